What follows belongs to an exercise in optimizing a design on an open flow for small area, a short achievable clock period and few clock cycles; a production flow would make more cautious choices.
Function was checked by simulation only, so behaviour that the tests miss may differ from the original.
The runs stand in the order in which they began. Some may have run side by side, so a run need not build on the results above it, and the first need not be the original design.
Not every run is shown, and edits may drop behaviour that the tests do not exercise.
Power figures rest on the tool's default switching activity, not on a simulated workload.

===== config.mk =====
export PLATFORM = sky130hd
export DESIGN_NAME = shake256_top
export DESIGN_NICKNAME = shake256_top
export VERILOG_FILES = /design/flow/design.v
export SDC_FILE = /design/flow/constraint.sdc
export NUM_CORES = 4
export LEC_CHECK = 0
export CAP_MARGIN = 40
export CORE_MARGIN = 2
export CORE_UTILIZATION = 30
export SLEW_MARGIN = 50

===== constraint.sdc =====
create_clock -name core_clock -period 5.0 [get_ports {clk_i}]
set_input_delay 1.0000 -clock core_clock [delete_from_list [all_inputs] [get_ports {clk_i}]]
set_output_delay 1.0000 -clock core_clock [all_outputs]
set_load 0.01 [all_outputs]

===== design.v =====
module keccak_round_constants_gen(
        input   [4:0]          round_number,
        output  reg [63:0]  round_constant_signal_out);
    always@(round_number)
    begin
        case(round_number)
            5'b00000 : round_constant_signal_out = 64'h0000_0000_0000_0001;
            5'b00001 : round_constant_signal_out = 64'h0000_0000_0000_8082;
            5'b00010 : round_constant_signal_out = 64'h8000_0000_0000_808A;
            5'b00011 : round_constant_signal_out = 64'h8000_0000_8000_8000;
            5'b00100 : round_constant_signal_out = 64'h0000_0000_0000_808B;
            5'b00101 : round_constant_signal_out = 64'h0000_0000_8000_0001;
            5'b00110 : round_constant_signal_out = 64'h8000_0000_8000_8081;
            5'b00111 : round_constant_signal_out = 64'h8000_0000_0000_8009;
            5'b01000 : round_constant_signal_out = 64'h0000_0000_0000_008A;
            5'b01001 : round_constant_signal_out = 64'h0000_0000_0000_0088;
            5'b01010 : round_constant_signal_out = 64'h0000_0000_8000_8009;
            5'b01011 : round_constant_signal_out = 64'h0000_0000_8000_000A;
            5'b01100 : round_constant_signal_out = 64'h0000_0000_8000_808B;
            5'b01101 : round_constant_signal_out = 64'h8000_0000_0000_008B;
            5'b01110 : round_constant_signal_out = 64'h8000_0000_0000_8089;
            5'b01111 : round_constant_signal_out = 64'h8000_0000_0000_8003;
            5'b10000 : round_constant_signal_out = 64'h8000_0000_0000_8002;
            5'b10001 : round_constant_signal_out = 64'h8000_0000_0000_0080;
            5'b10010 : round_constant_signal_out = 64'h0000_0000_0000_800A;
            5'b10011 : round_constant_signal_out = 64'h8000_0000_8000_000A;
            5'b10100 : round_constant_signal_out = 64'h8000_0000_8000_8081;
            5'b10101 : round_constant_signal_out = 64'h8000_0000_0000_8080;
            5'b10110 : round_constant_signal_out = 64'h0000_0000_8000_0001;
            5'b10111 : round_constant_signal_out = 64'h8000_0000_8000_8008;
            default : round_constant_signal_out = 0;
        endcase
    end
endmodule
module keccak_round 
#(
    parameter N = 64
)
(
    input   [1599:0]        Round_in,
    input   [N-1:0]         Round_constant_signal,
    output  [1599:0]        Round_out
    );
wire [N-1:0] theta_in [4:0][4:0];
wire [N-1:0] theta_out[4:0][4:0];
wire [N-1:0] pi_in    [4:0][4:0];
wire [N-1:0] pi_out   [4:0][4:0];
wire [N-1:0] rho_in   [4:0][4:0];
wire [N-1:0] rho_out  [4:0][4:0];
wire [N-1:0] chi_in   [4:0][4:0];
wire [N-1:0] chi_out  [4:0][4:0];
wire [N-1:0] iota_in  [4:0][4:0];
wire [N-1:0] iota_out [4:0][4:0];
wire [N-1:0] sum_sheet[4:0];
wire [N-1:0] round_in_map [4:0][4:0];
wire [N-1:0] round_out_map[4:0][4:0];
genvar i,j,k;
generate        
    for(i=0; i<5; i=i+1) begin
        for (j=0; j<5; j=j+1) begin
            for (k=0; k<64; k=k+1) begin
                assign round_in_map[i][j][k] = Round_in[64*(24-(5*i+j))+k];
            end
        end
    end
endgenerate
generate
    for(i=0; i<5; i=i+1) begin
        for (j=0; j<5; j=j+1) begin
            for (k=0; k<64; k=k+1) begin
                assign Round_out[64*(24-(5*i+j))+k] = round_out_map[i][j][k];
            end
        end
    end
endgenerate
genvar i_i, j_j;
generate
    for (i_i = 0; i_i < 5; i_i = i_i + 1) begin
        for (j_j = 0; j_j < 5; j_j = j_j + 1) begin
            assign  theta_in[i_i][j_j]          = round_in_map[i_i][j_j];
            assign  pi_in[i_i][j_j]             = rho_out[i_i][j_j];
            assign  rho_in[i_i][j_j]            = theta_out[i_i][j_j];
            assign  chi_in[i_i][j_j]            = pi_out[i_i][j_j];
            assign  iota_in[i_i][j_j]           = chi_out[i_i][j_j];
            assign  round_out_map[i_i][j_j]     = iota_out[i_i][j_j];
        end
    end
endgenerate
genvar y, x, z;
generate
    for (y = 0; y <= 4; y = y + 1) begin
        for (x = 0; x <= 2; x = x + 1) begin
            for (z = 0; z <= N-1; z = z + 1) begin
                assign chi_out[y][x][z] = chi_in[y][x][z] ^ (~(chi_in[y][x+1][z]) & chi_in[y][x+2][z]);
            end
        end
    end
endgenerate
genvar yy, ii;
generate
    for (yy = 0; yy <= 4; yy = yy + 1) begin
        for (ii = 0; ii <= N-1; ii = ii + 1) begin
            assign chi_out[yy][3][ii] = chi_in[yy][3][ii] ^ (~(chi_in[yy][4][ii]) & chi_in[yy][0][ii]);
        end
    end
endgenerate
genvar yyy, iii;
generate
   for (yyy = 0; yyy <= 4; yyy = yyy+ 1) begin 
       for (iii = 0; iii <= N-1; iii = iii + 1) begin 
           assign chi_out[yyy][4][iii] = chi_in[yyy][4][iii] ^ (~(chi_in[yyy][0][iii]) & chi_in[yyy][1][iii]);
       end
   end
endgenerate
genvar xx, jj;
generate
    for (xx = 0; xx <= 4; xx = xx + 1) begin 
        for (jj = 0; jj <= N-1; jj = jj + 1) begin 
            assign sum_sheet[xx][jj] = theta_in[0][xx][jj] ^ theta_in[1][xx][jj] ^ theta_in[2][xx][jj] ^ theta_in[3][xx][jj] ^ theta_in[4][xx][jj];
        end
    end
endgenerate
genvar m,n,o;
generate
    for(m = 0; m <= 4; m = m + 1) begin 
        for(n = 1; n <= 3; n = n + 1) begin
            assign theta_out[m][n][0] = theta_in[m][n][0] ^ sum_sheet[n-1][0] ^ sum_sheet[n+1][N-1];
            for(o = 1; o <= N-1; o = o + 1) begin 
                assign theta_out[m][n][o] = theta_in[m][n][o] ^ sum_sheet[n-1][o] ^ sum_sheet[n+1][o-1];
            end
        end
    end
endgenerate
genvar mm, oo;
generate
    for(mm = 0; mm <= 4; mm = mm + 1) begin
        assign theta_out[mm][0][0] = theta_in[mm][0][0] ^ sum_sheet[4][0] ^ sum_sheet[1][N-1];
        for(oo = 1; oo <= N-1; oo = oo + 1) begin 
            assign theta_out[mm][0][oo] = theta_in[mm][0][oo] ^ sum_sheet[4][oo] ^ sum_sheet[1][oo-1];
        end
    end
endgenerate
genvar p, q;
generate
    for(p = 0; p <= 4; p = p + 1) begin 
        assign theta_out[p][4][0] = theta_in[p][4][0] ^ sum_sheet[3][0] ^ sum_sheet[0][N-1];
        for(q = 1; q <= N-1; q = q + 1) begin 
            assign theta_out[p][4][q] = theta_in[p][4][q] ^ sum_sheet[3][q] ^ sum_sheet[0][q-1];
        end
    end
endgenerate
genvar pp,qq,rr;
generate
    for (pp = 0; pp <= 4; pp = pp + 1) begin
        for (qq = 0; qq <= 4; qq = qq + 1) begin
            for (rr = 0; rr <= N-1; rr = rr + 1) begin
                assign pi_out[(2*qq+3*pp) % 5][0*qq+1*pp][rr] = pi_in[pp][qq][rr];
            end
        end
    end
endgenerate
genvar f, g, h;
generate
    for (f = 1; f <= 4; f = f + 1) begin 
        for (g = 0; g <= 4; g = g + 1) begin
            for (h = 0; h <= N-1; h = h + 1) begin
                assign iota_out[f][g][h] = iota_in[f][g][h];
            end
        end
    end
endgenerate
genvar ff, gg;
generate
    for (ff = 1; ff <= 4; ff = ff + 1) begin 
        for (gg = 0; gg <= N-1; gg = gg + 1) begin 
            assign iota_out[0][ff][gg] = iota_in[0][ff][gg];
        end
    end
endgenerate
assign rho_out[0][0][ 0 ] = rho_in[0][0][ 0 ];
assign rho_out[0][1][ 0 ] = rho_in[0][1][ 63 ];
assign rho_out[0][2][ 0 ] = rho_in[0][2][ 2 ];
assign rho_out[0][3][ 0 ] = rho_in[0][3][ 36 ];
assign rho_out[0][4][ 0 ] = rho_in[0][4][ 37 ];
assign rho_out[1][0][ 0 ] = rho_in[1][0][ 28 ];
assign rho_out[1][1][ 0 ] = rho_in[1][1][ 20 ];
assign rho_out[1][2][ 0 ] = rho_in[1][2][ 58 ];
assign rho_out[1][3][ 0 ] = rho_in[1][3][ 9 ];
assign rho_out[1][4][ 0 ] = rho_in[1][4][ 44 ];
assign rho_out[2][0][ 0 ] = rho_in[2][0][ 61 ];
assign rho_out[2][1][ 0 ] = rho_in[2][1][ 54 ];
assign rho_out[2][2][ 0 ] = rho_in[2][2][ 21 ];
assign rho_out[2][3][ 0 ] = rho_in[2][3][ 39 ];
assign rho_out[2][4][ 0 ] = rho_in[2][4][ 25 ];
assign rho_out[3][0][ 0 ] = rho_in[3][0][ 23 ];
assign rho_out[3][1][ 0 ] = rho_in[3][1][ 19 ];
assign rho_out[3][2][ 0 ] = rho_in[3][2][ 49 ];
assign rho_out[3][3][ 0 ] = rho_in[3][3][ 43 ];
assign rho_out[3][4][ 0 ] = rho_in[3][4][ 56 ];
assign rho_out[4][0][ 0 ] = rho_in[4][0][ 46 ];
assign rho_out[4][1][ 0 ] = rho_in[4][1][ 62 ];
assign rho_out[4][2][ 0 ] = rho_in[4][2][ 3 ];
assign rho_out[4][3][ 0 ] = rho_in[4][3][ 8 ];
assign rho_out[4][4][ 0 ] = rho_in[4][4][ 50 ];
assign rho_out[0][0][ 1 ] = rho_in[0][0][ 1 ];
assign rho_out[0][1][ 1 ] = rho_in[0][1][ 0 ];
assign rho_out[0][2][ 1 ] = rho_in[0][2][ 3 ];
assign rho_out[0][3][ 1 ] = rho_in[0][3][ 37 ];
assign rho_out[0][4][ 1 ] = rho_in[0][4][ 38 ];
assign rho_out[1][0][ 1 ] = rho_in[1][0][ 29 ];
assign rho_out[1][1][ 1 ] = rho_in[1][1][ 21 ];
assign rho_out[1][2][ 1 ] = rho_in[1][2][ 59 ];
assign rho_out[1][3][ 1 ] = rho_in[1][3][ 10 ];
assign rho_out[1][4][ 1 ] = rho_in[1][4][ 45 ];
assign rho_out[2][0][ 1 ] = rho_in[2][0][ 62 ];
assign rho_out[2][1][ 1 ] = rho_in[2][1][ 55 ];
assign rho_out[2][2][ 1 ] = rho_in[2][2][ 22 ];
assign rho_out[2][3][ 1 ] = rho_in[2][3][ 40 ];
assign rho_out[2][4][ 1 ] = rho_in[2][4][ 26 ];
assign rho_out[3][0][ 1 ] = rho_in[3][0][ 24 ];
assign rho_out[3][1][ 1 ] = rho_in[3][1][ 20 ];
assign rho_out[3][2][ 1 ] = rho_in[3][2][ 50 ];
assign rho_out[3][3][ 1 ] = rho_in[3][3][ 44 ];
assign rho_out[3][4][ 1 ] = rho_in[3][4][ 57 ];
assign rho_out[4][0][ 1 ] = rho_in[4][0][ 47 ];
assign rho_out[4][1][ 1 ] = rho_in[4][1][ 63 ];
assign rho_out[4][2][ 1 ] = rho_in[4][2][ 4 ];
assign rho_out[4][3][ 1 ] = rho_in[4][3][ 9 ];
assign rho_out[4][4][ 1 ] = rho_in[4][4][ 51 ];
assign rho_out[0][0][ 2 ] = rho_in[0][0][ 2 ];
assign rho_out[0][1][ 2 ] = rho_in[0][1][ 1 ];
assign rho_out[0][2][ 2 ] = rho_in[0][2][ 4 ];
assign rho_out[0][3][ 2 ] = rho_in[0][3][ 38 ];
assign rho_out[0][4][ 2 ] = rho_in[0][4][ 39 ];
assign rho_out[1][0][ 2 ] = rho_in[1][0][ 30 ];
assign rho_out[1][1][ 2 ] = rho_in[1][1][ 22 ];
assign rho_out[1][2][ 2 ] = rho_in[1][2][ 60 ];
assign rho_out[1][3][ 2 ] = rho_in[1][3][ 11 ];
assign rho_out[1][4][ 2 ] = rho_in[1][4][ 46 ];
assign rho_out[2][0][ 2 ] = rho_in[2][0][ 63 ];
assign rho_out[2][1][ 2 ] = rho_in[2][1][ 56 ];
assign rho_out[2][2][ 2 ] = rho_in[2][2][ 23 ];
assign rho_out[2][3][ 2 ] = rho_in[2][3][ 41 ];
assign rho_out[2][4][ 2 ] = rho_in[2][4][ 27 ];
assign rho_out[3][0][ 2 ] = rho_in[3][0][ 25 ];
assign rho_out[3][1][ 2 ] = rho_in[3][1][ 21 ];
assign rho_out[3][2][ 2 ] = rho_in[3][2][ 51 ];
assign rho_out[3][3][ 2 ] = rho_in[3][3][ 45 ];
assign rho_out[3][4][ 2 ] = rho_in[3][4][ 58 ];
assign rho_out[4][0][ 2 ] = rho_in[4][0][ 48 ];
assign rho_out[4][1][ 2 ] = rho_in[4][1][ 0 ];
assign rho_out[4][2][ 2 ] = rho_in[4][2][ 5 ];
assign rho_out[4][3][ 2 ] = rho_in[4][3][ 10 ];
assign rho_out[4][4][ 2 ] = rho_in[4][4][ 52 ];
assign rho_out[0][0][ 3 ] = rho_in[0][0][ 3 ];
assign rho_out[0][1][ 3 ] = rho_in[0][1][ 2 ];
assign rho_out[0][2][ 3 ] = rho_in[0][2][ 5 ];
assign rho_out[0][3][ 3 ] = rho_in[0][3][ 39 ];
assign rho_out[0][4][ 3 ] = rho_in[0][4][ 40 ];
assign rho_out[1][0][ 3 ] = rho_in[1][0][ 31 ];
assign rho_out[1][1][ 3 ] = rho_in[1][1][ 23 ];
assign rho_out[1][2][ 3 ] = rho_in[1][2][ 61 ];
assign rho_out[1][3][ 3 ] = rho_in[1][3][ 12 ];
assign rho_out[1][4][ 3 ] = rho_in[1][4][ 47 ];
assign rho_out[2][0][ 3 ] = rho_in[2][0][ 0 ];
assign rho_out[2][1][ 3 ] = rho_in[2][1][ 57 ];
assign rho_out[2][2][ 3 ] = rho_in[2][2][ 24 ];
assign rho_out[2][3][ 3 ] = rho_in[2][3][ 42 ];
assign rho_out[2][4][ 3 ] = rho_in[2][4][ 28 ];
assign rho_out[3][0][ 3 ] = rho_in[3][0][ 26 ];
assign rho_out[3][1][ 3 ] = rho_in[3][1][ 22 ];
assign rho_out[3][2][ 3 ] = rho_in[3][2][ 52 ];
assign rho_out[3][3][ 3 ] = rho_in[3][3][ 46 ];
assign rho_out[3][4][ 3 ] = rho_in[3][4][ 59 ];
assign rho_out[4][0][ 3 ] = rho_in[4][0][ 49 ];
assign rho_out[4][1][ 3 ] = rho_in[4][1][ 1 ];
assign rho_out[4][2][ 3 ] = rho_in[4][2][ 6 ];
assign rho_out[4][3][ 3 ] = rho_in[4][3][ 11 ];
assign rho_out[4][4][ 3 ] = rho_in[4][4][ 53 ];
assign rho_out[0][0][ 4 ] = rho_in[0][0][ 4 ];
assign rho_out[0][1][ 4 ] = rho_in[0][1][ 3 ];
assign rho_out[0][2][ 4 ] = rho_in[0][2][ 6 ];
assign rho_out[0][3][ 4 ] = rho_in[0][3][ 40 ];
assign rho_out[0][4][ 4 ] = rho_in[0][4][ 41 ];
assign rho_out[1][0][ 4 ] = rho_in[1][0][ 32 ];
assign rho_out[1][1][ 4 ] = rho_in[1][1][ 24 ];
assign rho_out[1][2][ 4 ] = rho_in[1][2][ 62 ];
assign rho_out[1][3][ 4 ] = rho_in[1][3][ 13 ];
assign rho_out[1][4][ 4 ] = rho_in[1][4][ 48 ];
assign rho_out[2][0][ 4 ] = rho_in[2][0][ 1 ];
assign rho_out[2][1][ 4 ] = rho_in[2][1][ 58 ];
assign rho_out[2][2][ 4 ] = rho_in[2][2][ 25 ];
assign rho_out[2][3][ 4 ] = rho_in[2][3][ 43 ];
assign rho_out[2][4][ 4 ] = rho_in[2][4][ 29 ];
assign rho_out[3][0][ 4 ] = rho_in[3][0][ 27 ];
assign rho_out[3][1][ 4 ] = rho_in[3][1][ 23 ];
assign rho_out[3][2][ 4 ] = rho_in[3][2][ 53 ];
assign rho_out[3][3][ 4 ] = rho_in[3][3][ 47 ];
assign rho_out[3][4][ 4 ] = rho_in[3][4][ 60 ];
assign rho_out[4][0][ 4 ] = rho_in[4][0][ 50 ];
assign rho_out[4][1][ 4 ] = rho_in[4][1][ 2 ];
assign rho_out[4][2][ 4 ] = rho_in[4][2][ 7 ];
assign rho_out[4][3][ 4 ] = rho_in[4][3][ 12 ];
assign rho_out[4][4][ 4 ] = rho_in[4][4][ 54 ];
assign rho_out[0][0][ 5 ] = rho_in[0][0][ 5 ];
assign rho_out[0][1][ 5 ] = rho_in[0][1][ 4 ];
assign rho_out[0][2][ 5 ] = rho_in[0][2][ 7 ];
assign rho_out[0][3][ 5 ] = rho_in[0][3][ 41 ];
assign rho_out[0][4][ 5 ] = rho_in[0][4][ 42 ];
assign rho_out[1][0][ 5 ] = rho_in[1][0][ 33 ];
assign rho_out[1][1][ 5 ] = rho_in[1][1][ 25 ];
assign rho_out[1][2][ 5 ] = rho_in[1][2][ 63 ];
assign rho_out[1][3][ 5 ] = rho_in[1][3][ 14 ];
assign rho_out[1][4][ 5 ] = rho_in[1][4][ 49 ];
assign rho_out[2][0][ 5 ] = rho_in[2][0][ 2 ];
assign rho_out[2][1][ 5 ] = rho_in[2][1][ 59 ];
assign rho_out[2][2][ 5 ] = rho_in[2][2][ 26 ];
assign rho_out[2][3][ 5 ] = rho_in[2][3][ 44 ];
assign rho_out[2][4][ 5 ] = rho_in[2][4][ 30 ];
assign rho_out[3][0][ 5 ] = rho_in[3][0][ 28 ];
assign rho_out[3][1][ 5 ] = rho_in[3][1][ 24 ];
assign rho_out[3][2][ 5 ] = rho_in[3][2][ 54 ];
assign rho_out[3][3][ 5 ] = rho_in[3][3][ 48 ];
assign rho_out[3][4][ 5 ] = rho_in[3][4][ 61 ];
assign rho_out[4][0][ 5 ] = rho_in[4][0][ 51 ];
assign rho_out[4][1][ 5 ] = rho_in[4][1][ 3 ];
assign rho_out[4][2][ 5 ] = rho_in[4][2][ 8 ];
assign rho_out[4][3][ 5 ] = rho_in[4][3][ 13 ];
assign rho_out[4][4][ 5 ] = rho_in[4][4][ 55 ];
assign rho_out[0][0][ 6 ] = rho_in[0][0][ 6 ];
assign rho_out[0][1][ 6 ] = rho_in[0][1][ 5 ];
assign rho_out[0][2][ 6 ] = rho_in[0][2][ 8 ];
assign rho_out[0][3][ 6 ] = rho_in[0][3][ 42 ];
assign rho_out[0][4][ 6 ] = rho_in[0][4][ 43 ];
assign rho_out[1][0][ 6 ] = rho_in[1][0][ 34 ];
assign rho_out[1][1][ 6 ] = rho_in[1][1][ 26 ];
assign rho_out[1][2][ 6 ] = rho_in[1][2][ 0 ];
assign rho_out[1][3][ 6 ] = rho_in[1][3][ 15 ];
assign rho_out[1][4][ 6 ] = rho_in[1][4][ 50 ];
assign rho_out[2][0][ 6 ] = rho_in[2][0][ 3 ];
assign rho_out[2][1][ 6 ] = rho_in[2][1][ 60 ];
assign rho_out[2][2][ 6 ] = rho_in[2][2][ 27 ];
assign rho_out[2][3][ 6 ] = rho_in[2][3][ 45 ];
assign rho_out[2][4][ 6 ] = rho_in[2][4][ 31 ];
assign rho_out[3][0][ 6 ] = rho_in[3][0][ 29 ];
assign rho_out[3][1][ 6 ] = rho_in[3][1][ 25 ];
assign rho_out[3][2][ 6 ] = rho_in[3][2][ 55 ];
assign rho_out[3][3][ 6 ] = rho_in[3][3][ 49 ];
assign rho_out[3][4][ 6 ] = rho_in[3][4][ 62 ];
assign rho_out[4][0][ 6 ] = rho_in[4][0][ 52 ];
assign rho_out[4][1][ 6 ] = rho_in[4][1][ 4 ];
assign rho_out[4][2][ 6 ] = rho_in[4][2][ 9 ];
assign rho_out[4][3][ 6 ] = rho_in[4][3][ 14 ];
assign rho_out[4][4][ 6 ] = rho_in[4][4][ 56 ];
assign rho_out[0][0][ 7 ] = rho_in[0][0][ 7 ];
assign rho_out[0][1][ 7 ] = rho_in[0][1][ 6 ];
assign rho_out[0][2][ 7 ] = rho_in[0][2][ 9 ];
assign rho_out[0][3][ 7 ] = rho_in[0][3][ 43 ];
assign rho_out[0][4][ 7 ] = rho_in[0][4][ 44 ];
assign rho_out[1][0][ 7 ] = rho_in[1][0][ 35 ];
assign rho_out[1][1][ 7 ] = rho_in[1][1][ 27 ];
assign rho_out[1][2][ 7 ] = rho_in[1][2][ 1 ];
assign rho_out[1][3][ 7 ] = rho_in[1][3][ 16 ];
assign rho_out[1][4][ 7 ] = rho_in[1][4][ 51 ];
assign rho_out[2][0][ 7 ] = rho_in[2][0][ 4 ];
assign rho_out[2][1][ 7 ] = rho_in[2][1][ 61 ];
assign rho_out[2][2][ 7 ] = rho_in[2][2][ 28 ];
assign rho_out[2][3][ 7 ] = rho_in[2][3][ 46 ];
assign rho_out[2][4][ 7 ] = rho_in[2][4][ 32 ];
assign rho_out[3][0][ 7 ] = rho_in[3][0][ 30 ];
assign rho_out[3][1][ 7 ] = rho_in[3][1][ 26 ];
assign rho_out[3][2][ 7 ] = rho_in[3][2][ 56 ];
assign rho_out[3][3][ 7 ] = rho_in[3][3][ 50 ];
assign rho_out[3][4][ 7 ] = rho_in[3][4][ 63 ];
assign rho_out[4][0][ 7 ] = rho_in[4][0][ 53 ];
assign rho_out[4][1][ 7 ] = rho_in[4][1][ 5 ];
assign rho_out[4][2][ 7 ] = rho_in[4][2][ 10 ];
assign rho_out[4][3][ 7 ] = rho_in[4][3][ 15 ];
assign rho_out[4][4][ 7 ] = rho_in[4][4][ 57 ];
assign rho_out[0][0][ 8 ] = rho_in[0][0][ 8 ];
assign rho_out[0][1][ 8 ] = rho_in[0][1][ 7 ];
assign rho_out[0][2][ 8 ] = rho_in[0][2][ 10 ];
assign rho_out[0][3][ 8 ] = rho_in[0][3][ 44 ];
assign rho_out[0][4][ 8 ] = rho_in[0][4][ 45 ];
assign rho_out[1][0][ 8 ] = rho_in[1][0][ 36 ];
assign rho_out[1][1][ 8 ] = rho_in[1][1][ 28 ];
assign rho_out[1][2][ 8 ] = rho_in[1][2][ 2 ];
assign rho_out[1][3][ 8 ] = rho_in[1][3][ 17 ];
assign rho_out[1][4][ 8 ] = rho_in[1][4][ 52 ];
assign rho_out[2][0][ 8 ] = rho_in[2][0][ 5 ];
assign rho_out[2][1][ 8 ] = rho_in[2][1][ 62 ];
assign rho_out[2][2][ 8 ] = rho_in[2][2][ 29 ];
assign rho_out[2][3][ 8 ] = rho_in[2][3][ 47 ];
assign rho_out[2][4][ 8 ] = rho_in[2][4][ 33 ];
assign rho_out[3][0][ 8 ] = rho_in[3][0][ 31 ];
assign rho_out[3][1][ 8 ] = rho_in[3][1][ 27 ];
assign rho_out[3][2][ 8 ] = rho_in[3][2][ 57 ];
assign rho_out[3][3][ 8 ] = rho_in[3][3][ 51 ];
assign rho_out[3][4][ 8 ] = rho_in[3][4][ 0 ];
assign rho_out[4][0][ 8 ] = rho_in[4][0][ 54 ];
assign rho_out[4][1][ 8 ] = rho_in[4][1][ 6 ];
assign rho_out[4][2][ 8 ] = rho_in[4][2][ 11 ];
assign rho_out[4][3][ 8 ] = rho_in[4][3][ 16 ];
assign rho_out[4][4][ 8 ] = rho_in[4][4][ 58 ];
assign rho_out[0][0][ 9 ] = rho_in[0][0][ 9 ];
assign rho_out[0][1][ 9 ] = rho_in[0][1][ 8 ];
assign rho_out[0][2][ 9 ] = rho_in[0][2][ 11 ];
assign rho_out[0][3][ 9 ] = rho_in[0][3][ 45 ];
assign rho_out[0][4][ 9 ] = rho_in[0][4][ 46 ];
assign rho_out[1][0][ 9 ] = rho_in[1][0][ 37 ];
assign rho_out[1][1][ 9 ] = rho_in[1][1][ 29 ];
assign rho_out[1][2][ 9 ] = rho_in[1][2][ 3 ];
assign rho_out[1][3][ 9 ] = rho_in[1][3][ 18 ];
assign rho_out[1][4][ 9 ] = rho_in[1][4][ 53 ];
assign rho_out[2][0][ 9 ] = rho_in[2][0][ 6 ];
assign rho_out[2][1][ 9 ] = rho_in[2][1][ 63 ];
assign rho_out[2][2][ 9 ] = rho_in[2][2][ 30 ];
assign rho_out[2][3][ 9 ] = rho_in[2][3][ 48 ];
assign rho_out[2][4][ 9 ] = rho_in[2][4][ 34 ];
assign rho_out[3][0][ 9 ] = rho_in[3][0][ 32 ];
assign rho_out[3][1][ 9 ] = rho_in[3][1][ 28 ];
assign rho_out[3][2][ 9 ] = rho_in[3][2][ 58 ];
assign rho_out[3][3][ 9 ] = rho_in[3][3][ 52 ];
assign rho_out[3][4][ 9 ] = rho_in[3][4][ 1 ];
assign rho_out[4][0][ 9 ] = rho_in[4][0][ 55 ];
assign rho_out[4][1][ 9 ] = rho_in[4][1][ 7 ];
assign rho_out[4][2][ 9 ] = rho_in[4][2][ 12 ];
assign rho_out[4][3][ 9 ] = rho_in[4][3][ 17 ];
assign rho_out[4][4][ 9 ] = rho_in[4][4][ 59 ];
assign rho_out[0][0][ 10 ] = rho_in[0][0][ 10 ];
assign rho_out[0][1][ 10 ] = rho_in[0][1][ 9 ];
assign rho_out[0][2][ 10 ] = rho_in[0][2][ 12 ];
assign rho_out[0][3][ 10 ] = rho_in[0][3][ 46 ];
assign rho_out[0][4][ 10 ] = rho_in[0][4][ 47 ];
assign rho_out[1][0][ 10 ] = rho_in[1][0][ 38 ];
assign rho_out[1][1][ 10 ] = rho_in[1][1][ 30 ];
assign rho_out[1][2][ 10 ] = rho_in[1][2][ 4 ];
assign rho_out[1][3][ 10 ] = rho_in[1][3][ 19 ];
assign rho_out[1][4][ 10 ] = rho_in[1][4][ 54 ];
assign rho_out[2][0][ 10 ] = rho_in[2][0][ 7 ];
assign rho_out[2][1][ 10 ] = rho_in[2][1][ 0 ];
assign rho_out[2][2][ 10 ] = rho_in[2][2][ 31 ];
assign rho_out[2][3][ 10 ] = rho_in[2][3][ 49 ];
assign rho_out[2][4][ 10 ] = rho_in[2][4][ 35 ];
assign rho_out[3][0][ 10 ] = rho_in[3][0][ 33 ];
assign rho_out[3][1][ 10 ] = rho_in[3][1][ 29 ];
assign rho_out[3][2][ 10 ] = rho_in[3][2][ 59 ];
assign rho_out[3][3][ 10 ] = rho_in[3][3][ 53 ];
assign rho_out[3][4][ 10 ] = rho_in[3][4][ 2 ];
assign rho_out[4][0][ 10 ] = rho_in[4][0][ 56 ];
assign rho_out[4][1][ 10 ] = rho_in[4][1][ 8 ];
assign rho_out[4][2][ 10 ] = rho_in[4][2][ 13 ];
assign rho_out[4][3][ 10 ] = rho_in[4][3][ 18 ];
assign rho_out[4][4][ 10 ] = rho_in[4][4][ 60 ];
assign rho_out[0][0][ 11 ] = rho_in[0][0][ 11 ];
assign rho_out[0][1][ 11 ] = rho_in[0][1][ 10 ];
assign rho_out[0][2][ 11 ] = rho_in[0][2][ 13 ];
assign rho_out[0][3][ 11 ] = rho_in[0][3][ 47 ];
assign rho_out[0][4][ 11 ] = rho_in[0][4][ 48 ];
assign rho_out[1][0][ 11 ] = rho_in[1][0][ 39 ];
assign rho_out[1][1][ 11 ] = rho_in[1][1][ 31 ];
assign rho_out[1][2][ 11 ] = rho_in[1][2][ 5 ];
assign rho_out[1][3][ 11 ] = rho_in[1][3][ 20 ];
assign rho_out[1][4][ 11 ] = rho_in[1][4][ 55 ];
assign rho_out[2][0][ 11 ] = rho_in[2][0][ 8 ];
assign rho_out[2][1][ 11 ] = rho_in[2][1][ 1 ];
assign rho_out[2][2][ 11 ] = rho_in[2][2][ 32 ];
assign rho_out[2][3][ 11 ] = rho_in[2][3][ 50 ];
assign rho_out[2][4][ 11 ] = rho_in[2][4][ 36 ];
assign rho_out[3][0][ 11 ] = rho_in[3][0][ 34 ];
assign rho_out[3][1][ 11 ] = rho_in[3][1][ 30 ];
assign rho_out[3][2][ 11 ] = rho_in[3][2][ 60 ];
assign rho_out[3][3][ 11 ] = rho_in[3][3][ 54 ];
assign rho_out[3][4][ 11 ] = rho_in[3][4][ 3 ];
assign rho_out[4][0][ 11 ] = rho_in[4][0][ 57 ];
assign rho_out[4][1][ 11 ] = rho_in[4][1][ 9 ];
assign rho_out[4][2][ 11 ] = rho_in[4][2][ 14 ];
assign rho_out[4][3][ 11 ] = rho_in[4][3][ 19 ];
assign rho_out[4][4][ 11 ] = rho_in[4][4][ 61 ];
assign rho_out[0][0][ 12 ] = rho_in[0][0][ 12 ];
assign rho_out[0][1][ 12 ] = rho_in[0][1][ 11 ];
assign rho_out[0][2][ 12 ] = rho_in[0][2][ 14 ];
assign rho_out[0][3][ 12 ] = rho_in[0][3][ 48 ];
assign rho_out[0][4][ 12 ] = rho_in[0][4][ 49 ];
assign rho_out[1][0][ 12 ] = rho_in[1][0][ 40 ];
assign rho_out[1][1][ 12 ] = rho_in[1][1][ 32 ];
assign rho_out[1][2][ 12 ] = rho_in[1][2][ 6 ];
assign rho_out[1][3][ 12 ] = rho_in[1][3][ 21 ];
assign rho_out[1][4][ 12 ] = rho_in[1][4][ 56 ];
assign rho_out[2][0][ 12 ] = rho_in[2][0][ 9 ];
assign rho_out[2][1][ 12 ] = rho_in[2][1][ 2 ];
assign rho_out[2][2][ 12 ] = rho_in[2][2][ 33 ];
assign rho_out[2][3][ 12 ] = rho_in[2][3][ 51 ];
assign rho_out[2][4][ 12 ] = rho_in[2][4][ 37 ];
assign rho_out[3][0][ 12 ] = rho_in[3][0][ 35 ];
assign rho_out[3][1][ 12 ] = rho_in[3][1][ 31 ];
assign rho_out[3][2][ 12 ] = rho_in[3][2][ 61 ];
assign rho_out[3][3][ 12 ] = rho_in[3][3][ 55 ];
assign rho_out[3][4][ 12 ] = rho_in[3][4][ 4 ];
assign rho_out[4][0][ 12 ] = rho_in[4][0][ 58 ];
assign rho_out[4][1][ 12 ] = rho_in[4][1][ 10 ];
assign rho_out[4][2][ 12 ] = rho_in[4][2][ 15 ];
assign rho_out[4][3][ 12 ] = rho_in[4][3][ 20 ];
assign rho_out[4][4][ 12 ] = rho_in[4][4][ 62 ];
assign rho_out[0][0][ 13 ] = rho_in[0][0][ 13 ];
assign rho_out[0][1][ 13 ] = rho_in[0][1][ 12 ];
assign rho_out[0][2][ 13 ] = rho_in[0][2][ 15 ];
assign rho_out[0][3][ 13 ] = rho_in[0][3][ 49 ];
assign rho_out[0][4][ 13 ] = rho_in[0][4][ 50 ];
assign rho_out[1][0][ 13 ] = rho_in[1][0][ 41 ];
assign rho_out[1][1][ 13 ] = rho_in[1][1][ 33 ];
assign rho_out[1][2][ 13 ] = rho_in[1][2][ 7 ];
assign rho_out[1][3][ 13 ] = rho_in[1][3][ 22 ];
assign rho_out[1][4][ 13 ] = rho_in[1][4][ 57 ];
assign rho_out[2][0][ 13 ] = rho_in[2][0][ 10 ];
assign rho_out[2][1][ 13 ] = rho_in[2][1][ 3 ];
assign rho_out[2][2][ 13 ] = rho_in[2][2][ 34 ];
assign rho_out[2][3][ 13 ] = rho_in[2][3][ 52 ];
assign rho_out[2][4][ 13 ] = rho_in[2][4][ 38 ];
assign rho_out[3][0][ 13 ] = rho_in[3][0][ 36 ];
assign rho_out[3][1][ 13 ] = rho_in[3][1][ 32 ];
assign rho_out[3][2][ 13 ] = rho_in[3][2][ 62 ];
assign rho_out[3][3][ 13 ] = rho_in[3][3][ 56 ];
assign rho_out[3][4][ 13 ] = rho_in[3][4][ 5 ];
assign rho_out[4][0][ 13 ] = rho_in[4][0][ 59 ];
assign rho_out[4][1][ 13 ] = rho_in[4][1][ 11 ];
assign rho_out[4][2][ 13 ] = rho_in[4][2][ 16 ];
assign rho_out[4][3][ 13 ] = rho_in[4][3][ 21 ];
assign rho_out[4][4][ 13 ] = rho_in[4][4][ 63 ];
assign rho_out[0][0][ 14 ] = rho_in[0][0][ 14 ];
assign rho_out[0][1][ 14 ] = rho_in[0][1][ 13 ];
assign rho_out[0][2][ 14 ] = rho_in[0][2][ 16 ];
assign rho_out[0][3][ 14 ] = rho_in[0][3][ 50 ];
assign rho_out[0][4][ 14 ] = rho_in[0][4][ 51 ];
assign rho_out[1][0][ 14 ] = rho_in[1][0][ 42 ];
assign rho_out[1][1][ 14 ] = rho_in[1][1][ 34 ];
assign rho_out[1][2][ 14 ] = rho_in[1][2][ 8 ];
assign rho_out[1][3][ 14 ] = rho_in[1][3][ 23 ];
assign rho_out[1][4][ 14 ] = rho_in[1][4][ 58 ];
assign rho_out[2][0][ 14 ] = rho_in[2][0][ 11 ];
assign rho_out[2][1][ 14 ] = rho_in[2][1][ 4 ];
assign rho_out[2][2][ 14 ] = rho_in[2][2][ 35 ];
assign rho_out[2][3][ 14 ] = rho_in[2][3][ 53 ];
assign rho_out[2][4][ 14 ] = rho_in[2][4][ 39 ];
assign rho_out[3][0][ 14 ] = rho_in[3][0][ 37 ];
assign rho_out[3][1][ 14 ] = rho_in[3][1][ 33 ];
assign rho_out[3][2][ 14 ] = rho_in[3][2][ 63 ];
assign rho_out[3][3][ 14 ] = rho_in[3][3][ 57 ];
assign rho_out[3][4][ 14 ] = rho_in[3][4][ 6 ];
assign rho_out[4][0][ 14 ] = rho_in[4][0][ 60 ];
assign rho_out[4][1][ 14 ] = rho_in[4][1][ 12 ];
assign rho_out[4][2][ 14 ] = rho_in[4][2][ 17 ];
assign rho_out[4][3][ 14 ] = rho_in[4][3][ 22 ];
assign rho_out[4][4][ 14 ] = rho_in[4][4][ 0 ];
assign rho_out[0][0][ 15 ] = rho_in[0][0][ 15 ];
assign rho_out[0][1][ 15 ] = rho_in[0][1][ 14 ];
assign rho_out[0][2][ 15 ] = rho_in[0][2][ 17 ];
assign rho_out[0][3][ 15 ] = rho_in[0][3][ 51 ];
assign rho_out[0][4][ 15 ] = rho_in[0][4][ 52 ];
assign rho_out[1][0][ 15 ] = rho_in[1][0][ 43 ];
assign rho_out[1][1][ 15 ] = rho_in[1][1][ 35 ];
assign rho_out[1][2][ 15 ] = rho_in[1][2][ 9 ];
assign rho_out[1][3][ 15 ] = rho_in[1][3][ 24 ];
assign rho_out[1][4][ 15 ] = rho_in[1][4][ 59 ];
assign rho_out[2][0][ 15 ] = rho_in[2][0][ 12 ];
assign rho_out[2][1][ 15 ] = rho_in[2][1][ 5 ];
assign rho_out[2][2][ 15 ] = rho_in[2][2][ 36 ];
assign rho_out[2][3][ 15 ] = rho_in[2][3][ 54 ];
assign rho_out[2][4][ 15 ] = rho_in[2][4][ 40 ];
assign rho_out[3][0][ 15 ] = rho_in[3][0][ 38 ];
assign rho_out[3][1][ 15 ] = rho_in[3][1][ 34 ];
assign rho_out[3][2][ 15 ] = rho_in[3][2][ 0 ];
assign rho_out[3][3][ 15 ] = rho_in[3][3][ 58 ];
assign rho_out[3][4][ 15 ] = rho_in[3][4][ 7 ];
assign rho_out[4][0][ 15 ] = rho_in[4][0][ 61 ];
assign rho_out[4][1][ 15 ] = rho_in[4][1][ 13 ];
assign rho_out[4][2][ 15 ] = rho_in[4][2][ 18 ];
assign rho_out[4][3][ 15 ] = rho_in[4][3][ 23 ];
assign rho_out[4][4][ 15 ] = rho_in[4][4][ 1 ];
assign rho_out[0][0][ 16 ] = rho_in[0][0][ 16 ];
assign rho_out[0][1][ 16 ] = rho_in[0][1][ 15 ];
assign rho_out[0][2][ 16 ] = rho_in[0][2][ 18 ];
assign rho_out[0][3][ 16 ] = rho_in[0][3][ 52 ];
assign rho_out[0][4][ 16 ] = rho_in[0][4][ 53 ];
assign rho_out[1][0][ 16 ] = rho_in[1][0][ 44 ];
assign rho_out[1][1][ 16 ] = rho_in[1][1][ 36 ];
assign rho_out[1][2][ 16 ] = rho_in[1][2][ 10 ];
assign rho_out[1][3][ 16 ] = rho_in[1][3][ 25 ];
assign rho_out[1][4][ 16 ] = rho_in[1][4][ 60 ];
assign rho_out[2][0][ 16 ] = rho_in[2][0][ 13 ];
assign rho_out[2][1][ 16 ] = rho_in[2][1][ 6 ];
assign rho_out[2][2][ 16 ] = rho_in[2][2][ 37 ];
assign rho_out[2][3][ 16 ] = rho_in[2][3][ 55 ];
assign rho_out[2][4][ 16 ] = rho_in[2][4][ 41 ];
assign rho_out[3][0][ 16 ] = rho_in[3][0][ 39 ];
assign rho_out[3][1][ 16 ] = rho_in[3][1][ 35 ];
assign rho_out[3][2][ 16 ] = rho_in[3][2][ 1 ];
assign rho_out[3][3][ 16 ] = rho_in[3][3][ 59 ];
assign rho_out[3][4][ 16 ] = rho_in[3][4][ 8 ];
assign rho_out[4][0][ 16 ] = rho_in[4][0][ 62 ];
assign rho_out[4][1][ 16 ] = rho_in[4][1][ 14 ];
assign rho_out[4][2][ 16 ] = rho_in[4][2][ 19 ];
assign rho_out[4][3][ 16 ] = rho_in[4][3][ 24 ];
assign rho_out[4][4][ 16 ] = rho_in[4][4][ 2 ];
assign rho_out[0][0][ 17 ] = rho_in[0][0][ 17 ];
assign rho_out[0][1][ 17 ] = rho_in[0][1][ 16 ];
assign rho_out[0][2][ 17 ] = rho_in[0][2][ 19 ];
assign rho_out[0][3][ 17 ] = rho_in[0][3][ 53 ];
assign rho_out[0][4][ 17 ] = rho_in[0][4][ 54 ];
assign rho_out[1][0][ 17 ] = rho_in[1][0][ 45 ];
assign rho_out[1][1][ 17 ] = rho_in[1][1][ 37 ];
assign rho_out[1][2][ 17 ] = rho_in[1][2][ 11 ];
assign rho_out[1][3][ 17 ] = rho_in[1][3][ 26 ];
assign rho_out[1][4][ 17 ] = rho_in[1][4][ 61 ];
assign rho_out[2][0][ 17 ] = rho_in[2][0][ 14 ];
assign rho_out[2][1][ 17 ] = rho_in[2][1][ 7 ];
assign rho_out[2][2][ 17 ] = rho_in[2][2][ 38 ];
assign rho_out[2][3][ 17 ] = rho_in[2][3][ 56 ];
assign rho_out[2][4][ 17 ] = rho_in[2][4][ 42 ];
assign rho_out[3][0][ 17 ] = rho_in[3][0][ 40 ];
assign rho_out[3][1][ 17 ] = rho_in[3][1][ 36 ];
assign rho_out[3][2][ 17 ] = rho_in[3][2][ 2 ];
assign rho_out[3][3][ 17 ] = rho_in[3][3][ 60 ];
assign rho_out[3][4][ 17 ] = rho_in[3][4][ 9 ];
assign rho_out[4][0][ 17 ] = rho_in[4][0][ 63 ];
assign rho_out[4][1][ 17 ] = rho_in[4][1][ 15 ];
assign rho_out[4][2][ 17 ] = rho_in[4][2][ 20 ];
assign rho_out[4][3][ 17 ] = rho_in[4][3][ 25 ];
assign rho_out[4][4][ 17 ] = rho_in[4][4][ 3 ];
assign rho_out[0][0][ 18 ] = rho_in[0][0][ 18 ];
assign rho_out[0][1][ 18 ] = rho_in[0][1][ 17 ];
assign rho_out[0][2][ 18 ] = rho_in[0][2][ 20 ];
assign rho_out[0][3][ 18 ] = rho_in[0][3][ 54 ];
assign rho_out[0][4][ 18 ] = rho_in[0][4][ 55 ];
assign rho_out[1][0][ 18 ] = rho_in[1][0][ 46 ];
assign rho_out[1][1][ 18 ] = rho_in[1][1][ 38 ];
assign rho_out[1][2][ 18 ] = rho_in[1][2][ 12 ];
assign rho_out[1][3][ 18 ] = rho_in[1][3][ 27 ];
assign rho_out[1][4][ 18 ] = rho_in[1][4][ 62 ];
assign rho_out[2][0][ 18 ] = rho_in[2][0][ 15 ];
assign rho_out[2][1][ 18 ] = rho_in[2][1][ 8 ];
assign rho_out[2][2][ 18 ] = rho_in[2][2][ 39 ];
assign rho_out[2][3][ 18 ] = rho_in[2][3][ 57 ];
assign rho_out[2][4][ 18 ] = rho_in[2][4][ 43 ];
assign rho_out[3][0][ 18 ] = rho_in[3][0][ 41 ];
assign rho_out[3][1][ 18 ] = rho_in[3][1][ 37 ];
assign rho_out[3][2][ 18 ] = rho_in[3][2][ 3 ];
assign rho_out[3][3][ 18 ] = rho_in[3][3][ 61 ];
assign rho_out[3][4][ 18 ] = rho_in[3][4][ 10 ];
assign rho_out[4][0][ 18 ] = rho_in[4][0][ 0 ];
assign rho_out[4][1][ 18 ] = rho_in[4][1][ 16 ];
assign rho_out[4][2][ 18 ] = rho_in[4][2][ 21 ];
assign rho_out[4][3][ 18 ] = rho_in[4][3][ 26 ];
assign rho_out[4][4][ 18 ] = rho_in[4][4][ 4 ];
assign rho_out[0][0][ 19 ] = rho_in[0][0][ 19 ];
assign rho_out[0][1][ 19 ] = rho_in[0][1][ 18 ];
assign rho_out[0][2][ 19 ] = rho_in[0][2][ 21 ];
assign rho_out[0][3][ 19 ] = rho_in[0][3][ 55 ];
assign rho_out[0][4][ 19 ] = rho_in[0][4][ 56 ];
assign rho_out[1][0][ 19 ] = rho_in[1][0][ 47 ];
assign rho_out[1][1][ 19 ] = rho_in[1][1][ 39 ];
assign rho_out[1][2][ 19 ] = rho_in[1][2][ 13 ];
assign rho_out[1][3][ 19 ] = rho_in[1][3][ 28 ];
assign rho_out[1][4][ 19 ] = rho_in[1][4][ 63 ];
assign rho_out[2][0][ 19 ] = rho_in[2][0][ 16 ];
assign rho_out[2][1][ 19 ] = rho_in[2][1][ 9 ];
assign rho_out[2][2][ 19 ] = rho_in[2][2][ 40 ];
assign rho_out[2][3][ 19 ] = rho_in[2][3][ 58 ];
assign rho_out[2][4][ 19 ] = rho_in[2][4][ 44 ];
assign rho_out[3][0][ 19 ] = rho_in[3][0][ 42 ];
assign rho_out[3][1][ 19 ] = rho_in[3][1][ 38 ];
assign rho_out[3][2][ 19 ] = rho_in[3][2][ 4 ];
assign rho_out[3][3][ 19 ] = rho_in[3][3][ 62 ];
assign rho_out[3][4][ 19 ] = rho_in[3][4][ 11 ];
assign rho_out[4][0][ 19 ] = rho_in[4][0][ 1 ];
assign rho_out[4][1][ 19 ] = rho_in[4][1][ 17 ];
assign rho_out[4][2][ 19 ] = rho_in[4][2][ 22 ];
assign rho_out[4][3][ 19 ] = rho_in[4][3][ 27 ];
assign rho_out[4][4][ 19 ] = rho_in[4][4][ 5 ];
assign rho_out[0][0][ 20 ] = rho_in[0][0][ 20 ];
assign rho_out[0][1][ 20 ] = rho_in[0][1][ 19 ];
assign rho_out[0][2][ 20 ] = rho_in[0][2][ 22 ];
assign rho_out[0][3][ 20 ] = rho_in[0][3][ 56 ];
assign rho_out[0][4][ 20 ] = rho_in[0][4][ 57 ];
assign rho_out[1][0][ 20 ] = rho_in[1][0][ 48 ];
assign rho_out[1][1][ 20 ] = rho_in[1][1][ 40 ];
assign rho_out[1][2][ 20 ] = rho_in[1][2][ 14 ];
assign rho_out[1][3][ 20 ] = rho_in[1][3][ 29 ];
assign rho_out[1][4][ 20 ] = rho_in[1][4][ 0 ];
assign rho_out[2][0][ 20 ] = rho_in[2][0][ 17 ];
assign rho_out[2][1][ 20 ] = rho_in[2][1][ 10 ];
assign rho_out[2][2][ 20 ] = rho_in[2][2][ 41 ];
assign rho_out[2][3][ 20 ] = rho_in[2][3][ 59 ];
assign rho_out[2][4][ 20 ] = rho_in[2][4][ 45 ];
assign rho_out[3][0][ 20 ] = rho_in[3][0][ 43 ];
assign rho_out[3][1][ 20 ] = rho_in[3][1][ 39 ];
assign rho_out[3][2][ 20 ] = rho_in[3][2][ 5 ];
assign rho_out[3][3][ 20 ] = rho_in[3][3][ 63 ];
assign rho_out[3][4][ 20 ] = rho_in[3][4][ 12 ];
assign rho_out[4][0][ 20 ] = rho_in[4][0][ 2 ];
assign rho_out[4][1][ 20 ] = rho_in[4][1][ 18 ];
assign rho_out[4][2][ 20 ] = rho_in[4][2][ 23 ];
assign rho_out[4][3][ 20 ] = rho_in[4][3][ 28 ];
assign rho_out[4][4][ 20 ] = rho_in[4][4][ 6 ];
assign rho_out[0][0][ 21 ] = rho_in[0][0][ 21 ];
assign rho_out[0][1][ 21 ] = rho_in[0][1][ 20 ];
assign rho_out[0][2][ 21 ] = rho_in[0][2][ 23 ];
assign rho_out[0][3][ 21 ] = rho_in[0][3][ 57 ];
assign rho_out[0][4][ 21 ] = rho_in[0][4][ 58 ];
assign rho_out[1][0][ 21 ] = rho_in[1][0][ 49 ];
assign rho_out[1][1][ 21 ] = rho_in[1][1][ 41 ];
assign rho_out[1][2][ 21 ] = rho_in[1][2][ 15 ];
assign rho_out[1][3][ 21 ] = rho_in[1][3][ 30 ];
assign rho_out[1][4][ 21 ] = rho_in[1][4][ 1 ];
assign rho_out[2][0][ 21 ] = rho_in[2][0][ 18 ];
assign rho_out[2][1][ 21 ] = rho_in[2][1][ 11 ];
assign rho_out[2][2][ 21 ] = rho_in[2][2][ 42 ];
assign rho_out[2][3][ 21 ] = rho_in[2][3][ 60 ];
assign rho_out[2][4][ 21 ] = rho_in[2][4][ 46 ];
assign rho_out[3][0][ 21 ] = rho_in[3][0][ 44 ];
assign rho_out[3][1][ 21 ] = rho_in[3][1][ 40 ];
assign rho_out[3][2][ 21 ] = rho_in[3][2][ 6 ];
assign rho_out[3][3][ 21 ] = rho_in[3][3][ 0 ];
assign rho_out[3][4][ 21 ] = rho_in[3][4][ 13 ];
assign rho_out[4][0][ 21 ] = rho_in[4][0][ 3 ];
assign rho_out[4][1][ 21 ] = rho_in[4][1][ 19 ];
assign rho_out[4][2][ 21 ] = rho_in[4][2][ 24 ];
assign rho_out[4][3][ 21 ] = rho_in[4][3][ 29 ];
assign rho_out[4][4][ 21 ] = rho_in[4][4][ 7 ];
assign rho_out[0][0][ 22 ] = rho_in[0][0][ 22 ];
assign rho_out[0][1][ 22 ] = rho_in[0][1][ 21 ];
assign rho_out[0][2][ 22 ] = rho_in[0][2][ 24 ];
assign rho_out[0][3][ 22 ] = rho_in[0][3][ 58 ];
assign rho_out[0][4][ 22 ] = rho_in[0][4][ 59 ];
assign rho_out[1][0][ 22 ] = rho_in[1][0][ 50 ];
assign rho_out[1][1][ 22 ] = rho_in[1][1][ 42 ];
assign rho_out[1][2][ 22 ] = rho_in[1][2][ 16 ];
assign rho_out[1][3][ 22 ] = rho_in[1][3][ 31 ];
assign rho_out[1][4][ 22 ] = rho_in[1][4][ 2 ];
assign rho_out[2][0][ 22 ] = rho_in[2][0][ 19 ];
assign rho_out[2][1][ 22 ] = rho_in[2][1][ 12 ];
assign rho_out[2][2][ 22 ] = rho_in[2][2][ 43 ];
assign rho_out[2][3][ 22 ] = rho_in[2][3][ 61 ];
assign rho_out[2][4][ 22 ] = rho_in[2][4][ 47 ];
assign rho_out[3][0][ 22 ] = rho_in[3][0][ 45 ];
assign rho_out[3][1][ 22 ] = rho_in[3][1][ 41 ];
assign rho_out[3][2][ 22 ] = rho_in[3][2][ 7 ];
assign rho_out[3][3][ 22 ] = rho_in[3][3][ 1 ];
assign rho_out[3][4][ 22 ] = rho_in[3][4][ 14 ];
assign rho_out[4][0][ 22 ] = rho_in[4][0][ 4 ];
assign rho_out[4][1][ 22 ] = rho_in[4][1][ 20 ];
assign rho_out[4][2][ 22 ] = rho_in[4][2][ 25 ];
assign rho_out[4][3][ 22 ] = rho_in[4][3][ 30 ];
assign rho_out[4][4][ 22 ] = rho_in[4][4][ 8 ];
assign rho_out[0][0][ 23 ] = rho_in[0][0][ 23 ];
assign rho_out[0][1][ 23 ] = rho_in[0][1][ 22 ];
assign rho_out[0][2][ 23 ] = rho_in[0][2][ 25 ];
assign rho_out[0][3][ 23 ] = rho_in[0][3][ 59 ];
assign rho_out[0][4][ 23 ] = rho_in[0][4][ 60 ];
assign rho_out[1][0][ 23 ] = rho_in[1][0][ 51 ];
assign rho_out[1][1][ 23 ] = rho_in[1][1][ 43 ];
assign rho_out[1][2][ 23 ] = rho_in[1][2][ 17 ];
assign rho_out[1][3][ 23 ] = rho_in[1][3][ 32 ];
assign rho_out[1][4][ 23 ] = rho_in[1][4][ 3 ];
assign rho_out[2][0][ 23 ] = rho_in[2][0][ 20 ];
assign rho_out[2][1][ 23 ] = rho_in[2][1][ 13 ];
assign rho_out[2][2][ 23 ] = rho_in[2][2][ 44 ];
assign rho_out[2][3][ 23 ] = rho_in[2][3][ 62 ];
assign rho_out[2][4][ 23 ] = rho_in[2][4][ 48 ];
assign rho_out[3][0][ 23 ] = rho_in[3][0][ 46 ];
assign rho_out[3][1][ 23 ] = rho_in[3][1][ 42 ];
assign rho_out[3][2][ 23 ] = rho_in[3][2][ 8 ];
assign rho_out[3][3][ 23 ] = rho_in[3][3][ 2 ];
assign rho_out[3][4][ 23 ] = rho_in[3][4][ 15 ];
assign rho_out[4][0][ 23 ] = rho_in[4][0][ 5 ];
assign rho_out[4][1][ 23 ] = rho_in[4][1][ 21 ];
assign rho_out[4][2][ 23 ] = rho_in[4][2][ 26 ];
assign rho_out[4][3][ 23 ] = rho_in[4][3][ 31 ];
assign rho_out[4][4][ 23 ] = rho_in[4][4][ 9 ];
assign rho_out[0][0][ 24 ] = rho_in[0][0][ 24 ];
assign rho_out[0][1][ 24 ] = rho_in[0][1][ 23 ];
assign rho_out[0][2][ 24 ] = rho_in[0][2][ 26 ];
assign rho_out[0][3][ 24 ] = rho_in[0][3][ 60 ];
assign rho_out[0][4][ 24 ] = rho_in[0][4][ 61 ];
assign rho_out[1][0][ 24 ] = rho_in[1][0][ 52 ];
assign rho_out[1][1][ 24 ] = rho_in[1][1][ 44 ];
assign rho_out[1][2][ 24 ] = rho_in[1][2][ 18 ];
assign rho_out[1][3][ 24 ] = rho_in[1][3][ 33 ];
assign rho_out[1][4][ 24 ] = rho_in[1][4][ 4 ];
assign rho_out[2][0][ 24 ] = rho_in[2][0][ 21 ];
assign rho_out[2][1][ 24 ] = rho_in[2][1][ 14 ];
assign rho_out[2][2][ 24 ] = rho_in[2][2][ 45 ];
assign rho_out[2][3][ 24 ] = rho_in[2][3][ 63 ];
assign rho_out[2][4][ 24 ] = rho_in[2][4][ 49 ];
assign rho_out[3][0][ 24 ] = rho_in[3][0][ 47 ];
assign rho_out[3][1][ 24 ] = rho_in[3][1][ 43 ];
assign rho_out[3][2][ 24 ] = rho_in[3][2][ 9 ];
assign rho_out[3][3][ 24 ] = rho_in[3][3][ 3 ];
assign rho_out[3][4][ 24 ] = rho_in[3][4][ 16 ];
assign rho_out[4][0][ 24 ] = rho_in[4][0][ 6 ];
assign rho_out[4][1][ 24 ] = rho_in[4][1][ 22 ];
assign rho_out[4][2][ 24 ] = rho_in[4][2][ 27 ];
assign rho_out[4][3][ 24 ] = rho_in[4][3][ 32 ];
assign rho_out[4][4][ 24 ] = rho_in[4][4][ 10 ];
assign rho_out[0][0][ 25 ] = rho_in[0][0][ 25 ];
assign rho_out[0][1][ 25 ] = rho_in[0][1][ 24 ];
assign rho_out[0][2][ 25 ] = rho_in[0][2][ 27 ];
assign rho_out[0][3][ 25 ] = rho_in[0][3][ 61 ];
assign rho_out[0][4][ 25 ] = rho_in[0][4][ 62 ];
assign rho_out[1][0][ 25 ] = rho_in[1][0][ 53 ];
assign rho_out[1][1][ 25 ] = rho_in[1][1][ 45 ];
assign rho_out[1][2][ 25 ] = rho_in[1][2][ 19 ];
assign rho_out[1][3][ 25 ] = rho_in[1][3][ 34 ];
assign rho_out[1][4][ 25 ] = rho_in[1][4][ 5 ];
assign rho_out[2][0][ 25 ] = rho_in[2][0][ 22 ];
assign rho_out[2][1][ 25 ] = rho_in[2][1][ 15 ];
assign rho_out[2][2][ 25 ] = rho_in[2][2][ 46 ];
assign rho_out[2][3][ 25 ] = rho_in[2][3][ 0 ];
assign rho_out[2][4][ 25 ] = rho_in[2][4][ 50 ];
assign rho_out[3][0][ 25 ] = rho_in[3][0][ 48 ];
assign rho_out[3][1][ 25 ] = rho_in[3][1][ 44 ];
assign rho_out[3][2][ 25 ] = rho_in[3][2][ 10 ];
assign rho_out[3][3][ 25 ] = rho_in[3][3][ 4 ];
assign rho_out[3][4][ 25 ] = rho_in[3][4][ 17 ];
assign rho_out[4][0][ 25 ] = rho_in[4][0][ 7 ];
assign rho_out[4][1][ 25 ] = rho_in[4][1][ 23 ];
assign rho_out[4][2][ 25 ] = rho_in[4][2][ 28 ];
assign rho_out[4][3][ 25 ] = rho_in[4][3][ 33 ];
assign rho_out[4][4][ 25 ] = rho_in[4][4][ 11 ];
assign rho_out[0][0][ 26 ] = rho_in[0][0][ 26 ];
assign rho_out[0][1][ 26 ] = rho_in[0][1][ 25 ];
assign rho_out[0][2][ 26 ] = rho_in[0][2][ 28 ];
assign rho_out[0][3][ 26 ] = rho_in[0][3][ 62 ];
assign rho_out[0][4][ 26 ] = rho_in[0][4][ 63 ];
assign rho_out[1][0][ 26 ] = rho_in[1][0][ 54 ];
assign rho_out[1][1][ 26 ] = rho_in[1][1][ 46 ];
assign rho_out[1][2][ 26 ] = rho_in[1][2][ 20 ];
assign rho_out[1][3][ 26 ] = rho_in[1][3][ 35 ];
assign rho_out[1][4][ 26 ] = rho_in[1][4][ 6 ];
assign rho_out[2][0][ 26 ] = rho_in[2][0][ 23 ];
assign rho_out[2][1][ 26 ] = rho_in[2][1][ 16 ];
assign rho_out[2][2][ 26 ] = rho_in[2][2][ 47 ];
assign rho_out[2][3][ 26 ] = rho_in[2][3][ 1 ];
assign rho_out[2][4][ 26 ] = rho_in[2][4][ 51 ];
assign rho_out[3][0][ 26 ] = rho_in[3][0][ 49 ];
assign rho_out[3][1][ 26 ] = rho_in[3][1][ 45 ];
assign rho_out[3][2][ 26 ] = rho_in[3][2][ 11 ];
assign rho_out[3][3][ 26 ] = rho_in[3][3][ 5 ];
assign rho_out[3][4][ 26 ] = rho_in[3][4][ 18 ];
assign rho_out[4][0][ 26 ] = rho_in[4][0][ 8 ];
assign rho_out[4][1][ 26 ] = rho_in[4][1][ 24 ];
assign rho_out[4][2][ 26 ] = rho_in[4][2][ 29 ];
assign rho_out[4][3][ 26 ] = rho_in[4][3][ 34 ];
assign rho_out[4][4][ 26 ] = rho_in[4][4][ 12 ];
assign rho_out[0][0][ 27 ] = rho_in[0][0][ 27 ];
assign rho_out[0][1][ 27 ] = rho_in[0][1][ 26 ];
assign rho_out[0][2][ 27 ] = rho_in[0][2][ 29 ];
assign rho_out[0][3][ 27 ] = rho_in[0][3][ 63 ];
assign rho_out[0][4][ 27 ] = rho_in[0][4][ 0 ];
assign rho_out[1][0][ 27 ] = rho_in[1][0][ 55 ];
assign rho_out[1][1][ 27 ] = rho_in[1][1][ 47 ];
assign rho_out[1][2][ 27 ] = rho_in[1][2][ 21 ];
assign rho_out[1][3][ 27 ] = rho_in[1][3][ 36 ];
assign rho_out[1][4][ 27 ] = rho_in[1][4][ 7 ];
assign rho_out[2][0][ 27 ] = rho_in[2][0][ 24 ];
assign rho_out[2][1][ 27 ] = rho_in[2][1][ 17 ];
assign rho_out[2][2][ 27 ] = rho_in[2][2][ 48 ];
assign rho_out[2][3][ 27 ] = rho_in[2][3][ 2 ];
assign rho_out[2][4][ 27 ] = rho_in[2][4][ 52 ];
assign rho_out[3][0][ 27 ] = rho_in[3][0][ 50 ];
assign rho_out[3][1][ 27 ] = rho_in[3][1][ 46 ];
assign rho_out[3][2][ 27 ] = rho_in[3][2][ 12 ];
assign rho_out[3][3][ 27 ] = rho_in[3][3][ 6 ];
assign rho_out[3][4][ 27 ] = rho_in[3][4][ 19 ];
assign rho_out[4][0][ 27 ] = rho_in[4][0][ 9 ];
assign rho_out[4][1][ 27 ] = rho_in[4][1][ 25 ];
assign rho_out[4][2][ 27 ] = rho_in[4][2][ 30 ];
assign rho_out[4][3][ 27 ] = rho_in[4][3][ 35 ];
assign rho_out[4][4][ 27 ] = rho_in[4][4][ 13 ];
assign rho_out[0][0][ 28 ] = rho_in[0][0][ 28 ];
assign rho_out[0][1][ 28 ] = rho_in[0][1][ 27 ];
assign rho_out[0][2][ 28 ] = rho_in[0][2][ 30 ];
assign rho_out[0][3][ 28 ] = rho_in[0][3][ 0 ];
assign rho_out[0][4][ 28 ] = rho_in[0][4][ 1 ];
assign rho_out[1][0][ 28 ] = rho_in[1][0][ 56 ];
assign rho_out[1][1][ 28 ] = rho_in[1][1][ 48 ];
assign rho_out[1][2][ 28 ] = rho_in[1][2][ 22 ];
assign rho_out[1][3][ 28 ] = rho_in[1][3][ 37 ];
assign rho_out[1][4][ 28 ] = rho_in[1][4][ 8 ];
assign rho_out[2][0][ 28 ] = rho_in[2][0][ 25 ];
assign rho_out[2][1][ 28 ] = rho_in[2][1][ 18 ];
assign rho_out[2][2][ 28 ] = rho_in[2][2][ 49 ];
assign rho_out[2][3][ 28 ] = rho_in[2][3][ 3 ];
assign rho_out[2][4][ 28 ] = rho_in[2][4][ 53 ];
assign rho_out[3][0][ 28 ] = rho_in[3][0][ 51 ];
assign rho_out[3][1][ 28 ] = rho_in[3][1][ 47 ];
assign rho_out[3][2][ 28 ] = rho_in[3][2][ 13 ];
assign rho_out[3][3][ 28 ] = rho_in[3][3][ 7 ];
assign rho_out[3][4][ 28 ] = rho_in[3][4][ 20 ];
assign rho_out[4][0][ 28 ] = rho_in[4][0][ 10 ];
assign rho_out[4][1][ 28 ] = rho_in[4][1][ 26 ];
assign rho_out[4][2][ 28 ] = rho_in[4][2][ 31 ];
assign rho_out[4][3][ 28 ] = rho_in[4][3][ 36 ];
assign rho_out[4][4][ 28 ] = rho_in[4][4][ 14 ];
assign rho_out[0][0][ 29 ] = rho_in[0][0][ 29 ];
assign rho_out[0][1][ 29 ] = rho_in[0][1][ 28 ];
assign rho_out[0][2][ 29 ] = rho_in[0][2][ 31 ];
assign rho_out[0][3][ 29 ] = rho_in[0][3][ 1 ];
assign rho_out[0][4][ 29 ] = rho_in[0][4][ 2 ];
assign rho_out[1][0][ 29 ] = rho_in[1][0][ 57 ];
assign rho_out[1][1][ 29 ] = rho_in[1][1][ 49 ];
assign rho_out[1][2][ 29 ] = rho_in[1][2][ 23 ];
assign rho_out[1][3][ 29 ] = rho_in[1][3][ 38 ];
assign rho_out[1][4][ 29 ] = rho_in[1][4][ 9 ];
assign rho_out[2][0][ 29 ] = rho_in[2][0][ 26 ];
assign rho_out[2][1][ 29 ] = rho_in[2][1][ 19 ];
assign rho_out[2][2][ 29 ] = rho_in[2][2][ 50 ];
assign rho_out[2][3][ 29 ] = rho_in[2][3][ 4 ];
assign rho_out[2][4][ 29 ] = rho_in[2][4][ 54 ];
assign rho_out[3][0][ 29 ] = rho_in[3][0][ 52 ];
assign rho_out[3][1][ 29 ] = rho_in[3][1][ 48 ];
assign rho_out[3][2][ 29 ] = rho_in[3][2][ 14 ];
assign rho_out[3][3][ 29 ] = rho_in[3][3][ 8 ];
assign rho_out[3][4][ 29 ] = rho_in[3][4][ 21 ];
assign rho_out[4][0][ 29 ] = rho_in[4][0][ 11 ];
assign rho_out[4][1][ 29 ] = rho_in[4][1][ 27 ];
assign rho_out[4][2][ 29 ] = rho_in[4][2][ 32 ];
assign rho_out[4][3][ 29 ] = rho_in[4][3][ 37 ];
assign rho_out[4][4][ 29 ] = rho_in[4][4][ 15 ];
assign rho_out[0][0][ 30 ] = rho_in[0][0][ 30 ];
assign rho_out[0][1][ 30 ] = rho_in[0][1][ 29 ];
assign rho_out[0][2][ 30 ] = rho_in[0][2][ 32 ];
assign rho_out[0][3][ 30 ] = rho_in[0][3][ 2 ];
assign rho_out[0][4][ 30 ] = rho_in[0][4][ 3 ];
assign rho_out[1][0][ 30 ] = rho_in[1][0][ 58 ];
assign rho_out[1][1][ 30 ] = rho_in[1][1][ 50 ];
assign rho_out[1][2][ 30 ] = rho_in[1][2][ 24 ];
assign rho_out[1][3][ 30 ] = rho_in[1][3][ 39 ];
assign rho_out[1][4][ 30 ] = rho_in[1][4][ 10 ];
assign rho_out[2][0][ 30 ] = rho_in[2][0][ 27 ];
assign rho_out[2][1][ 30 ] = rho_in[2][1][ 20 ];
assign rho_out[2][2][ 30 ] = rho_in[2][2][ 51 ];
assign rho_out[2][3][ 30 ] = rho_in[2][3][ 5 ];
assign rho_out[2][4][ 30 ] = rho_in[2][4][ 55 ];
assign rho_out[3][0][ 30 ] = rho_in[3][0][ 53 ];
assign rho_out[3][1][ 30 ] = rho_in[3][1][ 49 ];
assign rho_out[3][2][ 30 ] = rho_in[3][2][ 15 ];
assign rho_out[3][3][ 30 ] = rho_in[3][3][ 9 ];
assign rho_out[3][4][ 30 ] = rho_in[3][4][ 22 ];
assign rho_out[4][0][ 30 ] = rho_in[4][0][ 12 ];
assign rho_out[4][1][ 30 ] = rho_in[4][1][ 28 ];
assign rho_out[4][2][ 30 ] = rho_in[4][2][ 33 ];
assign rho_out[4][3][ 30 ] = rho_in[4][3][ 38 ];
assign rho_out[4][4][ 30 ] = rho_in[4][4][ 16 ];
assign rho_out[0][0][ 31 ] = rho_in[0][0][ 31 ];
assign rho_out[0][1][ 31 ] = rho_in[0][1][ 30 ];
assign rho_out[0][2][ 31 ] = rho_in[0][2][ 33 ];
assign rho_out[0][3][ 31 ] = rho_in[0][3][ 3 ];
assign rho_out[0][4][ 31 ] = rho_in[0][4][ 4 ];
assign rho_out[1][0][ 31 ] = rho_in[1][0][ 59 ];
assign rho_out[1][1][ 31 ] = rho_in[1][1][ 51 ];
assign rho_out[1][2][ 31 ] = rho_in[1][2][ 25 ];
assign rho_out[1][3][ 31 ] = rho_in[1][3][ 40 ];
assign rho_out[1][4][ 31 ] = rho_in[1][4][ 11 ];
assign rho_out[2][0][ 31 ] = rho_in[2][0][ 28 ];
assign rho_out[2][1][ 31 ] = rho_in[2][1][ 21 ];
assign rho_out[2][2][ 31 ] = rho_in[2][2][ 52 ];
assign rho_out[2][3][ 31 ] = rho_in[2][3][ 6 ];
assign rho_out[2][4][ 31 ] = rho_in[2][4][ 56 ];
assign rho_out[3][0][ 31 ] = rho_in[3][0][ 54 ];
assign rho_out[3][1][ 31 ] = rho_in[3][1][ 50 ];
assign rho_out[3][2][ 31 ] = rho_in[3][2][ 16 ];
assign rho_out[3][3][ 31 ] = rho_in[3][3][ 10 ];
assign rho_out[3][4][ 31 ] = rho_in[3][4][ 23 ];
assign rho_out[4][0][ 31 ] = rho_in[4][0][ 13 ];
assign rho_out[4][1][ 31 ] = rho_in[4][1][ 29 ];
assign rho_out[4][2][ 31 ] = rho_in[4][2][ 34 ];
assign rho_out[4][3][ 31 ] = rho_in[4][3][ 39 ];
assign rho_out[4][4][ 31 ] = rho_in[4][4][ 17 ];
assign rho_out[0][0][ 32 ] = rho_in[0][0][ 32 ];
assign rho_out[0][1][ 32 ] = rho_in[0][1][ 31 ];
assign rho_out[0][2][ 32 ] = rho_in[0][2][ 34 ];
assign rho_out[0][3][ 32 ] = rho_in[0][3][ 4 ];
assign rho_out[0][4][ 32 ] = rho_in[0][4][ 5 ];
assign rho_out[1][0][ 32 ] = rho_in[1][0][ 60 ];
assign rho_out[1][1][ 32 ] = rho_in[1][1][ 52 ];
assign rho_out[1][2][ 32 ] = rho_in[1][2][ 26 ];
assign rho_out[1][3][ 32 ] = rho_in[1][3][ 41 ];
assign rho_out[1][4][ 32 ] = rho_in[1][4][ 12 ];
assign rho_out[2][0][ 32 ] = rho_in[2][0][ 29 ];
assign rho_out[2][1][ 32 ] = rho_in[2][1][ 22 ];
assign rho_out[2][2][ 32 ] = rho_in[2][2][ 53 ];
assign rho_out[2][3][ 32 ] = rho_in[2][3][ 7 ];
assign rho_out[2][4][ 32 ] = rho_in[2][4][ 57 ];
assign rho_out[3][0][ 32 ] = rho_in[3][0][ 55 ];
assign rho_out[3][1][ 32 ] = rho_in[3][1][ 51 ];
assign rho_out[3][2][ 32 ] = rho_in[3][2][ 17 ];
assign rho_out[3][3][ 32 ] = rho_in[3][3][ 11 ];
assign rho_out[3][4][ 32 ] = rho_in[3][4][ 24 ];
assign rho_out[4][0][ 32 ] = rho_in[4][0][ 14 ];
assign rho_out[4][1][ 32 ] = rho_in[4][1][ 30 ];
assign rho_out[4][2][ 32 ] = rho_in[4][2][ 35 ];
assign rho_out[4][3][ 32 ] = rho_in[4][3][ 40 ];
assign rho_out[4][4][ 32 ] = rho_in[4][4][ 18 ];
assign rho_out[0][0][ 33 ] = rho_in[0][0][ 33 ];
assign rho_out[0][1][ 33 ] = rho_in[0][1][ 32 ];
assign rho_out[0][2][ 33 ] = rho_in[0][2][ 35 ];
assign rho_out[0][3][ 33 ] = rho_in[0][3][ 5 ];
assign rho_out[0][4][ 33 ] = rho_in[0][4][ 6 ];
assign rho_out[1][0][ 33 ] = rho_in[1][0][ 61 ];
assign rho_out[1][1][ 33 ] = rho_in[1][1][ 53 ];
assign rho_out[1][2][ 33 ] = rho_in[1][2][ 27 ];
assign rho_out[1][3][ 33 ] = rho_in[1][3][ 42 ];
assign rho_out[1][4][ 33 ] = rho_in[1][4][ 13 ];
assign rho_out[2][0][ 33 ] = rho_in[2][0][ 30 ];
assign rho_out[2][1][ 33 ] = rho_in[2][1][ 23 ];
assign rho_out[2][2][ 33 ] = rho_in[2][2][ 54 ];
assign rho_out[2][3][ 33 ] = rho_in[2][3][ 8 ];
assign rho_out[2][4][ 33 ] = rho_in[2][4][ 58 ];
assign rho_out[3][0][ 33 ] = rho_in[3][0][ 56 ];
assign rho_out[3][1][ 33 ] = rho_in[3][1][ 52 ];
assign rho_out[3][2][ 33 ] = rho_in[3][2][ 18 ];
assign rho_out[3][3][ 33 ] = rho_in[3][3][ 12 ];
assign rho_out[3][4][ 33 ] = rho_in[3][4][ 25 ];
assign rho_out[4][0][ 33 ] = rho_in[4][0][ 15 ];
assign rho_out[4][1][ 33 ] = rho_in[4][1][ 31 ];
assign rho_out[4][2][ 33 ] = rho_in[4][2][ 36 ];
assign rho_out[4][3][ 33 ] = rho_in[4][3][ 41 ];
assign rho_out[4][4][ 33 ] = rho_in[4][4][ 19 ];
assign rho_out[0][0][ 34 ] = rho_in[0][0][ 34 ];
assign rho_out[0][1][ 34 ] = rho_in[0][1][ 33 ];
assign rho_out[0][2][ 34 ] = rho_in[0][2][ 36 ];
assign rho_out[0][3][ 34 ] = rho_in[0][3][ 6 ];
assign rho_out[0][4][ 34 ] = rho_in[0][4][ 7 ];
assign rho_out[1][0][ 34 ] = rho_in[1][0][ 62 ];
assign rho_out[1][1][ 34 ] = rho_in[1][1][ 54 ];
assign rho_out[1][2][ 34 ] = rho_in[1][2][ 28 ];
assign rho_out[1][3][ 34 ] = rho_in[1][3][ 43 ];
assign rho_out[1][4][ 34 ] = rho_in[1][4][ 14 ];
assign rho_out[2][0][ 34 ] = rho_in[2][0][ 31 ];
assign rho_out[2][1][ 34 ] = rho_in[2][1][ 24 ];
assign rho_out[2][2][ 34 ] = rho_in[2][2][ 55 ];
assign rho_out[2][3][ 34 ] = rho_in[2][3][ 9 ];
assign rho_out[2][4][ 34 ] = rho_in[2][4][ 59 ];
assign rho_out[3][0][ 34 ] = rho_in[3][0][ 57 ];
assign rho_out[3][1][ 34 ] = rho_in[3][1][ 53 ];
assign rho_out[3][2][ 34 ] = rho_in[3][2][ 19 ];
assign rho_out[3][3][ 34 ] = rho_in[3][3][ 13 ];
assign rho_out[3][4][ 34 ] = rho_in[3][4][ 26 ];
assign rho_out[4][0][ 34 ] = rho_in[4][0][ 16 ];
assign rho_out[4][1][ 34 ] = rho_in[4][1][ 32 ];
assign rho_out[4][2][ 34 ] = rho_in[4][2][ 37 ];
assign rho_out[4][3][ 34 ] = rho_in[4][3][ 42 ];
assign rho_out[4][4][ 34 ] = rho_in[4][4][ 20 ];
assign rho_out[0][0][ 35 ] = rho_in[0][0][ 35 ];
assign rho_out[0][1][ 35 ] = rho_in[0][1][ 34 ];
assign rho_out[0][2][ 35 ] = rho_in[0][2][ 37 ];
assign rho_out[0][3][ 35 ] = rho_in[0][3][ 7 ];
assign rho_out[0][4][ 35 ] = rho_in[0][4][ 8 ];
assign rho_out[1][0][ 35 ] = rho_in[1][0][ 63 ];
assign rho_out[1][1][ 35 ] = rho_in[1][1][ 55 ];
assign rho_out[1][2][ 35 ] = rho_in[1][2][ 29 ];
assign rho_out[1][3][ 35 ] = rho_in[1][3][ 44 ];
assign rho_out[1][4][ 35 ] = rho_in[1][4][ 15 ];
assign rho_out[2][0][ 35 ] = rho_in[2][0][ 32 ];
assign rho_out[2][1][ 35 ] = rho_in[2][1][ 25 ];
assign rho_out[2][2][ 35 ] = rho_in[2][2][ 56 ];
assign rho_out[2][3][ 35 ] = rho_in[2][3][ 10 ];
assign rho_out[2][4][ 35 ] = rho_in[2][4][ 60 ];
assign rho_out[3][0][ 35 ] = rho_in[3][0][ 58 ];
assign rho_out[3][1][ 35 ] = rho_in[3][1][ 54 ];
assign rho_out[3][2][ 35 ] = rho_in[3][2][ 20 ];
assign rho_out[3][3][ 35 ] = rho_in[3][3][ 14 ];
assign rho_out[3][4][ 35 ] = rho_in[3][4][ 27 ];
assign rho_out[4][0][ 35 ] = rho_in[4][0][ 17 ];
assign rho_out[4][1][ 35 ] = rho_in[4][1][ 33 ];
assign rho_out[4][2][ 35 ] = rho_in[4][2][ 38 ];
assign rho_out[4][3][ 35 ] = rho_in[4][3][ 43 ];
assign rho_out[4][4][ 35 ] = rho_in[4][4][ 21 ];
assign rho_out[0][0][ 36 ] = rho_in[0][0][ 36 ];
assign rho_out[0][1][ 36 ] = rho_in[0][1][ 35 ];
assign rho_out[0][2][ 36 ] = rho_in[0][2][ 38 ];
assign rho_out[0][3][ 36 ] = rho_in[0][3][ 8 ];
assign rho_out[0][4][ 36 ] = rho_in[0][4][ 9 ];
assign rho_out[1][0][ 36 ] = rho_in[1][0][ 0 ];
assign rho_out[1][1][ 36 ] = rho_in[1][1][ 56 ];
assign rho_out[1][2][ 36 ] = rho_in[1][2][ 30 ];
assign rho_out[1][3][ 36 ] = rho_in[1][3][ 45 ];
assign rho_out[1][4][ 36 ] = rho_in[1][4][ 16 ];
assign rho_out[2][0][ 36 ] = rho_in[2][0][ 33 ];
assign rho_out[2][1][ 36 ] = rho_in[2][1][ 26 ];
assign rho_out[2][2][ 36 ] = rho_in[2][2][ 57 ];
assign rho_out[2][3][ 36 ] = rho_in[2][3][ 11 ];
assign rho_out[2][4][ 36 ] = rho_in[2][4][ 61 ];
assign rho_out[3][0][ 36 ] = rho_in[3][0][ 59 ];
assign rho_out[3][1][ 36 ] = rho_in[3][1][ 55 ];
assign rho_out[3][2][ 36 ] = rho_in[3][2][ 21 ];
assign rho_out[3][3][ 36 ] = rho_in[3][3][ 15 ];
assign rho_out[3][4][ 36 ] = rho_in[3][4][ 28 ];
assign rho_out[4][0][ 36 ] = rho_in[4][0][ 18 ];
assign rho_out[4][1][ 36 ] = rho_in[4][1][ 34 ];
assign rho_out[4][2][ 36 ] = rho_in[4][2][ 39 ];
assign rho_out[4][3][ 36 ] = rho_in[4][3][ 44 ];
assign rho_out[4][4][ 36 ] = rho_in[4][4][ 22 ];
assign rho_out[0][0][ 37 ] = rho_in[0][0][ 37 ];
assign rho_out[0][1][ 37 ] = rho_in[0][1][ 36 ];
assign rho_out[0][2][ 37 ] = rho_in[0][2][ 39 ];
assign rho_out[0][3][ 37 ] = rho_in[0][3][ 9 ];
assign rho_out[0][4][ 37 ] = rho_in[0][4][ 10 ];
assign rho_out[1][0][ 37 ] = rho_in[1][0][ 1 ];
assign rho_out[1][1][ 37 ] = rho_in[1][1][ 57 ];
assign rho_out[1][2][ 37 ] = rho_in[1][2][ 31 ];
assign rho_out[1][3][ 37 ] = rho_in[1][3][ 46 ];
assign rho_out[1][4][ 37 ] = rho_in[1][4][ 17 ];
assign rho_out[2][0][ 37 ] = rho_in[2][0][ 34 ];
assign rho_out[2][1][ 37 ] = rho_in[2][1][ 27 ];
assign rho_out[2][2][ 37 ] = rho_in[2][2][ 58 ];
assign rho_out[2][3][ 37 ] = rho_in[2][3][ 12 ];
assign rho_out[2][4][ 37 ] = rho_in[2][4][ 62 ];
assign rho_out[3][0][ 37 ] = rho_in[3][0][ 60 ];
assign rho_out[3][1][ 37 ] = rho_in[3][1][ 56 ];
assign rho_out[3][2][ 37 ] = rho_in[3][2][ 22 ];
assign rho_out[3][3][ 37 ] = rho_in[3][3][ 16 ];
assign rho_out[3][4][ 37 ] = rho_in[3][4][ 29 ];
assign rho_out[4][0][ 37 ] = rho_in[4][0][ 19 ];
assign rho_out[4][1][ 37 ] = rho_in[4][1][ 35 ];
assign rho_out[4][2][ 37 ] = rho_in[4][2][ 40 ];
assign rho_out[4][3][ 37 ] = rho_in[4][3][ 45 ];
assign rho_out[4][4][ 37 ] = rho_in[4][4][ 23 ];
assign rho_out[0][0][ 38 ] = rho_in[0][0][ 38 ];
assign rho_out[0][1][ 38 ] = rho_in[0][1][ 37 ];
assign rho_out[0][2][ 38 ] = rho_in[0][2][ 40 ];
assign rho_out[0][3][ 38 ] = rho_in[0][3][ 10 ];
assign rho_out[0][4][ 38 ] = rho_in[0][4][ 11 ];
assign rho_out[1][0][ 38 ] = rho_in[1][0][ 2 ];
assign rho_out[1][1][ 38 ] = rho_in[1][1][ 58 ];
assign rho_out[1][2][ 38 ] = rho_in[1][2][ 32 ];
assign rho_out[1][3][ 38 ] = rho_in[1][3][ 47 ];
assign rho_out[1][4][ 38 ] = rho_in[1][4][ 18 ];
assign rho_out[2][0][ 38 ] = rho_in[2][0][ 35 ];
assign rho_out[2][1][ 38 ] = rho_in[2][1][ 28 ];
assign rho_out[2][2][ 38 ] = rho_in[2][2][ 59 ];
assign rho_out[2][3][ 38 ] = rho_in[2][3][ 13 ];
assign rho_out[2][4][ 38 ] = rho_in[2][4][ 63 ];
assign rho_out[3][0][ 38 ] = rho_in[3][0][ 61 ];
assign rho_out[3][1][ 38 ] = rho_in[3][1][ 57 ];
assign rho_out[3][2][ 38 ] = rho_in[3][2][ 23 ];
assign rho_out[3][3][ 38 ] = rho_in[3][3][ 17 ];
assign rho_out[3][4][ 38 ] = rho_in[3][4][ 30 ];
assign rho_out[4][0][ 38 ] = rho_in[4][0][ 20 ];
assign rho_out[4][1][ 38 ] = rho_in[4][1][ 36 ];
assign rho_out[4][2][ 38 ] = rho_in[4][2][ 41 ];
assign rho_out[4][3][ 38 ] = rho_in[4][3][ 46 ];
assign rho_out[4][4][ 38 ] = rho_in[4][4][ 24 ];
assign rho_out[0][0][ 39 ] = rho_in[0][0][ 39 ];
assign rho_out[0][1][ 39 ] = rho_in[0][1][ 38 ];
assign rho_out[0][2][ 39 ] = rho_in[0][2][ 41 ];
assign rho_out[0][3][ 39 ] = rho_in[0][3][ 11 ];
assign rho_out[0][4][ 39 ] = rho_in[0][4][ 12 ];
assign rho_out[1][0][ 39 ] = rho_in[1][0][ 3 ];
assign rho_out[1][1][ 39 ] = rho_in[1][1][ 59 ];
assign rho_out[1][2][ 39 ] = rho_in[1][2][ 33 ];
assign rho_out[1][3][ 39 ] = rho_in[1][3][ 48 ];
assign rho_out[1][4][ 39 ] = rho_in[1][4][ 19 ];
assign rho_out[2][0][ 39 ] = rho_in[2][0][ 36 ];
assign rho_out[2][1][ 39 ] = rho_in[2][1][ 29 ];
assign rho_out[2][2][ 39 ] = rho_in[2][2][ 60 ];
assign rho_out[2][3][ 39 ] = rho_in[2][3][ 14 ];
assign rho_out[2][4][ 39 ] = rho_in[2][4][ 0 ];
assign rho_out[3][0][ 39 ] = rho_in[3][0][ 62 ];
assign rho_out[3][1][ 39 ] = rho_in[3][1][ 58 ];
assign rho_out[3][2][ 39 ] = rho_in[3][2][ 24 ];
assign rho_out[3][3][ 39 ] = rho_in[3][3][ 18 ];
assign rho_out[3][4][ 39 ] = rho_in[3][4][ 31 ];
assign rho_out[4][0][ 39 ] = rho_in[4][0][ 21 ];
assign rho_out[4][1][ 39 ] = rho_in[4][1][ 37 ];
assign rho_out[4][2][ 39 ] = rho_in[4][2][ 42 ];
assign rho_out[4][3][ 39 ] = rho_in[4][3][ 47 ];
assign rho_out[4][4][ 39 ] = rho_in[4][4][ 25 ];
assign rho_out[0][0][ 40 ] = rho_in[0][0][ 40 ];
assign rho_out[0][1][ 40 ] = rho_in[0][1][ 39 ];
assign rho_out[0][2][ 40 ] = rho_in[0][2][ 42 ];
assign rho_out[0][3][ 40 ] = rho_in[0][3][ 12 ];
assign rho_out[0][4][ 40 ] = rho_in[0][4][ 13 ];
assign rho_out[1][0][ 40 ] = rho_in[1][0][ 4 ];
assign rho_out[1][1][ 40 ] = rho_in[1][1][ 60 ];
assign rho_out[1][2][ 40 ] = rho_in[1][2][ 34 ];
assign rho_out[1][3][ 40 ] = rho_in[1][3][ 49 ];
assign rho_out[1][4][ 40 ] = rho_in[1][4][ 20 ];
assign rho_out[2][0][ 40 ] = rho_in[2][0][ 37 ];
assign rho_out[2][1][ 40 ] = rho_in[2][1][ 30 ];
assign rho_out[2][2][ 40 ] = rho_in[2][2][ 61 ];
assign rho_out[2][3][ 40 ] = rho_in[2][3][ 15 ];
assign rho_out[2][4][ 40 ] = rho_in[2][4][ 1 ];
assign rho_out[3][0][ 40 ] = rho_in[3][0][ 63 ];
assign rho_out[3][1][ 40 ] = rho_in[3][1][ 59 ];
assign rho_out[3][2][ 40 ] = rho_in[3][2][ 25 ];
assign rho_out[3][3][ 40 ] = rho_in[3][3][ 19 ];
assign rho_out[3][4][ 40 ] = rho_in[3][4][ 32 ];
assign rho_out[4][0][ 40 ] = rho_in[4][0][ 22 ];
assign rho_out[4][1][ 40 ] = rho_in[4][1][ 38 ];
assign rho_out[4][2][ 40 ] = rho_in[4][2][ 43 ];
assign rho_out[4][3][ 40 ] = rho_in[4][3][ 48 ];
assign rho_out[4][4][ 40 ] = rho_in[4][4][ 26 ];
assign rho_out[0][0][ 41 ] = rho_in[0][0][ 41 ];
assign rho_out[0][1][ 41 ] = rho_in[0][1][ 40 ];
assign rho_out[0][2][ 41 ] = rho_in[0][2][ 43 ];
assign rho_out[0][3][ 41 ] = rho_in[0][3][ 13 ];
assign rho_out[0][4][ 41 ] = rho_in[0][4][ 14 ];
assign rho_out[1][0][ 41 ] = rho_in[1][0][ 5 ];
assign rho_out[1][1][ 41 ] = rho_in[1][1][ 61 ];
assign rho_out[1][2][ 41 ] = rho_in[1][2][ 35 ];
assign rho_out[1][3][ 41 ] = rho_in[1][3][ 50 ];
assign rho_out[1][4][ 41 ] = rho_in[1][4][ 21 ];
assign rho_out[2][0][ 41 ] = rho_in[2][0][ 38 ];
assign rho_out[2][1][ 41 ] = rho_in[2][1][ 31 ];
assign rho_out[2][2][ 41 ] = rho_in[2][2][ 62 ];
assign rho_out[2][3][ 41 ] = rho_in[2][3][ 16 ];
assign rho_out[2][4][ 41 ] = rho_in[2][4][ 2 ];
assign rho_out[3][0][ 41 ] = rho_in[3][0][ 0 ];
assign rho_out[3][1][ 41 ] = rho_in[3][1][ 60 ];
assign rho_out[3][2][ 41 ] = rho_in[3][2][ 26 ];
assign rho_out[3][3][ 41 ] = rho_in[3][3][ 20 ];
assign rho_out[3][4][ 41 ] = rho_in[3][4][ 33 ];
assign rho_out[4][0][ 41 ] = rho_in[4][0][ 23 ];
assign rho_out[4][1][ 41 ] = rho_in[4][1][ 39 ];
assign rho_out[4][2][ 41 ] = rho_in[4][2][ 44 ];
assign rho_out[4][3][ 41 ] = rho_in[4][3][ 49 ];
assign rho_out[4][4][ 41 ] = rho_in[4][4][ 27 ];
assign rho_out[0][0][ 42 ] = rho_in[0][0][ 42 ];
assign rho_out[0][1][ 42 ] = rho_in[0][1][ 41 ];
assign rho_out[0][2][ 42 ] = rho_in[0][2][ 44 ];
assign rho_out[0][3][ 42 ] = rho_in[0][3][ 14 ];
assign rho_out[0][4][ 42 ] = rho_in[0][4][ 15 ];
assign rho_out[1][0][ 42 ] = rho_in[1][0][ 6 ];
assign rho_out[1][1][ 42 ] = rho_in[1][1][ 62 ];
assign rho_out[1][2][ 42 ] = rho_in[1][2][ 36 ];
assign rho_out[1][3][ 42 ] = rho_in[1][3][ 51 ];
assign rho_out[1][4][ 42 ] = rho_in[1][4][ 22 ];
assign rho_out[2][0][ 42 ] = rho_in[2][0][ 39 ];
assign rho_out[2][1][ 42 ] = rho_in[2][1][ 32 ];
assign rho_out[2][2][ 42 ] = rho_in[2][2][ 63 ];
assign rho_out[2][3][ 42 ] = rho_in[2][3][ 17 ];
assign rho_out[2][4][ 42 ] = rho_in[2][4][ 3 ];
assign rho_out[3][0][ 42 ] = rho_in[3][0][ 1 ];
assign rho_out[3][1][ 42 ] = rho_in[3][1][ 61 ];
assign rho_out[3][2][ 42 ] = rho_in[3][2][ 27 ];
assign rho_out[3][3][ 42 ] = rho_in[3][3][ 21 ];
assign rho_out[3][4][ 42 ] = rho_in[3][4][ 34 ];
assign rho_out[4][0][ 42 ] = rho_in[4][0][ 24 ];
assign rho_out[4][1][ 42 ] = rho_in[4][1][ 40 ];
assign rho_out[4][2][ 42 ] = rho_in[4][2][ 45 ];
assign rho_out[4][3][ 42 ] = rho_in[4][3][ 50 ];
assign rho_out[4][4][ 42 ] = rho_in[4][4][ 28 ];
assign rho_out[0][0][ 43 ] = rho_in[0][0][ 43 ];
assign rho_out[0][1][ 43 ] = rho_in[0][1][ 42 ];
assign rho_out[0][2][ 43 ] = rho_in[0][2][ 45 ];
assign rho_out[0][3][ 43 ] = rho_in[0][3][ 15 ];
assign rho_out[0][4][ 43 ] = rho_in[0][4][ 16 ];
assign rho_out[1][0][ 43 ] = rho_in[1][0][ 7 ];
assign rho_out[1][1][ 43 ] = rho_in[1][1][ 63 ];
assign rho_out[1][2][ 43 ] = rho_in[1][2][ 37 ];
assign rho_out[1][3][ 43 ] = rho_in[1][3][ 52 ];
assign rho_out[1][4][ 43 ] = rho_in[1][4][ 23 ];
assign rho_out[2][0][ 43 ] = rho_in[2][0][ 40 ];
assign rho_out[2][1][ 43 ] = rho_in[2][1][ 33 ];
assign rho_out[2][2][ 43 ] = rho_in[2][2][ 0 ];
assign rho_out[2][3][ 43 ] = rho_in[2][3][ 18 ];
assign rho_out[2][4][ 43 ] = rho_in[2][4][ 4 ];
assign rho_out[3][0][ 43 ] = rho_in[3][0][ 2 ];
assign rho_out[3][1][ 43 ] = rho_in[3][1][ 62 ];
assign rho_out[3][2][ 43 ] = rho_in[3][2][ 28 ];
assign rho_out[3][3][ 43 ] = rho_in[3][3][ 22 ];
assign rho_out[3][4][ 43 ] = rho_in[3][4][ 35 ];
assign rho_out[4][0][ 43 ] = rho_in[4][0][ 25 ];
assign rho_out[4][1][ 43 ] = rho_in[4][1][ 41 ];
assign rho_out[4][2][ 43 ] = rho_in[4][2][ 46 ];
assign rho_out[4][3][ 43 ] = rho_in[4][3][ 51 ];
assign rho_out[4][4][ 43 ] = rho_in[4][4][ 29 ];
assign rho_out[0][0][ 44 ] = rho_in[0][0][ 44 ];
assign rho_out[0][1][ 44 ] = rho_in[0][1][ 43 ];
assign rho_out[0][2][ 44 ] = rho_in[0][2][ 46 ];
assign rho_out[0][3][ 44 ] = rho_in[0][3][ 16 ];
assign rho_out[0][4][ 44 ] = rho_in[0][4][ 17 ];
assign rho_out[1][0][ 44 ] = rho_in[1][0][ 8 ];
assign rho_out[1][1][ 44 ] = rho_in[1][1][ 0 ];
assign rho_out[1][2][ 44 ] = rho_in[1][2][ 38 ];
assign rho_out[1][3][ 44 ] = rho_in[1][3][ 53 ];
assign rho_out[1][4][ 44 ] = rho_in[1][4][ 24 ];
assign rho_out[2][0][ 44 ] = rho_in[2][0][ 41 ];
assign rho_out[2][1][ 44 ] = rho_in[2][1][ 34 ];
assign rho_out[2][2][ 44 ] = rho_in[2][2][ 1 ];
assign rho_out[2][3][ 44 ] = rho_in[2][3][ 19 ];
assign rho_out[2][4][ 44 ] = rho_in[2][4][ 5 ];
assign rho_out[3][0][ 44 ] = rho_in[3][0][ 3 ];
assign rho_out[3][1][ 44 ] = rho_in[3][1][ 63 ];
assign rho_out[3][2][ 44 ] = rho_in[3][2][ 29 ];
assign rho_out[3][3][ 44 ] = rho_in[3][3][ 23 ];
assign rho_out[3][4][ 44 ] = rho_in[3][4][ 36 ];
assign rho_out[4][0][ 44 ] = rho_in[4][0][ 26 ];
assign rho_out[4][1][ 44 ] = rho_in[4][1][ 42 ];
assign rho_out[4][2][ 44 ] = rho_in[4][2][ 47 ];
assign rho_out[4][3][ 44 ] = rho_in[4][3][ 52 ];
assign rho_out[4][4][ 44 ] = rho_in[4][4][ 30 ];
assign rho_out[0][0][ 45 ] = rho_in[0][0][ 45 ];
assign rho_out[0][1][ 45 ] = rho_in[0][1][ 44 ];
assign rho_out[0][2][ 45 ] = rho_in[0][2][ 47 ];
assign rho_out[0][3][ 45 ] = rho_in[0][3][ 17 ];
assign rho_out[0][4][ 45 ] = rho_in[0][4][ 18 ];
assign rho_out[1][0][ 45 ] = rho_in[1][0][ 9 ];
assign rho_out[1][1][ 45 ] = rho_in[1][1][ 1 ];
assign rho_out[1][2][ 45 ] = rho_in[1][2][ 39 ];
assign rho_out[1][3][ 45 ] = rho_in[1][3][ 54 ];
assign rho_out[1][4][ 45 ] = rho_in[1][4][ 25 ];
assign rho_out[2][0][ 45 ] = rho_in[2][0][ 42 ];
assign rho_out[2][1][ 45 ] = rho_in[2][1][ 35 ];
assign rho_out[2][2][ 45 ] = rho_in[2][2][ 2 ];
assign rho_out[2][3][ 45 ] = rho_in[2][3][ 20 ];
assign rho_out[2][4][ 45 ] = rho_in[2][4][ 6 ];
assign rho_out[3][0][ 45 ] = rho_in[3][0][ 4 ];
assign rho_out[3][1][ 45 ] = rho_in[3][1][ 0 ];
assign rho_out[3][2][ 45 ] = rho_in[3][2][ 30 ];
assign rho_out[3][3][ 45 ] = rho_in[3][3][ 24 ];
assign rho_out[3][4][ 45 ] = rho_in[3][4][ 37 ];
assign rho_out[4][0][ 45 ] = rho_in[4][0][ 27 ];
assign rho_out[4][1][ 45 ] = rho_in[4][1][ 43 ];
assign rho_out[4][2][ 45 ] = rho_in[4][2][ 48 ];
assign rho_out[4][3][ 45 ] = rho_in[4][3][ 53 ];
assign rho_out[4][4][ 45 ] = rho_in[4][4][ 31 ];
assign rho_out[0][0][ 46 ] = rho_in[0][0][ 46 ];
assign rho_out[0][1][ 46 ] = rho_in[0][1][ 45 ];
assign rho_out[0][2][ 46 ] = rho_in[0][2][ 48 ];
assign rho_out[0][3][ 46 ] = rho_in[0][3][ 18 ];
assign rho_out[0][4][ 46 ] = rho_in[0][4][ 19 ];
assign rho_out[1][0][ 46 ] = rho_in[1][0][ 10 ];
assign rho_out[1][1][ 46 ] = rho_in[1][1][ 2 ];
assign rho_out[1][2][ 46 ] = rho_in[1][2][ 40 ];
assign rho_out[1][3][ 46 ] = rho_in[1][3][ 55 ];
assign rho_out[1][4][ 46 ] = rho_in[1][4][ 26 ];
assign rho_out[2][0][ 46 ] = rho_in[2][0][ 43 ];
assign rho_out[2][1][ 46 ] = rho_in[2][1][ 36 ];
assign rho_out[2][2][ 46 ] = rho_in[2][2][ 3 ];
assign rho_out[2][3][ 46 ] = rho_in[2][3][ 21 ];
assign rho_out[2][4][ 46 ] = rho_in[2][4][ 7 ];
assign rho_out[3][0][ 46 ] = rho_in[3][0][ 5 ];
assign rho_out[3][1][ 46 ] = rho_in[3][1][ 1 ];
assign rho_out[3][2][ 46 ] = rho_in[3][2][ 31 ];
assign rho_out[3][3][ 46 ] = rho_in[3][3][ 25 ];
assign rho_out[3][4][ 46 ] = rho_in[3][4][ 38 ];
assign rho_out[4][0][ 46 ] = rho_in[4][0][ 28 ];
assign rho_out[4][1][ 46 ] = rho_in[4][1][ 44 ];
assign rho_out[4][2][ 46 ] = rho_in[4][2][ 49 ];
assign rho_out[4][3][ 46 ] = rho_in[4][3][ 54 ];
assign rho_out[4][4][ 46 ] = rho_in[4][4][ 32 ];
assign rho_out[0][0][ 47 ] = rho_in[0][0][ 47 ];
assign rho_out[0][1][ 47 ] = rho_in[0][1][ 46 ];
assign rho_out[0][2][ 47 ] = rho_in[0][2][ 49 ];
assign rho_out[0][3][ 47 ] = rho_in[0][3][ 19 ];
assign rho_out[0][4][ 47 ] = rho_in[0][4][ 20 ];
assign rho_out[1][0][ 47 ] = rho_in[1][0][ 11 ];
assign rho_out[1][1][ 47 ] = rho_in[1][1][ 3 ];
assign rho_out[1][2][ 47 ] = rho_in[1][2][ 41 ];
assign rho_out[1][3][ 47 ] = rho_in[1][3][ 56 ];
assign rho_out[1][4][ 47 ] = rho_in[1][4][ 27 ];
assign rho_out[2][0][ 47 ] = rho_in[2][0][ 44 ];
assign rho_out[2][1][ 47 ] = rho_in[2][1][ 37 ];
assign rho_out[2][2][ 47 ] = rho_in[2][2][ 4 ];
assign rho_out[2][3][ 47 ] = rho_in[2][3][ 22 ];
assign rho_out[2][4][ 47 ] = rho_in[2][4][ 8 ];
assign rho_out[3][0][ 47 ] = rho_in[3][0][ 6 ];
assign rho_out[3][1][ 47 ] = rho_in[3][1][ 2 ];
assign rho_out[3][2][ 47 ] = rho_in[3][2][ 32 ];
assign rho_out[3][3][ 47 ] = rho_in[3][3][ 26 ];
assign rho_out[3][4][ 47 ] = rho_in[3][4][ 39 ];
assign rho_out[4][0][ 47 ] = rho_in[4][0][ 29 ];
assign rho_out[4][1][ 47 ] = rho_in[4][1][ 45 ];
assign rho_out[4][2][ 47 ] = rho_in[4][2][ 50 ];
assign rho_out[4][3][ 47 ] = rho_in[4][3][ 55 ];
assign rho_out[4][4][ 47 ] = rho_in[4][4][ 33 ];
assign rho_out[0][0][ 48 ] = rho_in[0][0][ 48 ];
assign rho_out[0][1][ 48 ] = rho_in[0][1][ 47 ];
assign rho_out[0][2][ 48 ] = rho_in[0][2][ 50 ];
assign rho_out[0][3][ 48 ] = rho_in[0][3][ 20 ];
assign rho_out[0][4][ 48 ] = rho_in[0][4][ 21 ];
assign rho_out[1][0][ 48 ] = rho_in[1][0][ 12 ];
assign rho_out[1][1][ 48 ] = rho_in[1][1][ 4 ];
assign rho_out[1][2][ 48 ] = rho_in[1][2][ 42 ];
assign rho_out[1][3][ 48 ] = rho_in[1][3][ 57 ];
assign rho_out[1][4][ 48 ] = rho_in[1][4][ 28 ];
assign rho_out[2][0][ 48 ] = rho_in[2][0][ 45 ];
assign rho_out[2][1][ 48 ] = rho_in[2][1][ 38 ];
assign rho_out[2][2][ 48 ] = rho_in[2][2][ 5 ];
assign rho_out[2][3][ 48 ] = rho_in[2][3][ 23 ];
assign rho_out[2][4][ 48 ] = rho_in[2][4][ 9 ];
assign rho_out[3][0][ 48 ] = rho_in[3][0][ 7 ];
assign rho_out[3][1][ 48 ] = rho_in[3][1][ 3 ];
assign rho_out[3][2][ 48 ] = rho_in[3][2][ 33 ];
assign rho_out[3][3][ 48 ] = rho_in[3][3][ 27 ];
assign rho_out[3][4][ 48 ] = rho_in[3][4][ 40 ];
assign rho_out[4][0][ 48 ] = rho_in[4][0][ 30 ];
assign rho_out[4][1][ 48 ] = rho_in[4][1][ 46 ];
assign rho_out[4][2][ 48 ] = rho_in[4][2][ 51 ];
assign rho_out[4][3][ 48 ] = rho_in[4][3][ 56 ];
assign rho_out[4][4][ 48 ] = rho_in[4][4][ 34 ];
assign rho_out[0][0][ 49 ] = rho_in[0][0][ 49 ];
assign rho_out[0][1][ 49 ] = rho_in[0][1][ 48 ];
assign rho_out[0][2][ 49 ] = rho_in[0][2][ 51 ];
assign rho_out[0][3][ 49 ] = rho_in[0][3][ 21 ];
assign rho_out[0][4][ 49 ] = rho_in[0][4][ 22 ];
assign rho_out[1][0][ 49 ] = rho_in[1][0][ 13 ];
assign rho_out[1][1][ 49 ] = rho_in[1][1][ 5 ];
assign rho_out[1][2][ 49 ] = rho_in[1][2][ 43 ];
assign rho_out[1][3][ 49 ] = rho_in[1][3][ 58 ];
assign rho_out[1][4][ 49 ] = rho_in[1][4][ 29 ];
assign rho_out[2][0][ 49 ] = rho_in[2][0][ 46 ];
assign rho_out[2][1][ 49 ] = rho_in[2][1][ 39 ];
assign rho_out[2][2][ 49 ] = rho_in[2][2][ 6 ];
assign rho_out[2][3][ 49 ] = rho_in[2][3][ 24 ];
assign rho_out[2][4][ 49 ] = rho_in[2][4][ 10 ];
assign rho_out[3][0][ 49 ] = rho_in[3][0][ 8 ];
assign rho_out[3][1][ 49 ] = rho_in[3][1][ 4 ];
assign rho_out[3][2][ 49 ] = rho_in[3][2][ 34 ];
assign rho_out[3][3][ 49 ] = rho_in[3][3][ 28 ];
assign rho_out[3][4][ 49 ] = rho_in[3][4][ 41 ];
assign rho_out[4][0][ 49 ] = rho_in[4][0][ 31 ];
assign rho_out[4][1][ 49 ] = rho_in[4][1][ 47 ];
assign rho_out[4][2][ 49 ] = rho_in[4][2][ 52 ];
assign rho_out[4][3][ 49 ] = rho_in[4][3][ 57 ];
assign rho_out[4][4][ 49 ] = rho_in[4][4][ 35 ];
assign rho_out[0][0][ 50 ] = rho_in[0][0][ 50 ];
assign rho_out[0][1][ 50 ] = rho_in[0][1][ 49 ];
assign rho_out[0][2][ 50 ] = rho_in[0][2][ 52 ];
assign rho_out[0][3][ 50 ] = rho_in[0][3][ 22 ];
assign rho_out[0][4][ 50 ] = rho_in[0][4][ 23 ];
assign rho_out[1][0][ 50 ] = rho_in[1][0][ 14 ];
assign rho_out[1][1][ 50 ] = rho_in[1][1][ 6 ];
assign rho_out[1][2][ 50 ] = rho_in[1][2][ 44 ];
assign rho_out[1][3][ 50 ] = rho_in[1][3][ 59 ];
assign rho_out[1][4][ 50 ] = rho_in[1][4][ 30 ];
assign rho_out[2][0][ 50 ] = rho_in[2][0][ 47 ];
assign rho_out[2][1][ 50 ] = rho_in[2][1][ 40 ];
assign rho_out[2][2][ 50 ] = rho_in[2][2][ 7 ];
assign rho_out[2][3][ 50 ] = rho_in[2][3][ 25 ];
assign rho_out[2][4][ 50 ] = rho_in[2][4][ 11 ];
assign rho_out[3][0][ 50 ] = rho_in[3][0][ 9 ];
assign rho_out[3][1][ 50 ] = rho_in[3][1][ 5 ];
assign rho_out[3][2][ 50 ] = rho_in[3][2][ 35 ];
assign rho_out[3][3][ 50 ] = rho_in[3][3][ 29 ];
assign rho_out[3][4][ 50 ] = rho_in[3][4][ 42 ];
assign rho_out[4][0][ 50 ] = rho_in[4][0][ 32 ];
assign rho_out[4][1][ 50 ] = rho_in[4][1][ 48 ];
assign rho_out[4][2][ 50 ] = rho_in[4][2][ 53 ];
assign rho_out[4][3][ 50 ] = rho_in[4][3][ 58 ];
assign rho_out[4][4][ 50 ] = rho_in[4][4][ 36 ];
assign rho_out[0][0][ 51 ] = rho_in[0][0][ 51 ];
assign rho_out[0][1][ 51 ] = rho_in[0][1][ 50 ];
assign rho_out[0][2][ 51 ] = rho_in[0][2][ 53 ];
assign rho_out[0][3][ 51 ] = rho_in[0][3][ 23 ];
assign rho_out[0][4][ 51 ] = rho_in[0][4][ 24 ];
assign rho_out[1][0][ 51 ] = rho_in[1][0][ 15 ];
assign rho_out[1][1][ 51 ] = rho_in[1][1][ 7 ];
assign rho_out[1][2][ 51 ] = rho_in[1][2][ 45 ];
assign rho_out[1][3][ 51 ] = rho_in[1][3][ 60 ];
assign rho_out[1][4][ 51 ] = rho_in[1][4][ 31 ];
assign rho_out[2][0][ 51 ] = rho_in[2][0][ 48 ];
assign rho_out[2][1][ 51 ] = rho_in[2][1][ 41 ];
assign rho_out[2][2][ 51 ] = rho_in[2][2][ 8 ];
assign rho_out[2][3][ 51 ] = rho_in[2][3][ 26 ];
assign rho_out[2][4][ 51 ] = rho_in[2][4][ 12 ];
assign rho_out[3][0][ 51 ] = rho_in[3][0][ 10 ];
assign rho_out[3][1][ 51 ] = rho_in[3][1][ 6 ];
assign rho_out[3][2][ 51 ] = rho_in[3][2][ 36 ];
assign rho_out[3][3][ 51 ] = rho_in[3][3][ 30 ];
assign rho_out[3][4][ 51 ] = rho_in[3][4][ 43 ];
assign rho_out[4][0][ 51 ] = rho_in[4][0][ 33 ];
assign rho_out[4][1][ 51 ] = rho_in[4][1][ 49 ];
assign rho_out[4][2][ 51 ] = rho_in[4][2][ 54 ];
assign rho_out[4][3][ 51 ] = rho_in[4][3][ 59 ];
assign rho_out[4][4][ 51 ] = rho_in[4][4][ 37 ];
assign rho_out[0][0][ 52 ] = rho_in[0][0][ 52 ];
assign rho_out[0][1][ 52 ] = rho_in[0][1][ 51 ];
assign rho_out[0][2][ 52 ] = rho_in[0][2][ 54 ];
assign rho_out[0][3][ 52 ] = rho_in[0][3][ 24 ];
assign rho_out[0][4][ 52 ] = rho_in[0][4][ 25 ];
assign rho_out[1][0][ 52 ] = rho_in[1][0][ 16 ];
assign rho_out[1][1][ 52 ] = rho_in[1][1][ 8 ];
assign rho_out[1][2][ 52 ] = rho_in[1][2][ 46 ];
assign rho_out[1][3][ 52 ] = rho_in[1][3][ 61 ];
assign rho_out[1][4][ 52 ] = rho_in[1][4][ 32 ];
assign rho_out[2][0][ 52 ] = rho_in[2][0][ 49 ];
assign rho_out[2][1][ 52 ] = rho_in[2][1][ 42 ];
assign rho_out[2][2][ 52 ] = rho_in[2][2][ 9 ];
assign rho_out[2][3][ 52 ] = rho_in[2][3][ 27 ];
assign rho_out[2][4][ 52 ] = rho_in[2][4][ 13 ];
assign rho_out[3][0][ 52 ] = rho_in[3][0][ 11 ];
assign rho_out[3][1][ 52 ] = rho_in[3][1][ 7 ];
assign rho_out[3][2][ 52 ] = rho_in[3][2][ 37 ];
assign rho_out[3][3][ 52 ] = rho_in[3][3][ 31 ];
assign rho_out[3][4][ 52 ] = rho_in[3][4][ 44 ];
assign rho_out[4][0][ 52 ] = rho_in[4][0][ 34 ];
assign rho_out[4][1][ 52 ] = rho_in[4][1][ 50 ];
assign rho_out[4][2][ 52 ] = rho_in[4][2][ 55 ];
assign rho_out[4][3][ 52 ] = rho_in[4][3][ 60 ];
assign rho_out[4][4][ 52 ] = rho_in[4][4][ 38 ];
assign rho_out[0][0][ 53 ] = rho_in[0][0][ 53 ];
assign rho_out[0][1][ 53 ] = rho_in[0][1][ 52 ];
assign rho_out[0][2][ 53 ] = rho_in[0][2][ 55 ];
assign rho_out[0][3][ 53 ] = rho_in[0][3][ 25 ];
assign rho_out[0][4][ 53 ] = rho_in[0][4][ 26 ];
assign rho_out[1][0][ 53 ] = rho_in[1][0][ 17 ];
assign rho_out[1][1][ 53 ] = rho_in[1][1][ 9 ];
assign rho_out[1][2][ 53 ] = rho_in[1][2][ 47 ];
assign rho_out[1][3][ 53 ] = rho_in[1][3][ 62 ];
assign rho_out[1][4][ 53 ] = rho_in[1][4][ 33 ];
assign rho_out[2][0][ 53 ] = rho_in[2][0][ 50 ];
assign rho_out[2][1][ 53 ] = rho_in[2][1][ 43 ];
assign rho_out[2][2][ 53 ] = rho_in[2][2][ 10 ];
assign rho_out[2][3][ 53 ] = rho_in[2][3][ 28 ];
assign rho_out[2][4][ 53 ] = rho_in[2][4][ 14 ];
assign rho_out[3][0][ 53 ] = rho_in[3][0][ 12 ];
assign rho_out[3][1][ 53 ] = rho_in[3][1][ 8 ];
assign rho_out[3][2][ 53 ] = rho_in[3][2][ 38 ];
assign rho_out[3][3][ 53 ] = rho_in[3][3][ 32 ];
assign rho_out[3][4][ 53 ] = rho_in[3][4][ 45 ];
assign rho_out[4][0][ 53 ] = rho_in[4][0][ 35 ];
assign rho_out[4][1][ 53 ] = rho_in[4][1][ 51 ];
assign rho_out[4][2][ 53 ] = rho_in[4][2][ 56 ];
assign rho_out[4][3][ 53 ] = rho_in[4][3][ 61 ];
assign rho_out[4][4][ 53 ] = rho_in[4][4][ 39 ];
assign rho_out[0][0][ 54 ] = rho_in[0][0][ 54 ];
assign rho_out[0][1][ 54 ] = rho_in[0][1][ 53 ];
assign rho_out[0][2][ 54 ] = rho_in[0][2][ 56 ];
assign rho_out[0][3][ 54 ] = rho_in[0][3][ 26 ];
assign rho_out[0][4][ 54 ] = rho_in[0][4][ 27 ];
assign rho_out[1][0][ 54 ] = rho_in[1][0][ 18 ];
assign rho_out[1][1][ 54 ] = rho_in[1][1][ 10 ];
assign rho_out[1][2][ 54 ] = rho_in[1][2][ 48 ];
assign rho_out[1][3][ 54 ] = rho_in[1][3][ 63 ];
assign rho_out[1][4][ 54 ] = rho_in[1][4][ 34 ];
assign rho_out[2][0][ 54 ] = rho_in[2][0][ 51 ];
assign rho_out[2][1][ 54 ] = rho_in[2][1][ 44 ];
assign rho_out[2][2][ 54 ] = rho_in[2][2][ 11 ];
assign rho_out[2][3][ 54 ] = rho_in[2][3][ 29 ];
assign rho_out[2][4][ 54 ] = rho_in[2][4][ 15 ];
assign rho_out[3][0][ 54 ] = rho_in[3][0][ 13 ];
assign rho_out[3][1][ 54 ] = rho_in[3][1][ 9 ];
assign rho_out[3][2][ 54 ] = rho_in[3][2][ 39 ];
assign rho_out[3][3][ 54 ] = rho_in[3][3][ 33 ];
assign rho_out[3][4][ 54 ] = rho_in[3][4][ 46 ];
assign rho_out[4][0][ 54 ] = rho_in[4][0][ 36 ];
assign rho_out[4][1][ 54 ] = rho_in[4][1][ 52 ];
assign rho_out[4][2][ 54 ] = rho_in[4][2][ 57 ];
assign rho_out[4][3][ 54 ] = rho_in[4][3][ 62 ];
assign rho_out[4][4][ 54 ] = rho_in[4][4][ 40 ];
assign rho_out[0][0][ 55 ] = rho_in[0][0][ 55 ];
assign rho_out[0][1][ 55 ] = rho_in[0][1][ 54 ];
assign rho_out[0][2][ 55 ] = rho_in[0][2][ 57 ];
assign rho_out[0][3][ 55 ] = rho_in[0][3][ 27 ];
assign rho_out[0][4][ 55 ] = rho_in[0][4][ 28 ];
assign rho_out[1][0][ 55 ] = rho_in[1][0][ 19 ];
assign rho_out[1][1][ 55 ] = rho_in[1][1][ 11 ];
assign rho_out[1][2][ 55 ] = rho_in[1][2][ 49 ];
assign rho_out[1][3][ 55 ] = rho_in[1][3][ 0 ];
assign rho_out[1][4][ 55 ] = rho_in[1][4][ 35 ];
assign rho_out[2][0][ 55 ] = rho_in[2][0][ 52 ];
assign rho_out[2][1][ 55 ] = rho_in[2][1][ 45 ];
assign rho_out[2][2][ 55 ] = rho_in[2][2][ 12 ];
assign rho_out[2][3][ 55 ] = rho_in[2][3][ 30 ];
assign rho_out[2][4][ 55 ] = rho_in[2][4][ 16 ];
assign rho_out[3][0][ 55 ] = rho_in[3][0][ 14 ];
assign rho_out[3][1][ 55 ] = rho_in[3][1][ 10 ];
assign rho_out[3][2][ 55 ] = rho_in[3][2][ 40 ];
assign rho_out[3][3][ 55 ] = rho_in[3][3][ 34 ];
assign rho_out[3][4][ 55 ] = rho_in[3][4][ 47 ];
assign rho_out[4][0][ 55 ] = rho_in[4][0][ 37 ];
assign rho_out[4][1][ 55 ] = rho_in[4][1][ 53 ];
assign rho_out[4][2][ 55 ] = rho_in[4][2][ 58 ];
assign rho_out[4][3][ 55 ] = rho_in[4][3][ 63 ];
assign rho_out[4][4][ 55 ] = rho_in[4][4][ 41 ];
assign rho_out[0][0][ 56 ] = rho_in[0][0][ 56 ];
assign rho_out[0][1][ 56 ] = rho_in[0][1][ 55 ];
assign rho_out[0][2][ 56 ] = rho_in[0][2][ 58 ];
assign rho_out[0][3][ 56 ] = rho_in[0][3][ 28 ];
assign rho_out[0][4][ 56 ] = rho_in[0][4][ 29 ];
assign rho_out[1][0][ 56 ] = rho_in[1][0][ 20 ];
assign rho_out[1][1][ 56 ] = rho_in[1][1][ 12 ];
assign rho_out[1][2][ 56 ] = rho_in[1][2][ 50 ];
assign rho_out[1][3][ 56 ] = rho_in[1][3][ 1 ];
assign rho_out[1][4][ 56 ] = rho_in[1][4][ 36 ];
assign rho_out[2][0][ 56 ] = rho_in[2][0][ 53 ];
assign rho_out[2][1][ 56 ] = rho_in[2][1][ 46 ];
assign rho_out[2][2][ 56 ] = rho_in[2][2][ 13 ];
assign rho_out[2][3][ 56 ] = rho_in[2][3][ 31 ];
assign rho_out[2][4][ 56 ] = rho_in[2][4][ 17 ];
assign rho_out[3][0][ 56 ] = rho_in[3][0][ 15 ];
assign rho_out[3][1][ 56 ] = rho_in[3][1][ 11 ];
assign rho_out[3][2][ 56 ] = rho_in[3][2][ 41 ];
assign rho_out[3][3][ 56 ] = rho_in[3][3][ 35 ];
assign rho_out[3][4][ 56 ] = rho_in[3][4][ 48 ];
assign rho_out[4][0][ 56 ] = rho_in[4][0][ 38 ];
assign rho_out[4][1][ 56 ] = rho_in[4][1][ 54 ];
assign rho_out[4][2][ 56 ] = rho_in[4][2][ 59 ];
assign rho_out[4][3][ 56 ] = rho_in[4][3][ 0 ];
assign rho_out[4][4][ 56 ] = rho_in[4][4][ 42 ];
assign rho_out[0][0][ 57 ] = rho_in[0][0][ 57 ];
assign rho_out[0][1][ 57 ] = rho_in[0][1][ 56 ];
assign rho_out[0][2][ 57 ] = rho_in[0][2][ 59 ];
assign rho_out[0][3][ 57 ] = rho_in[0][3][ 29 ];
assign rho_out[0][4][ 57 ] = rho_in[0][4][ 30 ];
assign rho_out[1][0][ 57 ] = rho_in[1][0][ 21 ];
assign rho_out[1][1][ 57 ] = rho_in[1][1][ 13 ];
assign rho_out[1][2][ 57 ] = rho_in[1][2][ 51 ];
assign rho_out[1][3][ 57 ] = rho_in[1][3][ 2 ];
assign rho_out[1][4][ 57 ] = rho_in[1][4][ 37 ];
assign rho_out[2][0][ 57 ] = rho_in[2][0][ 54 ];
assign rho_out[2][1][ 57 ] = rho_in[2][1][ 47 ];
assign rho_out[2][2][ 57 ] = rho_in[2][2][ 14 ];
assign rho_out[2][3][ 57 ] = rho_in[2][3][ 32 ];
assign rho_out[2][4][ 57 ] = rho_in[2][4][ 18 ];
assign rho_out[3][0][ 57 ] = rho_in[3][0][ 16 ];
assign rho_out[3][1][ 57 ] = rho_in[3][1][ 12 ];
assign rho_out[3][2][ 57 ] = rho_in[3][2][ 42 ];
assign rho_out[3][3][ 57 ] = rho_in[3][3][ 36 ];
assign rho_out[3][4][ 57 ] = rho_in[3][4][ 49 ];
assign rho_out[4][0][ 57 ] = rho_in[4][0][ 39 ];
assign rho_out[4][1][ 57 ] = rho_in[4][1][ 55 ];
assign rho_out[4][2][ 57 ] = rho_in[4][2][ 60 ];
assign rho_out[4][3][ 57 ] = rho_in[4][3][ 1 ];
assign rho_out[4][4][ 57 ] = rho_in[4][4][ 43 ];
assign rho_out[0][0][ 58 ] = rho_in[0][0][ 58 ];
assign rho_out[0][1][ 58 ] = rho_in[0][1][ 57 ];
assign rho_out[0][2][ 58 ] = rho_in[0][2][ 60 ];
assign rho_out[0][3][ 58 ] = rho_in[0][3][ 30 ];
assign rho_out[0][4][ 58 ] = rho_in[0][4][ 31 ];
assign rho_out[1][0][ 58 ] = rho_in[1][0][ 22 ];
assign rho_out[1][1][ 58 ] = rho_in[1][1][ 14 ];
assign rho_out[1][2][ 58 ] = rho_in[1][2][ 52 ];
assign rho_out[1][3][ 58 ] = rho_in[1][3][ 3 ];
assign rho_out[1][4][ 58 ] = rho_in[1][4][ 38 ];
assign rho_out[2][0][ 58 ] = rho_in[2][0][ 55 ];
assign rho_out[2][1][ 58 ] = rho_in[2][1][ 48 ];
assign rho_out[2][2][ 58 ] = rho_in[2][2][ 15 ];
assign rho_out[2][3][ 58 ] = rho_in[2][3][ 33 ];
assign rho_out[2][4][ 58 ] = rho_in[2][4][ 19 ];
assign rho_out[3][0][ 58 ] = rho_in[3][0][ 17 ];
assign rho_out[3][1][ 58 ] = rho_in[3][1][ 13 ];
assign rho_out[3][2][ 58 ] = rho_in[3][2][ 43 ];
assign rho_out[3][3][ 58 ] = rho_in[3][3][ 37 ];
assign rho_out[3][4][ 58 ] = rho_in[3][4][ 50 ];
assign rho_out[4][0][ 58 ] = rho_in[4][0][ 40 ];
assign rho_out[4][1][ 58 ] = rho_in[4][1][ 56 ];
assign rho_out[4][2][ 58 ] = rho_in[4][2][ 61 ];
assign rho_out[4][3][ 58 ] = rho_in[4][3][ 2 ];
assign rho_out[4][4][ 58 ] = rho_in[4][4][ 44 ];
assign rho_out[0][0][ 59 ] = rho_in[0][0][ 59 ];
assign rho_out[0][1][ 59 ] = rho_in[0][1][ 58 ];
assign rho_out[0][2][ 59 ] = rho_in[0][2][ 61 ];
assign rho_out[0][3][ 59 ] = rho_in[0][3][ 31 ];
assign rho_out[0][4][ 59 ] = rho_in[0][4][ 32 ];
assign rho_out[1][0][ 59 ] = rho_in[1][0][ 23 ];
assign rho_out[1][1][ 59 ] = rho_in[1][1][ 15 ];
assign rho_out[1][2][ 59 ] = rho_in[1][2][ 53 ];
assign rho_out[1][3][ 59 ] = rho_in[1][3][ 4 ];
assign rho_out[1][4][ 59 ] = rho_in[1][4][ 39 ];
assign rho_out[2][0][ 59 ] = rho_in[2][0][ 56 ];
assign rho_out[2][1][ 59 ] = rho_in[2][1][ 49 ];
assign rho_out[2][2][ 59 ] = rho_in[2][2][ 16 ];
assign rho_out[2][3][ 59 ] = rho_in[2][3][ 34 ];
assign rho_out[2][4][ 59 ] = rho_in[2][4][ 20 ];
assign rho_out[3][0][ 59 ] = rho_in[3][0][ 18 ];
assign rho_out[3][1][ 59 ] = rho_in[3][1][ 14 ];
assign rho_out[3][2][ 59 ] = rho_in[3][2][ 44 ];
assign rho_out[3][3][ 59 ] = rho_in[3][3][ 38 ];
assign rho_out[3][4][ 59 ] = rho_in[3][4][ 51 ];
assign rho_out[4][0][ 59 ] = rho_in[4][0][ 41 ];
assign rho_out[4][1][ 59 ] = rho_in[4][1][ 57 ];
assign rho_out[4][2][ 59 ] = rho_in[4][2][ 62 ];
assign rho_out[4][3][ 59 ] = rho_in[4][3][ 3 ];
assign rho_out[4][4][ 59 ] = rho_in[4][4][ 45 ];
assign rho_out[0][0][ 60 ] = rho_in[0][0][ 60 ];
assign rho_out[0][1][ 60 ] = rho_in[0][1][ 59 ];
assign rho_out[0][2][ 60 ] = rho_in[0][2][ 62 ];
assign rho_out[0][3][ 60 ] = rho_in[0][3][ 32 ];
assign rho_out[0][4][ 60 ] = rho_in[0][4][ 33 ];
assign rho_out[1][0][ 60 ] = rho_in[1][0][ 24 ];
assign rho_out[1][1][ 60 ] = rho_in[1][1][ 16 ];
assign rho_out[1][2][ 60 ] = rho_in[1][2][ 54 ];
assign rho_out[1][3][ 60 ] = rho_in[1][3][ 5 ];
assign rho_out[1][4][ 60 ] = rho_in[1][4][ 40 ];
assign rho_out[2][0][ 60 ] = rho_in[2][0][ 57 ];
assign rho_out[2][1][ 60 ] = rho_in[2][1][ 50 ];
assign rho_out[2][2][ 60 ] = rho_in[2][2][ 17 ];
assign rho_out[2][3][ 60 ] = rho_in[2][3][ 35 ];
assign rho_out[2][4][ 60 ] = rho_in[2][4][ 21 ];
assign rho_out[3][0][ 60 ] = rho_in[3][0][ 19 ];
assign rho_out[3][1][ 60 ] = rho_in[3][1][ 15 ];
assign rho_out[3][2][ 60 ] = rho_in[3][2][ 45 ];
assign rho_out[3][3][ 60 ] = rho_in[3][3][ 39 ];
assign rho_out[3][4][ 60 ] = rho_in[3][4][ 52 ];
assign rho_out[4][0][ 60 ] = rho_in[4][0][ 42 ];
assign rho_out[4][1][ 60 ] = rho_in[4][1][ 58 ];
assign rho_out[4][2][ 60 ] = rho_in[4][2][ 63 ];
assign rho_out[4][3][ 60 ] = rho_in[4][3][ 4 ];
assign rho_out[4][4][ 60 ] = rho_in[4][4][ 46 ];
assign rho_out[0][0][ 61 ] = rho_in[0][0][ 61 ];
assign rho_out[0][1][ 61 ] = rho_in[0][1][ 60 ];
assign rho_out[0][2][ 61 ] = rho_in[0][2][ 63 ];
assign rho_out[0][3][ 61 ] = rho_in[0][3][ 33 ];
assign rho_out[0][4][ 61 ] = rho_in[0][4][ 34 ];
assign rho_out[1][0][ 61 ] = rho_in[1][0][ 25 ];
assign rho_out[1][1][ 61 ] = rho_in[1][1][ 17 ];
assign rho_out[1][2][ 61 ] = rho_in[1][2][ 55 ];
assign rho_out[1][3][ 61 ] = rho_in[1][3][ 6 ];
assign rho_out[1][4][ 61 ] = rho_in[1][4][ 41 ];
assign rho_out[2][0][ 61 ] = rho_in[2][0][ 58 ];
assign rho_out[2][1][ 61 ] = rho_in[2][1][ 51 ];
assign rho_out[2][2][ 61 ] = rho_in[2][2][ 18 ];
assign rho_out[2][3][ 61 ] = rho_in[2][3][ 36 ];
assign rho_out[2][4][ 61 ] = rho_in[2][4][ 22 ];
assign rho_out[3][0][ 61 ] = rho_in[3][0][ 20 ];
assign rho_out[3][1][ 61 ] = rho_in[3][1][ 16 ];
assign rho_out[3][2][ 61 ] = rho_in[3][2][ 46 ];
assign rho_out[3][3][ 61 ] = rho_in[3][3][ 40 ];
assign rho_out[3][4][ 61 ] = rho_in[3][4][ 53 ];
assign rho_out[4][0][ 61 ] = rho_in[4][0][ 43 ];
assign rho_out[4][1][ 61 ] = rho_in[4][1][ 59 ];
assign rho_out[4][2][ 61 ] = rho_in[4][2][ 0 ];
assign rho_out[4][3][ 61 ] = rho_in[4][3][ 5 ];
assign rho_out[4][4][ 61 ] = rho_in[4][4][ 47 ];
assign rho_out[0][0][ 62 ] = rho_in[0][0][ 62 ];
assign rho_out[0][1][ 62 ] = rho_in[0][1][ 61 ];
assign rho_out[0][2][ 62 ] = rho_in[0][2][ 0 ];
assign rho_out[0][3][ 62 ] = rho_in[0][3][ 34 ];
assign rho_out[0][4][ 62 ] = rho_in[0][4][ 35 ];
assign rho_out[1][0][ 62 ] = rho_in[1][0][ 26 ];
assign rho_out[1][1][ 62 ] = rho_in[1][1][ 18 ];
assign rho_out[1][2][ 62 ] = rho_in[1][2][ 56 ];
assign rho_out[1][3][ 62 ] = rho_in[1][3][ 7 ];
assign rho_out[1][4][ 62 ] = rho_in[1][4][ 42 ];
assign rho_out[2][0][ 62 ] = rho_in[2][0][ 59 ];
assign rho_out[2][1][ 62 ] = rho_in[2][1][ 52 ];
assign rho_out[2][2][ 62 ] = rho_in[2][2][ 19 ];
assign rho_out[2][3][ 62 ] = rho_in[2][3][ 37 ];
assign rho_out[2][4][ 62 ] = rho_in[2][4][ 23 ];
assign rho_out[3][0][ 62 ] = rho_in[3][0][ 21 ];
assign rho_out[3][1][ 62 ] = rho_in[3][1][ 17 ];
assign rho_out[3][2][ 62 ] = rho_in[3][2][ 47 ];
assign rho_out[3][3][ 62 ] = rho_in[3][3][ 41 ];
assign rho_out[3][4][ 62 ] = rho_in[3][4][ 54 ];
assign rho_out[4][0][ 62 ] = rho_in[4][0][ 44 ];
assign rho_out[4][1][ 62 ] = rho_in[4][1][ 60 ];
assign rho_out[4][2][ 62 ] = rho_in[4][2][ 1 ];
assign rho_out[4][3][ 62 ] = rho_in[4][3][ 6 ];
assign rho_out[4][4][ 62 ] = rho_in[4][4][ 48 ];
assign rho_out[0][0][ 63 ] = rho_in[0][0][ 63 ];
assign rho_out[0][1][ 63 ] = rho_in[0][1][ 62 ];
assign rho_out[0][2][ 63 ] = rho_in[0][2][ 1 ];
assign rho_out[0][3][ 63 ] = rho_in[0][3][ 35 ];
assign rho_out[0][4][ 63 ] = rho_in[0][4][ 36 ];
assign rho_out[1][0][ 63 ] = rho_in[1][0][ 27 ];
assign rho_out[1][1][ 63 ] = rho_in[1][1][ 19 ];
assign rho_out[1][2][ 63 ] = rho_in[1][2][ 57 ];
assign rho_out[1][3][ 63 ] = rho_in[1][3][ 8 ];
assign rho_out[1][4][ 63 ] = rho_in[1][4][ 43 ];
assign rho_out[2][0][ 63 ] = rho_in[2][0][ 60 ];
assign rho_out[2][1][ 63 ] = rho_in[2][1][ 53 ];
assign rho_out[2][2][ 63 ] = rho_in[2][2][ 20 ];
assign rho_out[2][3][ 63 ] = rho_in[2][3][ 38 ];
assign rho_out[2][4][ 63 ] = rho_in[2][4][ 24 ];
assign rho_out[3][0][ 63 ] = rho_in[3][0][ 22 ];
assign rho_out[3][1][ 63 ] = rho_in[3][1][ 18 ];
assign rho_out[3][2][ 63 ] = rho_in[3][2][ 48 ];
assign rho_out[3][3][ 63 ] = rho_in[3][3][ 42 ];
assign rho_out[3][4][ 63 ] = rho_in[3][4][ 55 ];
assign rho_out[4][0][ 63 ] = rho_in[4][0][ 45 ];
assign rho_out[4][1][ 63 ] = rho_in[4][1][ 61 ];
assign rho_out[4][2][ 63 ] = rho_in[4][2][ 2 ];
assign rho_out[4][3][ 63 ] = rho_in[4][3][ 7 ];
assign rho_out[4][4][ 63 ] = rho_in[4][4][ 49 ];
genvar hh;
generate
    for (hh = 0; hh <= N-1; hh = hh + 1) begin 
        assign iota_out[0][0][hh] = iota_in[0][0][hh] ^ Round_constant_signal[hh];
    end
endgenerate
function integer ABS;
    input integer numberIn;
    begin
        ABS = (numberIn < 0) ? -numberIn : numberIn;
    end
endfunction
endmodule
module keccak_top 
#(
    parameter N = 64,
    parameter IN_BUF_SIZE = 200,
    parameter OUT_BUF_SIZE = 200
)
(
    input                             Clock,        
    input                             Reset,        
    input                             Start,        
    input   [200*8-1:0]               Din,          
    input                             Req_more,     
    output  reg                       Ready,        
    output  [200*8-1:0]               Dout
                );        
reg  [4:0]       counter_nr_rounds;
wire [N-1:0]    Round_constant_signal;
wire [1599:0]   state_in;
wire [1599:0]   state_out;
reg  [1599:0]    reg_data;
wire [1599:0]   swap_data_in, swap_data_out;
wire [1599:0]  Round_in, Round_out;
genvar i;
generate
    for (i=0; i < 25; i=i+1)
    begin: swap_input
      assign swap_data_in[64*(i+1) -1:64*i] =   {   
                                                    Din[64*(i)+08-1:64*(i)+00], Din[64*(i)+16-1:64*(i)+08],
                                                    Din[64*(i)+24-1:64*(i)+16], Din[64*(i)+32-1:64*(i)+24],
                                                    Din[64*(i)+40-1:64*(i)+32], Din[64*(i)+48-1:64*(i)+40],
                                                    Din[64*(i)+56-1:64*(i)+48], Din[64*(i)+64-1:64*(i)+56]
                                                };
    end
endgenerate
assign state_in  = reg_data;
assign Round_in  = state_in;
keccak_round 
keccak_round_i
    (
    .Round_in               (Round_in),
    .Round_constant_signal  (Round_constant_signal),
    .Round_out              (Round_out)
    );
keccak_round_constants_gen 
keccak_round_constants_gen_i
    (
    .round_number(counter_nr_rounds),
    .round_constant_signal_out(Round_constant_signal)
    );
assign state_out = Round_out;
genvar j;
generate
    for (j=0; j < 25; j=j+1)
    begin: swap_output
      assign swap_data_out[64*(j+1)-1:64*j] =   {   
                                                    reg_data[64*(j)+08-1:64*(j)+00], reg_data[64*(j)+16-1:64*(j)+08],
                                                    reg_data[64*(j)+24-1:64*(j)+16], reg_data[64*(j)+32-1:64*(j)+24],
                                                    reg_data[64*(j)+40-1:64*(j)+32], reg_data[64*(j)+48-1:64*(j)+40],
                                                    reg_data[64*(j)+56-1:64*(j)+48], reg_data[64*(j)+64-1:64*(j)+56]
                                                };
    end
endgenerate
assign Dout = swap_data_out;
always @ (posedge Clock) begin
    if(Reset) begin
        reg_data        <= 0;
    end else if(Start) begin
        reg_data        <= swap_data_in;
    end else if(~Ready) begin
        reg_data        <= state_out;
    end
end
always @ (posedge Clock) begin
    if(Reset) begin
        counter_nr_rounds       <= 0;
        Ready                   <= 1;
    end else if((Start | Req_more) & Ready) begin
        counter_nr_rounds       <= 0;
        Ready                   <= 0;
    end else if(counter_nr_rounds == 23) begin
        counter_nr_rounds       <= 0;
        Ready                   <= 1;
    end else if(~Ready) begin
        counter_nr_rounds       <= counter_nr_rounds + 1;
    end
end
endmodule
module shake256_top
(
  input                     clk_i,               
  input                     rst_ni,              
  input                     start_i,             
  input   [63:0]            din_i,               
  input                     din_valid_i,         
  input                     last_din_i,          
  input   [3:0]             last_din_byte_i,     
  input                     dout_ready_i,        
  output                    din_ready_o,         
  output  [63:0]            dout_o,              
  output                    dout_valid_o         
);
localparam  DELIMITER = 8'h1F;  
localparam  S_IDLE      = 3'd0;
localparam  S_ABSORB    = 3'd1;
localparam  S_FULL      = 3'd2;
localparam  S_APPEND    = 3'd3;
localparam  S_LAST_FULL = 3'd4;
localparam  S_SQUEEZE   = 3'd5;
reg     [2:0]   state, nstate;   
reg             last_data;
reg             first_append;
reg     [3:0]   last_din_byte;
wire            buf_overflow;      
wire    [63:0]  sampled_din;       
reg     [63:0]  last_sampled_din;  
wire            buf_en;            
reg     [7:0]   byte_cnt;          
wire    [7:0]   byte_cnt_next;     
reg             dout_buf_available;  
wire            last_dout_buf;       
reg     [4:0]   dout_buf_cnt;        
reg     [1087:0]  data_buf;    
wire                keccak_start;
wire                keccak_squeeze;
wire                keccak_ready;
wire    [1599:0]    keccak_state_in;
wire    [1599:0]    keccak_state_out;
always @(posedge clk_i)
if(!rst_ni)
  data_buf <= 'h0;
else if(keccak_squeeze)
  data_buf <= keccak_state_out[1599-:1088];
else if(buf_en)
  data_buf <= {data_buf, sampled_din};
assign buf_en = din_ready_o & din_valid_i & (last_din_i? last_din_byte_i!=0 : 1'b1) | state==S_APPEND | dout_valid_o & dout_ready_i;
assign sampled_din = (din_ready_o & din_valid_i & last_din_i)? last_sampled_din :
                     state==S_APPEND? ((first_append & last_din_byte[2:0]==3'b000)? {DELIMITER, 56'd0} : 64'd0) :
                     state==S_SQUEEZE? 64'd0 :
                     din_i;
always @(*)
begin
  case(last_din_byte_i)
    1: last_sampled_din = {din_i[63-:1*8], DELIMITER, {6*8{1'b0}}};
    2: last_sampled_din = {din_i[63-:2*8], DELIMITER, {5*8{1'b0}}};
    3: last_sampled_din = {din_i[63-:3*8], DELIMITER, {4*8{1'b0}}};
    4: last_sampled_din = {din_i[63-:4*8], DELIMITER, {3*8{1'b0}}};
    5: last_sampled_din = {din_i[63-:5*8], DELIMITER, {2*8{1'b0}}};
    6: last_sampled_din = {din_i[63-:6*8], DELIMITER, {1*8{1'b0}}};
    7: last_sampled_din = {din_i[63-:7*8], DELIMITER             };
    default: last_sampled_din = din_i;
  endcase
end
always @(posedge clk_i)
if(!rst_ni)
  byte_cnt <= 0;
else if(start_i | buf_overflow)
  byte_cnt <= 0;
else if(buf_en)
  byte_cnt <= byte_cnt_next;
assign byte_cnt_next = (state!=S_SQUEEZE & din_valid_i & last_din_i & last_din_byte_i==0)? byte_cnt : byte_cnt + 8;
assign buf_overflow  = buf_en & byte_cnt_next==136;
always @(posedge clk_i)
if(!rst_ni)
  dout_buf_available <= 0;
else if(start_i)
  dout_buf_available <= 0;
else if(keccak_squeeze)
  dout_buf_available <= 1;
else if(last_dout_buf & dout_ready_i)
  dout_buf_available <= 0;
assign last_dout_buf = buf_overflow;
always @(posedge clk_i)
if(!rst_ni)
  state <= S_IDLE;
else if(start_i)
  state <= S_ABSORB;
else
  state <= nstate;
always @(*)
begin
  nstate = state;
  case(state)
    S_IDLE      : if(start_i)
                    nstate = S_ABSORB;
    S_ABSORB    : if(din_valid_i & last_din_i & last_din_byte_i!=8 & last_din_byte_i!=0 & byte_cnt==(136-8))
                    nstate = S_LAST_FULL;
                  else if(buf_overflow)
                    nstate = S_FULL;
                  else if(din_valid_i & last_din_i)
                    nstate = S_APPEND;
    S_FULL      : if(keccak_ready)
                    nstate = (last_data | last_din_i & din_valid_i)? S_APPEND : S_ABSORB;
    S_APPEND    : if(buf_overflow)
                    nstate = S_LAST_FULL;
    S_LAST_FULL : if(keccak_ready)
                    nstate = S_SQUEEZE;
    S_SQUEEZE   : if(start_i)
                    nstate = S_ABSORB;
    default     : nstate = S_IDLE;
  endcase
end
always @(posedge clk_i)
if(!rst_ni) begin
  last_data     <= 0;
  first_append  <= 0;
  last_din_byte <= 0;
end
else if(start_i) begin
  last_data     <= 0;
  first_append  <= 0;
  last_din_byte <= 0;
end
else if(last_din_i & din_ready_o) begin
  last_data     <= 1;
  first_append  <= 1;
  last_din_byte <= last_din_byte_i;
end
else if (first_append & state==S_APPEND)
  first_append <= 0;
assign din_ready_o = state==S_ABSORB | state==S_FULL & keccak_ready & ~last_data;
assign keccak_start     = (state==S_FULL | state==S_LAST_FULL) & keccak_ready;
assign keccak_squeeze   = state==S_SQUEEZE & keccak_ready & (~dout_buf_available | last_dout_buf & dout_ready_i);
assign keccak_state_in  = {keccak_state_out[1599-:1088]^ {data_buf[1087:8], data_buf[7]^(state==S_LAST_FULL), data_buf[6:0]}, keccak_state_out[1599-1088:0]};
assign dout_o       = data_buf[1087 -:64];
assign dout_valid_o = dout_buf_available;
keccak_top keccak_top (
    .Clock    (clk_i            ),       
    .Reset    (~rst_ni | start_i),       
    .Start    (keccak_start     ),       
    .Din      (keccak_state_in  ),       
    .Req_more (keccak_squeeze   ),       
    .Ready    (keccak_ready     ),       
    .Dout     (keccak_state_out ));      
endmodule 

===== run.sh =====
#!/bin/bash
# synth_recipe.tcl (not shown) runs the flow's synth.tcl, then flattens the netlist and writes it again
# the make line also repeats each setting of config.mk as NAME=value (left out here)
make -C /OpenROAD-flow-scripts/flow DESIGN_CONFIG=/design/flow/config.mk WORK_HOME=/design/flow/orfs CLKGATE_MAP_FILE= SYNTH_SCRIPT=/design/flow/synth_recipe.tcl finish

==> impl_metrics.toml, run 1 <==
[yosys]
async_reset_ff_frac = 0
synth_edf_count = 0
synth_area_leaders = "dfxtp_1, xnor2_1, nand2_1, o211a_1, xor2_1"
synth_top_area_frac = 0.3099
synthDistinctLibCells = 64
synthCells = 20130
syn_area_per_cell_um2 = 8.713
ys_seq_area_frac = 0.3099
yosys-top-cells-count = "nand2_1, xnor2_1, dfxtp_1"
yosysTopAreaCell = "dfxtp_1"
synth_nets = 20220
ys_ff_latch = 2715
yosysMostFrequentCell = "nand2_1"
synth_area_um2 = 175400
synth_flop_cell = "dfxtp_1"
ys_warn_count = 4

[route]
wl_mm = 1146
vias_per_cell = 5.626
antenna_left = 0
drc = 0
drt-initial-drc-count = 24820
drt-pass1-iter-count = 7
routedWlPerCell_um = 40.08
num_vias = 160900

[timing]
tightestPinTransition_ns = 0.9037
fin_ws_ns = 1.069
tns_ns = 0
clock.fmax_ghz = 0.2544
hold_viol_final = 0
fin_crit_sh = 0.7862
rsz0062_at_grt = "false"
setup-violations-final = 0
clock_skew_ns = 0.09536
slew_headroom = 0.3932
slew_viol_final = 0
final.min_clock_period_ns = 3.931

[min_path]
hold_depth = 2
min_from = "data_buf[684]"
min_path_type = "reg -> reg"
min_to = "data_buf[748]"

[clocking]
cts_resized = 0
cts_buffer_depth = 4
cts_hold_buf = 0
tritoncts = "built"
cts_max_level = 5
path_clk_slew_ns = 0.06
root_buffer = "clkbuf_16"
post_cts_buffers = 0
numCtsBuffers = 353
clk_latency_ns = 1.09
cts_sinks = 2715

[final_layout]
fin_nets = 20590
seq_area_um2 = 54380
final_util = 0.3733
multi_input_area_um2 = 127900
drive_gt1_frac = 0.1634
syn_to_final_growth_pct = 23.84
fin_area_um2 = 217200
fill_cells = 58910

[floorplan]
start_util = 0.3014
std_cell_rows = 280
die_x_um = 768.6
die_area_um2 = 590800
core-area_um2 = 581900
die_h_um = 768.6
io-pin-count = 140

[worst_setup_path]
end_kind = "flip-flop"
rr_startpoint = "keccak_top.reg_data[929]"
cp-start-kind = "flip-flop"
crit_path_max_fanout = 5
cp.required_ns = 5.99
critPathArrivalTime_ns = 4.92
worstSetupPathType = "reg -> reg"
worst-r2r-cell-count = 8
r2r_slack_ns = 1.07
r2r-end = "keccak_top.reg_data[555]"

[place]
hpwl_mm = 957.9
dpl-instance-area_um2 = 203900
io_buffers = 139
routabilityCongestion = 1.107
dp_slack_ns = 0.7697

[grt]
first_global_vias = 141900
grt_max_degree = 174
track_usage = 0.3739
grt_pass1_wl_mm = 1461
antenna_found_initial = 107
overflow = 0

[flow_run]
cap_violations = 0

[power]
p_per_area_nw_per_um2 = 243.6
p_leak_nw = 94.28
ir_worst_vdd_v = 0.0002853
power_mw = 52.91

[outcome]
status = "complete, no violations"
-- worst max path at each step --
stage,from,endpoint,slack (ns)
after floorplan,last_din_byte_i[2],keccak_top.keccak_round_i.Round_constant_signal[31],1.18
after global placement,last_din_byte_i[2],keccak_top.keccak_round_i.Round_constant_signal[31],0.76
after detailed placement,last_din_byte_i[2],keccak_top.keccak_round_i.Round_constant_signal[31],0.77
after CTS,state[0],din_ready_o,1.03
after global routing,state[0],din_ready_o,1.0
final,keccak_top.reg_data[929],keccak_top.reg_data[555],1.07
-- cell type report --
| class | count | area share |
|---|---|---|
| multi-input cells | 16050 | 0.5890 |
| flip-flops and latches | 2715 | 0.2504 |
| repair buffers | 1368 | 0.05944 |
| clock buffers | 506 | 0.04696 |
| well taps | 7755 | 0.04467 |
| clock inverters | 113 | 0.008462 |
| diodes | 68 | 0.0007834 |
| inverters | 17 | 0.0003514 |
-- where the power goes --
part | internal [mW] | switching, mW | leakage (nW)
clock | 15.7 | 11.9 | 5.88
combinational | 0.917 | 2.55 | 66.5
sequential | 21.7 | 0.134 | 21.9
-- flip-flops by register name, summed over array words and instances, names as in the netlist --
register / flops
dout_buf_available: 1
byte_cnt: 5
keccak_top.counter_nr_rounds: 5
keccak_top.keccak_round_i.Round_constant_signal: 7
last_data: 1
keccak_top.Ready: 1
state: 3
last_din_byte: 3
keccak_top.reg_data: 1600
first_append: 1
data_buf: 1088
-- logic make-up (layout without fill, tap and decap cells) --
family | count (synthesis) | count (layout) | synth area share
simple gates | 7609 | 7609 | 0.1834
fa+ha+maj | 10 | 10 | 0.0007134
flops | 2715 | 2715 | 0.3099
xor+xnor | 5264 | 5264 | 0.3078
other cells | 0 | 68 | 0
buf+inv | 1363 | 2004 | 0.03357
compound gates | 3163 | 3163 | 0.1643
mux | 7 | 7 | 0.0004138
-- metal layers --
metal / track usage / vias to the layer above / routed length, um / share of wire
met1: 0.4912 / 81240 / 463500 / 0.40
met5: 0 / - / 288 / 0.00025
met4: 0.2753 / 38 / 105800 / 0.092
li1: - / 68760 / - / -
met3: 0.1159 / 1645 / 132200 / 0.12
met2: 0.5104 / 9212 / 444400 / 0.39
-- cells in the final DEF (no fill, tap or decap), types with 99 or more instances in the layout --
cell type           n
nand2_1          4602
dfxtp_1          2694
xnor2_1          2235
nor2_1           1649
xor2_1           1282
o211a_1          1271
buf_4            1047
a311oi_1          902
xnor2_2           821
nand2b_1          736
xnor2_4           376
clkbuf_16         356
xnor3_1           320
a21oi_1           296
o311a_1           229
and3_1            222
nor2b_1           208
a311oi_2          130
buf_12            126
xor2_2            123
clkdlybuf4s50_1   121
xor2_4            107
a31oi_1           102
nand4b_1           99
-- critical path, stage by stage (launching register included) --
cell,delay [ns]
dfxtp_1,0.74
xnor3_1,0.67
xnor2_2,0.52
xor2_4,0.30
xnor2_4,0.52
buf_4,0.25
nand2_1,0.07
xnor2_1,0.54
o211a_1,0.21
-- per-stage QoR --
stage | cells | hold slack [ns]
final | 28600 | 0.4528
after global routing | 28530 | 0.4672
after CTS | 28510 | 0.4333
after detailed placement | 27890 | 0.4619
after global placement | 27840 | 0.4540
after floorplan | 20130 | 0.4368
Testbench counts, summed over its fixed seeds: cycles 14,484.
==> inputs of run 2 (changes only) <==
==> design.v (replaced) <==
module keccak_round_constants_gen (
  input      [4:0] round_i,
  output reg [6:0] rc_o
);
always @(*) begin
  case (round_i)
    5'd0:  rc_o = 7'b0000001;
    5'd1:  rc_o = 7'b0011010;
    5'd2:  rc_o = 7'b1011110;
    5'd3:  rc_o = 7'b1110000;
    5'd4:  rc_o = 7'b0011111;
    5'd5:  rc_o = 7'b0100001;
    5'd6:  rc_o = 7'b1111001;
    5'd7:  rc_o = 7'b1010101;
    5'd8:  rc_o = 7'b0001110;
    5'd9:  rc_o = 7'b0001100;
    5'd10: rc_o = 7'b0110101;
    5'd11: rc_o = 7'b0100110;
    5'd12: rc_o = 7'b0111111;
    5'd13: rc_o = 7'b1001111;
    5'd14: rc_o = 7'b1011101;
    5'd15: rc_o = 7'b1010011;
    5'd16: rc_o = 7'b1010010;
    5'd17: rc_o = 7'b1001000;
    5'd18: rc_o = 7'b0010110;
    5'd19: rc_o = 7'b1100110;
    5'd20: rc_o = 7'b1111001;
    5'd21: rc_o = 7'b1011000;
    5'd22: rc_o = 7'b0100001;
    5'd23: rc_o = 7'b1110100;
    default: rc_o = 7'b0000000;
  endcase
end
endmodule
module keccak_xor2 (
  input  [63:0] a, b,
  output [63:0] o
);
assign o = a ^ b;
endmodule
module keccak_xnor2 (
  input  [63:0] a, b,
  output [63:0] o
);
assign o = ~(a ^ b);
endmodule
module keccak_nand2 (
  input  [63:0] a, b,
  output [63:0] o
);
assign o = ~(a & b);
endmodule
module keccak_nor2 (
  input  [63:0] a, b,
  output [63:0] o
);
assign o = ~(a | b);
endmodule
module keccak_orn2 (
  input  [63:0] a, b,
  output [63:0] o
);
assign o = a | ~b;
endmodule
module keccak_round (
  input  [1599:0] s_i,
  input  [6:0]    rc_i,
  output [1599:0] s_o
);
wire [63:0] c0_01;
wire [63:0] c0_23;
wire [63:0] c0_234;
wire [63:0] c0;
wire [63:0] c1_01;
wire [63:0] c1_23;
wire [63:0] c1_234;
wire [63:0] c1;
wire [63:0] c2_01;
wire [63:0] c2_23;
wire [63:0] c2_234;
wire [63:0] c2;
wire [63:0] c3_01;
wire [63:0] c3_23;
wire [63:0] c3_234;
wire [63:0] c3;
wire [63:0] c4_01;
wire [63:0] c4_23;
wire [63:0] c4_234;
wire [63:0] c4;
wire [63:0] d0;
wire [63:0] d1;
wire [63:0] d2;
wire [63:0] d3;
wire [63:0] d4;
wire [63:0] e0;
wire [63:0] e5;
wire [63:0] e10;
wire [63:0] e15;
wire [63:0] e20;
wire [63:0] e1;
wire [63:0] e6;
wire [63:0] e11;
wire [63:0] e16;
wire [63:0] e21;
wire [63:0] e2;
wire [63:0] e7;
wire [63:0] e12;
wire [63:0] e17;
wire [63:0] e22;
wire [63:0] e3;
wire [63:0] e8;
wire [63:0] e13;
wire [63:0] e18;
wire [63:0] e23;
wire [63:0] e4;
wire [63:0] e9;
wire [63:0] e14;
wire [63:0] e19;
wire [63:0] e24;
wire [63:0] t0;
wire [63:0] o0;
wire [63:0] t1;
wire [63:0] t2;
wire [63:0] t3;
wire [63:0] t4;
wire [63:0] t5;
wire [63:0] t6;
wire [63:0] t7;
wire [63:0] t8;
wire [63:0] t9;
wire [63:0] t10;
wire [63:0] t11;
wire [63:0] t12;
wire [63:0] t13;
wire [63:0] t14;
wire [63:0] t15;
wire [63:0] t16;
wire [63:0] t17;
wire [63:0] t18;
wire [63:0] t19;
wire [63:0] t20;
wire [63:0] t21;
wire [63:0] t22;
wire [63:0] t23;
wire [63:0] t24;
keccak_xor2 u1 (.a(s_i[63:0]), .b(s_i[383:320]), .o(c0_01));
keccak_xor2 u2 (.a(s_i[703:640]), .b(s_i[1023:960]), .o(c0_23));
keccak_xor2 u3 (.a(c0_23), .b(s_i[1343:1280]), .o(c0_234));
keccak_xor2 u4 (.a(c0_01), .b(c0_234), .o(c0));
keccak_xor2 u5 (.a(s_i[127:64]), .b(s_i[447:384]), .o(c1_01));
keccak_xor2 u6 (.a(s_i[767:704]), .b(s_i[1087:1024]), .o(c1_23));
keccak_xor2 u7 (.a(c1_23), .b(s_i[1407:1344]), .o(c1_234));
keccak_xor2 u8 (.a(c1_01), .b(c1_234), .o(c1));
keccak_xor2 u9 (.a(s_i[191:128]), .b(s_i[511:448]), .o(c2_01));
keccak_xor2 u10 (.a(s_i[831:768]), .b(s_i[1151:1088]), .o(c2_23));
keccak_xor2 u11 (.a(c2_23), .b(s_i[1471:1408]), .o(c2_234));
keccak_xor2 u12 (.a(c2_01), .b(c2_234), .o(c2));
keccak_xor2 u13 (.a(s_i[255:192]), .b(s_i[575:512]), .o(c3_01));
keccak_xor2 u14 (.a(s_i[895:832]), .b(s_i[1215:1152]), .o(c3_23));
keccak_xor2 u15 (.a(c3_23), .b(s_i[1535:1472]), .o(c3_234));
keccak_xor2 u16 (.a(c3_01), .b(c3_234), .o(c3));
keccak_xor2 u17 (.a(s_i[319:256]), .b(s_i[639:576]), .o(c4_01));
keccak_xor2 u18 (.a(s_i[959:896]), .b(s_i[1279:1216]), .o(c4_23));
keccak_xor2 u19 (.a(c4_23), .b(s_i[1599:1536]), .o(c4_234));
keccak_xor2 u20 (.a(c4_01), .b(c4_234), .o(c4));
keccak_xor2 u21 (.a(c4), .b({c1[62:0], c1[63:63]}), .o(d0));
keccak_xor2 u22 (.a(c0), .b({c2[62:0], c2[63:63]}), .o(d1));
keccak_xor2 u23 (.a(c1), .b({c3[62:0], c3[63:63]}), .o(d2));
keccak_xor2 u24 (.a(c2), .b({c4[62:0], c4[63:63]}), .o(d3));
keccak_xor2 u25 (.a(c3), .b({c0[62:0], c0[63:63]}), .o(d4));
keccak_xor2 u26 (.a(s_i[63:0]), .b(d0), .o(e0));
keccak_xnor2 u27 (.a(s_i[383:320]), .b(d0), .o(e5));
keccak_xor2 u28 (.a(s_i[703:640]), .b(d0), .o(e10));
keccak_xnor2 u29 (.a(s_i[1023:960]), .b(d0), .o(e15));
keccak_xnor2 u30 (.a(s_i[1343:1280]), .b(d0), .o(e20));
keccak_xor2 u31 (.a(s_i[127:64]), .b(d1), .o(e1));
keccak_xnor2 u32 (.a(s_i[447:384]), .b(d1), .o(e6));
keccak_xor2 u33 (.a(s_i[767:704]), .b(d1), .o(e11));
keccak_xnor2 u34 (.a(s_i[1087:1024]), .b(d1), .o(e16));
keccak_xnor2 u35 (.a(s_i[1407:1344]), .b(d1), .o(e21));
keccak_xor2 u36 (.a(s_i[191:128]), .b(d2), .o(e2));
keccak_xnor2 u37 (.a(s_i[511:448]), .b(d2), .o(e7));
keccak_xor2 u38 (.a(s_i[831:768]), .b(d2), .o(e12));
keccak_xor2 u39 (.a(s_i[1151:1088]), .b(d2), .o(e17));
keccak_xnor2 u40 (.a(s_i[1471:1408]), .b(d2), .o(e22));
keccak_xnor2 u41 (.a(s_i[255:192]), .b(d3), .o(e3));
keccak_xor2 u42 (.a(s_i[575:512]), .b(d3), .o(e8));
keccak_xnor2 u43 (.a(s_i[895:832]), .b(d3), .o(e13));
keccak_xnor2 u44 (.a(s_i[1215:1152]), .b(d3), .o(e18));
keccak_xor2 u45 (.a(s_i[1535:1472]), .b(d3), .o(e23));
keccak_xor2 u46 (.a(s_i[319:256]), .b(d4), .o(e4));
keccak_xnor2 u47 (.a(s_i[639:576]), .b(d4), .o(e9));
keccak_xor2 u48 (.a(s_i[959:896]), .b(d4), .o(e14));
keccak_xor2 u49 (.a(s_i[1279:1216]), .b(d4), .o(e19));
keccak_xnor2 u50 (.a(s_i[1599:1536]), .b(d4), .o(e24));
keccak_nand2 u51 (.a({e6[19:0], e6[63:20]}), .b({e12[20:0], e12[63:21]}), .o(t0));
keccak_xnor2 u52 (.a(e0), .b(t0), .o(o0));
keccak_nor2 u53 (.a({e12[20:0], e12[63:21]}), .b({e18[42:0], e18[63:43]}), .o(t1));
keccak_xnor2 u54 (.a({e6[19:0], e6[63:20]}), .b(t1), .o(s_o[127:64]));
keccak_nand2 u55 (.a({e18[42:0], e18[63:43]}), .b({e24[49:0], e24[63:50]}), .o(t2));
keccak_xnor2 u56 (.a({e12[20:0], e12[63:21]}), .b(t2), .o(s_o[191:128]));
keccak_orn2 u57 (.a({e24[49:0], e24[63:50]}), .b(e0), .o(t3));
keccak_xor2 u58 (.a({e18[42:0], e18[63:43]}), .b(t3), .o(s_o[255:192]));
keccak_nor2 u59 (.a(e0), .b({e6[19:0], e6[63:20]}), .o(t4));
keccak_xor2 u60 (.a({e24[49:0], e24[63:50]}), .b(t4), .o(s_o[319:256]));
keccak_nand2 u61 (.a({e9[43:0], e9[63:44]}), .b({e10[60:0], e10[63:61]}), .o(t5));
keccak_xnor2 u62 (.a({e3[35:0], e3[63:36]}), .b(t5), .o(s_o[383:320]));
keccak_nor2 u63 (.a({e10[60:0], e10[63:61]}), .b({e16[18:0], e16[63:19]}), .o(t6));
keccak_xnor2 u64 (.a({e9[43:0], e9[63:44]}), .b(t6), .o(s_o[447:384]));
keccak_nand2 u65 (.a({e16[18:0], e16[63:19]}), .b({e22[2:0], e22[63:3]}), .o(t7));
keccak_xnor2 u66 (.a({e10[60:0], e10[63:61]}), .b(t7), .o(s_o[511:448]));
keccak_orn2 u67 (.a({e22[2:0], e22[63:3]}), .b({e3[35:0], e3[63:36]}), .o(t8));
keccak_xor2 u68 (.a({e16[18:0], e16[63:19]}), .b(t8), .o(s_o[575:512]));
keccak_nor2 u69 (.a({e3[35:0], e3[63:36]}), .b({e9[43:0], e9[63:44]}), .o(t9));
keccak_xor2 u70 (.a({e22[2:0], e22[63:3]}), .b(t9), .o(s_o[639:576]));
keccak_nand2 u71 (.a({e7[57:0], e7[63:58]}), .b({e13[38:0], e13[63:39]}), .o(t10));
keccak_xnor2 u72 (.a({e1[62:0], e1[63:63]}), .b(t10), .o(s_o[703:640]));
keccak_nor2 u73 (.a({e13[38:0], e13[63:39]}), .b({e19[55:0], e19[63:56]}), .o(t11));
keccak_xnor2 u74 (.a({e7[57:0], e7[63:58]}), .b(t11), .o(s_o[767:704]));
keccak_nand2 u75 (.a({e19[55:0], e19[63:56]}), .b({e20[45:0], e20[63:46]}), .o(t12));
keccak_xnor2 u76 (.a({e13[38:0], e13[63:39]}), .b(t12), .o(s_o[831:768]));
keccak_orn2 u77 (.a({e20[45:0], e20[63:46]}), .b({e1[62:0], e1[63:63]}), .o(t13));
keccak_xor2 u78 (.a({e19[55:0], e19[63:56]}), .b(t13), .o(s_o[895:832]));
keccak_nor2 u79 (.a({e1[62:0], e1[63:63]}), .b({e7[57:0], e7[63:58]}), .o(t14));
keccak_xor2 u80 (.a({e20[45:0], e20[63:46]}), .b(t14), .o(s_o[959:896]));
keccak_nand2 u81 (.a({e5[27:0], e5[63:28]}), .b({e11[53:0], e11[63:54]}), .o(t15));
keccak_xnor2 u82 (.a({e4[36:0], e4[63:37]}), .b(t15), .o(s_o[1023:960]));
keccak_nor2 u83 (.a({e11[53:0], e11[63:54]}), .b({e17[48:0], e17[63:49]}), .o(t16));
keccak_xnor2 u84 (.a({e5[27:0], e5[63:28]}), .b(t16), .o(s_o[1087:1024]));
keccak_nand2 u85 (.a({e17[48:0], e17[63:49]}), .b({e23[7:0], e23[63:8]}), .o(t17));
keccak_xnor2 u86 (.a({e11[53:0], e11[63:54]}), .b(t17), .o(s_o[1151:1088]));
keccak_orn2 u87 (.a({e23[7:0], e23[63:8]}), .b({e4[36:0], e4[63:37]}), .o(t18));
keccak_xor2 u88 (.a({e17[48:0], e17[63:49]}), .b(t18), .o(s_o[1215:1152]));
keccak_nor2 u89 (.a({e4[36:0], e4[63:37]}), .b({e5[27:0], e5[63:28]}), .o(t19));
keccak_xor2 u90 (.a({e23[7:0], e23[63:8]}), .b(t19), .o(s_o[1279:1216]));
keccak_nand2 u91 (.a({e8[8:0], e8[63:9]}), .b({e14[24:0], e14[63:25]}), .o(t20));
keccak_xnor2 u92 (.a({e2[1:0], e2[63:2]}), .b(t20), .o(s_o[1343:1280]));
keccak_nor2 u93 (.a({e14[24:0], e14[63:25]}), .b({e15[22:0], e15[63:23]}), .o(t21));
keccak_xnor2 u94 (.a({e8[8:0], e8[63:9]}), .b(t21), .o(s_o[1407:1344]));
keccak_nand2 u95 (.a({e15[22:0], e15[63:23]}), .b({e21[61:0], e21[63:62]}), .o(t22));
keccak_xnor2 u96 (.a({e14[24:0], e14[63:25]}), .b(t22), .o(s_o[1471:1408]));
keccak_orn2 u97 (.a({e21[61:0], e21[63:62]}), .b({e2[1:0], e2[63:2]}), .o(t23));
keccak_xor2 u98 (.a({e15[22:0], e15[63:23]}), .b(t23), .o(s_o[1535:1472]));
keccak_nor2 u99 (.a({e2[1:0], e2[63:2]}), .b({e8[8:0], e8[63:9]}), .o(t24));
keccak_xor2 u100 (.a({e21[61:0], e21[63:62]}), .b(t24), .o(s_o[1599:1536]));
assign s_o[63:0] = o0 ^ {rc_i[6], 31'd0, rc_i[5], 15'd0, rc_i[4], 7'd0,
                         rc_i[3], 3'd0, rc_i[2], 1'b0, rc_i[1], rc_i[0]};
endmodule
module keccak_rbit (
  input      clk,
  input      perm,
  input      r,
  input      p,
  output reg q
);
always @(posedge clk)
  q <= ~(perm ? r : p);
endmodule
module keccak_cbit (
  input      clk,
  input      clr,
  input      perm,
  input      r,
  output reg q
);
always @(posedge clk)
  if (clr)
    q <= 1'b0;
  else if (perm)
    q <= r;
endmodule
module keccak_top (
  input             clk_i,
  input             clr_i,      
  input             perm_i,     
  input             mask_i,     
  input             inv0_i,     
  input      [63:0] w_i,        
  input      [6:0]  rc_i,       
  output     [63:0] lane1_o,    
  output     [63:0] rnd0_o      
);
wire [1599:0] st;
wire [1599:0] rnd;
keccak_round u_round (.s_i(st), .rc_i(rc_i), .s_o(rnd));
wire [63:0] lane0   = mask_i ? {64{inv0_i}} : st[63:0];
wire [63:0] lane_in = ~(lane0 ^ w_i);
wire [1087:0] prev  = {lane_in, st[1087:64]};
genvar i;
generate
  for (i = 0; i < 1088; i = i + 1) begin : g_r
    keccak_rbit u_b (.clk(clk_i), .perm(perm_i), .r(rnd[i]), .p(prev[i]), .q(st[i]));
  end
  for (i = 1088; i < 1600; i = i + 1) begin : g_c
    keccak_cbit u_b (.clk(clk_i), .clr(clr_i), .perm(perm_i), .r(rnd[i]), .q(st[i]));
  end
endgenerate
assign lane1_o = st[127:64];
assign rnd0_o  = rnd[63:0];
endmodule
module shake256_top
(
  input                     clk_i,
  input                     rst_ni,
  input                     start_i,
  input   [63:0]            din_i,
  input                     din_valid_i,
  input                     last_din_i,
  input   [3:0]             last_din_byte_i,
  input                     dout_ready_i,
  output                    din_ready_o,
  output  [63:0]            dout_o,
  output                    dout_valid_o
);
localparam [1:0] S_IDLE    = 2'd0,
                 S_ABSORB  = 2'd1,
                 S_PERM    = 2'd2,
                 S_SQUEEZE = 2'd3;
reg  [1:0]  state;
reg  [4:0]  phase;    
reg  [4:0]  cnt;      
reg  [4:0]  rnd;      
reg  [4:0]  oidx;     
reg         fin;      
reg         pend1f;   
reg         fresh;    
reg         rdy;      
reg         ovalid;   
reg  [63:0] oreg;     
wire        ph16  = (phase == 5'd16);
wire        beat  = rdy & din_valid_i;
wire        take  = ovalid & dout_ready_i;
wire        padc  = (state == S_ABSORB) & fin;
wire        perm  = (state == S_PERM);
wire        last_round = perm & (rnd == 5'd23);
reg  [63:0] mw;
integer k;
always @(*) begin
  mw = 64'd0;
  if (beat) begin
    for (k = 0; k < 8; k = k + 1) begin
      if (!last_din_i || k < last_din_byte_i)
        mw[63-8*k -: 8] = din_i[63-8*k -: 8];
      else if (k == last_din_byte_i)
        mw[63-8*k -: 8] = 8'h1F;
    end
  end else if (padc & pend1f) begin
    mw[63:56] = 8'h1F;
  end
  if (ph16 & (beat & last_din_i & (last_din_byte_i != 4'd8) | padc))
    mw[7] = mw[7] ^ 1'b1;
end
wire [63:0] lw;
genvar g;
generate
  for (g = 0; g < 8; g = g + 1) begin : g_sw
    assign lw[8*g +: 8] = mw[63-8*g -: 8];
  end
endgenerate
wire [6:0]  rc;
wire [63:0] lane1;
wire [63:0] rnd0;
keccak_round_constants_gen u_rc (.round_i(rnd), .rc_o(rc));
keccak_top u_keccak (
  .clk_i   (clk_i),
  .clr_i   (start_i),
  .perm_i  (perm),
  .mask_i  (fresh),
  .inv0_i  (~phase[0]),
  .w_i     (lw),
  .rc_i    (rc),
  .lane1_o (lane1),
  .rnd0_o  (rnd0)
);
wire        inv1  = ~phase[0] & ~ph16;
wire [63:0] word1 = lane1 ^ {64{inv1}};
wire        ofree = ~ovalid | take;
wire        oload = (state == S_SQUEEZE) & ofree & (oidx != 5'd17) &
                    (ph16 ? (oidx == 5'd0) : (phase + 5'd1 == oidx));
reg  [1:0]  state_n;
reg  [4:0]  phase_n, cnt_n, rnd_n, oidx_n;
reg         fin_n, pend1f_n, fresh_n;
always @(*) begin
  state_n  = state;
  phase_n  = perm ? 5'd0 : (ph16 ? 5'd0 : phase + 5'd1);
  cnt_n    = cnt;
  rnd_n    = rnd;
  oidx_n   = oidx;
  fin_n    = fin;
  pend1f_n = pend1f;
  fresh_n  = fresh & ~ph16;
  case (state)
    S_ABSORB: begin
      if (beat) begin
        cnt_n = cnt + 5'd1;
        if (last_din_i) begin
          fin_n    = 1'b1;
          pend1f_n = (last_din_byte_i == 4'd8);
        end
      end
      if (padc)
        pend1f_n = 1'b0;
      if (ph16 & (beat & (cnt == 5'd16) | padc)) begin
        state_n = S_PERM;
        cnt_n   = 5'd0;
        fresh_n = 1'b0;
      end
    end
    S_PERM: begin
      rnd_n = rnd + 5'd1;
      if (last_round) begin
        rnd_n   = 5'd0;
        state_n = (fin & ~pend1f) ? S_SQUEEZE : S_ABSORB;
        oidx_n  = (fin & ~pend1f & ofree) ? 5'd1 : 5'd0;
      end
    end
    S_SQUEEZE: begin
      if (oload)
        oidx_n = oidx + 5'd1;
      if (ph16 & (oidx == 5'd17)) begin
        state_n = S_PERM;
        oidx_n  = 5'd0;
      end
    end
    default: state_n = S_IDLE;
  endcase
end
always @(posedge clk_i) begin
  if (!rst_ni) begin
    state  <= S_IDLE;
    phase  <= 5'd0;
    cnt    <= 5'd0;
    rnd    <= 5'd0;
    oidx   <= 5'd0;
    fin    <= 1'b0;
    pend1f <= 1'b0;
    fresh  <= 1'b0;
    rdy    <= 1'b0;
    ovalid <= 1'b0;
  end else if (start_i) begin
    state  <= S_ABSORB;
    phase  <= 5'd0;
    cnt    <= 5'd0;
    rnd    <= 5'd0;
    oidx   <= 5'd0;
    fin    <= 1'b0;
    pend1f <= 1'b0;
    fresh  <= 1'b1;
    rdy    <= 1'b1;
    ovalid <= 1'b0;
  end else begin
    state  <= state_n;
    phase  <= phase_n;
    cnt    <= cnt_n;
    rnd    <= rnd_n;
    oidx   <= oidx_n;
    fin    <= fin_n;
    pend1f <= pend1f_n;
    fresh  <= fresh_n;
    rdy    <= (state_n == S_ABSORB) & ~fin_n & (phase_n == cnt_n);
    if (last_round & fin & ~pend1f & ofree)
      ovalid <= 1'b1;
    else if (oload)
      ovalid <= 1'b1;
    else if (take)
      ovalid <= 1'b0;
  end
end
always @(posedge clk_i) begin
  if (last_round & ofree)
    oreg <= rnd0;
  else if (oload)
    oreg <= word1;
end
generate
  for (g = 0; g < 8; g = g + 1) begin : g_out
    assign dout_o[63-8*g -: 8] = oreg[8*g +: 8];
  end
endgenerate
assign din_ready_o  = rdy;
assign dout_valid_o = ovalid;
endmodule
--- a/config.mk
+++ b/config.mk
@@ -11 +11,2 @@
 export SLEW_MARGIN = 50
+export SYNTH_HIERARCHICAL = 1
==> impl_metrics.toml, run 2 <==
[outcome]
status = "complete, no violations"

[route]
routedWlPerCell_um = 43.74
vias_per_cell = 5.094
drt-initial-drc-count = 11210
antenna_left = 0
drc = 0
num_vias = 86060
wl_mm = 738.9
drt-pass1-iter-count = 6

[clocking]
clk_latency_ns = 1.01
post_cts_buffers = 0
path_clk_slew_ns = 0.07
cts_resized = 0
cts_max_level = 4
root_buffer = "clkbuf_16"
numCtsBuffers = 220
cts_hold_buf = 0
cts_sinks = 1691
cts_buffer_depth = 4
tritoncts = "built"

[min_path]
min_path_type = "in -> reg"

[final_layout]
top_register = "u_keccak.g_r.u_b.q"
final_common_cell = "xor2_1"
syn_to_final_growth_pct = 29.39
final_util = 0.3903
drive_gt1_frac = 0.1803
largest_register_ffs = 1088
fin_nets = 12000
finalNonFillerCells = 16890
layout_common_cells = "xor2_1, mux2i_1, dfxtp_1"

[timing]
clock.fmax_ghz = 0.2613
setup-violations-final = 0
fin_ws_ns = 1.172
rsz0062_at_grt = "false"
tightestPinTransition_ns = 0.9744
fin_crit_sh = 0.7656
final.min_clock_period_ns = 3.828
hold_viol_final = 0
slew_headroom = 0.3458
slew_viol_final = 0
clock_skew_ns = 0.06938

[floorplan]
start_util = 0.3016
std_cell_rows = 218
die_area_um2 = 359700
io-pin-count = 140
core-area_um2 = 353000
die_h_um = 599.7
die_x_um = 599.7

[yosys]
synth_top_area_frac = 0.3059
synth_flop_cell = "dfxtp_1"
async_reset_ff_frac = 0
ys_warn_count = 10
yosysMostFrequentCell = "xor2_1"
yosys-top-cells-count = "xor2_1, xnor2_1, mux2i_1"
synth_area_leaders = "dfxtp_1, xor2_1, mux2i_1, xnor2_1, nor2_1"
synthCells = 10940
synth_area_um2 = 106500
yosysTopAreaCell = "dfxtp_1"
ys_seq_area_frac = 0.3240
ys_ff_latch = 1691
syn_area_per_cell_um2 = 9.734
synthDistinctLibCells = 70
synth_nets = 11030
synth_edf_count = 64

[place]
placed_cells = 16420
dp_slack_ns = 1.377
hpwl_mm = 645.8
io_buffers = 139
routabilityCongestion = 1.103

[grt]
antenna_found_initial = 61
overflow = 0
grt_max_degree = 99
first_global_vias = 78880
track_usage = 0.4019
grt_pass1_wl_mm = 913.5

[worst_setup_path]
crit_path_max_fanout = 5
end_kind = "flip-flop"
slowest_delay_ns = 0.80
worstSetupPathType = "reg -> reg"
cp.required_ns = 5.81
worstPathCellList = "xor2_1 > xor2_1 > xor2_1 > xor2_2 > xor2_2 > buf_4 > nand2_1 > xnor2_1 > mux2i_1"
worst_path_max_delay_cell = "xnor2_1"
crit_top_cell = "xor2_1"
cp-start-kind = "flip-flop"
r2r_slack_ns = 1.17
path_buf_inv = 1
critPathArrivalTime_ns = 4.64
crit_family = "XOR/XNOR gates"

[flow_run]
cap_violations = 0
run 2: worst reg2reg max path: stages, from the launching register on:
cell     delay (ns)
dfxtp_1        0.54
xor2_1         0.21
xor2_1         0.20
xor2_1         0.52
xor2_2         0.59
xor2_2         0.20
buf_4          0.28
nand2_1        0.14
xnor2_1        0.80
mux2i_1        0.17
run 2: logic make-up (layout without fill, tap and decap cells):
logic type | count (synthesis) | count (layout) | share of synthesized area
fa+ha+maj | 15 | 15 | 0.001763
buf+inv | 121 | 1279 | 0.007721
xor+xnor | 4954 | 4954 | 0.4076
other cells | 0 | 68 | 0
flops | 1691 | 1691 | 0.3240
compound gates | 162 | 162 | 0.009555
simple gates | 2323 | 2323 | 0.09220
mux | 1671 | 1671 | 0.1572
run 2: final cells by class:
cell class                      instances  area (um^2)
Fill cell                           35480       215200
Tap cell                             4730         5918
Timing Repair Buffer                  865         7460
Multi-Input combinational cell       9125        82250
Sequential cell                      1691        34500
Antenna cell                           68        170.2
Inverter                               12        73.82
Clock inverter                         82        980.9
Clock buffer                          320         6394
run 2: per-module statistics from Yosys, one instance, submodules excluded:
| module | cells | flip-flops and latches |
|---|---|---|
| keccak_cbit | 3 | 1 |
| keccak_nand2 | 64 | 0 |
| keccak_round | 7 | 0 |
| keccak_orn2 | 64 | 0 |
| keccak_round_constants_gen | 55 | 0 |
| keccak_top | 206 | 0 |
| keccak_rbit | 2 | 1 |
| keccak_xnor2 | 64 | 0 |
| shake256_top | 557 | 91 |
| keccak_nor2 | 64 | 0 |
| keccak_xor2 | 64 | 0 |
run 2: path summary, 6_finish.rpt:
| path | start | depth (start not counted) | to |
|---|---|---|---|
| max | u_keccak.g_c[1113].u_b.q | 9 | u_keccak.g_r[996].u_b.q |
| max reg2reg | u_keccak.g_c[1113].u_b.q | 9 | u_keccak.g_r[996].u_b.q |
| min | start_i | 2 | u_keccak.g_c[1590].u_b.q |
| min reg2reg | u_keccak.g_r[390].u_b.q | 1 | u_keccak.g_r[326].u_b.q |
run 2: metrics by stage:
step | instance area (um^2) | hold slack (ns) | TNS [ns]
4_1_cts | 136900 | 0.3937 | 0
3_3_place_gp | 121400 | 0.4714 | 0
2_1_floorplan | 106600 | 0.4584 | -1636.58
6_report | 137800 | 0.4302 | 0
5_1_grt | 137700 | 0.4276 | 0
3_5_place_dp | 129500 | 0.4786 | 0
run 2: routing by layer:
layer  track usage  part of all wire  vias up
li1              -                 -    36810
met1        0.5161              0.41    44070
met2        0.5575              0.40     4095
met3        0.1185             0.097     1069
met4        0.3178             0.096       16
met5             0           0.00056        -
Testbench counts for the RTL of run 2, summed over its fixed seeds: cycles 15,844.
Power of run 2 is not shown: default switching activity piles up to over one toggle a cycle in this logic, so the estimate is an artifact.
==> inputs of run 3 (changes only) <==
--- a/design.v
+++ b/design.v
@@ -266,6 +266,3 @@
 always @(posedge clk)
-  if (clr)
-    q <= 1'b0;
-  else if (perm)
-    q <= r;
+  q <= perm ? r : (q & ~clr);
 endmodule
@@ -329,2 +326,3 @@
 reg  [63:0] oreg;     
+reg         clr;      
 wire        ph16  = (phase == 5'd16);
@@ -335,2 +333,4 @@
 wire        last_round = perm & (rnd == 5'd23);
+wire        b80 = ph16 & (beat & last_din_i & (last_din_byte_i != 4'd8) | padc);
+reg  [7:0]  sel, d1f;
 reg  [63:0] mw;
@@ -338,15 +338,10 @@
 always @(*) begin
-  mw = 64'd0;
-  if (beat) begin
-    for (k = 0; k < 8; k = k + 1) begin
-      if (!last_din_i || k < last_din_byte_i)
-        mw[63-8*k -: 8] = din_i[63-8*k -: 8];
-      else if (k == last_din_byte_i)
-        mw[63-8*k -: 8] = 8'h1F;
-    end
-  end else if (padc & pend1f) begin
-    mw[63:56] = 8'h1F;
+  for (k = 0; k < 8; k = k + 1) begin
+    sel[k] = beat & (~last_din_i | (last_din_byte_i > k));
+    d1f[k] = beat & last_din_i & (last_din_byte_i == k);
   end
-  if (ph16 & (beat & last_din_i & (last_din_byte_i != 4'd8) | padc))
-    mw[7] = mw[7] ^ 1'b1;
+  d1f[0] = d1f[0] | (padc & pend1f);
+  for (k = 0; k < 8; k = k + 1)
+    mw[63-8*k -: 8] = (din_i[63-8*k -: 8] & {8{sel[k]}}) | (8'h1F & {8{d1f[k]}});
+  mw[7] = mw[7] ^ b80;
 end
@@ -365,3 +360,3 @@
   .clk_i   (clk_i),
-  .clr_i   (start_i),
+  .clr_i   (clr),
   .perm_i  (perm),
@@ -468,2 +463,4 @@
 end
+always @(posedge clk_i)
+  clr <= start_i;
 always @(posedge clk_i) begin
--- a/config.mk
+++ b/config.mk
@@ -9,3 +9,4 @@
 export CORE_MARGIN = 2
-export CORE_UTILIZATION = 30
+export CORE_UTILIZATION = 50
+export SETUP_SLACK_MARGIN = 1.5
 export SLEW_MARGIN = 50
==> impl_metrics.toml, run 3 <==
[outcome]
status = "complete, no violations"

[min_path]
min_path_type = "reg -> reg"
hold_depth = 1

[final_layout]
top_register = "u_keccak.g_r.u_b.q"
drive_gt1_frac = 0.2006
largest_register_ffs = 1088
final_common_cell = "xor2_1"
syn_to_final_growth_pct = 24.90
fin_nets = 12280
layout_common_cells = "xor2_1, dfxtp_1, xnor2_1"

[clocking]
root_buffer = "clkbuf_16"
cts_sinks = 1692
numCtsBuffers = 201
cts_buffer_depth = 3
clk_latency_ns = 0.90
cts_max_level = 4
cts_hold_buf = 0
path_clk_slew_ns = 0.06
tritoncts = "built"

[timing]
rsz0062_at_grt = "true"
fin_crit_sh = 0.7461
final.min_clock_period_ns = 3.730
slew_viol_final = 0
tightestPinTransition_ns = 0.9248
hold_viol_final = 0
setup-violations-final = 0
clock_skew_ns = 0.04279
slew_headroom = 0.3829
clock.fmax_ghz = 0.2681
fin_ws_ns = 1.270

[worst_setup_path]
critPathArrivalTime_ns = 4.54
crit_path_max_fanout = 5
worst-r2r-cell-count = 8
worstSetupPathType = "reg -> reg"
end_kind = "flip-flop"
cp.required_ns = 5.81
r2r_slack_ns = 1.27
cp-start-kind = "flip-flop"

[place]
io_buffers = 139
routabilityCongestion = 1.242
hpwl_mm = 572.1
dp_slack_ns = 0.7346

[yosys]
synth_area_leaders = "dfxtp_1, xor2_1, xnor2_1, mux2i_1, nand2b_1"
synthDistinctLibCells = 63
synthCells = 11490
synth_area_um2 = 109100
yosys.area_share.xor_xnor = 0.3976
ys_seq_area_frac = 0.3163
syn_area_per_cell_um2 = 9.499
muxShareOfSynthArea = 0.1066
yosys-top-cells-count = "xor2_1, xnor2_1, dfxtp_1"
synth_top_family_by_area = "XOR/XNOR gates"
yosysMostFrequentCell = "xor2_1"
synth_nets = 11580
synth_edf_count = 64
async_reset_ff_frac = 0
synthAdderAreaFrac = 0.001720
synth_top_area_frac = 0.2987
yosysTopAreaCell = "dfxtp_1"
ys_warn_count = 10
ys_ff_latch = 1692
synth_flop_cell = "dfxtp_1"
yosys.area_share.simple = 0.1191
synth-compound-area-share = 0.05127

[route]
vias_per_cell = 6.266
wl_mm = 674.5
routedWlPerCell_um = 44.17
drc = 0
drt-initial-drc-count = 15470
antenna_left = 0
num_vias = 95690
drt-pass1-iter-count = 6

[floorplan]
die_area_um2 = 222000
io-pin-count = 140
start_util = 0.5030
die_x_um = 471.2
die_h_um = 471.2
std_cell_rows = 171
core-area_um2 = 217000

[grt]
grt_pass1_wl_mm = 858.1
overflow = 0
antenna_found_initial = 60
grt_max_degree = 149
first_global_vias = 89110
track_usage = 0.5896

[flow_run]
cap_violations = 0
-- run 3: cell types whose count changed after synthesis, sizes merged, moves of 11 or more --
cell / change
nand2: +523
nand2b: +513
mux2i: -511
o21ai: +508
nor2: -505
a21oi: +19
o21a: -19
clkbuf: +15
a21o: +11
-- run 3: final timing paths --
check | start | endpoint
worst max-delay path | u_keccak.g_c[1499].u_b.q | u_keccak.g_c[1206].u_b.q
worst min register to register | u_keccak.g_r[301].u_b.q | u_keccak.g_r[237].u_b.q
worst min-delay path | u_keccak.g_r[301].u_b.q | u_keccak.g_r[237].u_b.q
worst max register to register | u_keccak.g_c[1499].u_b.q | u_keccak.g_c[1206].u_b.q
-- run 3: metrics by stage --
step / utilization / setup TNS (ns) / instance area, um^2 / instances / hold WS [ns]
6_report: 0.6282 / 0 / 136300 / 15270 / 0.4914
5_1_grt: 0.6275 / 0 / 136100 / 15210 / 0.5030
4_1_cts: 0.6175 / 0 / 134000 / 15180 / 0.4756
3_5_place_dp: 0.5862 / 0 / 127200 / 14810 / 0.4742
3_3_place_gp: 0.5474 / 0 / 118800 / 14800 / 0.4659
2_1_floorplan: - / -2657.03 / 109100 / 11490 / 0.4584
-- run 3: modules after synthesis (local to each module, per instance) --
| module | times used | cells | cell area [um^2] | flops+latches |
|---|---|---|---|---|
| shake256_top | 1 | 595 | 5446 | 92 |
| keccak_top | 1 | 206 | 1795 | 0 |
| keccak_xnor2 | 28 | 64 | 560.5 | 0 |
| keccak_xor2 | 47 | 64 | 560.5 | 0 |
| keccak_round_constants_gen | 1 | 55 | 436.7 | 0 |
| keccak_orn2 | 5 | 64 | 400.4 | 0 |
| keccak_nand2 | 10 | 64 | 240.2 | 0 |
| keccak_nor2 | 10 | 64 | 240.2 | 0 |
| keccak_round | 1 | 7 | 61.31 | 0 |
| keccak_cbit | 512 | 4 | 38.79 | 1 |
| keccak_rbit | 1088 | 2 | 30.03 | 1 |
-- run 3: per-layer routing --
layer | track usage | vias to the layer above | wire [um]
li1 | - | 37910 | -
met3 | 0.3610 | 2643 | 113800
met4 | 0.6231 | 26 | 92660
met2 | 0.7642 | 7887 | 247100
met1 | 0.6232 | 47230 | 219400
met5 | 0.03461 | - | 1470
-- run 3: cell type report --
cell class | instances | area (um^2)
diodes | 63 | 157.7
well taps | 2854 | 3571
multi-input cells | 9666 | 85620
repair buffers | 616 | 5727
clock buffers | 318 | 6137
inverters | 13 | 77.57
fillers | 17670 | 80670
flip-flops and latches | 1692 | 34530
clock inverters | 50 | 466.7
-- run 3: cell families after synthesis --
family,count (synthesis)
flops,1692
buf+inv,129
mux,1161
simple gates,2850
compound gates,687
xor+xnor,4953
fa+ha+maj,15
-- run 3: critical path: stages, from the launching register on --
cell,delay (ns)
dfxtp_1,0.68
xor2_1,0.24
xor2_1,0.53
xor2_2,0.54
xor2_1,0.68
nand2b_1,0.19
xor2_1,0.58
nand2_1,0.13
o21ai_2,0.09
-- run 3: repair_timing --
action                     in CTS  in global routing
setup endpoints to repair      44                 41
resized for setup              19                 39
setup buffers                   3                  4
pin swaps                       1                  4
Testbench counts for the RTL of run 3, summed over its fixed seeds: cycles 15,844.
Power of run 3 is left out for the same reason.
==> inputs of run 4 (changes only) <==
--- a/config.mk
+++ b/config.mk
@@ -10,3 +10,3 @@
 export CORE_UTILIZATION = 50
-export SETUP_SLACK_MARGIN = 1.5
+export SETUP_SLACK_MARGIN = 1.0
 export SLEW_MARGIN = 50
==> impl_metrics.toml, run 4 <==
[place]
routabilityCongestion = 1.242
dpl-instance-area_um2 = 127200
io_buffers = 139
hpwl_mm = 572.1
dp_slack_ns = 0.7346

[yosys]
yosysTopAreaCell = "dfxtp_1"
synth_flop_cell = "dfxtp_1"
ys_ff_latch = 1692
yosysMostFrequentCell = "xor2_1"
yosys-top-cells-count = "xor2_1, xnor2_1, dfxtp_1"
synth_area_um2 = 109100
ys_warn_count = 10
synth_top_area_frac = 0.2987
syn_area_per_cell_um2 = 9.499
synth_nets = 11580
synth_area_leaders = "dfxtp_1, xor2_1, xnor2_1, mux2i_1, nand2b_1"
async_reset_ff_frac = 0
synthCells = 11490
synthDistinctLibCells = 63
synth_edf_count = 64
ys_seq_area_frac = 0.3163

[timing]
fin_crit_sh = 0.7860
final.min_clock_period_ns = 3.930
rsz0062_at_grt = "false"
hold_viol_final = 0
tightestPinTransition_ns = 0.9444
clock_skew_ns = 0.04012
setup-violations-final = 0
slew_headroom = 0.3699
fin_ws_ns = 1.070
slew_viol_final = 0
clock.fmax_ghz = 0.2545

[min_path]
min_to = "u_keccak.g_r[962].u_b.q"
min_path_type = "reg -> reg"
hold_depth = 1
min_from = "u_keccak.g_r[1026].u_b.q"

[flow_run]
cap_violations = 0

[final_layout]
largest_register_ffs = 1088
layout_common_cells = "xor2_1, dfxtp_1, xnor2_1"
final_common_cell = "xor2_1"
fin_nets = 12270
fin_area_um2 = 135700
drive_gt1_frac = 0.1968
top_register = "u_keccak.g_r.u_b.q"
syn_to_final_growth_pct = 24.36

[floorplan]
die_x_um = 471.2
core-area_um2 = 217000
start_util = 0.5030
die_area_um2 = 222000
io-pin-count = 140
die_h_um = 471.2
std_cell_rows = 171

[worst_setup_path]
r2r-end = "oreg[15]"
crit_path_max_fanout = 5
worst-r2r-cell-count = 10
worstSetupPathType = "reg -> reg"
r2r_slack_ns = 1.07
critPathArrivalTime_ns = 4.57
end_kind = "flip-flop"
cp-start-kind = "flip-flop"
rr_startpoint = "u_keccak.g_r[740].u_b.q"
cp.required_ns = 5.64

[clocking]
root_buffer = "clkbuf_16"
post_cts_buffers = 0
cts_resized = 0
numCtsBuffers = 201
cts_hold_buf = 0
tritoncts = "built"
cts_sinks = 1692
clk_latency_ns = 0.91
cts_max_level = 4
path_clk_slew_ns = 0.06
cts_buffer_depth = 3

[route]
drc = 0
antenna_left = 0
vias_per_cell = 6.320
drt-pass1-iter-count = 9
num_vias = 96580
drt-initial-drc-count = 16020
routedWlPerCell_um = 44.18
wl_mm = 675.2

[grt]
grt_max_degree = 149
grt_pass1_wl_mm = 858.2
track_usage = 0.5894
antenna_found_initial = 61
overflow = 0
first_global_vias = 88970

[outcome]
status = "complete, no violations"
==> run 4: cell families (layout without fill, tap and decap cells) <==
kind of cell	Yosys count	count (layout)	share of synthesized area
AO/OA/AOI/OAI	687	687	0.05127
multiplexers	1161	1161	0.1066
other	0	81	0
adder cells (fa/ha/maj)	15	15	0.001720
buffers and inverters	129	988	0.007499
flip-flops	1692	1692	0.3163
AND/OR/NAND/NOR	2850	2850	0.1191
XOR/XNOR	4953	4953	0.3976
==> run 4: worst max-delay path by stage <==
stage,startpoint,to,slack (ns),depth (start not counted)
finish,u_keccak.g_r[740].u_b.q,oreg[15],1.07,10
global route,u_keccak.g_r[740].u_b.q,oreg[15],1.19,10
CTS,u_keccak.g_r[961].u_b.q,oreg[45],1.15,9
detailed placement,last_din_i,u_keccak.g_r[1052].u_b.q,0.73,8
global placement,last_din_i,u_keccak.g_r[1052].u_b.q,0.64,8
floorplan,state[0],rnd[3],-2.08,5
==> run 4: cell type report <==
class | count | area (um^2)
Sequential cell | 1692 | 34530
Antenna cell | 81 | 202.7
Clock buffer | 318 | 6137
Timing Repair Buffer | 607 | 5595
Clock inverter | 50 | 466.7
Tap cell | 2854 | 3571
Multi-Input combinational cell | 9666 | 85120
Inverter | 13 | 77.57
Fill cell | 17750 | 81250
==> run 4: per-module statistics from Yosys, one instance, submodules excluded <==
module | cells | flip-flops and latches | area, um^2
keccak_cbit | 4 | 1 | 38.79
keccak_round_constants_gen | 55 | 0 | 436.7
keccak_xor2 | 64 | 0 | 560.5
keccak_rbit | 2 | 1 | 30.03
shake256_top | 595 | 92 | 5446
keccak_xnor2 | 64 | 0 | 560.5
keccak_nor2 | 64 | 0 | 240.2
keccak_nand2 | 64 | 0 | 240.2
keccak_orn2 | 64 | 0 | 400.4
keccak_round | 7 | 0 | 61.31
keccak_top | 206 | 0 | 1795
==> run 4: stage by stage <==
| stage | TNS, ns | std cells | utilization | hold slack, ns |
|---|---|---|---|---|
| 3_5_place_dp | 0 | 14810 | 0.5862 | 0.4742 |
| 3_3_place_gp | 0 | 14800 | 0.5474 | 0.4659 |
| 5_1_grt | 0 | 15200 | 0.6246 | 0.4930 |
| 6_report | 0 | 15280 | 0.6255 | 0.4829 |
| 2_1_floorplan | -2657.03 | 11490 | - | 0.4584 |
| 4_1_cts | 0 | 15180 | 0.6167 | 0.4756 |
==> run 4: critical path, cell delays in order (launching register included) <==
cell	delay [ns]
dfxtp_1	0.47
xor2_1	0.21
xor2_1	0.19
xor2_1	0.58
xor2_1	0.59
xor2_1	0.65
nand2_1	0.19
xnor2_1	0.24
xor2_1	0.25
nand2_1	0.08
o21ai_1	0.25
==> run 4: layer usage <==
layer	track usage	wire length, um
met5	0.01601	837
met4	0.6126	91430
met3	0.3478	113600
met2	0.7689	248300
met1	0.6327	221000
Power of run 4 is left out for the same reason.
==> inputs of run 5 (changes only) <==
--- a/config.mk
+++ b/config.mk
@@ -7,7 +7,7 @@
 export LEC_CHECK = 0
-export CAP_MARGIN = 40
+export CAP_MARGIN = 35
 export CORE_MARGIN = 2
 export CORE_UTILIZATION = 50
-export SETUP_SLACK_MARGIN = 1.0
-export SLEW_MARGIN = 50
+export SETUP_SLACK_MARGIN = 1.5
+export SLEW_MARGIN = 40
 export SYNTH_HIERARCHICAL = 1
==> impl_metrics.toml, run 5 <==
[clocking]
clk_latency_ns = 0.90
cts_sinks = 1692
tritoncts = "built"
path_clk_slew_ns = 0.06
cts_buffer_depth = 3
root_buffer = "clkbuf_16"
numCtsBuffers = 201
cts_max_level = 4
cts_hold_buf = 0

[timing]
fin_crit_sh = 0.7806
slew_headroom = 0.1364
tns_ns = 0
slew_viol_final = 0
clock_skew_ns = 0.03818
setup-violations-final = 0
tightestPinTransition_ns = 1.291
rsz0062_at_grt = "true"
final.min_clock_period_ns = 3.903
clock.fmax_ghz = 0.2562
hold_viol_final = 0

[yosys]
yosys-top-cells-count = "xor2_1, xnor2_1, dfxtp_1"
synth_nets = 11580
yosys.area_share.xor_xnor = 0.3976
async_reset_ff_frac = 0
yosys.area_share.simple = 0.1191
synth_edf_count = 64
synth-compound-area-share = 0.05127
synth_top_family_by_area = "XOR/XNOR gates"
muxShareOfSynthArea = 0.1066
ys_ff_latch = 1692
syn_area_per_cell_um2 = 9.499
yosysTopAreaCell = "dfxtp_1"
ys_warn_count = 10
synth_area_um2 = 109100
synth_top_area_frac = 0.2987
yosysMostFrequentCell = "xor2_1"
synth_flop_cell = "dfxtp_1"
synthDistinctLibCells = 63
ys_seq_area_frac = 0.3163
synthAdderAreaFrac = 0.001720
synth_area_leaders = "dfxtp_1, xor2_1, xnor2_1, mux2i_1, nand2b_1"
synthCells = 11490

[route]
routedWlPerCell_um = 44.26
antenna_left = 0
wl_mm = 674.8
drc = 0
num_vias = 95540
drt-pass1-iter-count = 9
drt-initial-drc-count = 15300
vias_per_cell = 6.267

[final_layout]
fin_area_um2 = 132600
syn_to_final_growth_pct = 21.52
multi_input_area_um2 = 82330
fill_cells = 18090
layout_common_cells = "xor2_1, dfxtp_1, xnor2_1"
final_common_cell = "xor2_1"
largest_register_ffs = 1088
seq_area_um2 = 34520
fin_nets = 12250
top_register = "u_keccak.g_r.u_b.q"
drive_gt1_frac = 0.1716

[min_path]
min_path_type = "reg -> reg"

[place]
dpl-instance-area_um2 = 123700
hpwl_mm = 571.3
routabilityCongestion = 1.242
io_buffers = 139

[grt]
grt_pass1_wl_mm = 856.2
overflow = 0
grt_max_degree = 149
track_usage = 0.5876
first_global_vias = 89000
antenna_found_initial = 63

[outcome]
status = "complete, no violations"

[worst_setup_path]
cp-start-kind = "flip-flop"
worst_path_max_delay_cell = "xor2_1"
worstPathCellList = "xor2_1 > xor2_1 > xor2_1 > xor2_2 > xor2_4 > nor2_1 > xor2_1 > nand2_1 > o21ai_2"
crit_path_max_fanout = 5
slowest_delay_ns = 1.02
critPathArrivalTime_ns = 4.64
end_kind = "flip-flop"
path_buf_inv = 0
crit_family = "XOR/XNOR gates"
cp.required_ns = 5.74
worstSetupPathType = "reg -> reg"
crit_top_cell = "xor2_1"

[floorplan]
io-pin-count = 140
die_area_um2 = 222000
die_x_um = 471.2
start_util = 0.5030
die_h_um = 471.2
std_cell_rows = 171
core-area_um2 = 217000

[flow_run]
cap_violations = 0
[run 5: modules after synthesis, one instance, submodules excluded]
| module | flops+latches | area, um^2 | cells |
|---|---|---|---|
| shake256_top | 92 | 5446 | 595 |
| keccak_top | 0 | 1795 | 206 |
| keccak_xnor2 | 0 | 560.5 | 64 |
| keccak_xor2 | 0 | 560.5 | 64 |
| keccak_round_constants_gen | 0 | 436.7 | 55 |
| keccak_orn2 | 0 | 400.4 | 64 |
| keccak_nand2 | 0 | 240.2 | 64 |
| keccak_nor2 | 0 | 240.2 | 64 |
| keccak_round | 0 | 61.31 | 7 |
| keccak_cbit | 1 | 38.79 | 4 |
| keccak_rbit | 1 | 30.03 | 2 |
[run 5: path summary, 6_finish.rpt]
kind | slack (ns) | endpoint | startpoint | depth (start not counted)
max | 1.10 | u_keccak.g_c[1552].u_b.q | u_keccak.g_c[1113].u_b.q | 9
min | 0.49 | u_keccak.g_r[551].u_b.q | u_keccak.g_r[615].u_b.q | 1
max reg2reg | 1.10 | u_keccak.g_c[1552].u_b.q | u_keccak.g_c[1113].u_b.q | 9
min reg2reg | 0.49 | u_keccak.g_r[551].u_b.q | u_keccak.g_r[615].u_b.q | 1
[run 5: cells by family (layout without fill, tap and decap cells)]
logic type | after synthesis | after routing
xor gates and xnor gates | 4953 | 4953
and+or+nand+nor | 2850 | 2850
DFF | 1692 | 1692
muxes | 1161 | 1161
AOI/OAI and AO/OA | 687 | 687
buffers and inverters | 129 | 970
adders and majority gates | 15 | 15
other | 0 | 64
[run 5: timing repair]
action / CTS / global route
pin swaps: 1 / 2
gates resized for setup: 65 / 86
buffers inserted: 4 / 2
setup endpoints to repair: 103 / 114
hold endpoints to repair: 0 / 0
[run 5: area by class of cell]
class                   instances  share of cell area
clock buffers                 317             0.04704
clock inverters                56            0.004218
flip-flops and latches       1692              0.2604
repair buffers                584             0.03877
diodes                         64            0.001208
well taps                    2854             0.02693
multi-input cells            9666              0.6209
inverters                      13           0.0005850
[run 5: routing by layer]
| metal | track usage | share of wire |
|---|---|---|
| met3 | 0.3571 | 0.17 |
| met4 | 0.6197 | 0.14 |
| met1 | 0.6200 | 0.33 |
| met5 | 0.02704 | 0.0015 |
| met2 | 0.7661 | 0.37 |
[run 5: per-stage QoR]
| stage | hold slack [ns] | utilization | setup slack, ns | cells |
|---|---|---|---|---|
| after floorplan | 0.4584 | - | -2.084 | 11490 |
| after global placement | 0.4659 | 0.5474 | 0.6371 | 14800 |
| after detailed placement | 0.4776 | 0.5700 | 0.7237 | 14800 |
| after CTS | 0.4785 | 0.6038 | 1.435 | 15180 |
| after global routing | 0.5094 | 0.6105 | 1.167 | 15180 |
| final | 0.4938 | 0.6112 | 1.097 | 15250 |
Power of run 5 is left out for the same reason.
==> inputs of run 6 (changes only) <==
--- a/config.mk
+++ b/config.mk
@@ -7,7 +7,9 @@
 export LEC_CHECK = 0
-export CAP_MARGIN = 35
+export CAP_MARGIN = 40
 export CORE_MARGIN = 2
 export CORE_UTILIZATION = 50
-export SETUP_SLACK_MARGIN = 1.5
-export SLEW_MARGIN = 40
+export CTS_CLUSTER_DIAMETER = 100
+export CTS_CLUSTER_SIZE = 25
+export SETUP_SLACK_MARGIN = 1.7
+export SLEW_MARGIN = 50
 export SYNTH_HIERARCHICAL = 1
==> impl_metrics.toml, run 6 <==
[worst_setup_path]
crit_start = "u_keccak.g_r[507].u_b.q"
r2r_slack_ns = 1.45
crit_path_max_fanout = 5
worstPathCellList = "xor2_1 > xor2_1 > xor2_1 > buf_4 > xor2_2 > nand2_1 > xnor2_1 > mux2i_1"
crit_top_cell = "xor2_1"
cp-start-kind = "flip-flop"
worstSetupPathType = "reg -> reg"
end_kind = "flip-flop"
crit_end = "u_keccak.g_r[966].u_b.q"
worst_path_max_delay_cell = "xnor2_1"
r2r-end = "u_keccak.g_r[966].u_b.q"
worst-r2r-cell-count = 8
slowest_delay_ns = 0.60
critPathArrivalTime_ns = 4.26
cp.required_ns = 5.70
rr_startpoint = "u_keccak.g_r[507].u_b.q"

[place]
routabilityCongestion = 1.242
io_buffers = 139
hpwl_mm = 572.1

[clocking]
cts_buffer_depth = 3
path_clk_slew_ns = 0.11
numCtsBuffers = 96
root_buffer = "clkbuf_16"
clk_latency_ns = 0.86
tritoncts = "built"
cts_max_level = 3
cts_sinks = 1692

[final_layout]
top_register = "u_keccak.g_r.u_b.q"
final_common_cell = "xor2_1"
layout_common_cells = "xor2_1, dfxtp_1, xnor2_1"
final_util = 0.6240
syn_to_final_growth_pct = 24.07
largest_register_ffs = 1088
fill_cells = 17680
fin_nets = 12190
drive_gt1_frac = 0.2048

[yosys]
yosysTopAreaCell = "dfxtp_1"
synth_flop_cell = "dfxtp_1"
synth_area_um2 = 109100
syn_area_per_cell_um2 = 9.499
synth_area_leaders = "dfxtp_1, xor2_1, xnor2_1, mux2i_1, nand2b_1"
ys_seq_area_frac = 0.3163
synthCells = 11490
yosysMostFrequentCell = "xor2_1"
synthDistinctLibCells = 63
async_reset_ff_frac = 0
ys_warn_count = 10
ys_ff_latch = 1692
synth_edf_count = 64
synth_nets = 11580
synth_top_area_frac = 0.2987
yosys-top-cells-count = "xor2_1, xnor2_1, dfxtp_1"

[route]
num_vias = 95440
vias_per_cell = 6.323
routedWlPerCell_um = 44.62
drt-initial-drc-count = 15480
antenna_left = 0
drc = 0
wl_mm = 673.5
drt-pass1-iter-count = 9

[timing]
slew_headroom = 0.3724
setup-violations-final = 0
clock_skew_ns = 0.05874
tightestPinTransition_ns = 0.9368
fin_crit_sh = 0.7103
rsz0062_at_grt = "true"
clock.fmax_ghz = 0.2816
final.min_clock_period_ns = 3.551
hold_viol_final = 0
slew_viol_final = 0

[grt]
overflow = 0
track_usage = 0.5872
first_global_vias = 87980
grt_max_degree = 149
antenna_found_initial = 56
grt_pass1_wl_mm = 854.1

[floorplan]
io-pin-count = 140
std_cell_rows = 171
start_util = 0.5030
die_x_um = 471.2
die_area_um2 = 222000
core-area_um2 = 217000
die_h_um = 471.2

[outcome]
status = "complete, no violations"

[min_path]
min_path_type = "reg -> reg"

[flow_run]
cap_violations = 0
==> run 6: final cells by class <==
type / instances / area [um^2] / area share
flip-flops and latches: 1692 / 34530 / 0.2551
well taps: 2854 / 3571 / 0.02638
inverters: 13 / 77.57 / 0.0005730
multi-input cells: 9666 / 87790 / 0.6484
clock buffers: 121 / 2634 / 0.01945
repair buffers: 633 / 5888 / 0.04349
diodes: 61 / 152.6 / 0.001128
clock inverters: 55 / 740.7 / 0.005471
==> run 6: critical path: cells and delay by family, from the launching register on <==
kind                   cells  cell delay, ns
XOR/XNOR                   5            2.36
flip-flops                 1            0.53
AND/OR/NAND/NOR            1            0.15
multiplexers               1            0.16
buffers and inverters      1            0.22
==> run 6: cells by family after synthesis <==
group | share of synthesized area
compound gates | 0.05127
xor+xnor | 0.3976
fa+ha+maj | 0.001720
buf+inv | 0.007499
flops | 0.3163
mux | 0.1066
simple gates | 0.1191
==> run 6: through the flow <==
stage	instance area (um^2)	cells	worst slack [ns]	hold slack (ns)	TNS, ns
floorplan	109100	11490	-2.084	0.4584	-2657.03
global placement	118800	14800	0.6371	0.4659	0
detailed placement	127200	14810	0.7346	0.4742	0
CTS	131800	15000	1.635	0.4902	0
global route	135200	15040	1.575	0.4941	0
finish	135400	15100	1.449	0.4935	0
==> run 6: what timing repair did <==
item | CTS | global route
pin swaps | 12 | 39
setup endpoints to repair | 181 | 281
gates cloned | 0 | 0
hold buffers | 0 | 0
buffers inserted | 7 | 23
resized for setup | 137 | 205
==> run 6: how the worst min path moves through the flow <==
stage | start | end | slack, ns | cells past startpoint
2_1_floorplan | u_keccak.g_r[164].u_b.q | u_keccak.g_r[100].u_b.q | 0.46 | 1
3_3_place_gp | u_keccak.g_r[821].u_b.q | u_keccak.g_r[757].u_b.q | 0.47 | 1
3_5_place_dp | u_keccak.g_r[819].u_b.q | u_keccak.g_r[755].u_b.q | 0.47 | 1
4_1_cts | u_keccak.g_r[1040].u_b.q | u_keccak.g_r[976].u_b.q | 0.49 | 1
5_1_grt | u_keccak.g_r[892].u_b.q | u_keccak.g_r[828].u_b.q | 0.49 | 1
6_report | u_keccak.g_r[301].u_b.q | u_keccak.g_r[237].u_b.q | 0.49 | 1
==> run 6: routing by layer <==
metal  GRT usage  vias up  part of all wire
li1            -    37530                 -
met1      0.6314    47480              0.33
met2      0.7647     7854              0.37
met3      0.3403     2545              0.17
met4      0.6151       32              0.14
met5     0.04218        -            0.0023
==> run 6: modules after synthesis (local to each module, per instance), excerpt <==
module                      times used  cell area, um^2  flops+latches  cells inside
keccak_nor2                         10            240.2              0            64
keccak_cbit                        512            38.79              1             4
keccak_nand2                        10            240.2              0            64
keccak_top                           1             1795              0           206
keccak_xnor2                        28            560.5              0            64
keccak_round                         1            61.31              0             7
keccak_round_constants_gen           1            436.7              0            55
shake256_top                         1             5446             92           595
keccak_xor2                         47            560.5              0            64
keccak_orn2                          5            400.4              0            64
Power of run 6 is left out for the same reason.
==> inputs of run 7 (changes only) <==
--- a/config.mk
+++ b/config.mk
@@ -7,9 +7,7 @@
 export LEC_CHECK = 0
-export CAP_MARGIN = 40
+export CAP_MARGIN = 35
 export CORE_MARGIN = 2
 export CORE_UTILIZATION = 50
-export CTS_CLUSTER_DIAMETER = 100
-export CTS_CLUSTER_SIZE = 25
 export SETUP_SLACK_MARGIN = 1.7
-export SLEW_MARGIN = 50
+export SLEW_MARGIN = 40
 export SYNTH_HIERARCHICAL = 1
==> impl_metrics.toml, run 7 <==
[route]
num_vias = 96150
routedWlPerCell_um = 44.34
drc = 0
antenna_left = 0
drt-pass1-iter-count = 9
drt-initial-drc-count = 15700
wl_mm = 676.7
vias_per_cell = 6.300

[timing]
slew_viol_final = 0
fin_crit_sh = 0.7183
clock.fmax_ghz = 0.2784
rsz0062_at_grt = "true"
timing.hold.ws_ns = 0.4824
fin_ws_ns = 1.409
final.min_clock_period_ns = 3.591
clock_skew_ns = 0.03291
tightestPinTransition_ns = 1.266
slew_headroom = 0.1522
hold_viol_final = 0
setup-violations-final = 0

[final_layout]
top_register = "u_keccak.g_r.u_b.q"
final_util = 0.6269
fin_nets = 12270
drive_gt1_frac = 0.1957
syn_to_final_growth_pct = 24.63
final_common_cell = "xor2_1"
layout_common_cells = "xor2_1, dfxtp_1, xnor2_1"
largest_register_ffs = 1088
fill_cells = 17620

[clocking]
numCtsBuffers = 201
tritoncts = "built"
cts_hold_buf = 0
cts_buffer_depth = 3
root_buffer = "clkbuf_16"
clk_latency_ns = 0.89
cts_sinks = 1692
path_clk_slew_ns = 0.06
cts_max_level = 4

[worst_setup_path]
slowest_delay_ns = 1.06
worst_path_max_delay_cell = "xnor2_2"
crit_top_cell = "xor2_1"
path_buf_inv = 0
cp.required_ns = 5.73
critPathArrivalTime_ns = 4.32
crit_path_max_fanout = 5
worstSetupPathType = "reg -> reg"
worstPathCellList = "xor2_1 > xor2_1 > xor2_1 > xor2_1 > xnor2_2 > nand2_1 > xnor2_1 > mux2i_1"
crit_family = "XOR/XNOR gates"
end_kind = "flip-flop"
cp-start-kind = "flip-flop"

[place]
dp_slack_ns = 0.7237
hpwl_mm = 571.3
io_buffers = 139
routabilityCongestion = 1.242

[yosys]
synth_area_leaders = "dfxtp_1, xor2_1, xnor2_1, mux2i_1, nand2b_1"
synth_nets = 11580
synth_flop_cell = "dfxtp_1"
synth_edf_count = 64
yosysTopAreaCell = "dfxtp_1"
ys_warn_count = 10
yosys-top-cells-count = "xor2_1, xnor2_1, dfxtp_1"
async_reset_ff_frac = 0
ys_seq_area_frac = 0.3163
yosysMostFrequentCell = "xor2_1"
synthCells = 11490
synth_area_um2 = 109100
ys_ff_latch = 1692
syn_area_per_cell_um2 = 9.499
synth_top_area_frac = 0.2987
synthDistinctLibCells = 63

[floorplan]
die_area_um2 = 222000
std_cell_rows = 171
start_util = 0.5030
io-pin-count = 140
core-area_um2 = 217000
die_x_um = 471.2
die_h_um = 471.2

[flow_run]
cap_violations = 0

[grt]
antenna_found_initial = 69
overflow = 0
grt_pass1_wl_mm = 858.5
grt_max_degree = 149
track_usage = 0.5893
first_global_vias = 89330

[outcome]
status = "complete, no violations"

[min_path]
min_path_type = "reg -> reg"
-- run 7: cell count changes in the layout (fill, tap and decap cells not counted), sizes merged --
cell / delta
buf: -20
bufinv: +4
clkbuf: +193
clkdlybuf4s50: -1
clkinv: +25
clkinvlp: -2
diode: -6
dlygate4sd2: +1
inv: -26
-- run 7: routing by layer --
layer / vias up / GRT usage / wire length (um)
met5: - / 0.04543 / 1250
met4: 38 / 0.6218 / 92350
met3: 2647 / 0.3545 / 116300
met1: 47560 / 0.6234 / 217800
met2: 8089 / 0.7673 / 249000
li1: 37820 / - / -
-- run 7: path summary, 6_finish.rpt --
path | cells after the start | end | startpoint | slack, ns
max | 8 | u_keccak.g_r[1016].u_b.q | u_keccak.g_r[723].u_b.q | 1.41
min | 1 | u_keccak.g_r[716].u_b.q | u_keccak.g_r[780].u_b.q | 0.48
max reg2reg | 8 | u_keccak.g_r[1016].u_b.q | u_keccak.g_r[723].u_b.q | 1.41
min reg2reg | 1 | u_keccak.g_r[716].u_b.q | u_keccak.g_r[780].u_b.q | 0.48
-- run 7: modules after synthesis, one instance, submodules excluded --
| module | cells | flip-flops and latches | area, um^2 |
|---|---|---|---|
| shake256_top | 595 | 92 | 5446 |
| keccak_top | 206 | 0 | 1795 |
| keccak_xnor2 | 64 | 0 | 560.5 |
| keccak_xor2 | 64 | 0 | 560.5 |
| keccak_round_constants_gen | 55 | 0 | 436.7 |
| keccak_orn2 | 64 | 0 | 400.4 |
| keccak_nand2 | 64 | 0 | 240.2 |
| keccak_nor2 | 64 | 0 | 240.2 |
| keccak_round | 7 | 0 | 61.31 |
| keccak_cbit | 4 | 1 | 38.79 |
| keccak_rbit | 2 | 1 | 30.03 |
-- run 7: per-stage QoR --
stage	cells	setup TNS [ns]	cell area, um^2
2_1_floorplan	11490	-2657.03	109100
3_3_place_gp	14800	0	118800
3_5_place_dp	14800	0	123700
4_1_cts	15180	0	132600
5_1_grt	15210	0	135900
6_report	15260	0	136000
-- run 7: cell families (layout without fill, tap and decap cells) --
family                   count (synthesis)  count (layout)  synth area share
flip-flops                            1692            1692            0.3163
XOR/XNOR                              4953            4953            0.3976
buffers and inverters                  129             996          0.007499
other                                    0              55                 0
AO/OA/AOI/OAI                          687             687           0.05127
multiplexers                          1161            1161            0.1066
AND/OR/NAND/NOR                       2850            2850            0.1191
adder cells (fa/ha/maj)                 15              15          0.001720
-- run 7: area by class of cell --
type	count	area (um^2)	share of cell area
diodes	55	137.6	0.001012
clock buffers	317	6237	0.04586
multi-input cells	9666	85380	0.6278
clock inverters	56	559.3	0.004113
well taps	2854	3571	0.02626
inverters	13	77.57	0.0005704
flip-flops and latches	1692	34520	0.2539
repair buffers	610	5505	0.04048
-- run 7: timing repair --
action                     CTS  global route
setup endpoints to repair  354           520
resized for setup          261           289
pin swaps                    8            43
setup buffers                7            24
Power of run 7 is left out for the same reason.
==> inputs of run 8 (changes only) <==
--- a/config.mk
+++ b/config.mk
@@ -7,7 +7,9 @@
 export LEC_CHECK = 0
-export CAP_MARGIN = 35
+export CAP_MARGIN = 40
 export CORE_MARGIN = 2
 export CORE_UTILIZATION = 50
-export SETUP_SLACK_MARGIN = 1.7
-export SLEW_MARGIN = 40
+export CTS_CLUSTER_DIAMETER = 100
+export CTS_CLUSTER_SIZE = 20
+export SETUP_SLACK_MARGIN = 1.9
+export SLEW_MARGIN = 50
 export SYNTH_HIERARCHICAL = 1
==> impl_metrics.toml, run 8 <==
[route]
drt-pass1-iter-count = 8
vias_per_cell = 6.337
drc = 0
wl_mm = 681.7
drt-initial-drc-count = 15760
antenna_left = 0
routedWlPerCell_um = 44.41
num_vias = 97280

[timing]
slew_headroom = 0.3346
clock.fmax_ghz = 0.3041
rsz0062_at_grt = "true"
fin_ws_ns = 1.712
clock_skew_ns = 0.04242
slew_viol_final = 0
hold_viol_final = 0
tightestPinTransition_ns = 0.9909
fin_crit_sh = 0.6576
setup-violations-final = 0
final.min_clock_period_ns = 3.288

[worst_setup_path]
cp-start-kind = "flip-flop"
worst-r2r-cell-count = 10
cp.required_ns = 5.79
worstPathCellList = "xor2_1 > xor2_1 > xor2_2 > xor2_1 > buf_4 > xnor2_2 > nand2_1 > xnor2_2 > nand2_1 > o21ai_2"
critPathArrivalTime_ns = 4.08
end_kind = "flip-flop"
r2r_slack_ns = 1.71
worst_path_max_delay_cell = "xnor2_2"
worstSetupPathType = "reg -> reg"
slowest_delay_ns = 0.54
crit_family = "XOR/XNOR gates"
path_buf_inv = 1
r2r-end = "u_keccak.g_c[1449].u_b.q"
crit_top_cell = "xor2_1"
cp.depth = 10
crit_path_max_fanout = 5
rr_startpoint = "u_keccak.g_c[1126].u_b.q"

[grt]
first_global_vias = 88860
grt_max_degree = 149
grt_pass1_wl_mm = 857.0
antenna_found_initial = 62
track_usage = 0.5902
overflow = 0

[floorplan]
core-area_um2 = 217000
die_area_um2 = 222000
die_h_um = 471.2
std_cell_rows = 171
io-pin-count = 140
start_util = 0.5030
die_x_um = 471.2

[clocking]
clk_latency_ns = 0.87
cts_max_level = 3
cts_sinks = 1692
numCtsBuffers = 101
root_buffer = "clkbuf_16"
tritoncts = "built"
cts_hold_buf = 0
path_clk_slew_ns = 0.10
cts_buffer_depth = 3

[yosys]
synthDistinctLibCells = 63
synth_top_area_frac = 0.2987
yosysMostFrequentCell = "xor2_1"
synth_flop_cell = "dfxtp_1"
synth_area_um2 = 109100
yosys-top-cells-count = "xor2_1, xnor2_1, dfxtp_1"
synth_area_leaders = "dfxtp_1, xor2_1, xnor2_1, mux2i_1, nand2b_1"
ys_ff_latch = 1692
synth_nets = 11580
synthCells = 11490
synth_edf_count = 64
ys_seq_area_frac = 0.3163
yosysTopAreaCell = "dfxtp_1"
async_reset_ff_frac = 0
ys_warn_count = 10
syn_area_per_cell_um2 = 9.499

[min_path]
min_to = "u_keccak.g_r[237].u_b.q"
hold_depth = 1
min_path_type = "reg -> reg"
min_from = "u_keccak.g_r[301].u_b.q"

[final_layout]
fin_area_um2 = 143100
fin_nets = 12450
syn_to_final_growth_pct = 31.12
final_common_cell = "xor2_1"
largest_register_ffs = 1088
top_register = "u_keccak.g_r.u_b.q"
drive_gt1_frac = 0.2384
layout_common_cells = "xor2_1, dfxtp_1, xnor2_1"
fill_cells = 16620

[place]
io_buffers = 139
dpl-instance-area_um2 = 127200
routabilityCongestion = 1.242
dp_slack_ns = 0.7346
hpwl_mm = 572.1

[outcome]
status = "complete, no violations"

[flow_run]
cap_violations = 0
-- run 8: cell counts after synthesis --
No cell type changed its count.
-- run 8: cell type report --
type	count	area, um^2	area share
Tap cell	2854	3571	0.02496
Timing Repair Buffer	889	8920	0.06234
Inverter	13	77.57	0.0005422
Multi-Input combinational cell	9666	92750	0.6483
Sequential cell	1692	34540	0.2414
Antenna cell	71	177.7	0.001242
Clock buffer	141	2793	0.01952
Clock inverter	25	250.2	0.001749
-- run 8: per-module statistics from Yosys, one instance, submodules excluded, a selection --
module                      area, um^2  copies in the design
keccak_cbit                      38.79                   512
keccak_rbit                      30.03                  1088
keccak_orn2                      400.4                     5
keccak_top                        1795                     1
keccak_round_constants_gen       436.7                     1
keccak_nor2                      240.2                    10
keccak_round                     61.31                     1
keccak_xor2                      560.5                    47
keccak_nand2                     240.2                    10
-- run 8: how the worst max path moves through the flow --
| stage | startpoint | to |
|---|---|---|
| finish | u_keccak.g_c[1126].u_b.q | u_keccak.g_c[1449].u_b.q |
| global placement | last_din_i | u_keccak.g_r[1052].u_b.q |
| CTS | u_keccak.g_r[743].u_b.q | u_keccak.g_c[1142].u_b.q |
| floorplan | state[0] | rnd[3] |
| detailed placement | last_din_i | u_keccak.g_r[1052].u_b.q |
| global route | u_keccak.g_r[1083].u_b.q | u_keccak.g_r[504].u_b.q |
-- run 8: kinds of logic after synthesis --
kind of cell / share of synthesized area
mux: 0.1066
xor+xnor: 0.3976
compound gates: 0.05127
buf+inv: 0.007499
fa+ha+maj: 0.001720
simple gates: 0.1191
flops: 0.3163
-- run 8: through the flow --
| stage | setup TNS, ns | util | hold WS (ns) | instances |
|---|---|---|---|---|
| after floorplan | -2657.03 | - | 0.4584 | 11490 |
| after detailed placement | 0 | 0.5862 | 0.4742 | 14810 |
| after CTS | 0 | 0.6245 | 0.4984 | 15040 |
| final | 0 | 0.6595 | 0.4916 | 15350 |
| after global routing | 0 | 0.6588 | 0.5147 | 15290 |
| after global placement | 0 | 0.5474 | 0.4659 | 14800 |
-- run 8: repair_timing --
item,4_1_cts,5_1_grt
resized for setup,521,414
pin swaps,89,223
gates cloned,0,0
endpoints found under the setup margin,704,718
hold endpoints to repair,0,0
setup buffers,64,223
-- run 8: routing by layer --
layer  up-vias  track usage  wire length, um
met5         -      0.04023             1988
met4        50       0.6236            94640
met3      2887       0.3534           115400
met1     48130       0.6251           218100
li1      37980            -                -
met2      8239       0.7695           251600
Power of run 8 is left out for the same reason.
==> inputs of run 9 (changes only) <==
--- a/config.mk
+++ b/config.mk
@@ -7,3 +7,3 @@
 export LEC_CHECK = 0
-export CAP_MARGIN = 40
+export CAP_MARGIN = 35
 export CORE_MARGIN = 2
@@ -13,3 +13,3 @@
 export SETUP_SLACK_MARGIN = 1.9
-export SLEW_MARGIN = 50
+export SLEW_MARGIN = 40
 export SYNTH_HIERARCHICAL = 1
==> impl_metrics.toml, run 9 <==
[outcome]
status = "complete, no violations"

[grt]
grt_pass1_wl_mm = 857.0
overflow = 0
first_global_vias = 88960
grt_max_degree = 149
antenna_found_initial = 57
track_usage = 0.5896

[route]
top_layer_used = "met5"
num_vias = 96260
m1WireLength_mm = 216.2
vias_per_cell = 6.295
dr_wl_met3_mm = 117.7
wl_mm = 681.6
antenna_left = 0
routedWlPerCell_um = 44.58
wl_met2_mm = 252.0
drt-initial-drc-count = 15490
drc = 0
drt-pass1-iter-count = 8

[worst_setup_path]
end_kind = "flip-flop"
worst-r2r-cell-count = 8
critPathArrivalTime_ns = 4.06
cp-start-kind = "flip-flop"
cp.required_ns = 5.71
crit_path_max_fanout = 5
worstSetupPathType = "reg -> reg"

[place]
dpl-instance-area_um2 = 123700
routabilityCongestion = 1.242
hpwl_mm = 571.3
io_buffers = 139
dp_slack_ns = 0.7237

[floorplan]
start_util = 0.5030
die_area_um2 = 222000
io-pin-count = 140
core-area_um2 = 217000
die_h_um = 471.2
std_cell_rows = 171
die_x_um = 471.2

[timing]
slew_viol_final = 0
rsz0062_at_grt = "true"
clock_skew_ns = 0.04488
slew_headroom = 0.2176
tightestPinTransition_ns = 1.174
timing.hold.ws_ns = 0.4921
fin_ws_ns = 1.645
fin_crit_sh = 0.6709
final.min_clock_period_ns = 3.355
setup-violations-final = 0
hold_viol_final = 0
clock.fmax_ghz = 0.2981

[final_layout]
syn_to_final_growth_pct = 29.92
largest_register_ffs = 1088
fin_area_um2 = 141800
final_common_cell = "xor2_1"
fin_nets = 12420
final_util = 0.6534
top_register = "u_keccak.g_r.u_b.q"
drive_gt1_frac = 0.2311
layout_common_cells = "xor2_1, dfxtp_1, xnor2_1"

[yosys]
yosysTopAreaCell = "dfxtp_1"
ys_seq_area_frac = 0.3163
synth_flop_cell = "dfxtp_1"
synth_top_area_frac = 0.2987
synthDistinctLibCells = 63
yosysMostFrequentCell = "xor2_1"
ys_ff_latch = 1692
synthCells = 11490
synth_nets = 11580
synth_area_leaders = "dfxtp_1, xor2_1, xnor2_1, mux2i_1, nand2b_1"
synth_edf_count = 64
async_reset_ff_frac = 0
synth_area_um2 = 109100
syn_area_per_cell_um2 = 9.499
ys_warn_count = 10
yosys-top-cells-count = "xor2_1, xnor2_1, dfxtp_1"

[clocking]
clk_latency_ns = 0.85
cts_hold_buf = 0
cts_buffer_depth = 3
path_clk_slew_ns = 0.11
numCtsBuffers = 100
cts_max_level = 3
tritoncts = "built"
cts_sinks = 1692
root_buffer = "clkbuf_16"

[min_path]
min_path_type = "reg -> reg"
hold_depth = 1

[flow_run]
cap_violations = 0
run 9: cell counts after synthesis:
Identical to the previous run, type by type.
run 9: critical path: stages (launching register included):
cell     delay [ns]
dfxtp_1        0.52
xor2_1         0.22
xor2_1         0.38
xor2_4         0.40
xor2_4         0.47
xor2_2         0.58
nand2_1        0.23
xnor2_1        0.28
mux2i_1        0.12
run 9: layout make-up:
| cell class | instances | area (um^2) |
|---|---|---|
| inverter | 13 | 77.57 |
| clock buffer | 134 | 2734 |
| sequential | 1692 | 34530 |
| fill | 16760 | 75190 |
| clock inverter | 23 | 252.7 |
| multi-input combinational | 9666 | 91940 |
| antenna | 53 | 132.6 |
| timing repair buffer | 856 | 8521 |
| tap | 2854 | 3571 |
run 9: what timing repair did:
action | CTS | global route
setup endpoints to repair | 1086 | 886
hold endpoints to repair | 0 | 0
pin swaps | 67 | 249
gates resized for setup | 738 | 569
buffers inserted | 58 | 220
run 9: worst paths after layout:
path | start | endpoint | slack (ns)
max | u_keccak.g_c[1164].u_b.q | u_keccak.g_r[788].u_b.q | 1.65
min | u_keccak.g_r[926].u_b.q | u_keccak.g_r[862].u_b.q | 0.49
max reg2reg | u_keccak.g_c[1164].u_b.q | u_keccak.g_r[788].u_b.q | 1.65
min reg2reg | u_keccak.g_r[926].u_b.q | u_keccak.g_r[862].u_b.q | 0.49
run 9: cells by family after synthesis:
kind of cell / after synthesis / share of synthesized area
flops: 1692 / 0.3163
mux: 1161 / 0.1066
fa+ha+maj: 15 / 0.001720
simple gates: 2850 / 0.1191
xor+xnor: 4953 / 0.3976
compound gates: 687 / 0.05127
buf+inv: 129 / 0.007499
run 9: per-module statistics from Yosys (local to each module, per instance):
module	copies in the design	cells	flip-flops and latches
keccak_cbit	512	4	1
keccak_nand2	10	64	0
keccak_nor2	10	64	0
keccak_orn2	5	64	0
keccak_rbit	1088	2	1
keccak_round	1	7	0
keccak_round_constants_gen	1	55	0
keccak_top	1	206	0
keccak_xnor2	28	64	0
keccak_xor2	47	64	0
shake256_top	1	595	92
run 9: stage by stage:
step | std cells | setup TNS [ns]
2_1_floorplan | 11490 | -2657.03
3_3_place_gp | 14800 | 0
3_5_place_dp | 14800 | 0
4_1_cts | 15020 | 0
5_1_grt | 15260 | 0
6_report | 15290 | 0
run 9: per-layer routing:
metal	up-vias	GRT usage
met1	47850	0.6146
met3	2836	0.3695
met5	-	0.02877
met4	46	0.6287
met2	7653	0.7664
li1	37870	-
Power of run 9 is left out for the same reason.

==> static timing again, ports no longer ideal <==
The flow's constraints put no driver on any port. The routed layouts listed below were extracted and timed again, unchanged, in two steps. Step 1 assumes that a clkbuf_16 drives the clock port and a buf_2 every other input. Step 2, shift: input delay + t, output delay - t, t = (earliest + latest rising clock arrival at the registers) / 2. This alone moves slack from input paths to output paths. a / b / c = no drivers / after step 1 / after step 2; a / b = the first two.
run	t, ns	setup WS [ns]	worst setup path after step 2
run 1	1.168	1.069 / 0.974 / 0.714	input to register
run 2	1.095	1.172 / 1.172 / 1.172	register to register
run 3	0.989	1.270 / 1.270 / 0.577	input to register
run 4	0.994	1.070 / 1.070 / 0.452	input to register
run 5	0.983	1.097 / 1.097 / 0.518	input to register
run 6	0.940	1.449 / 1.449 / 0.664	input to register
run 7	0.976	1.409 / 1.409 / 0.718	input to register
run 8	0.950	1.712 / 1.712 / 0.869	input to register
run 9	0.937	1.645 / 1.645 / 1.085	input to register
After both steps every run listed still meets setup and hold. For run 8, which loses most, drivers alone change the setup slack by 0.000 ns; drivers and shift together by -0.843 ns.
